Source: an optimization exercise on an open RTL-to-GDS flow (aim: small area). Production flows keep margins and buffers that such runs may drop. Where RTL was checked, it was by simulation tests only, not by an equivalence proof against the original. The runs stand in the order in which they began. Some may have run side by side, so a run need not build on the results above it, and the first need not be the original design. The series may have gaps, and a smaller design here may also do less where the tests do not look. No functional check of the RTL was part of runs 7 to 9 and 19. Power figures rest on the tool's default switching activity, not on a simulated workload.

[run.sh]
#!/bin/bash
# synth_recipe.tcl (not shown) runs the flow's synth.tcl, then flattens the netlist and writes it again
# the make line also repeats each setting of config.mk as NAME=value (left out here)
make -C /OpenROAD-flow-scripts/flow DESIGN_CONFIG=/design/flow/config.mk WORK_HOME=/design/flow/orfs CLKGATE_MAP_FILE= SYNTH_SCRIPT=/design/flow/synth_recipe.tcl finish
[config.mk]
export PLATFORM = sky130hd
export DESIGN_NAME = MotionDetection
export DESIGN_NICKNAME = MotionDetection
export VERILOG_FILES = /design/flow/design.v
export SDC_FILE = /design/flow/constraint.sdc
export NUM_CORES = 8
export LEC_CHECK = 0
export CAP_MARGIN = 20
export CORE_MARGIN = 2
export CORE_UTILIZATION = 40
export SLEW_MARGIN = 20
[constraint.sdc]
create_clock -name core_clock -period 10.0 [get_ports {clk}]
set_input_delay 2.0000 -clock core_clock [delete_from_list [all_inputs] [get_ports {clk}]]
set_output_delay 2.0000 -clock core_clock [all_outputs]
set_load 0.01 [all_outputs]
[design.v]
module md_sad8(a, b, s, c);
  input [63:0] a;
  input [63:0] b;
  output [10:0] s;
  output [10:0] c;
  wire ns1 = a[0] ^ b[0];
  wire nc2 = a[0] & b[0];
  wire ns3 = a[1] ^ b[1] ^ nc2;
  wire nc4 = (a[1] & b[1]) | (a[1] & nc2) | (b[1] & nc2);
  wire ns5 = a[2] ^ b[2] ^ nc4;
  wire nc6 = (a[2] & b[2]) | (a[2] & nc4) | (b[2] & nc4);
  wire ns7 = a[3] ^ b[3] ^ nc6;
  wire nc8 = (a[3] & b[3]) | (a[3] & nc6) | (b[3] & nc6);
  wire ns9 = a[4] ^ b[4] ^ nc8;
  wire nc10 = (a[4] & b[4]) | (a[4] & nc8) | (b[4] & nc8);
  wire ns11 = a[5] ^ b[5] ^ nc10;
  wire nc12 = (a[5] & b[5]) | (a[5] & nc10) | (b[5] & nc10);
  wire ns13 = a[6] ^ b[6] ^ nc12;
  wire nc14 = (a[6] & b[6]) | (a[6] & nc12) | (b[6] & nc12);
  wire ns15 = a[7] ^ b[7] ^ nc14;
  wire nc16 = (a[7] & b[7]) | (a[7] & nc14) | (b[7] & nc14);
  wire nv17 = ns1 ^ ~nc16;
  wire nv18 = ns3 ^ ~nc16;
  wire nv19 = ns5 ^ ~nc16;
  wire nv20 = ns7 ^ ~nc16;
  wire nv21 = ns9 ^ ~nc16;
  wire nv22 = ns11 ^ ~nc16;
  wire nv23 = ns13 ^ ~nc16;
  wire nv24 = ns15 ^ ~nc16;
  wire ns25 = a[8] ^ b[8];
  wire nc26 = a[8] & b[8];
  wire ns27 = a[9] ^ b[9] ^ nc26;
  wire nc28 = (a[9] & b[9]) | (a[9] & nc26) | (b[9] & nc26);
  wire ns29 = a[10] ^ b[10] ^ nc28;
  wire nc30 = (a[10] & b[10]) | (a[10] & nc28) | (b[10] & nc28);
  wire ns31 = a[11] ^ b[11] ^ nc30;
  wire nc32 = (a[11] & b[11]) | (a[11] & nc30) | (b[11] & nc30);
  wire ns33 = a[12] ^ b[12] ^ nc32;
  wire nc34 = (a[12] & b[12]) | (a[12] & nc32) | (b[12] & nc32);
  wire ns35 = a[13] ^ b[13] ^ nc34;
  wire nc36 = (a[13] & b[13]) | (a[13] & nc34) | (b[13] & nc34);
  wire ns37 = a[14] ^ b[14] ^ nc36;
  wire nc38 = (a[14] & b[14]) | (a[14] & nc36) | (b[14] & nc36);
  wire ns39 = a[15] ^ b[15] ^ nc38;
  wire nc40 = (a[15] & b[15]) | (a[15] & nc38) | (b[15] & nc38);
  wire nv41 = ns25 ^ ~nc40;
  wire nv42 = ns27 ^ ~nc40;
  wire nv43 = ns29 ^ ~nc40;
  wire nv44 = ns31 ^ ~nc40;
  wire nv45 = ns33 ^ ~nc40;
  wire nv46 = ns35 ^ ~nc40;
  wire nv47 = ns37 ^ ~nc40;
  wire nv48 = ns39 ^ ~nc40;
  wire ns49 = a[16] ^ b[16];
  wire nc50 = a[16] & b[16];
  wire ns51 = a[17] ^ b[17] ^ nc50;
  wire nc52 = (a[17] & b[17]) | (a[17] & nc50) | (b[17] & nc50);
  wire ns53 = a[18] ^ b[18] ^ nc52;
  wire nc54 = (a[18] & b[18]) | (a[18] & nc52) | (b[18] & nc52);
  wire ns55 = a[19] ^ b[19] ^ nc54;
  wire nc56 = (a[19] & b[19]) | (a[19] & nc54) | (b[19] & nc54);
  wire ns57 = a[20] ^ b[20] ^ nc56;
  wire nc58 = (a[20] & b[20]) | (a[20] & nc56) | (b[20] & nc56);
  wire ns59 = a[21] ^ b[21] ^ nc58;
  wire nc60 = (a[21] & b[21]) | (a[21] & nc58) | (b[21] & nc58);
  wire ns61 = a[22] ^ b[22] ^ nc60;
  wire nc62 = (a[22] & b[22]) | (a[22] & nc60) | (b[22] & nc60);
  wire ns63 = a[23] ^ b[23] ^ nc62;
  wire nc64 = (a[23] & b[23]) | (a[23] & nc62) | (b[23] & nc62);
  wire nv65 = ns49 ^ ~nc64;
  wire nv66 = ns51 ^ ~nc64;
  wire nv67 = ns53 ^ ~nc64;
  wire nv68 = ns55 ^ ~nc64;
  wire nv69 = ns57 ^ ~nc64;
  wire nv70 = ns59 ^ ~nc64;
  wire nv71 = ns61 ^ ~nc64;
  wire nv72 = ns63 ^ ~nc64;
  wire ns73 = a[24] ^ b[24];
  wire nc74 = a[24] & b[24];
  wire ns75 = a[25] ^ b[25] ^ nc74;
  wire nc76 = (a[25] & b[25]) | (a[25] & nc74) | (b[25] & nc74);
  wire ns77 = a[26] ^ b[26] ^ nc76;
  wire nc78 = (a[26] & b[26]) | (a[26] & nc76) | (b[26] & nc76);
  wire ns79 = a[27] ^ b[27] ^ nc78;
  wire nc80 = (a[27] & b[27]) | (a[27] & nc78) | (b[27] & nc78);
  wire ns81 = a[28] ^ b[28] ^ nc80;
  wire nc82 = (a[28] & b[28]) | (a[28] & nc80) | (b[28] & nc80);
  wire ns83 = a[29] ^ b[29] ^ nc82;
  wire nc84 = (a[29] & b[29]) | (a[29] & nc82) | (b[29] & nc82);
  wire ns85 = a[30] ^ b[30] ^ nc84;
  wire nc86 = (a[30] & b[30]) | (a[30] & nc84) | (b[30] & nc84);
  wire ns87 = a[31] ^ b[31] ^ nc86;
  wire nc88 = (a[31] & b[31]) | (a[31] & nc86) | (b[31] & nc86);
  wire nv89 = ns73 ^ ~nc88;
  wire nv90 = ns75 ^ ~nc88;
  wire nv91 = ns77 ^ ~nc88;
  wire nv92 = ns79 ^ ~nc88;
  wire nv93 = ns81 ^ ~nc88;
  wire nv94 = ns83 ^ ~nc88;
  wire nv95 = ns85 ^ ~nc88;
  wire nv96 = ns87 ^ ~nc88;
  wire ns97 = a[32] ^ b[32];
  wire nc98 = a[32] & b[32];
  wire ns99 = a[33] ^ b[33] ^ nc98;
  wire nc100 = (a[33] & b[33]) | (a[33] & nc98) | (b[33] & nc98);
  wire ns101 = a[34] ^ b[34] ^ nc100;
  wire nc102 = (a[34] & b[34]) | (a[34] & nc100) | (b[34] & nc100);
  wire ns103 = a[35] ^ b[35] ^ nc102;
  wire nc104 = (a[35] & b[35]) | (a[35] & nc102) | (b[35] & nc102);
  wire ns105 = a[36] ^ b[36] ^ nc104;
  wire nc106 = (a[36] & b[36]) | (a[36] & nc104) | (b[36] & nc104);
  wire ns107 = a[37] ^ b[37] ^ nc106;
  wire nc108 = (a[37] & b[37]) | (a[37] & nc106) | (b[37] & nc106);
  wire ns109 = a[38] ^ b[38] ^ nc108;
  wire nc110 = (a[38] & b[38]) | (a[38] & nc108) | (b[38] & nc108);
  wire ns111 = a[39] ^ b[39] ^ nc110;
  wire nc112 = (a[39] & b[39]) | (a[39] & nc110) | (b[39] & nc110);
  wire nv113 = ns97 ^ ~nc112;
  wire nv114 = ns99 ^ ~nc112;
  wire nv115 = ns101 ^ ~nc112;
  wire nv116 = ns103 ^ ~nc112;
  wire nv117 = ns105 ^ ~nc112;
  wire nv118 = ns107 ^ ~nc112;
  wire nv119 = ns109 ^ ~nc112;
  wire nv120 = ns111 ^ ~nc112;
  wire ns121 = a[40] ^ b[40];
  wire nc122 = a[40] & b[40];
  wire ns123 = a[41] ^ b[41] ^ nc122;
  wire nc124 = (a[41] & b[41]) | (a[41] & nc122) | (b[41] & nc122);
  wire ns125 = a[42] ^ b[42] ^ nc124;
  wire nc126 = (a[42] & b[42]) | (a[42] & nc124) | (b[42] & nc124);
  wire ns127 = a[43] ^ b[43] ^ nc126;
  wire nc128 = (a[43] & b[43]) | (a[43] & nc126) | (b[43] & nc126);
  wire ns129 = a[44] ^ b[44] ^ nc128;
  wire nc130 = (a[44] & b[44]) | (a[44] & nc128) | (b[44] & nc128);
  wire ns131 = a[45] ^ b[45] ^ nc130;
  wire nc132 = (a[45] & b[45]) | (a[45] & nc130) | (b[45] & nc130);
  wire ns133 = a[46] ^ b[46] ^ nc132;
  wire nc134 = (a[46] & b[46]) | (a[46] & nc132) | (b[46] & nc132);
  wire ns135 = a[47] ^ b[47] ^ nc134;
  wire nc136 = (a[47] & b[47]) | (a[47] & nc134) | (b[47] & nc134);
  wire nv137 = ns121 ^ ~nc136;
  wire nv138 = ns123 ^ ~nc136;
  wire nv139 = ns125 ^ ~nc136;
  wire nv140 = ns127 ^ ~nc136;
  wire nv141 = ns129 ^ ~nc136;
  wire nv142 = ns131 ^ ~nc136;
  wire nv143 = ns133 ^ ~nc136;
  wire nv144 = ns135 ^ ~nc136;
  wire ns145 = a[48] ^ b[48];
  wire nc146 = a[48] & b[48];
  wire ns147 = a[49] ^ b[49] ^ nc146;
  wire nc148 = (a[49] & b[49]) | (a[49] & nc146) | (b[49] & nc146);
  wire ns149 = a[50] ^ b[50] ^ nc148;
  wire nc150 = (a[50] & b[50]) | (a[50] & nc148) | (b[50] & nc148);
  wire ns151 = a[51] ^ b[51] ^ nc150;
  wire nc152 = (a[51] & b[51]) | (a[51] & nc150) | (b[51] & nc150);
  wire ns153 = a[52] ^ b[52] ^ nc152;
  wire nc154 = (a[52] & b[52]) | (a[52] & nc152) | (b[52] & nc152);
  wire ns155 = a[53] ^ b[53] ^ nc154;
  wire nc156 = (a[53] & b[53]) | (a[53] & nc154) | (b[53] & nc154);
  wire ns157 = a[54] ^ b[54] ^ nc156;
  wire nc158 = (a[54] & b[54]) | (a[54] & nc156) | (b[54] & nc156);
  wire ns159 = a[55] ^ b[55] ^ nc158;
  wire nc160 = (a[55] & b[55]) | (a[55] & nc158) | (b[55] & nc158);
  wire nv161 = ns145 ^ ~nc160;
  wire nv162 = ns147 ^ ~nc160;
  wire nv163 = ns149 ^ ~nc160;
  wire nv164 = ns151 ^ ~nc160;
  wire nv165 = ns153 ^ ~nc160;
  wire nv166 = ns155 ^ ~nc160;
  wire nv167 = ns157 ^ ~nc160;
  wire nv168 = ns159 ^ ~nc160;
  wire ns169 = a[56] ^ b[56];
  wire nc170 = a[56] & b[56];
  wire ns171 = a[57] ^ b[57] ^ nc170;
  wire nc172 = (a[57] & b[57]) | (a[57] & nc170) | (b[57] & nc170);
  wire ns173 = a[58] ^ b[58] ^ nc172;
  wire nc174 = (a[58] & b[58]) | (a[58] & nc172) | (b[58] & nc172);
  wire ns175 = a[59] ^ b[59] ^ nc174;
  wire nc176 = (a[59] & b[59]) | (a[59] & nc174) | (b[59] & nc174);
  wire ns177 = a[60] ^ b[60] ^ nc176;
  wire nc178 = (a[60] & b[60]) | (a[60] & nc176) | (b[60] & nc176);
  wire ns179 = a[61] ^ b[61] ^ nc178;
  wire nc180 = (a[61] & b[61]) | (a[61] & nc178) | (b[61] & nc178);
  wire ns181 = a[62] ^ b[62] ^ nc180;
  wire nc182 = (a[62] & b[62]) | (a[62] & nc180) | (b[62] & nc180);
  wire ns183 = a[63] ^ b[63] ^ nc182;
  wire nc184 = (a[63] & b[63]) | (a[63] & nc182) | (b[63] & nc182);
  wire nv185 = ns169 ^ ~nc184;
  wire nv186 = ns171 ^ ~nc184;
  wire nv187 = ns173 ^ ~nc184;
  wire nv188 = ns175 ^ ~nc184;
  wire nv189 = ns177 ^ ~nc184;
  wire nv190 = ns179 ^ ~nc184;
  wire nv191 = ns181 ^ ~nc184;
  wire nv192 = ns183 ^ ~nc184;
  wire ns193 = nv17 ^ nc16 ^ nv41;
  wire nc194 = (nv17 & nc16) | (nv17 & nv41) | (nc16 & nv41);
  wire ns195 = nc40 ^ nv65 ^ nc64;
  wire nc196 = (nc40 & nv65) | (nc40 & nc64) | (nv65 & nc64);
  wire ns197 = nv89 ^ nc88 ^ nv113;
  wire nc198 = (nv89 & nc88) | (nv89 & nv113) | (nc88 & nv113);
  wire ns199 = nc112 ^ nv137 ^ nc136;
  wire nc200 = (nc112 & nv137) | (nc112 & nc136) | (nv137 & nc136);
  wire ns201 = nv161 ^ nc160 ^ nv185;
  wire nc202 = (nv161 & nc160) | (nv161 & nv185) | (nc160 & nv185);
  wire ns203 = nv18 ^ nv42 ^ nv66;
  wire nc204 = (nv18 & nv42) | (nv18 & nv66) | (nv42 & nv66);
  wire ns205 = nv90 ^ nv114 ^ nv138;
  wire nc206 = (nv90 & nv114) | (nv90 & nv138) | (nv114 & nv138);
  wire ns207 = nv19 ^ nv43 ^ nv67;
  wire nc208 = (nv19 & nv43) | (nv19 & nv67) | (nv43 & nv67);
  wire ns209 = nv91 ^ nv115 ^ nv139;
  wire nc210 = (nv91 & nv115) | (nv91 & nv139) | (nv115 & nv139);
  wire ns211 = nv20 ^ nv44 ^ nv68;
  wire nc212 = (nv20 & nv44) | (nv20 & nv68) | (nv44 & nv68);
  wire ns213 = nv92 ^ nv116 ^ nv140;
  wire nc214 = (nv92 & nv116) | (nv92 & nv140) | (nv116 & nv140);
  wire ns215 = nv21 ^ nv45 ^ nv69;
  wire nc216 = (nv21 & nv45) | (nv21 & nv69) | (nv45 & nv69);
  wire ns217 = nv93 ^ nv117 ^ nv141;
  wire nc218 = (nv93 & nv117) | (nv93 & nv141) | (nv117 & nv141);
  wire ns219 = nv22 ^ nv46 ^ nv70;
  wire nc220 = (nv22 & nv46) | (nv22 & nv70) | (nv46 & nv70);
  wire ns221 = nv94 ^ nv118 ^ nv142;
  wire nc222 = (nv94 & nv118) | (nv94 & nv142) | (nv118 & nv142);
  wire ns223 = nv23 ^ nv47 ^ nv71;
  wire nc224 = (nv23 & nv47) | (nv23 & nv71) | (nv47 & nv71);
  wire ns225 = nv95 ^ nv119 ^ nv143;
  wire nc226 = (nv95 & nv119) | (nv95 & nv143) | (nv119 & nv143);
  wire ns227 = nv24 ^ nv48 ^ nv72;
  wire nc228 = (nv24 & nv48) | (nv24 & nv72) | (nv48 & nv72);
  wire ns229 = nv96 ^ nv120 ^ nv144;
  wire nc230 = (nv96 & nv120) | (nv96 & nv144) | (nv120 & nv144);
  wire ns231 = ns193 ^ ns195 ^ ns197;
  wire nc232 = (ns193 & ns195) | (ns193 & ns197) | (ns195 & ns197);
  wire ns233 = ns199 ^ ns201 ^ nc184;
  wire nc234 = (ns199 & ns201) | (ns199 & nc184) | (ns201 & nc184);
  wire ns235 = nc194 ^ nc196 ^ nc198;
  wire nc236 = (nc194 & nc196) | (nc194 & nc198) | (nc196 & nc198);
  wire ns237 = nc200 ^ nc202 ^ ns203;
  wire nc238 = (nc200 & nc202) | (nc200 & ns203) | (nc202 & ns203);
  wire ns239 = ns205 ^ nv162 ^ nv186;
  wire nc240 = (ns205 & nv162) | (ns205 & nv186) | (nv162 & nv186);
  wire ns241 = nc204 ^ nc206 ^ ns207;
  wire nc242 = (nc204 & nc206) | (nc204 & ns207) | (nc206 & ns207);
  wire ns243 = ns209 ^ nv163 ^ nv187;
  wire nc244 = (ns209 & nv163) | (ns209 & nv187) | (nv163 & nv187);
  wire ns245 = nc208 ^ nc210 ^ ns211;
  wire nc246 = (nc208 & nc210) | (nc208 & ns211) | (nc210 & ns211);
  wire ns247 = ns213 ^ nv164 ^ nv188;
  wire nc248 = (ns213 & nv164) | (ns213 & nv188) | (nv164 & nv188);
  wire ns249 = nc212 ^ nc214 ^ ns215;
  wire nc250 = (nc212 & nc214) | (nc212 & ns215) | (nc214 & ns215);
  wire ns251 = ns217 ^ nv165 ^ nv189;
  wire nc252 = (ns217 & nv165) | (ns217 & nv189) | (nv165 & nv189);
  wire ns253 = nc216 ^ nc218 ^ ns219;
  wire nc254 = (nc216 & nc218) | (nc216 & ns219) | (nc218 & ns219);
  wire ns255 = ns221 ^ nv166 ^ nv190;
  wire nc256 = (ns221 & nv166) | (ns221 & nv190) | (nv166 & nv190);
  wire ns257 = nc220 ^ nc222 ^ ns223;
  wire nc258 = (nc220 & nc222) | (nc220 & ns223) | (nc222 & ns223);
  wire ns259 = ns225 ^ nv167 ^ nv191;
  wire nc260 = (ns225 & nv167) | (ns225 & nv191) | (nv167 & nv191);
  wire ns261 = nc224 ^ nc226 ^ ns227;
  wire nc262 = (nc224 & nc226) | (nc224 & ns227) | (nc226 & ns227);
  wire ns263 = ns229 ^ nv168 ^ nv192;
  wire nc264 = (ns229 & nv168) | (ns229 & nv192) | (nv168 & nv192);
  wire ns265 = nc232 ^ nc234 ^ ns235;
  wire nc266 = (nc232 & nc234) | (nc232 & ns235) | (nc234 & ns235);
  wire ns267 = nc236 ^ nc238 ^ nc240;
  wire nc268 = (nc236 & nc238) | (nc236 & nc240) | (nc238 & nc240);
  wire ns269 = nc242 ^ nc244 ^ ns245;
  wire nc270 = (nc242 & nc244) | (nc242 & ns245) | (nc244 & ns245);
  wire ns271 = nc246 ^ nc248 ^ ns249;
  wire nc272 = (nc246 & nc248) | (nc246 & ns249) | (nc248 & ns249);
  wire ns273 = nc250 ^ nc252 ^ ns253;
  wire nc274 = (nc250 & nc252) | (nc250 & ns253) | (nc252 & ns253);
  wire ns275 = nc254 ^ nc256 ^ ns257;
  wire nc276 = (nc254 & nc256) | (nc254 & ns257) | (nc256 & ns257);
  wire ns277 = nc258 ^ nc260 ^ ns261;
  wire nc278 = (nc258 & nc260) | (nc258 & ns261) | (nc260 & ns261);
  wire ns279 = nc262 ^ nc264 ^ nc228;
  wire nc280 = (nc262 & nc264) | (nc262 & nc228) | (nc264 & nc228);
  wire ns281 = ns265 ^ ns237 ^ ns239;
  wire nc282 = (ns265 & ns237) | (ns265 & ns239) | (ns237 & ns239);
  wire ns283 = nc266 ^ ns267 ^ ns241;
  wire nc284 = (nc266 & ns267) | (nc266 & ns241) | (ns267 & ns241);
  wire ns285 = nc268 ^ ns269 ^ ns247;
  wire nc286 = (nc268 & ns269) | (nc268 & ns247) | (ns269 & ns247);
  wire ns287 = nc270 ^ ns271 ^ ns251;
  wire nc288 = (nc270 & ns271) | (nc270 & ns251) | (ns271 & ns251);
  wire ns289 = nc272 ^ ns273 ^ ns255;
  wire nc290 = (nc272 & ns273) | (nc272 & ns255) | (ns273 & ns255);
  wire ns291 = nc274 ^ ns275 ^ ns259;
  wire nc292 = (nc274 & ns275) | (nc274 & ns259) | (ns275 & ns259);
  wire ns293 = nc276 ^ ns277 ^ ns263;
  wire nc294 = (nc276 & ns277) | (nc276 & ns263) | (ns277 & ns263);
  wire ns295 = nc278 ^ ns279 ^ nc230;
  wire nc296 = (nc278 & ns279) | (nc278 & nc230) | (ns279 & nc230);
  wire ns297 = nc282 ^ ns283 ^ ns243;
  wire nc298 = (nc282 & ns283) | (nc282 & ns243) | (ns283 & ns243);
  wire ns299 = nc298 ^ nc284 ^ ns285;
  wire nc300 = (nc298 & nc284) | (nc298 & ns285) | (nc284 & ns285);
  wire ns301 = nc300 ^ nc286 ^ ns287;
  wire nc302 = (nc300 & nc286) | (nc300 & ns287) | (nc286 & ns287);
  wire ns303 = nc302 ^ nc288 ^ ns289;
  wire nc304 = (nc302 & nc288) | (nc302 & ns289) | (nc288 & ns289);
  wire ns305 = nc304 ^ nc290 ^ ns291;
  wire nc306 = (nc304 & nc290) | (nc304 & ns291) | (nc290 & ns291);
  wire ns307 = nc306 ^ nc292 ^ ns293;
  wire nc308 = (nc306 & nc292) | (nc306 & ns293) | (nc292 & ns293);
  wire ns309 = nc308 ^ nc294 ^ ns295;
  wire nc310 = (nc308 & nc294) | (nc308 & ns295) | (nc294 & ns295);
  wire ns311 = nc310 ^ nc296 ^ nc280;
  wire nc312 = (nc310 & nc296) | (nc310 & nc280) | (nc296 & nc280);
  assign s = {nc312,ns311,ns309,ns307,ns305,ns303,ns301,ns299,ns297,ns281,ns231};
  assign c = {1'b0,1'b0,1'b0,1'b0,1'b0,1'b0,1'b0,1'b0,1'b0,1'b0,ns233};
endmodule
module md_acc(a, x, z, y);
  input [15:0] a;
  input [10:0] x;
  input [10:0] z;
  output [15:0] y;
  wire ms1 = a[0] ^ x[0] ^ z[0];
  wire mc2 = (a[0] & x[0]) | (a[0] & z[0]) | (x[0] & z[0]);
  wire ms3 = a[1] ^ x[1] ^ z[1];
  wire mc4 = (a[1] & x[1]) | (a[1] & z[1]) | (x[1] & z[1]);
  wire ms5 = a[2] ^ x[2] ^ z[2];
  wire mc6 = (a[2] & x[2]) | (a[2] & z[2]) | (x[2] & z[2]);
  wire ms7 = a[3] ^ x[3] ^ z[3];
  wire mc8 = (a[3] & x[3]) | (a[3] & z[3]) | (x[3] & z[3]);
  wire ms9 = a[4] ^ x[4] ^ z[4];
  wire mc10 = (a[4] & x[4]) | (a[4] & z[4]) | (x[4] & z[4]);
  wire ms11 = a[5] ^ x[5] ^ z[5];
  wire mc12 = (a[5] & x[5]) | (a[5] & z[5]) | (x[5] & z[5]);
  wire ms13 = a[6] ^ x[6] ^ z[6];
  wire mc14 = (a[6] & x[6]) | (a[6] & z[6]) | (x[6] & z[6]);
  wire ms15 = a[7] ^ x[7] ^ z[7];
  wire mc16 = (a[7] & x[7]) | (a[7] & z[7]) | (x[7] & z[7]);
  wire ms17 = a[8] ^ x[8] ^ z[8];
  wire mc18 = (a[8] & x[8]) | (a[8] & z[8]) | (x[8] & z[8]);
  wire ms19 = a[9] ^ x[9] ^ z[9];
  wire mc20 = (a[9] & x[9]) | (a[9] & z[9]) | (x[9] & z[9]);
  wire ms21 = a[10] ^ x[10] ^ z[10];
  wire mc22 = (a[10] & x[10]) | (a[10] & z[10]) | (x[10] & z[10]);
  wire ms23 = mc2 ^ ms3;
  wire mc24 = mc2 & ms3;
  wire ms25 = mc4 ^ ms5 ^ mc24;
  wire mc26 = (mc4 & ms5) | (mc4 & mc24) | (ms5 & mc24);
  wire ms27 = mc6 ^ ms7 ^ mc26;
  wire mc28 = (mc6 & ms7) | (mc6 & mc26) | (ms7 & mc26);
  wire ms29 = mc8 ^ ms9 ^ mc28;
  wire mc30 = (mc8 & ms9) | (mc8 & mc28) | (ms9 & mc28);
  wire ms31 = mc10 ^ ms11 ^ mc30;
  wire mc32 = (mc10 & ms11) | (mc10 & mc30) | (ms11 & mc30);
  wire ms33 = mc12 ^ ms13 ^ mc32;
  wire mc34 = (mc12 & ms13) | (mc12 & mc32) | (ms13 & mc32);
  wire ms35 = mc14 ^ ms15 ^ mc34;
  wire mc36 = (mc14 & ms15) | (mc14 & mc34) | (ms15 & mc34);
  wire ms37 = mc16 ^ ms17 ^ mc36;
  wire mc38 = (mc16 & ms17) | (mc16 & mc36) | (ms17 & mc36);
  wire ms39 = mc18 ^ ms19 ^ mc38;
  wire mc40 = (mc18 & ms19) | (mc18 & mc38) | (ms19 & mc38);
  wire ms41 = mc20 ^ ms21 ^ mc40;
  wire mc42 = (mc20 & ms21) | (mc20 & mc40) | (ms21 & mc40);
  wire ms43 = mc22 ^ a[11] ^ mc42;
  wire mc44 = (mc22 & a[11]) | (mc22 & mc42) | (a[11] & mc42);
  wire ms45 = a[12] ^ mc44;
  wire mc46 = a[12] & mc44;
  wire ms47 = a[13] ^ mc46;
  wire mc48 = a[13] & mc46;
  wire ms49 = a[14] ^ mc48;
  wire mc50 = a[14] & mc48;
  wire ms51 = a[15] ^ mc50;
  wire mc52 = a[15] & mc50;
  assign y = {ms51,ms49,ms47,ms45,ms43,ms41,ms39,ms37,ms35,ms33,ms31,ms29,ms27,ms25,ms23,ms1};
endmodule
module MotionDetection(clk, ena, rst, din1, din2, dout, state, count,
                       sr_we, sr_addr, sr_wdata, sr_rdata,
                       cr_we, cr_addr, cr_wdata, cr_rdata);
input [31:0] din1, din2;
input clk, ena, rst;
input [3:0] state;
output [31:0] dout;
input [8:0] count;
output [11:0]  sr_we;
output [83:0]  sr_addr;
output [383:0] sr_wdata;
input  [383:0] sr_rdata;
output [3:0]   cr_we;
output [27:0]  cr_addr;
output [127:0] cr_wdata;
input  [127:0] cr_rdata;
reg        page;           
reg  [5:0] cx, cy;         
reg  [5:0] bestx, besty;
reg [15:0] bestsad;
reg [15:0] acc0, acc1, acc2;
reg [10:0] ps0, pc0, ps1, pc1, ps2, pc2;    
reg  [5:0] mvx, mvy;
assign dout = {10'b0, mvx, 10'b0, mvy};
genvar t;
integer i;
wire ld_c  = (count >= 9'd48)  && (count < 9'd112);
wire ld_01 = (count >= 9'd160) && (count < 9'd224);
wire ld_11 = (count >= 9'd272) && (count < 9'd336);
wire ld_12 = (count >= 9'd384) && (count < 9'd448);
wire ld_21 = (count >= 9'd448);
wire [3:0] lr = count[5:2] + (ld_c ? 4'd4 : ld_01 ? 4'd8 : ld_11 ? 4'd12 : 4'd0);
wire [1:0] lk = count[1:0];
wire tx0 = ld_c  | ld_11 | ld_12;
wire tx1 = ld_01 | ld_11 | ld_21;
wire tx2 = ld_01 | ld_12 | ld_21;
wire [1:0] ty0 = ld_c  ? 2'd0 : ld_11 ? 2'd1 : 2'd2;
wire [1:0] ty1 = ld_01 ? 2'd0 : ld_11 ? 2'd1 : 2'd2;
wire [1:0] ty2 = ld_01 ? 2'd0 : ld_12 ? 2'd1 : 2'd2;
wire [31:0] wd2   = ld_12 ? din1 : din2;        
wire [31:0] bus01 = lk[1] ? din1 : din2;
wire [31:0] bus23 = lk[1] ? din2 : wd2;
wire [31:0] bus45 = lk[1] ? wd2  : din1;
reg  [5:0] lwe;
reg  [6:0] laddr [0:5];
always @* begin
  for (i = 0; i < 6; i = i + 1) begin
    lwe[i] = 1'b0;
    laddr[i] = 7'd0;
  end
  lwe[0] = (tx0 & lk == 2'd0) | (tx1 & lk == 2'd2);
  laddr[0] = lk[1] ? {1'b1, ty1, lr} : {1'b0, ty0, lr};
  lwe[1] = (tx0 & lk == 2'd1) | (tx1 & lk == 2'd3);
  laddr[1] = lk[1] ? {1'b1, ty1, lr} : {1'b0, ty0, lr};
  lwe[2] = (tx0 & lk == 2'd2) | (tx2 & lk == 2'd0);
  laddr[2] = lk[1] ? {1'b0, ty0, lr} : {1'b1, ty2, lr};
  lwe[3] = (tx0 & lk == 2'd3) | (tx2 & lk == 2'd1);
  laddr[3] = lk[1] ? {1'b0, ty0, lr} : {1'b1, ty2, lr};
  lwe[4] = (tx1 & lk == 2'd0) | (tx2 & lk == 2'd2);
  laddr[4] = lk[1] ? {1'b1, ty2, lr} : {1'b0, ty1, lr};
  lwe[5] = (tx1 & lk == 2'd1) | (tx2 & lk == 2'd3);
  laddr[5] = lk[1] ? {1'b1, ty2, lr} : {1'b0, ty1, lr};
end
wire [1:0] step = count[8:7];
wire [6:0] n = count[6:0];
wire st0 = (step == 2'd0), st1 = (step == 2'd1), st2 = (step == 2'd2), st3 = (step == 2'd3);
wire [5:0] s = {2'b0, st0, st1, st2, st3};
wire [5:0] xl = cx - s;
wire [5:0] xr = cx + s;
function [2:0] gsel;    
  input [6:0] v;
  gsel = {(v >= 7'd80) && (v < 7'd112), (v >= 7'd40) && (v < 7'd72), v < 7'd32};
endfunction
wire [2:0] ga = gsel(n);
wire       act = |ga;
wire [4:0] la = ga[2] ? n - 7'd80 : ga[1] ? n - 7'd40 : n;
wire [3:0] rr = la[4:1];
wire       rh = la[0];
wire [5:0] ry = cy + (ga[0] ? -s : ga[1] ? 6'd0 : s) + {2'b0, rr};
wire [5:0] xb = xl + {1'b0, rh, 3'b0};        
wire [3:0] q0 = xb[5:2];
wire       cv = xl[2];
generate
for (t = 0; t < 12; t = t + 1) begin : sr
  localparam M = t % 6;
  wire ldset = (t < 6) ? ~page : page;       
  assign sr_we[t] = ena & ldset & lwe[M];
  assign sr_addr[7*t+6:7*t] = ldset ? laddr[M] : {(q0 > M), ry};
  assign sr_wdata[32*t+31:32*t] = (M < 2) ? bus01 : (M < 4) ? bus23 : bus45;
end
for (t = 0; t < 4; t = t + 1) begin : cr
  localparam E = t % 2;
  wire ldset = (t < 2) ? ~page : page;
  assign cr_we[t] = ena & ldset & ld_c;
  assign cr_addr[7*t+6:7*t] = ldset ? {1'b0, lk[0] ^ E[0], lr, lk[1]} : {1'b0, cv, rr, rh};
  assign cr_wdata[32*t+31:32*t] = ~din1;
end
endgenerate
wire [31:0] wset [0:5];
wire [31:0] cset [0:1];
generate
for (t = 0; t < 6; t = t + 1) begin : ws
  assign wset[t] = page ? sr_rdata[32*t+31:32*t] : sr_rdata[32*(t+6)+31:32*(t+6)];
end
for (t = 0; t < 2; t = t + 1) begin : cs
  assign cset[t] = page ? cr_rdata[32*t+31:32*t] : cr_rdata[32*(t+2)+31:32*(t+2)];
end
endgenerate
function [7:0] wbyte; input [2:0] m; input [1:0] b;
  reg [31:0] w;
  begin w = wset[m]; wbyte = w[31-8*b -: 8]; end
endfunction
wire       h1 = ~count[0];                  
wire [1:0] dd = xl[1:0];
wire [3:0] rl = {st3 & dd[1], st3 & ~dd[1], st2, st0 | st1};          
wire [2:0] rc = {st1 | st2 | (st3 & dd[1]), st3 & ~dd[1], st0};        
wire [3:0] rq = {st3 & dd[1], st3 & ~dd[1], st2, st0 | st1};          
wire [7:0] cl8 [0:7];
generate
for (t = 0; t < 8; t = t + 1) begin : cl
  wire [31:0] cw = cset[t/4];
  assign cl8[t] = cw[31-8*(t%4) -: 8];
end
endgenerate
wire [63:0] wa0, wa1, wa2, cb0, cb1, cb2;
wire [5:0] base0 = xl + {1'b0, h1, 3'b0};
wire [5:0] base1 = cx + {1'b0, h1, 3'b0};
wire [5:0] base2 = xr + {1'b0, h1, 3'b0};
generate
for (t = 0; t < 8; t = t + 1) begin : lane
  wire [2:0] k0 = base0[5:3] + (t < base0[2:0] ? 3'd1 : 3'd0);
  wire [2:0] k1 = base1[5:3] + (t < base1[2:0] ? 3'd1 : 3'd0);
  wire [2:0] k2 = base2[5:3] + (t < base2[2:0] ? 3'd1 : 3'd0);
  wire [2:0] o0 = {k0 == 3'd2 || k0 == 3'd5, k0 == 3'd1 || k0 == 3'd4, k0 == 3'd0 || k0 == 3'd3};
  wire [2:0] o1 = {k1 == 3'd2 || k1 == 3'd5, k1 == 3'd1 || k1 == 3'd4, k1 == 3'd0 || k1 == 3'd3};
  wire [2:0] o2 = {k2 == 3'd2 || k2 == 3'd5, k2 == 3'd1 || k2 == 3'd4, k2 == 3'd0 || k2 == 3'd3};
  localparam G = t / 4, B = t % 4;
  wire [7:0] wb0 = wset[G][31-8*B -: 8];
  wire [7:0] wb1 = wset[G+2][31-8*B -: 8];
  wire [7:0] wb2 = wset[G+4][31-8*B -: 8];
  assign wa0[8*t+7:8*t] = ({8{o0[0]}} & wb0) | ({8{o0[1]}} & wb1) | ({8{o0[2]}} & wb2);
  assign wa1[8*t+7:8*t] = ({8{o1[0]}} & wb0) | ({8{o1[1]}} & wb1) | ({8{o1[2]}} & wb2);
  assign wa2[8*t+7:8*t] = ({8{o2[0]}} & wb0) | ({8{o2[1]}} & wb1) | ({8{o2[2]}} & wb2);
  assign cb0[8*t+7:8*t] = ({8{rl[0]}} & cl8[t]) | ({8{rl[1]}} & cl8[(t+6)%8]) |
                          ({8{rl[2]}} & cl8[(t+7)%8]) | ({8{rl[3]}} & cl8[(t+5)%8]);
  assign cb1[8*t+7:8*t] = ({8{rc[0]}} & cl8[t]) | ({8{rc[1]}} & cl8[(t+6)%8]) |
                          ({8{rc[2]}} & cl8[(t+4)%8]);
  assign cb2[8*t+7:8*t] = ({8{rq[0]}} & cl8[t]) | ({8{rq[1]}} & cl8[(t+2)%8]) |
                          ({8{rq[2]}} & cl8[(t+5)%8]) | ({8{rq[3]}} & cl8[(t+3)%8]);
end
endgenerate
wire [10:0] s0, c0, s1, c1, s2, c2;
md_sad8 u0 (.a(wa0), .b(cb0), .s(s0), .c(c0));
md_sad8 u1 (.a(wa1), .b(cb1), .s(s1), .c(c1));
md_sad8 u2 (.a(wa2), .b(cb2), .s(s2), .c(c2));
always @(posedge clk) begin
  ps0 <= s0; pc0 <= c0;
  ps1 <= s1; pc1 <= c1;
  ps2 <= s2; pc2 <= c2;
end
wire [6:0] n2 = count[6:0] - 7'd2;           
wire [2:0] g2 = gsel(n2);
wire       act2 = |g2;
wire       first2 = (n2 == 7'd0) || (n2 == 7'd40) || (n2 == 7'd80);
wire [15:0] a0, a1, a2;
md_acc v0 (.a(first2 ? 16'd0 : acc0), .x(ps0), .z(pc0), .y(a0));
md_acc v1 (.a(first2 ? 16'd0 : acc1), .x(ps1), .z(pc1), .y(a1));
md_acc v2 (.a(first2 ? 16'd0 : acc2), .x(ps2), .z(pc2), .y(a2));
always @(posedge clk) begin
  if (ena & act2) begin
    acc0 <= a0;
    acc1 <= a1;
    acc2 <= a2;
  end
end
wire [6:0] nc = count[6:0] - 7'd34;
wire [2:0] gc = gsel(nc);
wire [6:0] lc = gc[2] ? nc - 7'd80 : gc[1] ? nc - 7'd40 : nc;
wire       cmp = (|gc) && (lc < 7'd3);
wire [1:0] cu = lc[1:0];
wire [15:0] cand = (cu == 2'd0) ? acc0 : (cu == 2'd1) ? acc1 : acc2;
wire [15:0] bref = (nc == 7'd0) ? 16'hffff : bestsad;
wire        lt = cand < bref;
wire [5:0]  cxu = (cu == 2'd0) ? xl : (cu == 2'd1) ? cx : xr;
wire [5:0]  cyg = cy + (gc[0] ? -s : gc[1] ? 6'd0 : s);
always @(posedge clk) begin
  if (ena) begin
    if (cmp & lt) begin
      bestsad <= cand;
      bestx <= cxu;
      besty <= cyg;
    end
    if (n == 7'd127) begin
      cx <= st3 ? 6'd16 : bestx;
      cy <= st3 ? 6'd16 : besty;
    end
    if (count == 9'd507) begin
      mvx <= bestx;
      mvy <= besty;
    end
  end
end
always @(posedge clk or negedge rst) begin
  if (~rst)
    page <= 1'b0;
  else if (ena && count == 9'd511)
    page <= ~page;
end
endmodule
==> results of run 1 <==
==> cells in the mapped netlist (8+ instances only) <==
library cell,n
mux2_2,353
xnor2_1,72
ha_1,166
o211ai_1,82
nor2_1,409
a221oi_1,29
clkbuf_1,255
a222oi_1,25
and2_1,60
nand3_1,136
mux2i_1,217
a21o_1,11
o32ai_1,8
nor3_1,8
inv_1,355
buf_2,29
o21ai_0,163
o22a_1,8
fa_1,373
edfxtp_1,100
buf_1,46
xnor3_1,9
nor2b_1,25
or2_2,39
a31oi_1,9
dfxtp_1,36
nand2b_1,53
xor2_1,177
a21oi_1,394
a22oi_1,54
o22ai_1,155
nand2_1,418
buf_4,479
a211oi_1,119
==> cells by family after synthesis <==
| family | synth area share (%) |
|---|---|
| buf+inv | 15.5 |
| xor+xnor | 6.31 |
| compound gates | 17.1 |
| other cells | 0.00931 |
| simple gates | 12.8 |
| fa+ha+maj | 23.7 |
| flops | 9.31 |
| mux | 15.3 |
==> results list, run 1 <==
* Status: aborted with a tool error
- Yosys top cell area share: roughly 19%
* Height of the die: around 320 microns
- The stage where the run came to a stop is I/O pin placement.
- Share of synthesized registers carrying an async set or reset: less than 1%
* Effective utilization at floorplan: between 40% and 50%
* Cell taking the most area after synthesis: fa_1
- The floorplan has 116 rows.
- In the synthesized netlist the dominant register cell turns out to be edfxtp_1.
- Averaged over all synthesized cells, the footprint is roughly 8 sq um.
* Number of register bits inferred by synthesis: roughly 140
- Sequential area share after synthesis: 9.31%
- The synthesized netlist occupies a cell area of about 40000 sq um.
- Yosys mapped a number of flops with a built-in enable equal to 100.
* Post-synthesis instance total: 4970
- By area the synthesized netlist is led by fa_1, mux2_2, buf_4.
- The floorplan step set the die width to approximately 320 microns.
* Error that stopped the run: [ERROR PPL-0024] Number of IO pins (1264) exceeds maximum number of available positions (1158). Increase the die perimeter from 1285.02um to 1719.04um.
* Distinct cell type count after synthesis: 75
* Count of yosys warnings during synthesis: 2
==> inputs of run 2 (changes only) <==
--- a/design.v
+++ b/design.v
@@ -1,8 +1,9 @@
-module md_sad8(a, b, s, c);
+module md_sad8(a, b, s, c, p);
   input [63:0] a;
   input [63:0] b;
   output [10:0] s;
   output [10:0] c;
+  output [3:0] p;
   wire ns1 = a[0] ^ b[0];
   wire nc2 = a[0] & b[0];
   wire ns3 = a[1] ^ b[1] ^ nc2;
@@ -195,142 +196,130 @@
   wire nv190 = ns179 ^ ~nc184;
   wire nv191 = ns181 ^ ~nc184;
   wire nv192 = ns183 ^ ~nc184;
-  wire ns193 = nv17 ^ nc16 ^ nv41;
-  wire nc194 = (nv17 & nc16) | (nv17 & nv41) | (nc16 & nv41);
-  wire ns195 = nc40 ^ nv65 ^ nc64;
-  wire nc196 = (nc40 & nv65) | (nc40 & nc64) | (nv65 & nc64);
-  wire ns197 = nv89 ^ nc88 ^ nv113;
-  wire nc198 = (nv89 & nc88) | (nv89 & nv113) | (nc88 & nv113);
-  wire ns199 = nc112 ^ nv137 ^ nc136;
-  wire nc200 = (nc112 & nv137) | (nc112 & nc136) | (nv137 & nc136);
-  wire ns201 = nv161 ^ nc160 ^ nv185;
-  wire nc202 = (nv161 & nc160) | (nv161 & nv185) | (nc160 & nv185);
-  wire ns203 = nv18 ^ nv42 ^ nv66;
-  wire nc204 = (nv18 & nv42) | (nv18 & nv66) | (nv42 & nv66);
-  wire ns205 = nv90 ^ nv114 ^ nv138;
-  wire nc206 = (nv90 & nv114) | (nv90 & nv138) | (nv114 & nv138);
-  wire ns207 = nv19 ^ nv43 ^ nv67;
-  wire nc208 = (nv19 & nv43) | (nv19 & nv67) | (nv43 & nv67);
-  wire ns209 = nv91 ^ nv115 ^ nv139;
-  wire nc210 = (nv91 & nv115) | (nv91 & nv139) | (nv115 & nv139);
-  wire ns211 = nv20 ^ nv44 ^ nv68;
-  wire nc212 = (nv20 & nv44) | (nv20 & nv68) | (nv44 & nv68);
-  wire ns213 = nv92 ^ nv116 ^ nv140;
-  wire nc214 = (nv92 & nv116) | (nv92 & nv140) | (nv116 & nv140);
-  wire ns215 = nv21 ^ nv45 ^ nv69;
-  wire nc216 = (nv21 & nv45) | (nv21 & nv69) | (nv45 & nv69);
-  wire ns217 = nv93 ^ nv117 ^ nv141;
-  wire nc218 = (nv93 & nv117) | (nv93 & nv141) | (nv117 & nv141);
-  wire ns219 = nv22 ^ nv46 ^ nv70;
-  wire nc220 = (nv22 & nv46) | (nv22 & nv70) | (nv46 & nv70);
-  wire ns221 = nv94 ^ nv118 ^ nv142;
-  wire nc222 = (nv94 & nv118) | (nv94 & nv142) | (nv118 & nv142);
-  wire ns223 = nv23 ^ nv47 ^ nv71;
-  wire nc224 = (nv23 & nv47) | (nv23 & nv71) | (nv47 & nv71);
-  wire ns225 = nv95 ^ nv119 ^ nv143;
-  wire nc226 = (nv95 & nv119) | (nv95 & nv143) | (nv119 & nv143);
-  wire ns227 = nv24 ^ nv48 ^ nv72;
-  wire nc228 = (nv24 & nv48) | (nv24 & nv72) | (nv48 & nv72);
-  wire ns229 = nv96 ^ nv120 ^ nv144;
-  wire nc230 = (nv96 & nv120) | (nv96 & nv144) | (nv120 & nv144);
-  wire ns231 = ns193 ^ ns195 ^ ns197;
-  wire nc232 = (ns193 & ns195) | (ns193 & ns197) | (ns195 & ns197);
-  wire ns233 = ns199 ^ ns201 ^ nc184;
-  wire nc234 = (ns199 & ns201) | (ns199 & nc184) | (ns201 & nc184);
-  wire ns235 = nc194 ^ nc196 ^ nc198;
-  wire nc236 = (nc194 & nc196) | (nc194 & nc198) | (nc196 & nc198);
-  wire ns237 = nc200 ^ nc202 ^ ns203;
-  wire nc238 = (nc200 & nc202) | (nc200 & ns203) | (nc202 & ns203);
-  wire ns239 = ns205 ^ nv162 ^ nv186;
-  wire nc240 = (ns205 & nv162) | (ns205 & nv186) | (nv162 & nv186);
-  wire ns241 = nc204 ^ nc206 ^ ns207;
-  wire nc242 = (nc204 & nc206) | (nc204 & ns207) | (nc206 & ns207);
-  wire ns243 = ns209 ^ nv163 ^ nv187;
-  wire nc244 = (ns209 & nv163) | (ns209 & nv187) | (nv163 & nv187);
-  wire ns245 = nc208 ^ nc210 ^ ns211;
-  wire nc246 = (nc208 & nc210) | (nc208 & ns211) | (nc210 & ns211);
-  wire ns247 = ns213 ^ nv164 ^ nv188;
-  wire nc248 = (ns213 & nv164) | (ns213 & nv188) | (nv164 & nv188);
-  wire ns249 = nc212 ^ nc214 ^ ns215;
-  wire nc250 = (nc212 & nc214) | (nc212 & ns215) | (nc214 & ns215);
-  wire ns251 = ns217 ^ nv165 ^ nv189;
-  wire nc252 = (ns217 & nv165) | (ns217 & nv189) | (nv165 & nv189);
-  wire ns253 = nc216 ^ nc218 ^ ns219;
-  wire nc254 = (nc216 & nc218) | (nc216 & ns219) | (nc218 & ns219);
-  wire ns255 = ns221 ^ nv166 ^ nv190;
-  wire nc256 = (ns221 & nv166) | (ns221 & nv190) | (nv166 & nv190);
-  wire ns257 = nc220 ^ nc222 ^ ns223;
-  wire nc258 = (nc220 & nc222) | (nc220 & ns223) | (nc222 & ns223);
-  wire ns259 = ns225 ^ nv167 ^ nv191;
-  wire nc260 = (ns225 & nv167) | (ns225 & nv191) | (nv167 & nv191);
-  wire ns261 = nc224 ^ nc226 ^ ns227;
-  wire nc262 = (nc224 & nc226) | (nc224 & ns227) | (nc226 & ns227);
-  wire ns263 = ns229 ^ nv168 ^ nv192;
-  wire nc264 = (ns229 & nv168) | (ns229 & nv192) | (nv168 & nv192);
-  wire ns265 = nc232 ^ nc234 ^ ns235;
-  wire nc266 = (nc232 & nc234) | (nc232 & ns235) | (nc234 & ns235);
-  wire ns267 = nc236 ^ nc238 ^ nc240;
-  wire nc268 = (nc236 & nc238) | (nc236 & nc240) | (nc238 & nc240);
-  wire ns269 = nc242 ^ nc244 ^ ns245;
-  wire nc270 = (nc242 & nc244) | (nc242 & ns245) | (nc244 & ns245);
-  wire ns271 = nc246 ^ nc248 ^ ns249;
-  wire nc272 = (nc246 & nc248) | (nc246 & ns249) | (nc248 & ns249);
-  wire ns273 = nc250 ^ nc252 ^ ns253;
-  wire nc274 = (nc250 & nc252) | (nc250 & ns253) | (nc252 & ns253);
-  wire ns275 = nc254 ^ nc256 ^ ns257;
-  wire nc276 = (nc254 & nc256) | (nc254 & ns257) | (nc256 & ns257);
-  wire ns277 = nc258 ^ nc260 ^ ns261;
-  wire nc278 = (nc258 & nc260) | (nc258 & ns261) | (nc260 & ns261);
-  wire ns279 = nc262 ^ nc264 ^ nc228;
-  wire nc280 = (nc262 & nc264) | (nc262 & nc228) | (nc264 & nc228);
-  wire ns281 = ns265 ^ ns237 ^ ns239;
-  wire nc282 = (ns265 & ns237) | (ns265 & ns239) | (ns237 & ns239);
-  wire ns283 = nc266 ^ ns267 ^ ns241;
-  wire nc284 = (nc266 & ns267) | (nc266 & ns241) | (ns267 & ns241);
-  wire ns285 = nc268 ^ ns269 ^ ns247;
-  wire nc286 = (nc268 & ns269) | (nc268 & ns247) | (ns269 & ns247);
-  wire ns287 = nc270 ^ ns271 ^ ns251;
-  wire nc288 = (nc270 & ns271) | (nc270 & ns251) | (ns271 & ns251);
-  wire ns289 = nc272 ^ ns273 ^ ns255;
-  wire nc290 = (nc272 & ns273) | (nc272 & ns255) | (ns273 & ns255);
-  wire ns291 = nc274 ^ ns275 ^ ns259;
-  wire nc292 = (nc274 & ns275) | (nc274 & ns259) | (ns275 & ns259);
-  wire ns293 = nc276 ^ ns277 ^ ns263;
-  wire nc294 = (nc276 & ns277) | (nc276 & ns263) | (ns277 & ns263);
-  wire ns295 = nc278 ^ ns279 ^ nc230;
-  wire nc296 = (nc278 & ns279) | (nc278 & nc230) | (ns279 & nc230);
-  wire ns297 = nc282 ^ ns283 ^ ns243;
-  wire nc298 = (nc282 & ns283) | (nc282 & ns243) | (ns283 & ns243);
-  wire ns299 = nc298 ^ nc284 ^ ns285;
-  wire nc300 = (nc298 & nc284) | (nc298 & ns285) | (nc284 & ns285);
-  wire ns301 = nc300 ^ nc286 ^ ns287;
-  wire nc302 = (nc300 & nc286) | (nc300 & ns287) | (nc286 & ns287);
-  wire ns303 = nc302 ^ nc288 ^ ns289;
-  wire nc304 = (nc302 & nc288) | (nc302 & ns289) | (nc288 & ns289);
-  wire ns305 = nc304 ^ nc290 ^ ns291;
-  wire nc306 = (nc304 & nc290) | (nc304 & ns291) | (nc290 & ns291);
-  wire ns307 = nc306 ^ nc292 ^ ns293;
-  wire nc308 = (nc306 & nc292) | (nc306 & ns293) | (nc292 & ns293);
-  wire ns309 = nc308 ^ nc294 ^ ns295;
-  wire nc310 = (nc308 & nc294) | (nc308 & ns295) | (nc294 & ns295);
-  wire ns311 = nc310 ^ nc296 ^ nc280;
-  wire nc312 = (nc310 & nc296) | (nc310 & nc280) | (nc296 & nc280);
-  assign s = {nc312,ns311,ns309,ns307,ns305,ns303,ns301,ns299,ns297,ns281,ns231};
-  assign c = {1'b0,1'b0,1'b0,1'b0,1'b0,1'b0,1'b0,1'b0,1'b0,1'b0,ns233};
+  wire ns193 = nv113 ^ nv137 ^ nv161;
+  wire nc194 = (nv113 & nv137) | (nv113 & nv161) | (nv137 & nv161);
+  wire ns195 = nv17 ^ nv185 ^ nv41;
+  wire nc196 = (nv17 & nv185) | (nv17 & nv41) | (nv185 & nv41);
+  wire ns197 = nv114 ^ nv138 ^ nv162;
+  wire nc198 = (nv114 & nv138) | (nv114 & nv162) | (nv138 & nv162);
+  wire ns199 = nv18 ^ nv186 ^ nv42;
+  wire nc200 = (nv18 & nv186) | (nv18 & nv42) | (nv186 & nv42);
+  wire ns201 = nv115 ^ nv139 ^ nv163;
+  wire nc202 = (nv115 & nv139) | (nv115 & nv163) | (nv139 & nv163);
+  wire ns203 = nv187 ^ nv19 ^ nv43;
+  wire nc204 = (nv187 & nv19) | (nv187 & nv43) | (nv19 & nv43);
+  wire ns205 = nv116 ^ nv140 ^ nv164;
+  wire nc206 = (nv116 & nv140) | (nv116 & nv164) | (nv140 & nv164);
+  wire ns207 = nv188 ^ nv20 ^ nv44;
+  wire nc208 = (nv188 & nv20) | (nv188 & nv44) | (nv20 & nv44);
+  wire ns209 = nv117 ^ nv141 ^ nv165;
+  wire nc210 = (nv117 & nv141) | (nv117 & nv165) | (nv141 & nv165);
+  wire ns211 = nv189 ^ nv21 ^ nv45;
+  wire nc212 = (nv189 & nv21) | (nv189 & nv45) | (nv21 & nv45);
+  wire ns213 = nv118 ^ nv142 ^ nv166;
+  wire nc214 = (nv118 & nv142) | (nv118 & nv166) | (nv142 & nv166);
+  wire ns215 = nv190 ^ nv22 ^ nv46;
+  wire nc216 = (nv190 & nv22) | (nv190 & nv46) | (nv22 & nv46);
+  wire ns217 = nv119 ^ nv143 ^ nv167;
+  wire nc218 = (nv119 & nv143) | (nv119 & nv167) | (nv143 & nv167);
+  wire ns219 = nv191 ^ nv23 ^ nv47;
+  wire nc220 = (nv191 & nv23) | (nv191 & nv47) | (nv23 & nv47);
+  wire ns221 = nv120 ^ nv144 ^ nv168;
+  wire nc222 = (nv120 & nv144) | (nv120 & nv168) | (nv144 & nv168);
+  wire ns223 = nv192 ^ nv24 ^ nv48;
+  wire nc224 = (nv192 & nv24) | (nv192 & nv48) | (nv24 & nv48);
+  wire ns225 = nv65 ^ nv89 ^ ns193;
+  wire nc226 = (nv65 & nv89) | (nv65 & ns193) | (nv89 & ns193);
+  wire ns227 = nv66 ^ nv90 ^ nc194;
+  wire nc228 = (nv66 & nv90) | (nv66 & nc194) | (nv90 & nc194);
+  wire ns229 = nc196 ^ ns197 ^ ns199;
+  wire nc230 = (nc196 & ns197) | (nc196 & ns199) | (ns197 & ns199);
+  wire ns231 = nv67 ^ nv91 ^ nc198;
+  wire nc232 = (nv67 & nv91) | (nv67 & nc198) | (nv91 & nc198);
+  wire ns233 = nc200 ^ ns201 ^ ns203;
+  wire nc234 = (nc200 & ns201) | (nc200 & ns203) | (ns201 & ns203);
+  wire ns235 = nv68 ^ nv92 ^ nc202;
+  wire nc236 = (nv68 & nv92) | (nv68 & nc202) | (nv92 & nc202);
+  wire ns237 = nc204 ^ ns205 ^ ns207;
+  wire nc238 = (nc204 & ns205) | (nc204 & ns207) | (ns205 & ns207);
+  wire ns239 = nv69 ^ nv93 ^ nc206;
+  wire nc240 = (nv69 & nv93) | (nv69 & nc206) | (nv93 & nc206);
+  wire ns241 = nc208 ^ ns209 ^ ns211;
+  wire nc242 = (nc208 & ns209) | (nc208 & ns211) | (ns209 & ns211);
+  wire ns243 = nv70 ^ nv94 ^ nc210;
+  wire nc244 = (nv70 & nv94) | (nv70 & nc210) | (nv94 & nc210);
+  wire ns245 = nc212 ^ ns213 ^ ns215;
+  wire nc246 = (nc212 & ns213) | (nc212 & ns215) | (ns213 & ns215);
+  wire ns247 = nv71 ^ nv95 ^ nc214;
+  wire nc248 = (nv71 & nv95) | (nv71 & nc214) | (nv95 & nc214);
+  wire ns249 = nc216 ^ ns217 ^ ns219;
+  wire nc250 = (nc216 & ns217) | (nc216 & ns219) | (ns217 & ns219);
+  wire ns251 = nv72 ^ nv96 ^ nc218;
+  wire nc252 = (nv72 & nv96) | (nv72 & nc218) | (nv96 & nc218);
+  wire ns253 = nc220 ^ ns221 ^ ns223;
+  wire nc254 = (nc220 & ns221) | (nc220 & ns223) | (ns221 & ns223);
+  wire ns255 = nc226 ^ ns227 ^ ns229;
+  wire nc256 = (nc226 & ns227) | (nc226 & ns229) | (ns227 & ns229);
+  wire ns257 = nc228 ^ nc230 ^ ns231;
+  wire nc258 = (nc228 & nc230) | (nc228 & ns231) | (nc230 & ns231);
+  wire ns259 = nc232 ^ nc234 ^ ns235;
+  wire nc260 = (nc232 & nc234) | (nc232 & ns235) | (nc234 & ns235);
+  wire ns261 = nc236 ^ nc238 ^ ns239;
+  wire nc262 = (nc236 & nc238) | (nc236 & ns239) | (nc238 & ns239);
+  wire ns263 = nc240 ^ nc242 ^ ns243;
+  wire nc264 = (nc240 & nc242) | (nc240 & ns243) | (nc242 & ns243);
+  wire ns265 = nc244 ^ nc246 ^ ns247;
+  wire nc266 = (nc244 & nc246) | (nc244 & ns247) | (nc246 & ns247);
+  wire ns267 = nc248 ^ nc250 ^ ns251;
+  wire nc268 = (nc248 & nc250) | (nc248 & ns251) | (nc250 & ns251);
+  wire ns269 = nc222 ^ nc224 ^ nc252;
+  wire nc270 = (nc222 & nc224) | (nc222 & nc252) | (nc224 & nc252);
+  wire ns271 = ns233 ^ nc256 ^ ns257;
+  wire nc272 = (ns233 & nc256) | (ns233 & ns257) | (nc256 & ns257);
+  wire ns273 = ns237 ^ nc258 ^ ns259;
+  wire nc274 = (ns237 & nc258) | (ns237 & ns259) | (nc258 & ns259);
+  wire ns275 = ns241 ^ nc260 ^ ns261;
+  wire nc276 = (ns241 & nc260) | (ns241 & ns261) | (nc260 & ns261);
+  wire ns277 = ns245 ^ nc262 ^ ns263;
+  wire nc278 = (ns245 & nc262) | (ns245 & ns263) | (nc262 & ns263);
+  wire ns279 = ns249 ^ nc264 ^ ns265;
+  wire nc280 = (ns249 & nc264) | (ns249 & ns265) | (nc264 & ns265);
+  wire ns281 = ns253 ^ nc266 ^ ns267;
+  wire nc282 = (ns253 & nc266) | (ns253 & ns267) | (nc266 & ns267);
+  wire ns283 = nc254 ^ nc268 ^ ns269;
+  wire nc284 = (nc254 & nc268) | (nc254 & ns269) | (nc268 & ns269);
+  wire ns285 = nc112 ^ nc136 ^ nc16;
+  wire nc286 = (nc112 & nc136) | (nc112 & nc16) | (nc136 & nc16);
+  wire ns287 = nc160 ^ nc184 ^ nc40;
+  wire nc288 = (nc160 & nc184) | (nc160 & nc40) | (nc184 & nc40);
+  wire ns289 = nc64 ^ nc88;
+  wire nc290 = nc64 & nc88;
+  wire ns291 = ns289 ^ ns285 ^ ns287;
+  wire nc292 = (ns289 & ns285) | (ns289 & ns287) | (ns285 & ns287);
+  wire ns293 = nc290 ^ nc286 ^ nc288;
+  wire nc294 = (nc290 & nc286) | (nc290 & nc288) | (nc286 & nc288);
+  wire ns295 = nc292 ^ ns293;
+  wire nc296 = nc292 & ns293;
+  wire ns297 = nc294 ^ nc296;
+  wire nc298 = nc294 & nc296;
+  assign p = {nc298,ns297,ns295,ns291};
+  assign s = {1'b0,nc284,nc282,nc280,nc278,nc276,nc274,nc272,ns271,ns255,ns195};
+  assign c = {1'b0,nc270,ns283,ns281,ns279,ns277,ns275,ns273,1'b0,1'b0,ns225};
 endmodule
-module md_acc(a, x, z, y);
+module md_acc(a, x, z, p, y);
   input [15:0] a;
   input [10:0] x;
   input [10:0] z;
+  input [3:0] p;
   output [15:0] y;
-  wire ms1 = a[0] ^ x[0] ^ z[0];
-  wire mc2 = (a[0] & x[0]) | (a[0] & z[0]) | (x[0] & z[0]);
-  wire ms3 = a[1] ^ x[1] ^ z[1];
-  wire mc4 = (a[1] & x[1]) | (a[1] & z[1]) | (x[1] & z[1]);
-  wire ms5 = a[2] ^ x[2] ^ z[2];
-  wire mc6 = (a[2] & x[2]) | (a[2] & z[2]) | (x[2] & z[2]);
-  wire ms7 = a[3] ^ x[3] ^ z[3];
-  wire mc8 = (a[3] & x[3]) | (a[3] & z[3]) | (x[3] & z[3]);
+  wire ms1 = a[0] ^ p[0] ^ x[0];
+  wire mc2 = (a[0] & p[0]) | (a[0] & x[0]) | (p[0] & x[0]);
+  wire ms3 = a[1] ^ p[1] ^ x[1];
+  wire mc4 = (a[1] & p[1]) | (a[1] & x[1]) | (p[1] & x[1]);
+  wire ms5 = a[2] ^ p[2] ^ x[2];
+  wire mc6 = (a[2] & p[2]) | (a[2] & x[2]) | (p[2] & x[2]);
+  wire ms7 = a[3] ^ p[3] ^ x[3];
+  wire mc8 = (a[3] & p[3]) | (a[3] & x[3]) | (p[3] & x[3]);
   wire ms9 = a[4] ^ x[4] ^ z[4];
   wire mc10 = (a[4] & x[4]) | (a[4] & z[4]) | (x[4] & z[4]);
   wire ms11 = a[5] ^ x[5] ^ z[5];
@@ -345,12 +334,12 @@
   wire mc20 = (a[9] & x[9]) | (a[9] & z[9]) | (x[9] & z[9]);
   wire ms21 = a[10] ^ x[10] ^ z[10];
   wire mc22 = (a[10] & x[10]) | (a[10] & z[10]) | (x[10] & z[10]);
-  wire ms23 = mc2 ^ ms3;
-  wire mc24 = mc2 & ms3;
-  wire ms25 = mc4 ^ ms5 ^ mc24;
-  wire mc26 = (mc4 & ms5) | (mc4 & mc24) | (ms5 & mc24);
-  wire ms27 = mc6 ^ ms7 ^ mc26;
-  wire mc28 = (mc6 & ms7) | (mc6 & mc26) | (ms7 & mc26);
+  wire ms23 = z[1] ^ mc2 ^ ms3;
+  wire mc24 = (z[1] & mc2) | (z[1] & ms3) | (mc2 & ms3);
+  wire ms25 = z[2] ^ mc4 ^ ms5;
+  wire mc26 = (z[2] & mc4) | (z[2] & ms5) | (mc4 & ms5);
+  wire ms27 = z[3] ^ mc6 ^ ms7;
+  wire mc28 = (z[3] & mc6) | (z[3] & ms7) | (mc6 & ms7);
   wire ms29 = mc8 ^ ms9 ^ mc28;
   wire mc30 = (mc8 & ms9) | (mc8 & mc28) | (ms9 & mc28);
   wire ms31 = mc10 ^ ms11 ^ mc30;
@@ -365,17 +354,41 @@
   wire mc40 = (mc18 & ms19) | (mc18 & mc38) | (ms19 & mc38);
   wire ms41 = mc20 ^ ms21 ^ mc40;
   wire mc42 = (mc20 & ms21) | (mc20 & mc40) | (ms21 & mc40);
-  wire ms43 = mc22 ^ a[11] ^ mc42;
-  wire mc44 = (mc22 & a[11]) | (mc22 & mc42) | (a[11] & mc42);
-  wire ms45 = a[12] ^ mc44;
-  wire mc46 = a[12] & mc44;
-  wire ms47 = a[13] ^ mc46;
-  wire mc48 = a[13] & mc46;
-  wire ms49 = a[14] ^ mc48;
-  wire mc50 = a[14] & mc48;
-  wire ms51 = a[15] ^ mc50;
-  wire mc52 = a[15] & mc50;
-  assign y = {ms51,ms49,ms47,ms45,ms43,ms41,ms39,ms37,ms35,ms33,ms31,ms29,ms27,ms25,ms23,ms1};
+  wire ms43 = a[11] ^ mc22 ^ mc42;
+  wire mc44 = (a[11] & mc22) | (a[11] & mc42) | (mc22 & mc42);
+  wire ms45 = z[0] ^ ms1;
+  wire mc46 = z[0] & ms1;
+  wire ms47 = ms23 ^ mc46;
+  wire mc48 = ms23 & mc46;
+  wire ms49 = mc24 ^ ms25 ^ mc48;
+  wire mc50 = (mc24 & ms25) | (mc24 & mc48) | (ms25 & mc48);
+  wire ms51 = mc26 ^ ms27 ^ mc50;
+  wire mc52 = (mc26 & ms27) | (mc26 & mc50) | (ms27 & mc50);
+  wire ms53 = ms29 ^ mc52;
+  wire mc54 = ms29 & mc52;
+  wire ms55 = ms31 ^ mc54;
+  wire mc56 = ms31 & mc54;
+  wire ms57 = ms33 ^ mc56;
+  wire mc58 = ms33 & mc56;
+  wire ms59 = ms35 ^ mc58;
+  wire mc60 = ms35 & mc58;
+  wire ms61 = ms37 ^ mc60;
+  wire mc62 = ms37 & mc60;
+  wire ms63 = ms39 ^ mc62;
+  wire mc64 = ms39 & mc62;
+  wire ms65 = ms41 ^ mc64;
+  wire mc66 = ms41 & mc64;
+  wire ms67 = ms43 ^ mc66;
+  wire mc68 = ms43 & mc66;
+  wire ms69 = mc44 ^ a[12] ^ mc68;
+  wire mc70 = (mc44 & a[12]) | (mc44 & mc68) | (a[12] & mc68);
+  wire ms71 = a[13] ^ mc70;
+  wire mc72 = a[13] & mc70;
+  wire ms73 = a[14] ^ mc72;
+  wire mc74 = a[14] & mc72;
+  wire ms75 = a[15] ^ mc74;
+  wire mc76 = a[15] & mc74;
+  assign y = {ms75,ms73,ms71,ms69,ms67,ms65,ms63,ms61,ms59,ms57,ms55,ms53,ms51,ms49,ms47,ms45};
 endmodule
 module MotionDetection(clk, ena, rst, din1, din2, dout, state, count,
                        sr_we, sr_addr, sr_wdata, sr_rdata,
@@ -399,6 +412,7 @@
 reg [15:0] bestsad;
 reg [15:0] acc0, acc1, acc2;
 reg [10:0] ps0, pc0, ps1, pc1, ps2, pc2;    
+reg  [3:0] pp0, pp1, pp2;                   
 reg  [5:0] mvx, mvy;
 assign dout = {10'b0, mvx, 10'b0, mvy};
 genvar t;
@@ -489,11 +503,19 @@
   reg [31:0] w;
   begin w = wset[m]; wbyte = w[31-8*b -: 8]; end
 endfunction
-wire       h1 = ~count[0];                  
-wire [1:0] dd = xl[1:0];
-wire [3:0] rl = {st3 & dd[1], st3 & ~dd[1], st2, st0 | st1};          
-wire [2:0] rc = {st1 | st2 | (st3 & dd[1]), st3 & ~dd[1], st0};        
-wire [3:0] rq = {st3 & dd[1], st3 & ~dd[1], st2, st0 | st1};          
+reg  [5:0] base0, base1, base2;    
+reg  [1:0] st1r, dd;               
+always @(posedge clk) begin
+  base0 <= xl + {1'b0, rh, 3'b0};
+  base1 <= cx + {1'b0, rh, 3'b0};
+  base2 <= xr + {1'b0, rh, 3'b0};
+  st1r <= step;
+  dd <= xl[1:0];
+end
+wire sd0 = (st1r == 2'd0), sd1 = (st1r == 2'd1), sd2 = (st1r == 2'd2), sd3 = (st1r == 2'd3);
+wire [3:0] rl = {sd3 & dd[1], sd3 & ~dd[1], sd2, sd0 | sd1};          
+wire [2:0] rc = {sd1 | sd2 | (sd3 & dd[1]), sd3 & ~dd[1], sd0};        
+wire [3:0] rq = {sd3 & dd[1], sd3 & ~dd[1], sd2, sd0 | sd1};          
 wire [7:0] cl8 [0:7];
 generate
 for (t = 0; t < 8; t = t + 1) begin : cl
@@ -502,9 +524,6 @@
 end
 endgenerate
 wire [63:0] wa0, wa1, wa2, cb0, cb1, cb2;
-wire [5:0] base0 = xl + {1'b0, h1, 3'b0};
-wire [5:0] base1 = cx + {1'b0, h1, 3'b0};
-wire [5:0] base2 = xr + {1'b0, h1, 3'b0};
 generate
 for (t = 0; t < 8; t = t + 1) begin : lane
   wire [2:0] k0 = base0[5:3] + (t < base0[2:0] ? 3'd1 : 3'd0);
@@ -529,22 +548,23 @@
 end
 endgenerate
 wire [10:0] s0, c0, s1, c1, s2, c2;
-md_sad8 u0 (.a(wa0), .b(cb0), .s(s0), .c(c0));
-md_sad8 u1 (.a(wa1), .b(cb1), .s(s1), .c(c1));
-md_sad8 u2 (.a(wa2), .b(cb2), .s(s2), .c(c2));
+wire [3:0]  p0, p1, p2;
+md_sad8 u0 (.a(wa0), .b(cb0), .s(s0), .c(c0), .p(p0));
+md_sad8 u1 (.a(wa1), .b(cb1), .s(s1), .c(c1), .p(p1));
+md_sad8 u2 (.a(wa2), .b(cb2), .s(s2), .c(c2), .p(p2));
 always @(posedge clk) begin
-  ps0 <= s0; pc0 <= c0;
-  ps1 <= s1; pc1 <= c1;
-  ps2 <= s2; pc2 <= c2;
+  ps0 <= s0; pc0 <= c0; pp0 <= p0;
+  ps1 <= s1; pc1 <= c1; pp1 <= p1;
+  ps2 <= s2; pc2 <= c2; pp2 <= p2;
 end
 wire [6:0] n2 = count[6:0] - 7'd2;           
 wire [2:0] g2 = gsel(n2);
 wire       act2 = |g2;
 wire       first2 = (n2 == 7'd0) || (n2 == 7'd40) || (n2 == 7'd80);
 wire [15:0] a0, a1, a2;
-md_acc v0 (.a(first2 ? 16'd0 : acc0), .x(ps0), .z(pc0), .y(a0));
-md_acc v1 (.a(first2 ? 16'd0 : acc1), .x(ps1), .z(pc1), .y(a1));
-md_acc v2 (.a(first2 ? 16'd0 : acc2), .x(ps2), .z(pc2), .y(a2));
+md_acc v0 (.a(first2 ? 16'd0 : acc0), .x(ps0), .z(pc0), .p(pp0), .y(a0));
+md_acc v1 (.a(first2 ? 16'd0 : acc1), .x(ps1), .z(pc1), .p(pp1), .y(a1));
+md_acc v2 (.a(first2 ? 16'd0 : acc2), .x(ps2), .z(pc2), .p(pp2), .y(a2));
 always @(posedge clk) begin
   if (ena & act2) begin
     acc0 <= a0;
--- a/config.mk
+++ b/config.mk
@@ -6,6 +6,6 @@
 export NUM_CORES = 8
 export LEC_CHECK = 0
 export CAP_MARGIN = 20
-export CORE_MARGIN = 2
-export CORE_UTILIZATION = 40
+export CORE_AREA = 10 10 440 440
+export DIE_AREA = 0 0 450 450
 export SLEW_MARGIN = 20
==> run 2 against run 1 <==
  * Now clean on timing, DRC and antenna
  * Synthesized cell count grew 1.4%
  * Synthesized area grew 1.4%
==> results list, run 2 <==
- The run finished with no timing, DRC or antenna violations.
- Insertion delay of the later-clocked pin in the worst-skew pair: 0.46 ns
- The number of enable-type register cells in the synthesized netlist is 100 (unchanged).
- Final global-route overflow total: 0
* Static power due to leakage: 21.0 nW
- In the global route stage, overall resource usage came out at between 20 and 25%.
* Total placed instance area: roughly 52000 sq um
- By area, the combinational part of the netlist is dominated by adder cells.
- Syn_area_per_cell: 8.10 sq um (about the same)
- Sequential area share after synthesis: 11.6% (+2.3 points)
* TritonCTS clock tree: done
- Summing all non-filler instances in the final layout gives an area of ~53000 sq um.
- between 1000 and 1500 I/O pins were placed.
- The count of buffers added on input and output ports is 1235.
- Setup repair after global routing left no endpoint under its margin.
* Type of the most critical hold path: flip-flop to flip-flop
* Slowest-stage cell, CP: fa_1
- The fraction of synthesized cell area in xor and xnor cells was 5.53% (-0.78 points).
- The number of hold buffers added after CTS was 0.
* Total length of routed wires: roughly 240 mm
- Post-synthesis instance total: 5042 (+1.4%)
- The number of warnings printed during yosys synthesis came to 2 (unchanged).
- Count of antenna-violating nets left after detailed routing: 0
- Counting the buffers created by CTS gives 17.
* Total setup violations reported at the end of the flow: 0
- DR WL met3: about 15 mm
- The distinct cell type count after synthesis was 68 (-9.3%).
- Root Driver: clkbuf_16
- For the final database, setup skew stands at about 0.017 ns.
- Traced cell by cell, the critical path runs through clkdlybuf4s50_1, mux2_2, mux2_2, nand2_1, nand3_1, ha_1, fa_1, fa_1, fa_1, fa_1, fa_1, fa_1, fa_1, buf_4, xor2_1, fa_1, fa_1, fa_1, inv_1, fa_1.
* Via/cell ratio: roughly 4.9
- After synthesis, the cell types taking the most area are fa_1, mux2_2, buf_4.
- Highest net fanout along the worst path: 8
* Post-cts repair resize count: 0
- The async set-reset flop share out of synthesis was 0.538% (-0.19 points).
- The startpoint identified for the worst register-to-register timing path is base1[1]$_DFF_P_.
- After layout, the minimum clock period comes to roughly 9.2 ns.
* Hold Path Origin: besty[0]$_DFFE_PP_
- After detailed routing, the average wire length per cell comes to ~30 microns.
* Synthesized-area fraction occupied by adder cells: 24.6% (+0.92 points)
- The most used flip-flop cell after synthesis is edfxtp_1.
- Crit path largest cell delay: between 0.5 and 0.6 ns
* Die Footprint: around 200000 sq um
- The number of antenna violations at the first check in global routing was 22.
* Total Neg Setup Slack: 0 ns
- The chip width came to 450 microns (+40%).
- Data on the critical path is required at its endpoint by 10.41 ns.
- Data on the critical path arrives at its endpoint at a little under 10 ns.
- Post-Synthesis Cell Area: 40800 sq um (+1.4%)
- The number of max-slew violations in the final report is 0.
- H-Tree Depth: 4
* Launching instance or port of the critical path: cr_rdata[48]
- The mux cell area share after synthesis was 13.6% (-1.7 points).
- Post-CTS repair timing setup buffer count: 0
- First-pass GRT wire length: 318 mm
- STA classifies the critical path startpoint as an input port.
- The detailed router put a total of approximately 86 mm of wire on met1.
- After the last flow step, the layout net total stands at 6778.
- Worst vdd ir: 0.374 mV
- At the pin with the least slew margin, the transition time is roughly 1.2 ns.
* Final hold violations: 0
- Placement row count: 157 (+35%)
- The tool flagged a number of max-cap violations equal to 0.
- The worst pin sits at a relative slew slack of a little under 20%.
* Top Layer Used: met5
- Vias: 39500
- Clock Sink Count: 186
* Height of the die: 450 microns (+40%)
- The post-synthesis register bit count is 186 (+36%).
* Share of the synthesized area in compound gates (AO/OA/AOI/OAI): 16.7% (-0.38 points)
- The fraction of the mapped netlist area in simple logic gates was 12.6% (-0.23 points).
- Cell taking the most area after synthesis: fa_1
- Share of post-route cells with drive strength above 1: under 10%
- STA classifies the critical path endpoint as a flip-flop.
- On the critical path the largest part of the delay comes from adder cells.
- Critical path buffer and inverter count: 3
* Most common cell after layout, fill and taps aside: clkdlybuf4s50_1
- Max Fclk: about 0.11 GHz
- CTS clk-pin slew, worst paths: about 0.08 ns
- In the post-synthesis netlist, the cell with the most instances is nand2_1.
- Effective utilization at floorplan: 22.2% (-18 points)
* Area inside the core boundary: between 150000 and 200000 sq um
* Largest net degree at the start of global routing: 66
- Sorting the synthesized cells by how often they occur yields nand2_1, buf_4, nor2_1.
* Yosys top cell area share: 19.1% (+0.53 points)
* Area growth syn-to-layout: 29.9%
- Top library cells by usage in the layout, fill and taps aside: clkdlybuf4s50_1, nand2_1, nor2_1, fa_1, a21oi_1
- Drt pass-1 iters: 8
* Most frequent cell on the critical path: fa_1
* HPWL after detailed placement: ~210 mm
- Maximum root-to-sink buffer count: 2
- Routability congestion estimate: roughly 1.0
- Power density normalized to cell area: 301 nW/um^2
- Final cycle utilization of the critical path: just over 90%
* DRC violation count after routing: 0
* DRC marker count from the first detailed-route iteration: around 3800
* Setup Crit Path Kind: input port to flip-flop
- Sum of met2 wire segment lengths after detailed routing: 122 mm
- Number of global-route vias before repair: around 39000
==> run 2: changes by cell type after synthesis, moves of 32 or more <==
| cell | before | now |
|---|---|---|
| a211oi_1 | 119 | 180 |
| mux2i_1 | 217 | 159 |
| or2_2 | 39 | 7 |
| xor2_1 | 177 | 123 |
| o21ai_0 | 163 | 244 |
| o211ai_1 | 82 | 3 |
| nand2_1 | 418 | 559 |
| xnor2_1 | 72 | 129 |
| dfxtp_1 | 36 | 85 |
==> run 2: cell type report <==
type	instances	area, sq um
Antenna cell	5	12.5
Clock buffer	18	450
Clock inverter	14	168
Fill cell	19700	130000
Inverter	353	1330
Multi-Input combinational cell	3710	30000
Sequential cell	186	4740
Tap cell	2464	3080
Timing Repair Buffer	1348	13200
==> run 2: power by group <==
part           switching (W)  internal [W]  total (W)
registers           0.000196       0.00157    0.00177
clock network       0.000352      0.000354   0.000706
logic                0.00799       0.00548     0.0135
==> run 2: cell families (layout without fill, tap and decap cells) <==
| group | count (synthesis) | after routing |
|---|---|---|
| AOI/OAI and AO/OA | 1127 | 1127 |
| adders and majority gates | 570 | 570 |
| buffers and inverters | 1169 | 1733 |
| and+or+nand+nor | 1222 | 1222 |
| muxes | 512 | 512 |
| DFF | 186 | 186 |
| xor gates and xnor gates | 255 | 255 |
| other | 1 | 29 |
==> run 2: final timing paths <==
check,endpoint,cells past startpoint,slack (ns)
min in group asynchronous,page$_DFFE_PN0P_,1,1.68
worst min register to register,mvy[0]$_DFFE_PP_,0,0.45
worst min-delay path,mvy[0]$_DFFE_PP_,0,0.45
max in group asynchronous,page$_DFFE_PN0P_,1,8.21
worst max-delay path,ps0[2]$_DFF_P_,20,0.79
worst max register to register,pc1[4]$_DFF_P_,19,0.82
==> run 2: per-layer routing <==
metal / vias up / GRT usage (%)
li1: 17900 / -
met1: 19200 / 24.1
met2: 2043 / 40.4
met3: 350 / 3.42
met4: 12 / 12.6
met5: - / 0
==> run 2: through the flow <==
| step | utilization, % | worst slack (ns) | hold WS [ns] | std cells | total power, W |
|---|---|---|---|---|---|
| after detailed placement | 28.5 | 0.320 | 0.437 | 8061 | 0.0152 |
| final | 28.9 | 0.788 | 0.452 | 8098 | 0.0159 |
| after CTS | 28.9 | 0.807 | 0.452 | 8093 | 0.0160 |
| after floorplan | - | 1.19 | 0.399 | 5065 | 0.00999 |
| after global placement | 28.5 | 0.356 | 0.428 | 8061 | 0.0149 |
| after global routing | 28.9 | 0.504 | 0.465 | 8095 | 0.0176 |
==> inputs of run 3 (changes only) <==
==> flow/run.sh (new file) <==
#!/bin/bash
# Standard layout (standard.sh), with the port buffers that ORFS's
# buffer_ports inserts on every input and output made sky130_fd_sc_hd__buf_1.
set -euo pipefail
bash standard.sh BUFFER_PORTS_ARGS="-buffer_cell sky130_fd_sc_hd__buf_1" finish > orfs_make.log 2>&1
==> standard.sh (new file) <==
#!/bin/bash
# synth_recipe.tcl (not shown) runs the flow's synth.tcl, then flattens the netlist and writes it again
# the make line also repeats each setting of config.mk as NAME=value (left out here)
make -C /OpenROAD-flow-scripts/flow DESIGN_CONFIG=/design/flow/config.mk WORK_HOME=/design/flow/orfs CLKGATE_MAP_FILE= SYNTH_SCRIPT=/design/flow/synth_recipe.tcl "${@:-finish}"
removed: run.sh
==> run 3 against run 2 <==
  * Still clean
  * Design area fell by 15%
  * Sequential share of layout area rose by 1.5 points
  * Flip-flop and latch count did not move
  * Synthesized area did not move
  * Sequential power barely moved
  * Critical path type unchanged
  * Critical endpoint is now acc1[15]$_DFFE_PP_
  * Largest cell class unchanged
==> results list, run 3 <==
- The synthesized instance count is 5042 (unchanged).
- Setup Crit Path Kind: input port to flip-flop
- Count of antenna-violating nets left after detailed routing: 0 (unchanged)
- The count of buffers from port buffering came to 1235 (unchanged).
- Final hold violations: 0 (unchanged)
- Total setup violations reported at the end of the flow: 0 (unchanged)
- The fill cell total of the finished layout is 20100 (+1.7%).
- Share of post-route cells with drive strength above 1: 9.46% (-0.077 points)
* Signal arrival time at the worst endpoint: 9.30 ns (-0.32 ns)
- The detailed router used layers up to and including met5.
- The number of hold buffers added after CTS came to 0 (unchanged).
* Die Footprint: 203000 sq um (unchanged)
* Sum of met2 wire segment lengths after detailed routing: 122 mm (about the same)
- The CTS buffer count is 17 (unchanged).
- The power spent charging and discharging nets came to 0.00861 W (+0.81%).
* Root Driver: clkbuf_16
- Most common cell in the netlist: nand2_1
* H-Tree Depth: 4 (unchanged)
- Post-place setup slack: 0.445 ns (+0.125 ns)
- Among cell families on the critical path, the largest total delay comes from adder cells.
- The final critical-path required period is 9.12 ns (-0.0974 ns).
* Area growth syn-to-layout: 10.7%
- Worst rel slew slack: 24.1% (+4.4 points)
- The power per cell area is 345 nW/um^2 (+15%).
- Share of synthesized registers carrying an async set or reset: 0.538% (unchanged)
* Number of global-route vias before repair: 39000 (+1.3%)
- The library cell used most frequently in the layout, excluding fill and tap cells, is buf_1.
- The detailed-placement wirelength estimate was 207 mm (-0.13%).
- Via/cell ratio: 4.88 (about the same)
* Count of yosys warnings during synthesis: 2 (unchanged)
* Top library cells by usage in the layout, fill and taps aside: buf_1, nand2_1, nor2_1, fa_1, a21oi_1
- Met1 Wirelength: 86.2 mm (about the same)
- The depth of the worst register-to-register path is 19 (unchanged).
- Yosys top cell area share: 19.1% (unchanged)
- The largest stage delay on the critical path is 0.53 ns (about the same).
- DRC violation count after routing: 0 (unchanged)
- The final setup skew came to 0.0188 ns (+0.00183 ns).
* Launching element type of the critical path: input port
- Vias: 39500 (-0.038%)
* Max Fclk: 0.110 GHz (+1.1%)
- The first-pass iteration count of the detailed router came to 8 (unchanged).
* Top area cells in the synthesized netlist: fa_1, mux2_2, buf_4
- Clock Sink Count: 186 (unchanged)
- The commonest cells after synthesis are nand2_1, buf_4, nor2_1.
* Die Span X: 450 microns (unchanged)
- The data required time of the worst path is 10.19 ns (-0.22 ns).
- Area inside the core boundary: 183000 sq um (unchanged)
- The total of max-cap violations came to 0 (unchanged).
* Switching Share: 55.1% (+1.6 points)
- Distinct cell type count after synthesis: 68 (unchanged)
- Setup repair after global routing left no endpoint under its margin.
* Most frequent cell on the critical path: fa_1
- DR WL/cell: 29.4 microns (-0.20%)
- The sum of negative setup slack is 0 ns (unchanged).
- The height of the chip was 450 microns (unchanged).
- The number of max-slew violations in the final report is 0 (unchanged).
* Setup WS post-layout: 0.885 ns (+0.0974 ns)
- The worst-case clock buffer depth came to 2 (unchanged).
- The internal power was 0.00701 W (-5.3%).
- The worst ir drop on vdd came to 0.408 mV (+8.9%).
- The register-to-register setup slack is 0.98 ns (+0.16 ns).
- The post-route worst hold slack was 0.446 ns (-0.00576 ns).
* Static power due to leakage: 17.6 nW (-16%)
- The post-layout net count was 6771 (-0.10%).
- Sequential area share after synthesis: 11.6% (unchanged)
* Post-cts repair resize count: 0 (unchanged)
- The final core utilization came to 24.6% (-4.3 points).
- Crit. path cell count: 29 (+45%)
- Antenna violations before repair: 25 (+14%)
* Highest net fanout along the worst path: 21 (+13)
* Post-Synthesis Cell Area: 40800 sq um (unchanged)
* Type of the most critical hold path: flip-flop to flip-flop
* Total length of routed wires: 238 mm (-0.25%)
- Effective utilization at floorplan: 22.2% (unchanged)
- Final global-route overflow total: 0 (unchanged)
- The first-iteration detailed-routing DRC count was 3811 (-0.96%).
* Final cycle utilization of the critical path: 91.2% (-0.97 points)
* Post-CTS repair timing setup buffer count: 0 (unchanged)
- DR WL met3: 15.4 mm (+5.9%)
- Number of register bits inferred by synthesis: 186 (unchanged)
* Total GRT Usage: 22.1% (about the same)
- The first-pass GRT wire length was 319 mm (about the same).
- Number of enable-type register cells in the synthesized netlist: 100 (unchanged)
- Largest net degree at the start of global routing: 63 (-4.5%)
- The clock slew seen by the registers of the worst setup and hold paths is 0.07 ns (about the same).
- The count of buffering cells on the critical path with inverters included came to 8 (+5).
- Slowest-stage cell, CP: a21oi_4
- The global placer's final weighted congestion is 1.06 (+1.4%).
- Syn_area_per_cell: 8.10 sq um (unchanged)
* Number of stages on the worst hold path: 0 (unchanged)
- The measured slew at the worst slew-check pin is 1.14 ns (-0.0657 ns).
- The worst setup path is captured at a flip-flop.
- The largest total area in the synthesized netlist belongs to fa_1.
- Status: no timing/DRC/antenna violations
- Register share of total power: 11.2% (about the same)
- The power share of the clock group is 4.2% (-0.2 points).
- Insertion delay of the later-clocked pin in the worst-skew pair: 0.46 ns (about the same)
- TritonCTS built the clock tree.
- Main flop type after synthesis: edfxtp_1
- The count of boundary I/O pins was 1264 (unchanged).
* Placement row count: 157 (unchanged)
- Part of the power in combinational logic: 84.5% (about the same)
run 3: routing by layer:
| layer | up-vias | track usage, % |
|---|---|---|
| met1 | 19300 | 24.2 |
| li1 | 17900 | - |
| met5 | - | 0 |
| met4 | 16 | 11.6 |
| met3 | 308 | 3.74 |
| met2 | 2022 | 40.4 |
run 3: area by class of cell:
cell class                 instances  area [sq um]  share of cell area (%)
inverter                         353          1330                    2.93
clock inverter                    14           129                   0.285
sequential                       186          4740                    10.5
tap                             2464          3080                    6.82
timing repair buffer            1341          5490                    12.1
antenna                            8          20.0                  0.0443
multi-input combinational       3710         30000                    66.3
clock buffer                      18           430                   0.952
run 3: logic make-up after synthesis:
group	after synthesis	share of synthesized area [%]
AOI/OAI and AO/OA	1127	16.7
adders and majority gates	570	24.6
xor gates and xnor gates	255	5.53
other	1	0.00919
muxes	512	13.6
and+or+nand+nor	1222	12.6
DFF	186	11.6
buffers and inverters	1169	15.3
run 3: worst register-to-register path, delay by kind of cell (launching register included):
family | cells | cell delay, ns
AO/OA/AOI/OAI | 1 | 0.28
adder cells (fa/ha/maj) | 14 | 6.40
flip-flops | 1 | 1.07
XOR/XNOR | 1 | 0.30
buffers and inverters | 1 | 0.06
AND/OR/NAND/NOR | 2 | 0.79
run 3: worst paths after layout:
kind                               startpoint                 end
max                                  count[2]  acc1[15]$_DFFE_PP_
min                        bestx[4]$_DFFE_PP_    mvx[4]$_DFFE_PP_
max reg2reg                  base2[1]$_DFF_P_      pc2[5]$_DFF_P_
min reg2reg                bestx[4]$_DFFE_PP_    mvx[4]$_DFFE_PP_
max in group asynchronous                 rst    page$_DFFE_PN0P_
min in group asynchronous                 rst    page$_DFFE_PN0P_
run 3: power by group through the flow:
stage	clock network, W	logic (W)	registers [W]
after floorplan	0	0.00830	0.00168
after global placement	0	0.0130	0.00177
after detailed placement	0	0.0131	0.00177
after CTS	0.000674	0.0131	0.00176
after global routing	0.000705	0.0148	0.00178
final	0.000661	0.0132	0.00175
run 3: metrics by stage:
| stage | cells | area [sq um] | total power [W] |
|---|---|---|---|
| 3_5_place_dp | 8054 | 44600 | 0.0149 |
| 6_report | 8094 | 45200 | 0.0156 |
| 3_3_place_gp | 8054 | 44600 | 0.0147 |
| 2_1_floorplan | 5065 | 40900 | 0.00999 |
| 5_1_grt | 8087 | 45200 | 0.0172 |
| 4_1_cts | 8086 | 45200 | 0.0156 |
==> inputs of run 4 (changes only) <==
--- a/design.v
+++ b/design.v
@@ -524,14 +524,19 @@
 end
 endgenerate
 wire [63:0] wa0, wa1, wa2, cb0, cb1, cb2;
+function [2:0] mod3oh; input [2:0] v;
+  mod3oh = {v == 3'd2 || v == 3'd5, v == 3'd1 || v == 3'd4, v == 3'd0 || v == 3'd3};
+endfunction
+function [7:0] therm; input [2:0] v;    
+  therm = ~(8'hff << v);
+endfunction
+wire [2:0] bk0 = mod3oh(base0[5:3]), bk1 = mod3oh(base1[5:3]), bk2 = mod3oh(base2[5:3]);
+wire [7:0] th0 = therm(base0[2:0]), th1 = therm(base1[2:0]), th2 = therm(base2[2:0]);
 generate
 for (t = 0; t < 8; t = t + 1) begin : lane
-  wire [2:0] k0 = base0[5:3] + (t < base0[2:0] ? 3'd1 : 3'd0);
-  wire [2:0] k1 = base1[5:3] + (t < base1[2:0] ? 3'd1 : 3'd0);
-  wire [2:0] k2 = base2[5:3] + (t < base2[2:0] ? 3'd1 : 3'd0);
-  wire [2:0] o0 = {k0 == 3'd2 || k0 == 3'd5, k0 == 3'd1 || k0 == 3'd4, k0 == 3'd0 || k0 == 3'd3};
-  wire [2:0] o1 = {k1 == 3'd2 || k1 == 3'd5, k1 == 3'd1 || k1 == 3'd4, k1 == 3'd0 || k1 == 3'd3};
-  wire [2:0] o2 = {k2 == 3'd2 || k2 == 3'd5, k2 == 3'd1 || k2 == 3'd4, k2 == 3'd0 || k2 == 3'd3};
+  wire [2:0] o0 = th0[t] ? {bk0[1:0], bk0[2]} : bk0;
+  wire [2:0] o1 = th1[t] ? {bk1[1:0], bk1[2]} : bk1;
+  wire [2:0] o2 = th2[t] ? {bk2[1:0], bk2[2]} : bk2;
   localparam G = t / 4, B = t % 4;
   wire [7:0] wb0 = wset[G][31-8*B -: 8];
   wire [7:0] wb1 = wset[G+2][31-8*B -: 8];
--- a/config.mk
+++ b/config.mk
@@ -5,7 +5,9 @@
 export SDC_FILE = /design/flow/constraint.sdc
 export NUM_CORES = 8
 export LEC_CHECK = 0
+export ABC_AREA = 1
 export CAP_MARGIN = 20
 export CORE_AREA = 10 10 440 440
 export DIE_AREA = 0 0 450 450
+export GPL_TIMING_DRIVEN = 0
 export SLEW_MARGIN = 20
==> run 4 against run 3 <==
  * Clock skew down 0.0053 ns
  * Utilization shrank 0.31 points
  * Sequential power down 5%
==> results list, run 4 <==
* Status: no timing/DRC/antenna violations
* Count of antenna-violating nets left after detailed routing: 0 (unchanged)
- The number of max-slew violations in the final report was 0 (unchanged).
- Via/cell ratio: 4.48 (-8.1%)
- The sum of negative setup slack is 0 ns (unchanged).
- The number of warnings printed during yosys synthesis was 2 (unchanged).
* Sequential area share after synthesis: 13.5% (+1.9 points)
* Power density normalized to cell area: 322 nW/um^2 (-6.7%)
* Yosys top cell area share: 22.2% (+3.1 points)
- The netlist area before placement was 35100 sq um (-14%).
* Final global-route overflow total: 0 (unchanged)
* Number of register bits inferred by synthesis: 186 (unchanged)
- Clock skew after layout: 0.0135 ns (-0.00533 ns)
* Height of the die: 450 microns (unchanged)
* Share of synthesized registers carrying an async set or reset: 0.538% (unchanged)
* Final net count: 7575 (+12%)
- The ratio of cells with drive above 1 in the final layout was 11.2% (+1.8 points).
* Post-synthesis instance total: 5114 (+1.4%)
* Main flop type after synthesis: edfxtp_1
- The final core utilization was 24.3% (-0.31 points).
- The relative slew slack came to 15.7% (-8.4 points).
* Post-place setup slack: -0.823 ns (-1.27 ns)
- Synth cell count leaders: nand2_1, inv_1, buf_4
* Routability congestion estimate: 1.03 (-2.8%)
- The register-to-register setup slack was 0.21 ns (-0.77 ns).
* Static power due to leakage: 21.1 nW (+20%)
* Final hold violations: 0 (unchanged)
- The measured slew at the worst slew-check pin came to 1.25 ns (+0.115 ns).
- DRC marker count from the first detailed-route iteration: 3780 (-0.81%)
- DRC violation count after routing: 0 (unchanged)
- Top area cells in the synthesized netlist: fa_1, nand2_1, buf_4
- The CTS buffer count is 17 (unchanged).
- The insertion delay of the later-clocked pin in the worst-skew pair came to 0.46 ns (about the same).
* RSZ-0062 raised after global routing: yes
* Setup WS post-layout: 0.132 ns (-0.753 ns)
* CP endpoint kind: flip-flop
- The average cell area after synthesis came to 6.86 sq um (-15%).
* Final Critical Period: 9.87 ns (+0.753 ns)
- Vias: 40100 (+1.5%)
* Area inside the core boundary: 183000 sq um (unchanged)
- The count of standard-cell rows is 157 (unchanged).
- Die Span X: 450 microns (unchanged)
* Distinct cell type count after synthesis: 49 (-28%)
* Total setup violations reported at the end of the flow: 0 (unchanged)
* CTS Hold Bufs: 0 (unchanged)
- Maximum root-to-sink buffer count: 2 (unchanged)
- The floorplan die area was 203000 sq um (unchanged).
- The global router's overall resource usage is 25.8% (+3.7 points).
- The number of global-route vias before repair is 39800 (+1.9%).
- The H-tree level count is 4 (unchanged).
- Leaving out fill and tap cells, the most frequent cell in the layout is nand2_1.
- The number of enable-type register cells in the synthesized netlist is 100 (unchanged).
- Cell taking the most area after synthesis: fa_1
- Type of the most critical hold path: flip-flop to flip-flop
- Tightest hold margin: 0.449 ns (+0.00313 ns)
* Most common cell in the netlist: nand2_1
- The area growth from synthesis to layout is 27.2%.
* DR WL/cell: 30.8 microns (+4.7%)
- Signal arrival time at the worst endpoint: 10.27 ns (+0.97 ns)
- Largest net degree at the start of global routing: 23 (-63%)
- Number of fillers in the final layout: 20800 (+3.7%)
- Max Fclk: 0.101 GHz (-7.6%)
* Top library cells by usage in the layout, fill and taps aside: nand2_1, buf_1, inv_1, buf_4, fa_1
- First-pass GRT wire length: 358 mm (+12%)
- By startpoint and endpoint, the worst setup path is classified as input port to flip-flop.
- TritonCTS clock tree: done
* Final cycle utilization of the critical path: 98.7% (+7.5 points)
* Total length of routed wires: 275 mm (+16%)
- Count of buffers inserted at the top-level ports: 1234 (-0.081%)
- Number of placed I/O pins: 1264 (unchanged)
- The peak fanout along the critical path was 8 (-62%).
* CTS clk-pin slew, worst paths: 0.08 ns (about the same)
* Launching element type of the critical path: input port
* Effective utilization at floorplan: 19.1% (-3.1 points)
- The detailed-placement wirelength estimate is 248 mm (+20%).
* Drt pass-1 iters: 8 (unchanged)
- Clock Sink Count: 186 (unchanged)
* Root Driver: clkbuf_16
- The number of antenna violations at the first check in global routing came to 16 (-36%).
- CP required: 10.40 ns (+0.21 ns)
* Max Cap Viol: 0 (unchanged)
- The worst ir drop on vdd was 0.525 mV (+29%).
==> run 4: cell count changes after synthesis, moves of 46 or more <==
cell      change
nand2_1    +1450
mux2_2      -352
a21oi_1     -326
nand3_1     +242
nor2_1      -241
inv_1       +212
a211oi_1    -177
mux2i_1     -146
o22ai_1     -143
clkbuf_1     -89
and2_1       -53
buf_1        -46
==> run 4: per-layer routing <==
| metal | wire length (microns) | vias up | track usage, % |
|---|---|---|---|
| met5 | 56 | - | 0 |
| met4 | 20700 | 8 | 15.7 |
| met3 | 14200 | 401 | 3.18 |
| met2 | 141000 | 2042 | 47.5 |
| met1 | 98800 | 19600 | 27.9 |
| li1 | - | 18000 | - |
==> run 4: timing repair <==
| item | in CTS | in global routing |
|---|---|---|
| buffers inserted | 0 | 0 |
| gates resized for setup | 2 | 3 |
| endpoints found under the setup margin | 8 | 24 |
==> run 4: cell families (layout without fill, tap and decap cells) <==
logic type,Yosys count,count (layout),synth area share [%]
multiplexers,13,13,0.371
adder cells (fa/ha/maj),526,526,27.1
AND/OR/NAND/NOR,2576,2576,29.4
flip-flops,186,186,13.5
XOR/XNOR,215,215,5.42
other,1,30,0.0107
AO/OA/AOI/OAI,368,368,5.85
buffers and inverters,1229,2562,18.4
==> run 4: worst max-delay path, cell delays in order <==
cell,delay [ns]
buf_1,0.07
or2_2,0.28
o21ai_1,0.53
inv_1,0.35
nand2_1,0.17
nand4_1,0.30
fa_1,0.54
fa_1,0.46
fa_1,0.46
fa_1,0.57
fa_1,0.56
fa_1,0.49
fa_1,0.51
clkbuf_1,0.34
xnor2_1,0.26
fa_1,0.68
inv_1,0.12
fa_1,0.44
fa_1,0.54
inv_1,0.06
fa_1,0.52
==> run 4: report_power, final <==
group	leakage, nW	internal [W]	switching, W	total, W
Clock	0.286	0.000334	0.000334	0.000668
Combinational	19.2	0.00456	0.00749	0.0121
Sequential	1.66	0.00152	0.000144	0.00167
==> run 4: layout make-up <==
cell class | count | area (sq um) | share of cell area (%)
Multi-Input combinational cell | 3722 | 24300 | 54.4
Timing Repair Buffer | 1302 | 5490 | 12.3
Sequential cell | 186 | 4730 | 10.6
Buffer | 653 | 4320 | 9.67
Tap cell | 2464 | 3080 | 6.91
Inverter | 575 | 2160 | 4.84
Clock buffer | 18 | 429 | 0.961
Clock inverter | 14 | 149 | 0.334
Antenna cell | 6 | 15.0 | 0.0336
==> run 4: path summary, 6_finish.rpt <==
kind / startpoint / endpoint / cells past startpoint
max: cr_rdata[1] / pc0[5]$_DFF_P_ / 21
min: bestx[4]$_DFFE_PP_ / mvx[4]$_DFFE_PP_ / 0
max reg2reg: st1r[0]$_DFF_P_ / pc0[5]$_DFF_P_ / 23
min reg2reg: bestx[4]$_DFFE_PP_ / mvx[4]$_DFFE_PP_ / 0
max in group asynchronous: rst / page$_DFFE_PN0P_ / 1
min in group asynchronous: rst / page$_DFFE_PN0P_ / 1
==> run 4: metrics by stage <==
stage | cells | cell area, sq um | power (W)
6_report | 8940 | 44600 | 0.0144
5_1_grt | 8936 | 44600 | 0.0159
4_1_cts | 8935 | 44600 | 0.0143
3_5_place_dp | 8903 | 44000 | 0.0136
3_3_place_gp | 8835 | 42900 | 0.0133
2_1_floorplan | 5137 | 35200 | 0.00850
==> inputs of run 5 (changes only) <==
--- a/config.mk
+++ b/config.mk
@@ -9,5 +9,4 @@
 export CAP_MARGIN = 20
 export CORE_AREA = 10 10 440 440
 export DIE_AREA = 0 0 450 450
-export GPL_TIMING_DRIVEN = 0
 export SLEW_MARGIN = 20
==> run 5 against run 4 <==
  * Highest routed layer unchanged
  * Clock skew decreased by 0.00063 ns
  * Global-route usage decreased by 4.0 points
  * Critical path type unchanged
  * Largest power group unchanged
  * Power decreased by 8.1%
  * Largest cell class unchanged
  * Clock power increased by 7.3%
  * Flip-flop and latch count unchanged
  * Sequential power about the same
  * Design area decreased by 9.1%
  * First-iteration DRC count decreased by 3.1%
  * Critical endpoint is now pc2[4]$_DFF_P_
  * Still clean
  * Final cell count decreased by 6.4%
==> results list, run 5 <==
* Total length of routed wires: 233 mm (-15%)
* Die Footprint: 203000 sq um (unchanged)
* Post-CTS repair timing setup buffer count: 0 (unchanged)
- The post-layout net count is 7005 (-7.5%).
- Overall power: 0.0132 W (-8.1%)
- Final Max Slew Viols: 0 (unchanged)
- Insertion delay of the later-clocked pin in the worst-skew pair: 0.46 ns (about the same)
- Final hold violations: 0 (unchanged)
- The synthesized design spends more area on one cell type than any other, namely fa_1.
- H-Tree Depth: 4 (unchanged)
- The clock slew seen by the registers of the worst setup and hold paths is 0.08 ns (about the same).
* Xor/xnor share of the synthesized area: 5.42% (unchanged)
- The mean number of vias per cell is 4.40 (-1.8%).
- Share of synthesized registers carrying an async set or reset: 0.538% (unchanged)
* Syn_area_per_cell: 6.86 sq um (unchanged)
* DR WL/cell: 27.9 microns (-9.4%)
* Antenna violations before repair: 16 (unchanged)
* Number of enable-type register cells in the synthesized netlist: 100 (unchanged)
- Share of the synthesized area in compound gates (AO/OA/AOI/OAI): 5.85% (unchanged)
* Top area cells in the synthesized netlist: fa_1, nand2_1, buf_4
- Crit path largest cell delay: 0.69 ns (about the same)
* Launching instance or port of the critical path: cr_rdata[25]
* Status: no timing/DRC/antenna violations
- The total congestion overflow after global routing is 0 (unchanged).
- The peak fanout along the critical path is 9 (+1).
- Main flop type after synthesis: edfxtp_1
- Launching point of the worst reg2reg path: page$_DFFE_PN0P_
- The critical path goes through buf_1, or2_2, o21ai_1, buf_4, inv_1, buf_4, nand2_1, nand3_1, fa_1, fa_1, fa_1, fa_1, fa_1, fa_1, fa_1, xnor2_1, fa_1, inv_1, fa_1, fa_1, inv_1, fa_1.
- Top library cells by usage in the layout, fill and taps aside: nand2_1, buf_1, inv_1, fa_1, nand3_1
* Worst reg2reg path depth: 22 (-4.3%)
- The effective utilization at floorplan came to 19.1% (unchanged).
- Share of post-route cells with drive strength above 1: 4.49% (-6.7 points)
* Placement row count: 157 (unchanged)
- The number of routed nets with antenna violations came to 0 (unchanged).
* Type of the most critical hold path: flip-flop to flip-flop
- Yosys top cell area share: 22.2% (unchanged)
- The first-pass GRT wire length came to 308 mm (-14%).
- The sum of negative setup slack is 0 ns (unchanged).
- Post-cts repair resize count: 0 (-2)
- The fraction of the mapped netlist area in simple logic gates was 29.4% (unchanged).
- By instance count, the cell type seen most on the critical path is fa_1.
- Vias: 36800 (-8.1%)
* Most common cell after layout, fill and taps aside: nand2_1
- The global router's overall resource usage was 21.7% (-4.0 points).
* Clock Sink Count: 186 (unchanged)
* Number of fillers in the final layout: 20700 (-0.48%)
* Synthesized-area fraction occupied by adder cells: 27.1% (unchanged)
* Height of the die: 450 microns (unchanged)
- Post-Synthesis Cell Area: 35100 sq um (unchanged)
- Setup repair after global routing left no endpoint under its margin.
- Die Span X: 450 microns (unchanged)
- Slowest-stage cell, CP: fa_1
- Most common cell in the netlist: nand2_1
- Tightest hold margin: 0.446 ns (-0.00352 ns)
- Launching element type of the critical path: input port
- On the critical path the largest part of the delay comes from adder cells.
* Number of register bits inferred by synthesis: 186 (unchanged)
* Final cycle utilization of the critical path: 90.2% (-8.5 points)
- The final setup skew is 0.0129 ns (-0.000633 ns).
- The final worst slack came to 0.980 ns (+0.849 ns).
- Final Critical Period: 9.02 ns (-0.849 ns)
- The number of cells on the critical path was 22 (+4.8%).
- Number of placed I/O pins: 1264 (unchanged)
- Number of global-route vias before repair: 36200 (-8.9%)
- The pin count of the biggest net entering global routing came to 125 (+440%).
* Count of yosys warnings during synthesis: 2 (unchanged)
* Sequential area share after synthesis: 13.5% (unchanged)
- Number of stages on the worst hold path: 0 (unchanged)
- The relative slew slack is 21.0% (+5.3 points).
- CP endpoint kind: flip-flop
- The first-pass iteration count of the detailed router came to 6 (-2).
* Fraction of synthesized area in multiplexers: 0.371% (unchanged)
- The worst hold path begins at cx[0]$_SDFFCE_PP0P_.
* Static power due to leakage: 18.7 nW (-11%)
* Post-synthesis instance total: 5114 (unchanged)
- Compared with the post-synthesis result, the final layout area differs by 15.7%.
* Max Cap Viol: 0 (unchanged)
* Synth cell count leaders: nand2_1, inv_1, buf_4
- The global placer's final weighted congestion is 1.08 (+4.9%).
- TritonCTS built the clock tree.
- Signal arrival time at the worst endpoint: 9.43 ns (-0.84 ns)
* Worst vdd ir: 0.308 mV (-41%)
- Distinct cell type count after synthesis: 49 (unchanged)
- Critical path buffer and inverter count: 6 (+1)
* Area inside the core boundary: 183000 sq um (unchanged)
- Post-place setup slack: 0.511 ns (+1.33 ns)
- CP required: 10.41 ns (about the same)
- The critical path in this run is classified as input port to flip-flop.
* Power density normalized to cell area: 326 nW/um^2 (+1.0%)
* Count of buffers inserted at the top-level ports: 1235 (+0.081%)
- CTS Buf Count: 17 (unchanged)
- Root Driver: clkbuf_16
- HPWL after detailed placement: 210 mm (-15%)
* Maximum root-to-sink buffer count: 2 (unchanged)
- CTS Hold Bufs: 0 (unchanged)
* Total setup violations reported at the end of the flow: 0 (unchanged)
- Dominant combinational cell family by area after synthesis: simple AND/OR/NAND/NOR gates
- Max Fclk: 0.111 GHz (+9.4%)
- The remaining routing DRC violations is 0 (unchanged).
* DRC marker count from the first detailed-route iteration: 3664 (-3.1%)
- The measured slew at the worst slew-check pin came to 1.17 ns (-0.0793 ns).
## run 5: cell count changes in the layout (fill, tap and decap cells not counted), sizes merged
cell	change
clkbuf	-136
clkinv	-1
bufinv	+1
buf	-434
diode	-1
## run 5: worst reg2reg max path, stage by stage (launching register included)
cell and delay, ns:
dfrtp_4 0.66, inv_8 0.20, or2_2 0.65, o21ai_1 0.18, buf_4 0.24, inv_1 0.11, buf_4 0.14, nand2_1 0.09
nand3_1 0.14, fa_1 0.48, fa_1 0.48, fa_1 0.47, fa_1 0.48, fa_1 0.49, fa_1 0.48, fa_1 0.68
xnor2_1 0.26, fa_1 0.69, inv_1 0.10, fa_1 0.46, fa_1 0.52, inv_1 0.05, fa_1 0.52
## run 5: area by class of cell
class                           instances  area, sq um  share of cell area, %
Multi-Input combinational cell       3722        24100                   59.5
Timing Repair Buffer                 1385         5840                   14.4
Sequential cell                       186         4730                   11.7
Tap cell                             2464         3080                   7.59
Inverter                              575         2170                   5.35
Clock buffer                           18          439                   1.08
Clock inverter                         14          176                  0.435
Antenna cell                            5         12.5                 0.0308
## run 5: final timing paths
path / slack [ns] / endpoint
min in group asynchronous: 1.30 / page$_DFFE_PN0P_
setup / recovery: 0.98 / pc2[4]$_DFF_P_
setup reg to reg: 1.36 / pc2[4]$_DFF_P_
hold / removal: 0.45 / base1[0]$_DFF_P_
hold reg to reg: 0.45 / base1[0]$_DFF_P_
max in group asynchronous: 8.59 / page$_DFFE_PN0P_
## run 5: per-stage QoR
| step | area [sq um] | cells | utilization, % |
|---|---|---|---|
| 4_1_cts | 40600 | 8364 | 22.1 |
| 2_1_floorplan | 35200 | 5137 | - |
| 3_5_place_dp | 40000 | 8332 | 21.8 |
| 3_3_place_gp | 39900 | 8330 | 21.8 |
| 5_1_grt | 40600 | 8365 | 22.1 |
| 6_report | 40600 | 8369 | 22.1 |
## run 5: metal layers
metal | GRT usage, % | vias up | wire [microns]
li1 | - | 16800 | -
met2 | 41.1 | 1802 | 122000
met1 | 23.6 | 17900 | 84400
met5 | 0 | - | 45
met4 | 10.9 | 8 | 14300
met3 | 2.78 | 290 | 12100
## run 5: power by group
part	switching, W	internal, W	total, W	leakage [nW]
registers	0.000155	0.00152	0.00168	1.65
logic	0.00673	0.00409	0.0108	16.7
clock network	0.000348	0.000368	0.000717	0.304
total	0.00724	0.00598	0.0132	18.7
## run 5: logic make-up after synthesis
kind of cell | count (synthesis)
and+or+nand+nor | 2576
buffers and inverters | 1229
adders and majority gates | 526
AOI/OAI and AO/OA | 368
xor gates and xnor gates | 215
DFF | 186
muxes | 13
other | 1
==> inputs of run 6 (changes only) <==
--- a/config.mk
+++ b/config.mk
@@ -9,4 +9,5 @@
 export CAP_MARGIN = 20
 export CORE_AREA = 10 10 440 440
 export DIE_AREA = 0 0 450 450
+export PLACE_DENSITY = 0.85
 export SLEW_MARGIN = 20
==> run 6 against run 5 <==
  * Still clean on timing, DRC and antenna
  * Sequential share of layout area is 0.13 points higher
  * Combinational power hardly changed
  * Synthesized area stayed put
  * Die area stayed put
  * Utilization is 0.25 points lower
  * Register-to-register slack worse by 0.07 ns
  * Count of clock-buffer cells in the layout is 1 higher
  * Clock skew is 0.00055 ns higher
  * Non-clock buffer count is 43 lower
  * Via count is 1.5% higher
  * First-iteration DRC count is 28% higher
  * Critical endpoint is now pc0[7]$_DFF_P_
  * Largest power group unchanged
  * Highest routed layer unchanged
==> results list, run 6 <==
- The ratio of cells with drive above 1 in the final layout is 3.70% (-0.79 points).
- Insertion delay of the later-clocked pin in the worst-skew pair: 0.45 ns (about the same)
* DR WL/cell: 27.5 microns (-1.3%)
* Final Max Slew Viols: 0 (unchanged)
- The height of the chip came to 450 microns (unchanged).
* TritonCTS clock tree: done
* Endpoint of the lowest-slack register-to-register path: pc0[7]$_DFF_P_
* Count of antenna-violating nets left after detailed routing: 0 (unchanged)
- Die Footprint: 203000 sq um (unchanged)
* Number of placed I/O pins: 1264 (unchanged)
* Signal arrival time at the worst endpoint: 9.52 ns (+0.09 ns)
* Number of global-route vias before repair: 36000 (-0.64%)
- Most frequent cell on the critical path: fa_1
- Crit path largest cell delay: 0.73 ns (+0.04 ns)
- The clock slew seen by the registers of the worst setup and hold paths was 0.07 ns (about the same).
- Type of the most critical hold path: flip-flop to flip-flop
- Slew at the pin with the worst max-slew slack: 1.28 ns (+0.112 ns)
- The number of cells on the critical path is 19 (-14%).
- Sequential area share after synthesis: 13.5% (unchanged)
- The register-to-register setup slack came to 1.29 ns (-0.07 ns).
- Worst rel slew slack: 13.4% (-7.6 points)
- Yosys top cell area share: 22.2% (unchanged)
- The CTS buffer count is 17 (unchanged).
* Main flop type after synthesis: edfxtp_1
* H-Tree Depth: 4 (unchanged)
- Total GRT Usage: 21.3% (-0.46 points)
- The first-iteration detailed-routing DRC count is 4689 (+28%).
- The worst-case clock buffer depth came to 2 (unchanged).
- The data required time of the worst path was 10.31 ns (-0.10 ns).
* Most common cell after layout, fill and taps aside: nand2_1
* Xor/xnor share of the synthesized area: 5.42% (unchanged)
* Worst reg2reg path depth: 19 (-14%)
* Number of enable-type register cells in the synthesized netlist: 100 (unchanged)
- The global placer's final weighted congestion is 1.08 (-0.90%).
- Highest net fanout along the worst path: 9 (unchanged)
- The final critical-path required period was 9.21 ns (+0.188 ns).
* CTS Hold Bufs: 0 (unchanged)
- Setup WS post-layout: 0.792 ns (-0.188 ns)
- Area growth syn-to-layout: 14.4%
* CP endpoint kind: flip-flop
- In this run the critical register-to-register path is launched from page$_DFFE_PN0P_.
- The final total power is 0.0130 W (-1.4%).
* Total length of routed wires: 229 mm (-1.7%)
- The post-synthesis register bit count is 186 (unchanged).
- Antenna violations before repair: 28 (+12)
- Slowest-stage cell, CP: fa_1
- RSZ-0062 raised after global routing: no
* HPWL after detailed placement: 203 mm (-3.3%)
* Number of fillers in the final layout: 20600 (-0.32%)
- The run finished with no timing, DRC or antenna violations.
- The remaining routing DRC violations was 0 (unchanged).
- The leakage power figure came to 18.4 nW (-1.4%).
* First-pass GRT wire length: 301 mm (-2.1%)
- Clock skew after layout: 0.0134 ns (+0.000549 ns)
* Family of cells with the greatest summed delay on the critical path: adder cells
- The pre-CTS worst setup slack was 0.328 ns (-0.183 ns).
* Placement row count: 157 (unchanged)
- Vias: 37400 (+1.5%)
- Yosys attributes the largest share of cell area to fa_1, nand2_1, buf_4.
- Post-Synthesis Cell Area: 35100 sq um (unchanged)
- The distinct cell type count after synthesis was 49 (unchanged).
- Synthesized-area fraction occupied by adder cells: 27.1% (unchanged)
- Following the worst setup path forward leads to its endpoint at pc0[7]$_DFF_P_.
- Worst vdd ir: 0.358 mV (+16%)
* Max Fclk: 0.109 GHz (-2.0%)
- The count of buffering cells on the critical path with inverters included was 3 (-3).
- After synthesis, the largest family of logic cells by area is simple AND/OR/NAND/NOR gates.
- Fraction of synthesized area in multiplexers: 0.371% (unchanged)
* Post-cts repair resize count: 0 (unchanged)
- Post-synthesis instance total: 5114 (unchanged)
- Critical-path cell list: buf_1, or2_2, o21ai_1, inv_1, nand2_1, nand4_1, fa_1, fa_1, fa_1, fa_1, fa_1, fa_1, fa_1, xor2_1, fa_1, fa_1, fa_1, inv_1, fa_1
- Top library cells by usage in the layout, fill and taps aside: nand2_1, buf_1, inv_1, fa_1, nand3_1
- Total setup violations reported at the end of the flow: 0 (unchanged)
- The total congestion overflow after global routing was 0 (unchanged).
* Number of stages on the worst hold path: 0 (unchanged)
- Clock Sink Count: 186 (unchanged)
- Basic-gate share of the synthesized area counting and, or, nand and nor cells: 29.4% (unchanged)
* Post-CTS repair timing setup buffer count: 0 (unchanged)
- The power per cell area came to 325 nW/um^2 (-0.31%).
* Syn_area_per_cell: 6.86 sq um (unchanged)
- The first-pass iteration count of the detailed router was 7 (+1).
- The hold violation total from the final report is 0 (unchanged).
- Most common cell in the netlist: nand2_1
- The mean number of vias per cell was 4.48 (+1.9%).
- Count of buffers inserted at the top-level ports: 1235 (unchanged)
* Final Util: 21.9% (-0.25 points)
- The ratio of final minimum period to clock period was 92.1% (+1.9 points).
- Share of synthesized registers carrying an async set or reset: 0.538% (unchanged)
- The effective utilization at floorplan came to 19.1% (unchanged).
- The post-layout net count came to 6962 (-0.61%).
- The sum of negative setup slack is 0 ns (unchanged).
- Area inside the core boundary: 183000 sq um (unchanged)
* Largest net degree at the start of global routing: 102 (-18%)
- The biggest area contributor in the post-synthesis netlist is fa_1.
- Launching instance or port of the critical path: cr_rdata[49]
- By startpoint and endpoint, the worst setup path is classified as input port to flip-flop.
- The compound-cell area share of the yosys netlist was 5.85% (unchanged).
- Tightest hold margin: 0.444 ns (-0.00164 ns)
* Launching element type of the critical path: input port
- Hold Path Origin: cx[0]$_SDFFCE_PP0P_
- Root Driver: clkbuf_16
* Synth cell count leaders: nand2_1, inv_1, buf_4
* Max Cap Viol: 0 (unchanged)
- The chip width was 450 microns (unchanged).
* Count of yosys warnings during synthesis: 2 (unchanged)
==> run 6: changes by cell type in the layout (fill, tap and decap cells not counted), moves of 3 or more <==
cell / before / now
clkinv_2: 0 / 5
buf_12: 6 / 1
mux2i_1: 13 / 10
o21ai_1: 67 / 74
diode_2: 5 / 13
o21ai_2: 31 / 25
mux2i_2: 0 / 3
inv_8: 6 / 1
buf_4: 144 / 106
==> run 6: how the worst min path moves through the flow <==
stage                             to  slack [ns]
finish              base1[0]$_DFF_P_        0.44
global route        mvx[3]$_DFFE_PP_        0.46
CTS                 base1[0]$_DFF_P_        0.44
detailed placement  base1[0]$_DFF_P_        0.41
global placement    base1[0]$_DFF_P_        0.42
floorplan           base1[0]$_DFF_P_        0.38
==> run 6: metal layers <==
layer	part of all wire (%)	track usage, %
met1	32	21.7
met2	52	39.5
met3	6.9	3.03
met4	8.7	15.5
met5	0.019	0
==> run 6: where the power goes <==
group / switching (W) / total, W / internal (W)
Sequential: 0.000154 / 0.00168 / 0.00152
Combinational: 0.00666 / 0.0107 / 0.00405
Clock: 0.000314 / 0.000640 / 0.000327
Total: 0.00713 / 0.0130 / 0.00590
==> run 6: through the flow <==
stage,area (sq um),std cells
2_1_floorplan,35200,5137
3_5_place_dp,39600,8289
4_1_cts,40100,8321
5_1_grt,40100,8330
6_report,40100,8334
3_3_place_gp,39500,8287
==> run 6: final cells by class <==
class | instances | area, sq um | share of cell area (%)
multi-input combinational | 3722 | 24100 | 60.1
sequential | 186 | 4730 | 11.8
timing repair buffer | 1342 | 5460 | 13.6
clock buffer | 19 | 443 | 1.10
inverter | 575 | 2170 | 5.41
clock inverter | 13 | 92.6 | 0.231
tap | 2464 | 3080 | 7.68
antenna | 13 | 32.5 | 0.0811
==> run 6: logic make-up (layout without fill, tap and decap cells) <==
| group | after synthesis | in the layout |
|---|---|---|
| other cells | 1 | 37 |
| mux | 13 | 13 |
| xor+xnor | 215 | 215 |
| buf+inv | 1229 | 1949 |
| simple gates | 2576 | 2576 |
| fa+ha+maj | 526 | 526 |
| compound gates | 368 | 368 |
| flops | 186 | 186 |
==> inputs of run 7 (changes only) <==
--- a/design.v
+++ b/design.v
@@ -4,22 +4,22 @@
   output [10:0] s;
   output [10:0] c;
   output [3:0] p;
-  wire ns1 = a[0] ^ b[0];
-  wire nc2 = a[0] & b[0];
-  wire ns3 = a[1] ^ b[1] ^ nc2;
-  wire nc4 = (a[1] & b[1]) | (a[1] & nc2) | (b[1] & nc2);
-  wire ns5 = a[2] ^ b[2] ^ nc4;
-  wire nc6 = (a[2] & b[2]) | (a[2] & nc4) | (b[2] & nc4);
-  wire ns7 = a[3] ^ b[3] ^ nc6;
-  wire nc8 = (a[3] & b[3]) | (a[3] & nc6) | (b[3] & nc6);
-  wire ns9 = a[4] ^ b[4] ^ nc8;
-  wire nc10 = (a[4] & b[4]) | (a[4] & nc8) | (b[4] & nc8);
-  wire ns11 = a[5] ^ b[5] ^ nc10;
-  wire nc12 = (a[5] & b[5]) | (a[5] & nc10) | (b[5] & nc10);
-  wire ns13 = a[6] ^ b[6] ^ nc12;
-  wire nc14 = (a[6] & b[6]) | (a[6] & nc12) | (b[6] & nc12);
-  wire ns15 = a[7] ^ b[7] ^ nc14;
-  wire nc16 = (a[7] & b[7]) | (a[7] & nc14) | (b[7] & nc14);
+  wire ns1 = a[0] ^ ~b[0];
+  wire nc2 = a[0] & ~b[0];
+  wire ns3 = a[1] ^ ~b[1] ^ nc2;
+  wire nc4 = (a[1] & ~b[1]) | (a[1] & nc2) | (~b[1] & nc2);
+  wire ns5 = a[2] ^ ~b[2] ^ nc4;
+  wire nc6 = (a[2] & ~b[2]) | (a[2] & nc4) | (~b[2] & nc4);
+  wire ns7 = a[3] ^ ~b[3] ^ nc6;
+  wire nc8 = (a[3] & ~b[3]) | (a[3] & nc6) | (~b[3] & nc6);
+  wire ns9 = a[4] ^ ~b[4] ^ nc8;
+  wire nc10 = (a[4] & ~b[4]) | (a[4] & nc8) | (~b[4] & nc8);
+  wire ns11 = a[5] ^ ~b[5] ^ nc10;
+  wire nc12 = (a[5] & ~b[5]) | (a[5] & nc10) | (~b[5] & nc10);
+  wire ns13 = a[6] ^ ~b[6] ^ nc12;
+  wire nc14 = (a[6] & ~b[6]) | (a[6] & nc12) | (~b[6] & nc12);
+  wire ns15 = a[7] ^ ~b[7] ^ nc14;
+  wire nc16 = (a[7] & ~b[7]) | (a[7] & nc14) | (~b[7] & nc14);
   wire nv17 = ns1 ^ ~nc16;
   wire nv18 = ns3 ^ ~nc16;
   wire nv19 = ns5 ^ ~nc16;
@@ -28,22 +28,22 @@
   wire nv22 = ns11 ^ ~nc16;
   wire nv23 = ns13 ^ ~nc16;
   wire nv24 = ns15 ^ ~nc16;
-  wire ns25 = a[8] ^ b[8];
-  wire nc26 = a[8] & b[8];
-  wire ns27 = a[9] ^ b[9] ^ nc26;
-  wire nc28 = (a[9] & b[9]) | (a[9] & nc26) | (b[9] & nc26);
-  wire ns29 = a[10] ^ b[10] ^ nc28;
-  wire nc30 = (a[10] & b[10]) | (a[10] & nc28) | (b[10] & nc28);
-  wire ns31 = a[11] ^ b[11] ^ nc30;
-  wire nc32 = (a[11] & b[11]) | (a[11] & nc30) | (b[11] & nc30);
-  wire ns33 = a[12] ^ b[12] ^ nc32;
-  wire nc34 = (a[12] & b[12]) | (a[12] & nc32) | (b[12] & nc32);
-  wire ns35 = a[13] ^ b[13] ^ nc34;
-  wire nc36 = (a[13] & b[13]) | (a[13] & nc34) | (b[13] & nc34);
-  wire ns37 = a[14] ^ b[14] ^ nc36;
-  wire nc38 = (a[14] & b[14]) | (a[14] & nc36) | (b[14] & nc36);
-  wire ns39 = a[15] ^ b[15] ^ nc38;
-  wire nc40 = (a[15] & b[15]) | (a[15] & nc38) | (b[15] & nc38);
+  wire ns25 = a[8] ^ ~b[8];
+  wire nc26 = a[8] & ~b[8];
+  wire ns27 = a[9] ^ ~b[9] ^ nc26;
+  wire nc28 = (a[9] & ~b[9]) | (a[9] & nc26) | (~b[9] & nc26);
+  wire ns29 = a[10] ^ ~b[10] ^ nc28;
+  wire nc30 = (a[10] & ~b[10]) | (a[10] & nc28) | (~b[10] & nc28);
+  wire ns31 = a[11] ^ ~b[11] ^ nc30;
+  wire nc32 = (a[11] & ~b[11]) | (a[11] & nc30) | (~b[11] & nc30);
+  wire ns33 = a[12] ^ ~b[12] ^ nc32;
+  wire nc34 = (a[12] & ~b[12]) | (a[12] & nc32) | (~b[12] & nc32);
+  wire ns35 = a[13] ^ ~b[13] ^ nc34;
+  wire nc36 = (a[13] & ~b[13]) | (a[13] & nc34) | (~b[13] & nc34);
+  wire ns37 = a[14] ^ ~b[14] ^ nc36;
+  wire nc38 = (a[14] & ~b[14]) | (a[14] & nc36) | (~b[14] & nc36);
+  wire ns39 = a[15] ^ ~b[15] ^ nc38;
+  wire nc40 = (a[15] & ~b[15]) | (a[15] & nc38) | (~b[15] & nc38);
   wire nv41 = ns25 ^ ~nc40;
   wire nv42 = ns27 ^ ~nc40;
   wire nv43 = ns29 ^ ~nc40;
@@ -52,22 +52,22 @@
   wire nv46 = ns35 ^ ~nc40;
   wire nv47 = ns37 ^ ~nc40;
   wire nv48 = ns39 ^ ~nc40;
-  wire ns49 = a[16] ^ b[16];
-  wire nc50 = a[16] & b[16];
-  wire ns51 = a[17] ^ b[17] ^ nc50;
-  wire nc52 = (a[17] & b[17]) | (a[17] & nc50) | (b[17] & nc50);
-  wire ns53 = a[18] ^ b[18] ^ nc52;
-  wire nc54 = (a[18] & b[18]) | (a[18] & nc52) | (b[18] & nc52);
-  wire ns55 = a[19] ^ b[19] ^ nc54;
-  wire nc56 = (a[19] & b[19]) | (a[19] & nc54) | (b[19] & nc54);
-  wire ns57 = a[20] ^ b[20] ^ nc56;
-  wire nc58 = (a[20] & b[20]) | (a[20] & nc56) | (b[20] & nc56);
-  wire ns59 = a[21] ^ b[21] ^ nc58;
-  wire nc60 = (a[21] & b[21]) | (a[21] & nc58) | (b[21] & nc58);
-  wire ns61 = a[22] ^ b[22] ^ nc60;
-  wire nc62 = (a[22] & b[22]) | (a[22] & nc60) | (b[22] & nc60);
-  wire ns63 = a[23] ^ b[23] ^ nc62;
-  wire nc64 = (a[23] & b[23]) | (a[23] & nc62) | (b[23] & nc62);
+  wire ns49 = a[16] ^ ~b[16];
+  wire nc50 = a[16] & ~b[16];
+  wire ns51 = a[17] ^ ~b[17] ^ nc50;
+  wire nc52 = (a[17] & ~b[17]) | (a[17] & nc50) | (~b[17] & nc50);
+  wire ns53 = a[18] ^ ~b[18] ^ nc52;
+  wire nc54 = (a[18] & ~b[18]) | (a[18] & nc52) | (~b[18] & nc52);
+  wire ns55 = a[19] ^ ~b[19] ^ nc54;
+  wire nc56 = (a[19] & ~b[19]) | (a[19] & nc54) | (~b[19] & nc54);
+  wire ns57 = a[20] ^ ~b[20] ^ nc56;
+  wire nc58 = (a[20] & ~b[20]) | (a[20] & nc56) | (~b[20] & nc56);
+  wire ns59 = a[21] ^ ~b[21] ^ nc58;
+  wire nc60 = (a[21] & ~b[21]) | (a[21] & nc58) | (~b[21] & nc58);
+  wire ns61 = a[22] ^ ~b[22] ^ nc60;
+  wire nc62 = (a[22] & ~b[22]) | (a[22] & nc60) | (~b[22] & nc60);
+  wire ns63 = a[23] ^ ~b[23] ^ nc62;
+  wire nc64 = (a[23] & ~b[23]) | (a[23] & nc62) | (~b[23] & nc62);
   wire nv65 = ns49 ^ ~nc64;
   wire nv66 = ns51 ^ ~nc64;
   wire nv67 = ns53 ^ ~nc64;
@@ -76,22 +76,22 @@
   wire nv70 = ns59 ^ ~nc64;
   wire nv71 = ns61 ^ ~nc64;
   wire nv72 = ns63 ^ ~nc64;
-  wire ns73 = a[24] ^ b[24];
-  wire nc74 = a[24] & b[24];
-  wire ns75 = a[25] ^ b[25] ^ nc74;
-  wire nc76 = (a[25] & b[25]) | (a[25] & nc74) | (b[25] & nc74);
-  wire ns77 = a[26] ^ b[26] ^ nc76;
-  wire nc78 = (a[26] & b[26]) | (a[26] & nc76) | (b[26] & nc76);
-  wire ns79 = a[27] ^ b[27] ^ nc78;
-  wire nc80 = (a[27] & b[27]) | (a[27] & nc78) | (b[27] & nc78);
-  wire ns81 = a[28] ^ b[28] ^ nc80;
-  wire nc82 = (a[28] & b[28]) | (a[28] & nc80) | (b[28] & nc80);
-  wire ns83 = a[29] ^ b[29] ^ nc82;
-  wire nc84 = (a[29] & b[29]) | (a[29] & nc82) | (b[29] & nc82);
-  wire ns85 = a[30] ^ b[30] ^ nc84;
-  wire nc86 = (a[30] & b[30]) | (a[30] & nc84) | (b[30] & nc84);
-  wire ns87 = a[31] ^ b[31] ^ nc86;
-  wire nc88 = (a[31] & b[31]) | (a[31] & nc86) | (b[31] & nc86);
+  wire ns73 = a[24] ^ ~b[24];
+  wire nc74 = a[24] & ~b[24];
+  wire ns75 = a[25] ^ ~b[25] ^ nc74;
+  wire nc76 = (a[25] & ~b[25]) | (a[25] & nc74) | (~b[25] & nc74);
+  wire ns77 = a[26] ^ ~b[26] ^ nc76;
+  wire nc78 = (a[26] & ~b[26]) | (a[26] & nc76) | (~b[26] & nc76);
+  wire ns79 = a[27] ^ ~b[27] ^ nc78;
+  wire nc80 = (a[27] & ~b[27]) | (a[27] & nc78) | (~b[27] & nc78);
+  wire ns81 = a[28] ^ ~b[28] ^ nc80;
+  wire nc82 = (a[28] & ~b[28]) | (a[28] & nc80) | (~b[28] & nc80);
+  wire ns83 = a[29] ^ ~b[29] ^ nc82;
+  wire nc84 = (a[29] & ~b[29]) | (a[29] & nc82) | (~b[29] & nc82);
+  wire ns85 = a[30] ^ ~b[30] ^ nc84;
+  wire nc86 = (a[30] & ~b[30]) | (a[30] & nc84) | (~b[30] & nc84);
+  wire ns87 = a[31] ^ ~b[31] ^ nc86;
+  wire nc88 = (a[31] & ~b[31]) | (a[31] & nc86) | (~b[31] & nc86);
   wire nv89 = ns73 ^ ~nc88;
   wire nv90 = ns75 ^ ~nc88;
   wire nv91 = ns77 ^ ~nc88;
@@ -100,22 +100,22 @@
   wire nv94 = ns83 ^ ~nc88;
   wire nv95 = ns85 ^ ~nc88;
   wire nv96 = ns87 ^ ~nc88;
-  wire ns97 = a[32] ^ b[32];
-  wire nc98 = a[32] & b[32];
-  wire ns99 = a[33] ^ b[33] ^ nc98;
-  wire nc100 = (a[33] & b[33]) | (a[33] & nc98) | (b[33] & nc98);
-  wire ns101 = a[34] ^ b[34] ^ nc100;
-  wire nc102 = (a[34] & b[34]) | (a[34] & nc100) | (b[34] & nc100);
-  wire ns103 = a[35] ^ b[35] ^ nc102;
-  wire nc104 = (a[35] & b[35]) | (a[35] & nc102) | (b[35] & nc102);
-  wire ns105 = a[36] ^ b[36] ^ nc104;
-  wire nc106 = (a[36] & b[36]) | (a[36] & nc104) | (b[36] & nc104);
-  wire ns107 = a[37] ^ b[37] ^ nc106;
-  wire nc108 = (a[37] & b[37]) | (a[37] & nc106) | (b[37] & nc106);
-  wire ns109 = a[38] ^ b[38] ^ nc108;
-  wire nc110 = (a[38] & b[38]) | (a[38] & nc108) | (b[38] & nc108);
-  wire ns111 = a[39] ^ b[39] ^ nc110;
-  wire nc112 = (a[39] & b[39]) | (a[39] & nc110) | (b[39] & nc110);
+  wire ns97 = a[32] ^ ~b[32];
+  wire nc98 = a[32] & ~b[32];
+  wire ns99 = a[33] ^ ~b[33] ^ nc98;
+  wire nc100 = (a[33] & ~b[33]) | (a[33] & nc98) | (~b[33] & nc98);
+  wire ns101 = a[34] ^ ~b[34] ^ nc100;
+  wire nc102 = (a[34] & ~b[34]) | (a[34] & nc100) | (~b[34] & nc100);
+  wire ns103 = a[35] ^ ~b[35] ^ nc102;
+  wire nc104 = (a[35] & ~b[35]) | (a[35] & nc102) | (~b[35] & nc102);
+  wire ns105 = a[36] ^ ~b[36] ^ nc104;
+  wire nc106 = (a[36] & ~b[36]) | (a[36] & nc104) | (~b[36] & nc104);
+  wire ns107 = a[37] ^ ~b[37] ^ nc106;
+  wire nc108 = (a[37] & ~b[37]) | (a[37] & nc106) | (~b[37] & nc106);
+  wire ns109 = a[38] ^ ~b[38] ^ nc108;
+  wire nc110 = (a[38] & ~b[38]) | (a[38] & nc108) | (~b[38] & nc108);
+  wire ns111 = a[39] ^ ~b[39] ^ nc110;
+  wire nc112 = (a[39] & ~b[39]) | (a[39] & nc110) | (~b[39] & nc110);
   wire nv113 = ns97 ^ ~nc112;
   wire nv114 = ns99 ^ ~nc112;
   wire nv115 = ns101 ^ ~nc112;
@@ -124,22 +124,22 @@
   wire nv118 = ns107 ^ ~nc112;
   wire nv119 = ns109 ^ ~nc112;
   wire nv120 = ns111 ^ ~nc112;
-  wire ns121 = a[40] ^ b[40];
-  wire nc122 = a[40] & b[40];
-  wire ns123 = a[41] ^ b[41] ^ nc122;
-  wire nc124 = (a[41] & b[41]) | (a[41] & nc122) | (b[41] & nc122);
-  wire ns125 = a[42] ^ b[42] ^ nc124;
-  wire nc126 = (a[42] & b[42]) | (a[42] & nc124) | (b[42] & nc124);
-  wire ns127 = a[43] ^ b[43] ^ nc126;
-  wire nc128 = (a[43] & b[43]) | (a[43] & nc126) | (b[43] & nc126);
-  wire ns129 = a[44] ^ b[44] ^ nc128;
-  wire nc130 = (a[44] & b[44]) | (a[44] & nc128) | (b[44] & nc128);
-  wire ns131 = a[45] ^ b[45] ^ nc130;
-  wire nc132 = (a[45] & b[45]) | (a[45] & nc130) | (b[45] & nc130);
-  wire ns133 = a[46] ^ b[46] ^ nc132;
-  wire nc134 = (a[46] & b[46]) | (a[46] & nc132) | (b[46] & nc132);
-  wire ns135 = a[47] ^ b[47] ^ nc134;
-  wire nc136 = (a[47] & b[47]) | (a[47] & nc134) | (b[47] & nc134);
+  wire ns121 = a[40] ^ ~b[40];
+  wire nc122 = a[40] & ~b[40];
+  wire ns123 = a[41] ^ ~b[41] ^ nc122;
+  wire nc124 = (a[41] & ~b[41]) | (a[41] & nc122) | (~b[41] & nc122);
+  wire ns125 = a[42] ^ ~b[42] ^ nc124;
+  wire nc126 = (a[42] & ~b[42]) | (a[42] & nc124) | (~b[42] & nc124);
+  wire ns127 = a[43] ^ ~b[43] ^ nc126;
+  wire nc128 = (a[43] & ~b[43]) | (a[43] & nc126) | (~b[43] & nc126);
+  wire ns129 = a[44] ^ ~b[44] ^ nc128;
+  wire nc130 = (a[44] & ~b[44]) | (a[44] & nc128) | (~b[44] & nc128);
+  wire ns131 = a[45] ^ ~b[45] ^ nc130;
+  wire nc132 = (a[45] & ~b[45]) | (a[45] & nc130) | (~b[45] & nc130);
+  wire ns133 = a[46] ^ ~b[46] ^ nc132;
+  wire nc134 = (a[46] & ~b[46]) | (a[46] & nc132) | (~b[46] & nc132);
+  wire ns135 = a[47] ^ ~b[47] ^ nc134;
+  wire nc136 = (a[47] & ~b[47]) | (a[47] & nc134) | (~b[47] & nc134);
   wire nv137 = ns121 ^ ~nc136;
   wire nv138 = ns123 ^ ~nc136;
   wire nv139 = ns125 ^ ~nc136;
@@ -148,22 +148,22 @@
   wire nv142 = ns131 ^ ~nc136;
   wire nv143 = ns133 ^ ~nc136;
   wire nv144 = ns135 ^ ~nc136;
-  wire ns145 = a[48] ^ b[48];
-  wire nc146 = a[48] & b[48];
-  wire ns147 = a[49] ^ b[49] ^ nc146;
-  wire nc148 = (a[49] & b[49]) | (a[49] & nc146) | (b[49] & nc146);
-  wire ns149 = a[50] ^ b[50] ^ nc148;
-  wire nc150 = (a[50] & b[50]) | (a[50] & nc148) | (b[50] & nc148);
-  wire ns151 = a[51] ^ b[51] ^ nc150;
-  wire nc152 = (a[51] & b[51]) | (a[51] & nc150) | (b[51] & nc150);
-  wire ns153 = a[52] ^ b[52] ^ nc152;
-  wire nc154 = (a[52] & b[52]) | (a[52] & nc152) | (b[52] & nc152);
-  wire ns155 = a[53] ^ b[53] ^ nc154;
-  wire nc156 = (a[53] & b[53]) | (a[53] & nc154) | (b[53] & nc154);
-  wire ns157 = a[54] ^ b[54] ^ nc156;
-  wire nc158 = (a[54] & b[54]) | (a[54] & nc156) | (b[54] & nc156);
-  wire ns159 = a[55] ^ b[55] ^ nc158;
-  wire nc160 = (a[55] & b[55]) | (a[55] & nc158) | (b[55] & nc158);
+  wire ns145 = a[48] ^ ~b[48];
+  wire nc146 = a[48] & ~b[48];
+  wire ns147 = a[49] ^ ~b[49] ^ nc146;
+  wire nc148 = (a[49] & ~b[49]) | (a[49] & nc146) | (~b[49] & nc146);
+  wire ns149 = a[50] ^ ~b[50] ^ nc148;
+  wire nc150 = (a[50] & ~b[50]) | (a[50] & nc148) | (~b[50] & nc148);
+  wire ns151 = a[51] ^ ~b[51] ^ nc150;
+  wire nc152 = (a[51] & ~b[51]) | (a[51] & nc150) | (~b[51] & nc150);
+  wire ns153 = a[52] ^ ~b[52] ^ nc152;
+  wire nc154 = (a[52] & ~b[52]) | (a[52] & nc152) | (~b[52] & nc152);
+  wire ns155 = a[53] ^ ~b[53] ^ nc154;
+  wire nc156 = (a[53] & ~b[53]) | (a[53] & nc154) | (~b[53] & nc154);
+  wire ns157 = a[54] ^ ~b[54] ^ nc156;
+  wire nc158 = (a[54] & ~b[54]) | (a[54] & nc156) | (~b[54] & nc156);
+  wire ns159 = a[55] ^ ~b[55] ^ nc158;
+  wire nc160 = (a[55] & ~b[55]) | (a[55] & nc158) | (~b[55] & nc158);
   wire nv161 = ns145 ^ ~nc160;
   wire nv162 = ns147 ^ ~nc160;
   wire nv163 = ns149 ^ ~nc160;
@@ -172,22 +172,22 @@
   wire nv166 = ns155 ^ ~nc160;
   wire nv167 = ns157 ^ ~nc160;
   wire nv168 = ns159 ^ ~nc160;
-  wire ns169 = a[56] ^ b[56];
-  wire nc170 = a[56] & b[56];
-  wire ns171 = a[57] ^ b[57] ^ nc170;
-  wire nc172 = (a[57] & b[57]) | (a[57] & nc170) | (b[57] & nc170);
-  wire ns173 = a[58] ^ b[58] ^ nc172;
-  wire nc174 = (a[58] & b[58]) | (a[58] & nc172) | (b[58] & nc172);
-  wire ns175 = a[59] ^ b[59] ^ nc174;
-  wire nc176 = (a[59] & b[59]) | (a[59] & nc174) | (b[59] & nc174);
-  wire ns177 = a[60] ^ b[60] ^ nc176;
-  wire nc178 = (a[60] & b[60]) | (a[60] & nc176) | (b[60] & nc176);
-  wire ns179 = a[61] ^ b[61] ^ nc178;
-  wire nc180 = (a[61] & b[61]) | (a[61] & nc178) | (b[61] & nc178);
-  wire ns181 = a[62] ^ b[62] ^ nc180;
-  wire nc182 = (a[62] & b[62]) | (a[62] & nc180) | (b[62] & nc180);
-  wire ns183 = a[63] ^ b[63] ^ nc182;
-  wire nc184 = (a[63] & b[63]) | (a[63] & nc182) | (b[63] & nc182);
+  wire ns169 = a[56] ^ ~b[56];
+  wire nc170 = a[56] & ~b[56];
+  wire ns171 = a[57] ^ ~b[57] ^ nc170;
+  wire nc172 = (a[57] & ~b[57]) | (a[57] & nc170) | (~b[57] & nc170);
+  wire ns173 = a[58] ^ ~b[58] ^ nc172;
+  wire nc174 = (a[58] & ~b[58]) | (a[58] & nc172) | (~b[58] & nc172);
+  wire ns175 = a[59] ^ ~b[59] ^ nc174;
+  wire nc176 = (a[59] & ~b[59]) | (a[59] & nc174) | (~b[59] & nc174);
+  wire ns177 = a[60] ^ ~b[60] ^ nc176;
+  wire nc178 = (a[60] & ~b[60]) | (a[60] & nc176) | (~b[60] & nc176);
+  wire ns179 = a[61] ^ ~b[61] ^ nc178;
+  wire nc180 = (a[61] & ~b[61]) | (a[61] & nc178) | (~b[61] & nc178);
+  wire ns181 = a[62] ^ ~b[62] ^ nc180;
+  wire nc182 = (a[62] & ~b[62]) | (a[62] & nc180) | (~b[62] & nc180);
+  wire ns183 = a[63] ^ ~b[63] ^ nc182;
+  wire nc184 = (a[63] & ~b[63]) | (a[63] & nc182) | (~b[63] & nc182);
   wire nv185 = ns169 ^ ~nc184;
   wire nv186 = ns171 ^ ~nc184;
   wire nv187 = ns173 ^ ~nc184;
@@ -486,7 +486,7 @@
   wire ldset = (t < 2) ? ~page : page;
   assign cr_we[t] = ena & ldset & ld_c;
   assign cr_addr[7*t+6:7*t] = ldset ? {1'b0, lk[0] ^ E[0], lr, lk[1]} : {1'b0, cv, rr, rh};
-  assign cr_wdata[32*t+31:32*t] = ~din1;
+  assign cr_wdata[32*t+31:32*t] = din1;
 end
 endgenerate
 wire [31:0] wset [0:5];
@@ -503,15 +503,19 @@
   reg [31:0] w;
   begin w = wset[m]; wbyte = w[31-8*b -: 8]; end
 endfunction
-reg  [5:0] base0, base1, base2;    
-reg  [1:0] st1r, dd;               
+reg  [1:0] st1r;
+reg        h1;
 always @(posedge clk) begin
-  base0 <= xl + {1'b0, rh, 3'b0};
-  base1 <= cx + {1'b0, rh, 3'b0};
-  base2 <= xr + {1'b0, rh, 3'b0};
   st1r <= step;
-  dd <= xl[1:0];
+  h1 <= rh;
 end
+wire [5:0] sstep1 = {2'b0, st1r == 2'd0, st1r == 2'd1, st1r == 2'd2, st1r == 2'd3};
+wire [5:0] x1l = cx - sstep1;
+wire [5:0] x1r = cx + sstep1;
+wire [1:0] dd = x1l[1:0];
+wire [5:0] base0 = x1l + {1'b0, h1, 3'b0};    
+wire [5:0] base1 = cx  + {1'b0, h1, 3'b0};
+wire [5:0] base2 = x1r + {1'b0, h1, 3'b0};
 wire sd0 = (st1r == 2'd0), sd1 = (st1r == 2'd1), sd2 = (st1r == 2'd2), sd3 = (st1r == 2'd3);
 wire [3:0] rl = {sd3 & dd[1], sd3 & ~dd[1], sd2, sd0 | sd1};          
 wire [2:0] rc = {sd1 | sd2 | (sd3 & dd[1]), sd3 & ~dd[1], sd0};        
==> flow/run.sh (replaced) <==
#!/bin/bash
# Standard layout (standard.sh) with two changes:
#  - the port buffers that ORFS's buffer_ports inserts on every input and output
#    are sky130_fd_sc_hd__buf_1;
#  - synthesis maps the logic with flow/abc_area.script (an area-oriented ABC
#    script) instead of ORFS's abc_area.script. Everything else, registers
#    included, is the standard synthesis.
set -euo pipefail
here=$(pwd)
mkdir -p scripts
for f in "$FLOW_HOME"/scripts/*; do ln -sf "$f" scripts/; done
rm -f scripts/abc_area.script
cp flow/abc_area.script scripts/abc_area.script
bash standard.sh SCRIPTS_DIR="$here/scripts" \
  BUFFER_PORTS_ARGS="-buffer_cell sky130_fd_sc_hd__buf_1" finish > orfs_make.log 2>&1
==> flow/abc_area.script (new file) <==
strash
dch -f
map -a
mfs2
strash
dch -f
map -a
topo
stime -c
--- a/config.mk
+++ b/config.mk
@@ -9,5 +9,4 @@
 export CAP_MARGIN = 20
 export CORE_AREA = 10 10 440 440
 export DIE_AREA = 0 0 450 450
-export PLACE_DENSITY = 0.85
 export SLEW_MARGIN = 20
==> run 7 against run 6 <==
  * Still clean
  * Count of clock-buffer cells in the layout shrank 2
  * Critical path depth rose by 14
  * Via count is 5.6% lower
  * Global-route usage fell by 0.37 points
  * Utilization rose by 0.51 points
  * Die area stayed put
  * Clock skew rose by 0.0078 ns
  * Register-to-register slack worse by 0.84 ns
  * Sequential power down 3%
==> results list, run 7 <==
- The run finished with no timing, DRC or antenna violations.
- The number of global-route vias before repair came to 34800 (-3.3%).
- Yosys top cell area share: 23.6% (+1.4 points)
- Via/cell ratio: 4.51 (+0.46%)
- Setup WS post-layout: 0.452 ns (-0.340 ns)
- Setup repair after global routing left no endpoint under its margin.
- The relative slew slack was 17.7% (+4.3 points).
- Synth cell count leaders: nand2_1, clkinv_1, buf_4
* Sequential area share after synthesis: 13.3% (-0.21 points)
- CTS Buf Count: 17 (unchanged)
* Most common cell after layout, fill and taps aside: buf_1
- The sequential group share of total power came to 9.9% (-3.0 points).
- Syn_area_per_cell: 7.54 sq um (+9.9%)
- The height of the chip came to 450 microns (unchanged).
* Final hold violations: 0 (unchanged)
* Number of register bits inferred by synthesis: 170 (-8.6%)
- Count of antenna-violating nets left after detailed routing: 0 (unchanged)
- Final Critical Period: 9.55 ns (+0.340 ns)
- The number of max-slew violations in the final report was 0 (unchanged).
* Area growth syn-to-layout: 23.6%
- The post-route worst hold slack came to 0.467 ns (+0.0226 ns).
* Power density normalized to cell area: 401 nW/um^2 (+23%)
* Routability congestion estimate: 1.06 (-1.2%)
* Effective utilization at floorplan: 18.1% (-1.0 points)
* CP endpoint kind: flip-flop
- CP required: 10.40 ns (+0.09 ns)
* Final cycle utilization of the critical path: 95.5% (+3.4 points)
- The post-route standard cell area excluding fillers is 41100 sq um (+2.3%).
- The final count of negative-setup-slack endpoints is 0 (unchanged).
* Clock Sink Count: 170 (-8.6%)
- HPWL after detailed placement: 201 mm (-0.99%)
- Vias: 35300 (-5.6%)
* Part of the power in combinational logic: 85.6% (+3.4 points)
- Root Driver: clkbuf_16
- The area of placed instances was 40400 sq um (+2.1%).
* Top library cells by usage in the layout, fill and taps aside: buf_1, nand2_1, clkinv_1, nor2_1, fa_2
- Final net count: 6486 (-6.8%)
- The number of antenna violations at the first check in global routing was 7 (-75%).
- Switching Share: 53.4% (-1.4 points)
- The power share of the clock group is 4.5% (-0.4 points).
- Max Fclk: 0.105 GHz (-3.6%)
- The count of boundary I/O pins is 1264 (unchanged).
* Maximum root-to-sink buffer count: 2 (unchanged)
- The clock slew seen by the registers of the worst setup and hold paths came to 0.09 ns (+0.02 ns).
* Final Util: 22.4% (+0.51 points)
- The remaining routing DRC violations came to 0 (unchanged).
* DRC marker count from the first detailed-route iteration: 3960 (-16%)
* Crit path largest cell delay: 0.56 ns (-0.17 ns)
- Launching element type of the critical path: flip-flop
- TritonCTS clock tree: done
- The total of max-cap violations came to 0 (unchanged).
- The per-cell routed wire length came to 28.7 microns (+4.4%).
* Highest net fanout along the worst path: 9 (unchanged)
- The H-tree level count came to 4 (unchanged).
* Worst vdd ir: 0.624 mV (+74%)
* Main flop type after synthesis: edfxtp_1
- Share of synthesized registers carrying an async set or reset: 0.588% (+0.051 points)
- Signal arrival time at the worst endpoint: 9.95 ns (+0.43 ns)
- Slowest-stage cell, CP: fa_1
* Count of buffers inserted at the top-level ports: 1235 (unchanged)
* Clock skew after layout: 0.0212 ns (+0.00780 ns)
* Setup Crit Path Kind: flip-flop to flip-flop
- Total length of routed wires: 225 mm (-1.9%)
* Top area cells in the synthesized netlist: fa_1, nand2_1, buf_4
- Drt pass-1 iters: 9 (+2)
* Die Footprint: 203000 sq um (unchanged)
- Post-place setup slack: 0.260 ns (-0.0678 ns)
- The synthesized instance count came to 4404 (-14%).
* Cell Int Power: 0.00767 W (+30%)
- Share of post-route cells with drive strength above 1: 12.7% (+9.0 points)
- The core box area came to 183000 sq um (unchanged).
- The leakage power figure came to 15.9 nW (-14%).
- The total congestion overflow after global routing is 0 (unchanged).
* Type of the most critical hold path: flip-flop to flip-flop
* Cell taking the most area after synthesis: fa_1
* Die Span X: 450 microns (unchanged)
- Number of enable-type register cells in the synthesized netlist: 100 (unchanged)
* First-pass GRT wire length: 296 mm (-1.8%)
* Net switching power: 0.00878 W (+23%)
* Placement row count: 157 (unchanged)
* Post-Synthesis Cell Area: 33200 sq um (-5.3%)
- The number of hold buffers added after CTS came to 0 (unchanged).
- The insertion delay of the later-clocked pin in the worst-skew pair was 0.47 ns (+0.02 ns).
- Post-CTS repair timing setup buffer count: 0 (unchanged)
- Most common cell in the netlist: nand2_1
- Counting stages on the worst path, the most repeated cell is fa_2.
* Slew at the pin with the worst max-slew slack: 1.22 ns (-0.0638 ns)
- Overall power: 0.0165 W (+26%)
- The number of warnings printed during yosys synthesis came to 2 (unchanged).
- The global router's overall resource usage was 20.9% (-0.37 points).
- The distinct cell type count after synthesis was 39 (-20%).
- The post-cts sizing count was 0 (unchanged).
- The pin count of the biggest net entering global routing is 110 (+7.8%).
-- run 7: cell count changes after synthesis, moves of 175 or more --
cell      previous run  this run
a22oi_1              5       180
clkinv_1             3       510
inv_1              564         0
nand2_1           2009      1164
nand3_1            367        24
nor2_1             149       387
-- run 7: path summary, 6_finish.rpt --
check / cells past startpoint / start / to / slack [ns]
worst min-delay path: 0 / bestx[4]$_DFFE_PP_ / mvx[4]$_DFFE_PP_ / 0.47
worst max register to register: 33 / st1r[1]$_DFF_P_ / pc2[7]$_DFF_P_ / 0.45
worst max-delay path: 33 / st1r[1]$_DFF_P_ / pc2[7]$_DFF_P_ / 0.45
min in group asynchronous: 1 / rst / page$_DFFE_PN0P_ / 1.28
worst min register to register: 0 / bestx[4]$_DFFE_PP_ / mvx[4]$_DFFE_PP_ / 0.47
max in group asynchronous: 1 / rst / page$_DFFE_PN0P_ / 8.61
-- run 7: power groups by stage --
stage | Clock [W] | Combinational, W | Sequential (W)
after floorplan | 0 | 0.00869 | 0.00162
after CTS | 0.000751 | 0.0138 | 0.00164
final | 0.000736 | 0.0141 | 0.00163
after detailed placement | 0 | 0.0138 | 0.00166
after global routing | 0.000776 | 0.0154 | 0.00166
after global placement | 0 | 0.0135 | 0.00165
-- run 7: cell type report --
class / instances / area [sq um]
Antenna cell: 5 / 12.5
Clock buffer: 17 / 425
Clock inverter: 15 / 213
Fill cell: 20500 / 142000
Inverter: 510 / 1990
Multi-Input combinational cell: 3243 / 24900
Sequential cell: 170 / 4410
Tap cell: 2464 / 3080
Timing Repair Buffer: 1411 / 6070
-- run 7: logic make-up (layout without fill, tap and decap cells) --
logic type               Yosys count  in the layout  share of synthesized area (%)
AO/OA/AOI/OAI                    669            669                           12.4
XOR/XNOR                         222            222                           5.85
adder cells (fa/ha/maj)          541            541                           29.2
buffers and inverters           1014           1953                           17.2
flip-flops                       170            170                           13.3
multiplexers                      56             56                           1.69
other                              1             29                         0.0113
AND/OR/NAND/NOR                 1731           1731                           20.3
-- run 7: metrics by stage --
stage,setup TNS (ns),instances
floorplan,-93.69,4427
global placement,0,7796
detailed placement,0,7797
CTS,0,7829
global route,0,7831
finish,0,7835
-- run 7: metal layers --
layer	global-route usage (%)	up-vias	wire (microns)
met1	23.2	17300	80200
met3	3.14	256	15400
li1	-	15700	-
met5	0	-	18
met2	39.0	2005	117000
met4	9.53	2	12000
-- run 7: critical path: cells and delay by family (launching register included) --
family | cells | cell delay, ns
compound gates | 4 | 1.08
xor+xnor | 1 | 0.22
fa+ha+maj | 15 | 5.85
buf+inv | 7 | 0.92
flops | 1 | 0.36
simple gates | 6 | 1.03
==> inputs of run 8 (changes only) <==
==> flow/run.sh (replaced) <==
#!/bin/bash
# Standard layout (standard.sh), with the port buffers that ORFS's
# buffer_ports inserts on every input and output made sky130_fd_sc_hd__buf_1.
set -euo pipefail
bash standard.sh BUFFER_PORTS_ARGS="-buffer_cell sky130_fd_sc_hd__buf_1" finish > orfs_make.log 2>&1
--- a/config.mk
+++ b/config.mk
@@ -9,4 +9,5 @@
 export CAP_MARGIN = 20
 export CORE_AREA = 10 10 440 440
 export DIE_AREA = 0 0 450 450
+export PLACE_DENSITY = 0.85
 export SLEW_MARGIN = 20
removed: flow/abc_area.script
==> run 8 against run 7 <==
  * First-iteration DRC count increased by 26%
  * Sequential power about the same
  * Wire length increased by 5.3%
  * Final cell count increased by 6.2%
  * Count of clock-buffer cells in the layout unchanged
==> results list, run 8 <==
- Number of global-route vias before repair: 36500 (+4.9%)
- The clock net sink count is 170 (unchanged).
- Final hold violations: 0 (unchanged)
- The run finished with no timing, DRC or antenna violations.
* Family of cells with the greatest summed delay on the critical path: adder cells
- The ratio of final minimum period to clock period was 96.0% (+0.57 points).
* Yosys top cell area share: 22.0% (-1.6 points)
- Dominant combinational cell family by area after synthesis: simple AND/OR/NAND/NOR gates
* Syn_area_per_cell: 7.00 sq um (-7.2%)
- The height of the chip is 450 microns (unchanged).
- The fraction of synthesized cell area in xor and xnor cells is 5.49% (-0.36 points).
- The depth of the worst register-to-register path came to 26 (-21%).
* H-Tree Depth: 4 (unchanged)
- Post-cts repair resize count: 0 (unchanged)
- Setup Crit Path Kind: flip-flop to flip-flop
- Worst rel slew slack: 10.5% (-7.3 points)
* Worst vdd ir: 0.485 mV (-22%)
- Proportion of power drawn by the clock network: 5.0% (+0.5 points)
- The async set-reset flop share out of synthesis was 0.588% (unchanged).
- Routability congestion estimate: 1.12 (+5.0%)
* Signal arrival time at the worst endpoint: 9.93 ns (-0.02 ns)
- FF-to-FF setup slack: 0.40 ns (-0.06 ns)
- Top area cells in the synthesized netlist: fa_1, nand2_1, buf_4
- The mean number of vias per cell was 4.61 (+2.2%).
- Antenna violations before repair: 36 (+29)
- The power spent charging and discharging nets is 0.00766 W (-13%).
* Synth cell count leaders: nand2_1, inv_1, buf_4
- Area growth syn-to-layout: 14.2%
* DRC marker count from the first detailed-route iteration: 4999 (+26%)
- Sequential area share after synthesis: 12.3% (-0.92 points)
- Total length of routed wires: 237 mm (+5.3%)
- Number of stages on the worst hold path: 0 (unchanged)
- The net switching share of the total power is 55.1% (+1.8 points).
* Distinct cell type count after synthesis: 58 (+49%)
- Cell taking the most area after synthesis: fa_1
* Crit path largest cell delay: 0.80 ns (+0.24 ns)
- Share of the synthesized area in compound gates (AO/OA/AOI/OAI): 8.50% (-3.9 points)
- For this design, the slowest cell found on the critical path is fa_1.
* Final global-route overflow total: 0 (unchanged)
- The pin count of the biggest net entering global routing is 123 (+12%).
* Final Critical Period: 9.60 ns (+0.0567 ns)
- Slew at the pin with the worst max-slew slack: 1.33 ns (+0.108 ns)
- TritonCTS clock tree: done
- The clock slew seen by the registers of the worst setup and hold paths was 0.08 ns (about the same).
- The number of hold buffers added after CTS came to 0 (unchanged).
- Tightest hold margin: 0.453 ns (-0.0138 ns)
- DRC violation count after routing: 0 (unchanged)
* Most frequent cell on the critical path: fa_1
* Final Max Slew Viols: 0 (unchanged)
* Most common cell after layout, fill and taps aside: nand2_1
* Area inside the core boundary: 183000 sq um (unchanged)
- The CTS buffer count is 17 (unchanged).
- The detailed-routing wirelength on met1 is 73.1 mm (-8.8%).
* Insertion delay of the later-clocked pin in the worst-skew pair: 0.46 ns (about the same)
* Number of fillers in the final layout: 20700 (+0.78%)
- Max Fclk: 0.104 GHz (-0.59%)
- Register share of total power: 11.9% (+2.0 points)
- Share of post-route cells with drive strength above 1: 6.04% (-6.6 points)
- The worst setup path is captured at a flip-flop.
- Count of yosys warnings during synthesis: 2 (unchanged)
- Number of enable-type register cells in the synthesized netlist: 100 (unchanged)
- The worst setup path is launched from a flip-flop.
- First-pass GRT wire length: 310 mm (+4.9%)
* Clock skew after layout: 0.0123 ns (-0.00889 ns)
- Main flop type after synthesis: edfxtp_1
* Most common cell in the netlist: nand2_1
* Highest net fanout along the worst path: 9 (unchanged)
- The data required time of the worst path was 10.33 ns (-0.07 ns).
* Total Neg Setup Slack: 0 ns (unchanged)
* Die Footprint: 203000 sq um (unchanged)
* DR WL/cell: 28.5 microns (-0.81%)
- The number of vias after detailed routing came to 38300 (+8.6%).
* HPWL after detailed placement: 210 mm (+4.5%)
- Total GRT Usage: 22.0% (+1.1 points)
- Placement row count: 157 (unchanged)
- Total setup violations reported at the end of the flow: 0 (unchanged)
- Number of register bits inferred by synthesis: 170 (unchanged)
- Type of the most critical hold path: flip-flop to flip-flop
- The count of buffers from port buffering is 1235 (unchanged).
* Effective utilization at floorplan: 19.5% (+1.4 points)
- Sum of met2 wire segment lengths after detailed routing: 123 mm (+4.5%)
- The worst register-to-register path begins at st1r[0]$_DFF_P_.
- Post-Synthesis Cell Area: 35700 sq um (+7.5%)
- Hold Path Origin: besty[1]$_DFFE_PP_
- Synthesized-area fraction occupied by adder cells: 27.2% (-2.0 points)
* RSZ-0062 raised after global routing: no
- The worst-case clock buffer depth came to 2 (unchanged).
- The post-layout net count came to 6961 (+7.3%).
- The mux cell area share after synthesis came to 0.0841% (-1.6 points).
* Critical path buffer and inverter count: 4 (-3)
* Number of placed I/O pins: 1264 (unchanged)
- The total of max-cap violations was 0 (unchanged).
- Post-synthesis instance total: 5102 (+16%)
- The worst hold path terminates at mvy[1]$_DFFE_PP_.
- The chip width came to 450 microns (unchanged).
* Top library cells by usage in the layout, fill and taps aside: nand2_1, buf_1, inv_1, nand3_1, fa_1
- Top Layer Used: met5
- The leakage power figure came to 18.2 nW (+15%).
* Power density normalized to cell area: 341 nW/um^2 (-15%)
* DR WL met3: 19.8 mm (+29%)
- Cell Int Power: 0.00623 W (-19%)
- Basic-gate share of the synthesized area counting and, or, nand and nor cells: 27.6% (+7.3 points)
- Post-CTS repair timing setup buffer count: 0 (unchanged)
* Endpoint of the lowest-slack register-to-register path: pc2[8]$_DFF_P_
- In this run the clock root is driven by a clkbuf_16.
- Count of antenna-violating nets left after detailed routing: 0 (unchanged)
- The proportion of power drawn by combinational gates came to 83.1% (-2.5 points).
- The first-pass iteration count of the detailed router is 8 (-1).
-- run 8: kinds of logic (layout without fill, tap and decap cells) --
kind of cell	Yosys count	after routing
and+or+nand+nor	2369	2369
buffers and inverters	1252	1968
AOI/OAI and AO/OA	545	545
adders and majority gates	541	541
xor gates and xnor gates	221	221
DFF	170	170
muxes	3	3
other	1	38
-- run 8: layout make-up --
cell class              count  area, sq um  area share [%]
well taps                2464         3080            7.56
clock inverters            15          170           0.417
flip-flops and latches    170         4410            10.8
multi-input cells        3703        24800            60.8
diodes                     14         35.0          0.0859
inverters                 560         2120            5.21
clock buffers              17          425            1.04
repair buffers           1376         5740            14.1
-- run 8: routing by layer --
layer  GRT usage, %  up-vias
li1               -    17000
met1           21.6    18100
met2           41.1     2685
met3           4.26      557
met4           15.6       12
met5              0        -
-- run 8: per-stage QoR --
stage	area [sq um]	std cells	utilization (%)	total power, W	worst slack (ns)
floorplan	35800	5125	-	0.00873	0.841
global placement	40100	8270	21.9	0.0121	0.412
detailed placement	40100	8272	21.9	0.0127	0.429
CTS	40700	8304	22.2	0.0135	0.360
global route	40800	8312	22.2	0.0152	0.0439
finish	40800	8319	22.2	0.0139	0.395
-- run 8: worst max-delay path by stage --
| stage | cells past startpoint | start | endpoint |
|---|---|---|---|
| 2_1_floorplan | 35 | st1r[0]$_DFF_P_ | pc0[7]$_DFF_P_ |
| 3_3_place_gp | 35 | st1r[1]$_DFF_P_ | pc0[5]$_DFF_P_ |
| 3_5_place_dp | 35 | st1r[1]$_DFF_P_ | pc0[5]$_DFF_P_ |
| 4_1_cts | 35 | st1r[1]$_DFF_P_ | pc0[5]$_DFF_P_ |
| 5_1_grt | 35 | st1r[1]$_DFF_P_ | pc0[5]$_DFF_P_ |
| 6_report | 26 | st1r[0]$_DFF_P_ | pc2[8]$_DFF_P_ |
-- run 8: power by group through the flow --
stage | clock network [W] | logic (W) | registers [W]
after detailed placement | 0 | 0.0110 | 0.00166
after global placement | 0 | 0.0105 | 0.00165
after global routing | 0.000717 | 0.0128 | 0.00167
final | 0.000692 | 0.0116 | 0.00166
after CTS | 0.000689 | 0.0112 | 0.00165
after floorplan | 0 | 0.00714 | 0.00159
==> inputs of run 9 (changes only) <==
==> flow/run.sh (replaced) <==
#!/bin/bash
# Standard layout (standard.sh) with two changes:
#  - the port buffers that ORFS's buffer_ports inserts on every input and output
#    are sky130_fd_sc_hd__buf_1;
#  - synthesis maps the logic with flow/abc_area.script (an area-oriented ABC
#    script) instead of ORFS's abc_area.script. Everything else, registers
#    included, is the standard synthesis.
set -euo pipefail
here=$(pwd)
mkdir -p scripts
for f in "$FLOW_HOME"/scripts/*; do ln -sf "$f" scripts/; done
rm -f scripts/abc_area.script
cp flow/abc_area.script scripts/abc_area.script
bash standard.sh SCRIPTS_DIR="$here/scripts" \
  BUFFER_PORTS_ARGS="-buffer_cell sky130_fd_sc_hd__buf_1" finish > orfs_make.log 2>&1
==> flow/abc_area.script (new file) <==
strash
&get -n
&st
&dch
&nf
&put
topo
stime -c
upsize -c
dnsize -c
==> run 9 against run 8 <==
  * Worst hold slack about the same
  * Highest routed layer unchanged
  * Via count down 14%
  * Sequential share of layout area up 0.19 points
  * Design area down 1.7%
  * Still clean
  * Synthesized area down 6.4%
  * Non-clock buffer count up 83
  * Die area unchanged
  * Critical endpoint is now pc2[6]$_DFF_P_
  * Clock skew up 0.0053 ns
==> results list, run 9 <==
- Crit. path cell count: 30 (+15%)
- Critical path buffer and inverter count: 6 (+2)
- Number of global-route vias before repair: 33300 (-8.8%)
- Post-synthesis instance total: 3629 (-29%)
- Endpoint of the lowest-slack register-to-register path: pc2[6]$_DFF_P_
- The global placer's final weighted congestion came to 1.08 (-2.8%).
- Final hold violations: 0 (unchanged)
* Cell Int Power: 0.00686 W (+10%)
- The netlist area before placement came to 33400 sq um (-6.4%).
- Slowest-stage cell, CP: fa_1
- Most common cell in the netlist: buf_4
* Maximum root-to-sink buffer count: 2 (unchanged)
- The sequential group share of total power was 11.2% (-0.7 points).
- The distinct cell type count after synthesis is 54 (-6.9%).
- The post-layout net count is 5759 (-17%).
* Switching Share: 54.0% (-1.1 points)
- Clock Sink Count: 170 (unchanged)
- The number of warnings printed during yosys synthesis is 2 (unchanged).
* Worst Setup EP: pc2[6]$_DFF_P_
- The first-pass GRT wire length is 269 mm (-13%).
- CP endpoint kind: flip-flop
- Post-place setup slack: -0.0308 ns (-0.459 ns)
- The floorplan die area came to 203000 sq um (unchanged).
* HPWL after detailed placement: 180 mm (-14%)
- Worst vdd ir: 0.454 mV (-6.4%)
* Antenna violations before repair: 59 (+64%)
- Effective utilization at floorplan: 18.2% (-1.2 points)
- Among cell families on the critical path, the largest total delay comes from adder cells.
* Yosys top cell area share: 23.5% (+1.5 points)
- Placement row count: 157 (unchanged)
* Total length of routed wires: 204 mm (-14%)
* Final Critical Period: 9.79 ns (+0.187 ns)
- CP required: 10.34 ns (about the same)
- The sum of negative setup slack came to 0 ns (unchanged).
* Share of synthesized registers carrying an async set or reset: 0.588% (unchanged)
- Largest net degree at the start of global routing: 95 (-23%)
* Insertion delay of the later-clocked pin in the worst-skew pair: 0.46 ns (about the same)
- Syn_area_per_cell: 9.21 sq um (+32%)
- The first-pass iteration count of the detailed router came to 7 (-1).
* Type of the most critical hold path: flip-flop to flip-flop
- The data arrival time of the critical path is 10.13 ns (+0.20 ns).
- The number of hold buffers added after CTS is 0 (unchanged).
- The power per cell area was 372 nW/um^2 (+9.2%).
* DRC violation count after routing: 0 (unchanged)
- Final cycle utilization of the critical path: 97.9% (+1.9 points)
* Top library cells by usage in the layout, fill and taps aside: buf_1, fa_1, nand2_1, clkinv_1, nor2_1
- CTS clk-pin slew, worst paths: 0.07 ns (about the same)
* Final Max Slew Viols: 0 (unchanged)
- Overall power: 0.0149 W (+7.4%)
- Part of the power in combinational logic: 84.4% (+1.3 points)
* Total placed instance area: 39300 sq um (-2.2%)
- The number of enable-type register cells in the synthesized netlist was 100 (unchanged).
* Max Cap Viol: 0 (unchanged)
- Total setup violations reported at the end of the flow: 0 (unchanged)
* Hold Path Origin: besty[5]$_DFFE_PP_
- In this run the clock root is driven by a clkbuf_16.
* DRC marker count from the first detailed-route iteration: 4043 (-19%)
- The most critical setup path has its startpoint at st1r[0]$_DFF_P_.
- The count of buffers from port buffering is 1235 (unchanged).
* TritonCTS clock tree: done
* Status: no timing/DRC/antenna violations
- Proportion of power drawn by the clock network: 4.4% (-0.6 points)
* DR WL/cell: 28.7 microns (+0.71%)
- Slew at the pin with the worst max-slew slack: 1.20 ns (-0.134 ns)
- The non-filler instance count after layout came to 7110 (-15%).
- The global router's overall resource usage is 18.8% (-3.2 points).
- The startpoint identified for the worst register-to-register timing path is st1r[0]$_DFF_P_.
* Via/cell ratio: 4.63 (+0.41%)
- CTS Buf Count: 17 (unchanged)
- Crit path largest cell delay: 0.61 ns (-0.19 ns)
- The chip width came to 450 microns (unchanged).
- Clock skew after layout: 0.0176 ns (+0.00528 ns)
- The number of vias after detailed routing came to 32900 (-14%).
- The number of routed nets with antenna violations was 0 (unchanged).
- Worst rel slew slack: 20.0% (+9.5 points)
- Compared with the post-synthesis result, the final layout area differs by 19.9%.
* Main flop type after synthesis: edfxtp_1
- Most frequent cell on the critical path: fa_1
- The ratio of cells with drive above 1 in the final layout was 7.82% (+1.8 points).
- The height of the chip was 450 microns (unchanged).
- Top area cells in the synthesized netlist: fa_1, buf_4, edfxtp_1
* Number of placed I/O pins: 1264 (unchanged)
* Most common cell after layout, fill and taps aside: buf_1
* H-Tree Depth: 4 (unchanged)
- STA classifies the critical path startpoint as a flip-flop.
* Setup Crit Path Kind: flip-flop to flip-flop
* Setup WS post-layout: 0.208 ns (-0.187 ns)
* Number of stages on the worst hold path: 0 (unchanged)
* Synth cell count leaders: buf_4, fa_1, nand2_1
- Static power due to leakage: 14.1 nW (-23%)
* Max Fclk: 0.102 GHz (-1.9%)
- The power spent charging and discharging nets came to 0.00806 W (+5.2%).
* Final global-route overflow total: 0 (unchanged)
* FF-to-FF setup slack: 0.21 ns (-0.19 ns)
- Post-placement cell count: 7061 (-15%)
- The peak fanout along the critical path came to 9 (unchanged).
- The core box area came to 183000 sq um (unchanged).
- Number of register bits inferred by synthesis: 170 (unchanged)
* Cell taking the most area after synthesis: fa_1
- The post-route standard cell area excluding fillers was 40100 sq um (-1.7%).
- Sequential area share after synthesis: 13.2% (+0.84 points)
- Worst reg2reg path depth: 30 (+15%)
==> run 9: cell types whose count changed in the layout (fill, tap and decap cells not counted), sizes merged, moves of 108 or more <==
cell | before | now
inv | 566 | 10
nand2 | 1615 | 365
clkinv | 6 | 319
nand3 | 403 | 15
mux2i | 3 | 163
mux2 | 0 | 205
o21ai | 295 | 187
==> run 9: power groups by stage <==
stage | registers (W) | logic, W | clock network (W)
3_5_place_dp | 0.00168 | 0.0121 | 0
4_1_cts | 0.00167 | 0.0122 | 0.000654
5_1_grt | 0.00170 | 0.0138 | 0.000685
6_report | 0.00167 | 0.0126 | 0.000654
3_3_place_gp | 0.00167 | 0.0116 | 0
2_1_floorplan | 0.00162 | 0.00772 | 0
==> run 9: worst min path at each step <==
stage                            end  slack (ns)
floorplan           mvx[4]$_DFFE_PP_        0.42
global placement    mvy[4]$_DFFE_PP_        0.43
detailed placement  mvx[3]$_DFFE_PP_        0.43
CTS                 mvy[5]$_DFFE_PP_        0.45
global route        mvy[5]$_DFFE_PP_        0.46
finish              mvy[5]$_DFFE_PP_        0.45
==> run 9: metrics by stage <==
step	utilization, %	hold WS [ns]
floorplan	-	0.417
global placement	21.4	0.430
detailed placement	21.4	0.430
CTS	21.7	0.454
global route	21.8	0.457
finish	21.8	0.453
==> run 9: layer usage <==
| layer | vias up | track usage (%) | part of all wire, % |
|---|---|---|---|
| li1 | 14200 | - | - |
| met5 | - | 0 | 0.063 |
| met3 | 602 | 4.38 | 8.5 |
| met1 | 15800 | 18.2 | 31 |
| met2 | 2290 | 34.8 | 51 |
| met4 | 20 | 13.8 | 9.2 |
==> run 9: cell type report <==
type                            count  area (sq um)
Antenna cell                        7          17.5
Sequential cell                   170          4410
Inverter                          320          1200
Timing Repair Buffer             1459          6420
Fill cell                       20100        143000
Multi-Input combinational cell   2658         24400
Clock buffer                       19           433
Tap cell                         2464          3080
Clock inverter                     13           130
==> run 9: cells by family (layout without fill, tap and decap cells) <==
kind of cell / after synthesis / in the layout / share of synthesized area, %
flip-flops: 170 / 170 / 13.2
buffers and inverters: 824 / 1811 / 14.9
adder cells (fa/ha/maj): 541 / 541 / 29.1
AO/OA/AOI/OAI: 690 / 690 / 14.4
multiplexers: 368 / 368 / 11.9
XOR/XNOR: 234 / 234 / 6.13
AND/OR/NAND/NOR: 801 / 801 / 10.4
other: 1 / 31 / 0.0112
==> run 9: what timing repair did <==
item	in CTS	in global routing
gates resized for setup	1	37
setup endpoints to repair	9	28
buffers inserted	0	2
pin swaps	0	2
cloned	0	1
==> run 9: worst register-to-register path: cells and delay by family, from the launching register on <==
| family | cells | cell delay [ns] |
|---|---|---|
| adder cells (fa/ha/maj) | 15 | 6.69 |
| buffers and inverters | 6 | 0.83 |
| AO/OA/AOI/OAI | 3 | 0.72 |
| multiplexers | 1 | 0.43 |
| XOR/XNOR | 2 | 0.40 |
| flip-flops | 1 | 0.34 |
| AND/OR/NAND/NOR | 3 | 0.28 |
==> inputs of run 10 (changes only) <==
==> design.v: back to that of run 4 <==
==> run 10 against run 9 <==
  * Still clean on timing, DRC and antenna
  * Critical path type is now input port to flip-flop
  * Largest cell class unchanged
  * Highest routed layer unchanged
  * Wire length increased by 11%
  * Non-clock buffer count decreased by 69
  * First-iteration DRC count increased by 29%
  * Count of clock-buffer cells in the layout increased by 8
  * Critical path depth increased by 2
==> results list, run 10 <==
- Cell Int Power: 0.00626 W (-8.6%)
* Highest net fanout along the worst path: 36 (+27)
* Share of synthesized registers carrying an async set or reset: 0.538% (-0.051 points)
* Final Max Slew Viols: 0 (unchanged)
- Clock skew after layout: 0.0315 ns (+0.0138 ns)
- The first-pass iteration count of the detailed router came to 11 (+4).
- CTS clk-pin slew, worst paths: 0.06 ns (about the same)
- Hold Path Origin: besty[5]$_DFFE_PP_
* Static power due to leakage: 13.9 nW (-1.5%)
- STA classifies the critical path startpoint as an input port.
- Signal arrival time at the worst endpoint: 9.68 ns (-0.45 ns)
- Setup repair after global routing left no endpoint under its margin.
- Crit path largest cell delay: 0.42 ns (-0.19 ns)
- DR WL/cell: 31.5 microns (+9.9%)
- Final cycle utilization of the critical path: 94.3% (-3.6 points)
* Via/cell ratio: 4.78 (+3.4%)
- Area inside the core boundary: 183000 sq um (unchanged)
- The depth of the worst register-to-register path is 19 (-37%).
* Total Neg Setup Slack: 0 ns (unchanged)
* Share of post-route cells with drive strength above 1: 6.88% (-0.94 points)
* Die Span X: 450 microns (unchanged)
* Max Fclk: 0.106 GHz (+3.9%)
- The average cell area after synthesis was 8.88 sq um (-3.6%).
- Net switching power: 0.00717 W (-11%)
- In this run the worst hold path is classified as flip-flop to flip-flop.
- Most frequent cell on the critical path: fa_1
- Final Critical Period: 9.43 ns (-0.364 ns)
* Root Driver: clkbuf_16
- CTS Buf Count: 25 (+8)
- Clock Sink Count: 186 (+9.4%)
- Worst vdd ir: 0.335 mV (-26%)
- The number of hold buffers added after CTS was 0 (unchanged).
- Height of the die: 450 microns (unchanged)
- Total GRT Usage: 20.9% (+2.1 points)
- The worst setup path is of the input port to flip-flop kind.
* Top library cells by usage in the layout, fill and taps aside: buf_1, nand2_1, fa_1, clkinv_1, nor2_1
- The largest individual stage delay along the critical path comes from the cell clkinv_1.
* Endpoint of the lowest-slack register-to-register path: ps1[2]$_DFF_P_
- The power share of the clock group came to 6.1% (+1.7 points).
- Status: no timing/DRC/antenna violations
- The number of routed nets with antenna violations is 0 (unchanged).
- The floorplan die area is 203000 sq um (unchanged).
* Post-Synthesis Cell Area: 32900 sq um (-1.7%)
- The relative slew slack was 12.8% (-7.2 points).
- Sequential area share after synthesis: 14.4% (+1.2 points)
- The net switching share of the total power was 53.4% (-0.68 points).
- The count of buffers from port buffering came to 1235 (unchanged).
- Part of the power in combinational logic: 81.2% (-3.2 points)
- The post-cts sizing count was 0 (-1).
* Post-CTS repair timing setup buffer count: 0 (unchanged)
- Final net count: 5789 (+0.52%)
* Antenna violations before repair: 64 (+8.5%)
- The H-tree level count is 4 (unchanged).
- The count of boundary I/O pins came to 1264 (unchanged).
* Maximum root-to-sink buffer count: 3 (+1)
* Final global-route overflow total: 0 (unchanged)
- The pin count of the biggest net entering global routing was 79 (-17%).
* Synth cell count leaders: nand2_1, buf_4, fa_1
- Launching point of the worst reg2reg path: base0[1]$_DFF_P_
- DRC marker count from the first detailed-route iteration: 5200 (+29%)
* Number of stages on the worst hold path: 0 (unchanged)
- Most common cell in the netlist: nand2_1
- The synthesized instance count is 3703 (+2.0%).
- Final Util: 21.5% (-0.39 points)
- Number of global-route vias before repair: 33500 (+0.63%)
* Placement row count: 157 (unchanged)
- Yosys top cell area share: 23.7% (+0.21 points)
- Distinct cell type count after synthesis: 49 (-9.3%)
- HPWL after detailed placement: 197 mm (+9.3%)
- The number of vias after detailed routing came to 34300 (+4.3%).
- The post-synthesis register bit count was 186 (+9.4%).
- The data required time of the worst path came to 10.25 ns (-0.09 ns).
- The number of enable-type register cells in the synthesized netlist came to 100 (unchanged).
- The synthesized design spends more area on one cell type than any other, namely fa_1.
- Top area cells in the synthesized netlist: fa_1, buf_4, edfxtp_1
- The final count of negative-setup-slack endpoints came to 0 (unchanged).
- The total detailed-routing wirelength came to 226 mm (+11%).
- The library cell used most frequently in the layout, excluding fill and tap cells, is buf_1.
- Slew at the pin with the worst max-slew slack: 1.31 ns (+0.112 ns)
- The effective utilization at floorplan is 17.9% (-0.30 points).
- Endpoint of the worst hold path: mvy[5]$_DFFE_PP_
- DRC violation count after routing: 0 (unchanged)
- The most used flip-flop cell after synthesis is edfxtp_1.
- The insertion delay of the later-clocked pin in the worst-skew pair is 0.52 ns (+0.06 ns).
- Register share of total power: 12.7% (+1.5 points)
- CP endpoint kind: flip-flop
- The power per cell area was 341 nW/um^2 (-8.3%).
* Final hold violations: 0 (unchanged)
- The first-pass GRT wire length was 292 mm (+8.5%).
* Count of yosys warnings during synthesis: 2 (unchanged)
* TritonCTS clock tree: done
- The register-to-register setup slack was 0.84 ns (+0.63 ns).
- The total of max-cap violations came to 0 (unchanged).
* Area growth syn-to-layout: 19.8%
* Routability congestion estimate: 1.18 (+8.5%)
-- run 10: changes by cell type in the layout (fill, tap and decap cells not counted), moves of 50 or more --
cell	previous run	this run
mux2_1	146	74
nand2_1	364	520
nand4_1	1	51
clkinv_1	317	370
buf_4	209	152
o221ai_1	63	164
a221oi_1	78	3
nand3_1	15	94
o21ai_0	175	99
-- run 10: cells by family (layout without fill, tap and decap cells) --
logic type                 count (synthesis)  in the layout  synth area share (%)
AOI/OAI and AO/OA                        619            619                  12.9
xor gates and xnor gates                 225            225                  5.99
adders and majority gates                526            526                  28.9
buffers and inverters                    858           1809                  15.2
DFF                                      186            186                  14.4
muxes                                    293            293                  9.45
other                                      1             52                0.0114
and+or+nand+nor                          995            995                  13.2
-- run 10: power by group through the flow --
stage	sequential, W	clock (W)	combinational [W]
after floorplan	0.00167	0	0.00732
final	0.00171	0.000819	0.0109
after global routing	0.00173	0.000854	0.0123
after detailed placement	0.00172	0	0.0106
after global placement	0.00171	0	0.0102
after CTS	0.00171	0.000832	0.0107
-- run 10: routing by layer --
layer,wire [microns],global-route usage (%),vias up
met5,208,0,-
met4,16800,12.4,30
met3,28500,8.06,654
met2,98800,32.6,2868
met1,81500,24.3,16500
li1,-,-,14300
-- run 10: critical path: cells and delay by family --
family	cells	cell delay, ns
adder cells (fa/ha/maj)	16	4.75
AND/OR/NAND/NOR	4	0.43
XOR/XNOR	2	0.39
AO/OA/AOI/OAI	1	0.14
buffers and inverters	9	1.92
-- run 10: area by class of cell --
| type | instances | area, sq um |
|---|---|---|
| Multi-Input combinational cell | 2682 | 23500 |
| Timing Repair Buffer | 1390 | 5830 |
| Sequential cell | 186 | 4730 |
| Clock buffer | 27 | 643 |
| Fill cell | 20100 | 144000 |
| Antenna cell | 28 | 70.1 |
| Tap cell | 2464 | 3080 |
| Clock inverter | 6 | 65.1 |
| Inverter | 386 | 1450 |
-- run 10: worst max-delay path by stage --
stage                    endpoint        startpoint
2_1_floorplan      pc1[7]$_DFF_P_  page$_DFFE_PN0P_
3_3_place_gp   acc2[15]$_DFFE_PP_          count[2]
3_5_place_dp   acc0[15]$_DFFE_PP_          count[2]
4_1_cts        acc0[15]$_DFFE_PP_          count[2]
5_1_grt        acc2[15]$_DFFE_PP_          count[2]
6_report       acc2[15]$_DFFE_PP_          count[2]
-- run 10: metrics by stage --
step / total power [W] / instances / setup slack [ns] / area (sq um) / hold WS (ns)
6_report: 0.0134 / 7169 / 0.572 / 39400 / 0.446
5_1_grt: 0.0149 / 7151 / 0.161 / 39300 / 0.454
4_1_cts: 0.0132 / 7137 / 0.669 / 39200 / 0.441
3_5_place_dp: 0.0124 / 7104 / 0.153 / 38500 / 0.430
3_3_place_gp: 0.0119 / 7104 / 0.219 / 38500 / 0.432
2_1_floorplan: 0.00899 / 3726 / 0.449 / 33000 / 0.404
==> inputs of run 11 (changes only) <==
--- a/design.v
+++ b/design.v
@@ -407,12 +407,15 @@
 output [127:0] cr_wdata;
 input  [127:0] cr_rdata;
 reg        page;           
+reg  [3:0] slot;           
+reg  [5:0] loc;            
 reg  [5:0] cx, cy;         
 reg  [5:0] bestx, besty;
 reg [15:0] bestsad;
 reg [15:0] acc0, acc1, acc2;
 reg [10:0] ps0, pc0, ps1, pc1, ps2, pc2;    
 reg  [3:0] pp0, pp1, pp2;                   
+reg        act1, first1, act2, first2;      
 reg  [5:0] mvx, mvy;
 assign dout = {10'b0, mvx, 10'b0, mvy};
 genvar t;
@@ -437,10 +440,6 @@
 reg  [5:0] lwe;
 reg  [6:0] laddr [0:5];
 always @* begin
-  for (i = 0; i < 6; i = i + 1) begin
-    lwe[i] = 1'b0;
-    laddr[i] = 7'd0;
-  end
   lwe[0] = (tx0 & lk == 2'd0) | (tx1 & lk == 2'd2);
   laddr[0] = lk[1] ? {1'b1, ty1, lr} : {1'b0, ty0, lr};
   lwe[1] = (tx0 & lk == 2'd1) | (tx1 & lk == 2'd3);
@@ -454,22 +453,34 @@
   lwe[5] = (tx1 & lk == 2'd1) | (tx2 & lk == 2'd3);
   laddr[5] = lk[1] ? {1'b1, ty2, lr} : {1'b0, ty1, lr};
 end
-wire [1:0] step = count[8:7];
-wire [6:0] n = count[6:0];
+wire [1:0] step = (slot >= 4'd9) ? 2'd3 : (slot >= 4'd6) ? 2'd2 : (slot >= 4'd3) ? 2'd1 : 2'd0;
+wire [1:0] grow = slot - {step, 1'b0} - {2'b0, step};    
+wire       run  = (slot < 4'd12);
+wire       last = (loc == ((grow == 2'd2 || slot == 4'd0) ? 6'd36 : 6'd34));
+always @(posedge clk) begin
+  if (ena) begin
+    if (count == 9'd511) begin
+      slot <= 4'd0;
+      loc <= 6'd0;
+    end else if (run & last) begin
+      if (slot != 4'd0 || count == 9'd111) begin
+        slot <= slot + 4'd1;
+        loc <= 6'd0;
+      end
+    end else if (run) begin
+      loc <= loc + 6'd1;
+    end
+  end
+end
 wire st0 = (step == 2'd0), st1 = (step == 2'd1), st2 = (step == 2'd2), st3 = (step == 2'd3);
 wire [5:0] s = {2'b0, st0, st1, st2, st3};
 wire [5:0] xl = cx - s;
 wire [5:0] xr = cx + s;
-function [2:0] gsel;    
-  input [6:0] v;
-  gsel = {(v >= 7'd80) && (v < 7'd112), (v >= 7'd40) && (v < 7'd72), v < 7'd32};
-endfunction
-wire [2:0] ga = gsel(n);
-wire       act = |ga;
-wire [4:0] la = ga[2] ? n - 7'd80 : ga[1] ? n - 7'd40 : n;
-wire [3:0] rr = la[4:1];
-wire       rh = la[0];
-wire [5:0] ry = cy + (ga[0] ? -s : ga[1] ? 6'd0 : s) + {2'b0, rr};
+wire       act = run & (loc < 6'd32);
+wire [3:0] rr = loc[4:1];
+wire       rh = loc[0];
+wire [5:0] gy = cy + (grow == 2'd0 ? -s : grow == 2'd1 ? 6'd0 : s);    
+wire [5:0] ry = gy + {2'b0, rr};
 wire [5:0] xb = xl + {1'b0, rh, 3'b0};        
 wire [3:0] q0 = xb[5:2];
 wire       cv = xl[2];
@@ -481,28 +492,15 @@
   assign sr_addr[7*t+6:7*t] = ldset ? laddr[M] : {(q0 > M), ry};
   assign sr_wdata[32*t+31:32*t] = (M < 2) ? bus01 : (M < 4) ? bus23 : bus45;
 end
-for (t = 0; t < 4; t = t + 1) begin : cr
-  localparam E = t % 2;
-  wire ldset = (t < 2) ? ~page : page;
-  assign cr_we[t] = ena & ldset & ld_c;
-  assign cr_addr[7*t+6:7*t] = ldset ? {1'b0, lk[0] ^ E[0], lr, lk[1]} : {1'b0, cv, rr, rh};
+for (t = 0; t < 2; t = t + 1) begin : cr
+  assign cr_we[t] = ena & ld_c;
+  assign cr_addr[7*t+6:7*t] = ld_c ? {page, lk[0] ^ t[0], lr, lk[1]} : {~page, cv, rr, rh};
   assign cr_wdata[32*t+31:32*t] = ~din1;
 end
 endgenerate
-wire [31:0] wset [0:5];
-wire [31:0] cset [0:1];
-generate
-for (t = 0; t < 6; t = t + 1) begin : ws
-  assign wset[t] = page ? sr_rdata[32*t+31:32*t] : sr_rdata[32*(t+6)+31:32*(t+6)];
-end
-for (t = 0; t < 2; t = t + 1) begin : cs
-  assign cset[t] = page ? cr_rdata[32*t+31:32*t] : cr_rdata[32*(t+2)+31:32*(t+2)];
-end
-endgenerate
-function [7:0] wbyte; input [2:0] m; input [1:0] b;
-  reg [31:0] w;
-  begin w = wset[m]; wbyte = w[31-8*b -: 8]; end
-endfunction
+assign cr_we[3:2] = 2'b00;
+assign cr_addr[27:14] = 14'd0;
+assign cr_wdata[127:64] = 128'd0;
 reg  [5:0] base0, base1, base2;    
 reg  [1:0] st1r, dd;               
 always @(posedge clk) begin
@@ -511,15 +509,25 @@
   base2 <= xr + {1'b0, rh, 3'b0};
   st1r <= step;
   dd <= xl[1:0];
+  act1 <= act;
+  first1 <= act & (loc == 6'd0);
+  act2 <= act1;
+  first2 <= first1;
 end
 wire sd0 = (st1r == 2'd0), sd1 = (st1r == 2'd1), sd2 = (st1r == 2'd2), sd3 = (st1r == 2'd3);
+wire [31:0] wset [0:5];
+generate
+for (t = 0; t < 6; t = t + 1) begin : ws
+  assign wset[t] = page ? sr_rdata[32*t+31:32*t] : sr_rdata[32*(t+6)+31:32*(t+6)];
+end
+endgenerate
 wire [3:0] rl = {sd3 & dd[1], sd3 & ~dd[1], sd2, sd0 | sd1};          
 wire [2:0] rc = {sd1 | sd2 | (sd3 & dd[1]), sd3 & ~dd[1], sd0};        
 wire [3:0] rq = {sd3 & dd[1], sd3 & ~dd[1], sd2, sd0 | sd1};          
 wire [7:0] cl8 [0:7];
 generate
 for (t = 0; t < 8; t = t + 1) begin : cl
-  wire [31:0] cw = cset[t/4];
+  wire [31:0] cw = cr_rdata[32*(t/4)+31:32*(t/4)];
   assign cl8[t] = cw[31-8*(t%4) -: 8];
 end
 endgenerate
@@ -562,10 +570,6 @@
   ps1 <= s1; pc1 <= c1; pp1 <= p1;
   ps2 <= s2; pc2 <= c2; pp2 <= p2;
 end
-wire [6:0] n2 = count[6:0] - 7'd2;           
-wire [2:0] g2 = gsel(n2);
-wire       act2 = |g2;
-wire       first2 = (n2 == 7'd0) || (n2 == 7'd40) || (n2 == 7'd80);
 wire [15:0] a0, a1, a2;
 md_acc v0 (.a(first2 ? 16'd0 : acc0), .x(ps0), .z(pc0), .p(pp0), .y(a0));
 md_acc v1 (.a(first2 ? 16'd0 : acc1), .x(ps1), .z(pc1), .p(pp1), .y(a1));
@@ -577,26 +581,37 @@
     acc2 <= a2;
   end
 end
-wire [6:0] nc = count[6:0] - 7'd34;
-wire [2:0] gc = gsel(nc);
-wire [6:0] lc = gc[2] ? nc - 7'd80 : gc[1] ? nc - 7'd40 : nc;
-wire       cmp = (|gc) && (lc < 7'd3);
-wire [1:0] cu = lc[1:0];
-wire [15:0] cand = (cu == 2'd0) ? acc0 : (cu == 2'd1) ? acc1 : acc2;
-wire [15:0] bref = (nc == 7'd0) ? 16'hffff : bestsad;
-wire        lt = cand < bref;
-wire [5:0]  cxu = (cu == 2'd0) ? xl : (cu == 2'd1) ? cx : xr;
-wire [5:0]  cyg = cy + (gc[0] ? -s : gc[1] ? 6'd0 : s);
+reg  [4:0]  cpipe;                 
+reg  [5:0]  cgy;                   
+reg         cg0, cg2;              
+always @(posedge clk) begin
+  cpipe <= {cpipe[3:0], act & (loc == 6'd31)};
+  if (act & (loc == 6'd31)) begin
+    cgy <= gy;
+    cg0 <= (grow == 2'd0);
+    cg2 <= (grow == 2'd2);
+  end
+end
+wire        cmp0 = cpipe[2], cmp1 = cpipe[3], cmp2 = cpipe[4];
+wire [15:0] cand = cmp0 ? acc0 : cmp1 ? acc1 : acc2;
+wire [15:0] bref = (cmp0 & cg0) ? 16'hffff : bestsad;
+wire        lt = (cmp0 | cmp1 | cmp2) & (cand < bref);
+wire [5:0]  cxu = cmp0 ? xl : cmp1 ? cx : xr;
+wire [5:0]  nbx = lt ? cxu : bestx;
+wire [5:0]  nby = lt ? cgy : besty;
 always @(posedge clk) begin
   if (ena) begin
-    if (cmp & lt) begin
+    if (lt) begin
       bestsad <= cand;
       bestx <= cxu;
-      besty <= cyg;
+      besty <= cgy;
     end
-    if (n == 7'd127) begin
-      cx <= st3 ? 6'd16 : bestx;
-      cy <= st3 ? 6'd16 : besty;
+    if (count == 9'd511) begin
+      cx <= 6'd16;
+      cy <= 6'd16;
+    end else if (cmp2 & cg2) begin
+      cx <= nbx;
+      cy <= nby;
     end
     if (count == 9'd507) begin
       mvx <= bestx;
--- a/config.mk
+++ b/config.mk
@@ -8,6 +8,7 @@
 export ABC_AREA = 1
 export CAP_MARGIN = 20
 export CORE_AREA = 10 10 440 440
+export CTS_BUF_LIST = sky130_fd_sc_hd__clkbuf_4 sky130_fd_sc_hd__clkbuf_8
 export DIE_AREA = 0 0 450 450
 export PLACE_DENSITY = 0.85
 export SLEW_MARGIN = 20
==> run 11 against run 10 <==
  * Synthesized cell count is 5.9% lower
  * Count of clock-buffer cells in the layout increased by 22
  * Design area shrank 2.4%
  * Maximum frequency up 3.5%
  * Synthesized area fell by 0.84%
  * Flip-flop and latch count rose by 27
  * Clock power fell by 5.3%
  * Clock skew rose by 0.031 ns
  * Sequential power is 4% lower
  * Wire length fell by 0.93%
  * Critical endpoint is now ps1[8]$_DFF_P_
  * Utilization decreased by 0.52 points
==> results list, run 11 <==
- The pre-CTS worst setup slack was 0.613 ns (+0.460 ns).
* Number of register bits inferred by synthesis: 213 (+15%)
* Area inside the core boundary: 183000 sq um (unchanged)
- Number of placed I/O pins: 1264 (unchanged)
- The total of max-cap violations is 0 (unchanged).
- DR WL/cell: 32.6 microns (+3.4%)
* Maximum root-to-sink buffer count: 3 (unchanged)
- Power density normalized to cell area: 218 nW/um^2 (-36%)
- The fill cell total of the finished layout came to 20300 (+0.85%).
- Crit path largest cell delay: 1.02 ns (+0.60 ns)
- The count of buffers from port buffering was 1095 (-11%).
- Total placed instance area: 37700 sq um (-2.1%)
* Worst vdd ir: 0.202 mV (-40%)
- The sequential share of the synthesized area is 16.7% (+2.3 points).
- Area growth syn-to-layout: 17.9%
- The post-route standard cell area excluding fillers was 38400 sq um (-2.4%).
- DR WL met3: 24.0 mm (-16%)
* Synth cell count leaders: buf_4, nand2_1, fa_1
* RSZ-0062 raised after global routing: no
* CTS Hold Bufs: 0 (unchanged)
- Yosys top cell area share: 23.6% (-0.046 points)
- The remaining routing DRC violations is 0 (unchanged).
* DRC marker count from the first detailed-route iteration: 4786 (-8.0%)
- The floorplan die area came to 203000 sq um (unchanged).
- Share of post-route cells with drive strength above 1: 5.11% (-1.8 points)
- The post-route worst hold slack is 0.336 ns (-0.109 ns).
- The post-layout net count is 5470 (-5.5%).
* CTS Buf Count: 34 (+36%)
* Count of yosys warnings during synthesis: 2 (unchanged)
- The leakage power figure is 13.7 nW (-1.4%).
- Setup Crit Path Kind: flip-flop to flip-flop
- The global placer's final weighted congestion is 1.13 (-3.6%).
- Status: no timing/DRC/antenna violations
* Total setup violations reported at the end of the flow: 0 (unchanged)
* Final cycle utilization of the critical path: 91.1% (-3.2 points)
* Vias: 32100 (-6.4%)
- The final critical-path required period came to 9.11 ns (-0.317 ns).
- The number of enable-type register cells in the synthesized netlist came to 118 (+18%).
- Slew at the pin with the worst max-slew slack: 1.38 ns (+0.0751 ns)
* Post-CTS repair timing setup buffer count: 0 (unchanged)
- Largest net degree at the start of global routing: 78 (-1.3%)
- The number of antenna violations at the first check in global routing came to 56 (-13%).
- Post-synthesis instance total: 3485 (-5.9%)
* Root Driver: clkbuf_8
- Main flop type after synthesis: edfxtp_1
- Syn_area_per_cell: 9.36 sq um (+5.4%)
- The detailed-placement wirelength estimate was 195 mm (-0.81%).
- The multi-input logic area was 22700 sq um (-3.4%).
- Critical-path cell list: nor2_1, o21ai_0, o221ai_1, ha_1, fa_1, fa_1, fa_1, fa_1, fa_1, fa_1, fa_1, xnor2_1, fa_1, clkinv_1, fa_1, fa_1, clkinv_1, fa_1
- Final Util: 20.9% (-0.52 points)
- The insertion delay of the later-clocked pin in the worst-skew pair was 0.58 ns (+0.06 ns).
- Clock Sink Count: 213 (+15%)
- The H-tree level count is 2 (-2).
- CP endpoint kind: flip-flop
- Met1 Wirelength: 94.6 mm (+16%)
- The slowest stage of the critical path is the dfxtp_1 cell.
* Number of global-route vias before repair: 32500 (-2.9%)
- The global router's overall resource usage is 20.9% (-0.085 points).
- The worst setup path is launched from a flip-flop.
- CTS clk-pin slew, worst paths: 0.07 ns (about the same)
- Final global-route overflow total: 0 (unchanged)
- Die Span X: 450 microns (unchanged)
* Clock skew after layout: 0.0621 ns (+0.0306 ns)
* Distinct cell type count after synthesis: 55 (+12%)
* Highest net fanout along the worst path: 12 (-67%)
* Total Neg Setup Slack: 0 ns (unchanged)
- Worst rel slew slack: 7.80% (-5.0 points)
- Share of synthesized registers carrying an async set or reset: 0.469% (-0.068 points)
* CP required: 10.45 ns (+0.20 ns)
* Most common cell in the netlist: buf_4
- The data arrival time of the critical path came to 9.56 ns (-0.12 ns).
- The first-pass iteration count of the detailed router was 13 (+2).
* Final hold violations: 0 (unchanged)
* Type of the most critical hold path: flip-flop to flip-flop
* Final Max Slew Viols: 0 (unchanged)
- The combined flip-flop and latch cell area was 5450 sq um (+15%).
- Height of the die: 450 microns (unchanged)
* Sum of met2 wire segment lengths after detailed routing: 94.1 mm (-4.8%)
* Post-Synthesis Cell Area: 32600 sq um (-0.84%)
- Top area cells in the synthesized netlist: fa_1, buf_4, edfxtp_1
* Post-cts repair resize count: 0 (unchanged)
* Cell taking the most area after synthesis: fa_1
- The total detailed-routing wirelength is 224 mm (-0.93%).
- First-pass GRT wire length: 291 mm (-0.57%)
* Via/cell ratio: 4.68 (-2.3%)
* Most common cell after layout, fill and taps aside: buf_1
- The count of standard-cell rows came to 157 (unchanged).
* Top library cells by usage in the layout, fill and taps aside: buf_1, nand2_1, fa_1, clkinv_1, o221ai_1
- Max Fclk: 0.110 GHz (+3.5%)
- By instance count, the cell type seen most on the critical path is fa_1.
- Top Layer Used: met5
* Count of antenna-violating nets left after detailed routing: 0 (unchanged)
- Effective utilization at floorplan: 17.8% (-0.15 points)
- The final worst slack is 0.889 ns (+0.317 ns).
* TritonCTS clock tree: done
run 11: changes by cell type after synthesis, sizes merged, moves of 18 or more:
| cell | delta |
|---|---|
| nand4 | -39 |
| nand2 | -93 |
| a22oi | +49 |
| nor2b | +43 |
| nor2 | -45 |
| nand3 | +21 |
| and2 | -50 |
| a21oi | -29 |
| o21ai | -85 |
| edfxtp | +18 |
| nand2b | -20 |
| a222oi | +19 |
| o221ai | +21 |
run 11: report_power, final:
group / internal, W / switching, W
Combinational: 0.00233 / 0.00364
Sequential: 0.00148 / 0.000167
Clock: 0.000396 / 0.000380
Total: 0.00421 / 0.00419
run 11: critical path: cells and delay by family (launching register included):
family          cells  cell delay, ns
fa+ha+maj          12            6.14
compound gates      2            1.05
flops               1            1.02
simple gates        1            0.27
xor+xnor            1            0.26
buf+inv             2            0.26
run 11: area by class of cell:
type | instances | area share [%]
timing repair buffer | 1217 | 13.2
sequential | 213 | 14.2
inverter | 374 | 3.65
antenna | 19 | 0.124
tap | 2464 | 8.02
clock inverter | 13 | 0.212
multi-input combinational | 2518 | 59.1
clock buffer | 49 | 1.58
run 11: path summary, 6_finish.rpt:
kind	start	to	slack, ns	cells after the start
worst min-delay path	cpipe[1]$_DFF_P_	cpipe[2]$_DFF_P_	0.34	0
max in group asynchronous	rst	page$_DFFE_PN0P_	8.57	1
worst max register to register	base1[2]$_DFF_P_	ps1[8]$_DFF_P_	0.89	18
min in group asynchronous	rst	page$_DFFE_PN0P_	1.26	1
worst min register to register	cpipe[1]$_DFF_P_	cpipe[2]$_DFF_P_	0.34	0
worst max-delay path	base1[2]$_DFF_P_	ps1[8]$_DFF_P_	0.89	18
run 11: metal layers:
layer	vias to the layer above	global-route usage [%]
li1	13400	-
met1	15900	27.4
met4	20	7.97
met3	509	7.51
met5	-	0
met2	2335	31.1
run 11: metrics by stage:
| stage | std cells | power (W) |
|---|---|---|
| after detailed placement | 6786 | 0.00756 |
| after global routing | 6852 | 0.00922 |
| after global placement | 6786 | 0.00728 |
| after CTS | 6848 | 0.00835 |
| final | 6867 | 0.00840 |
| after floorplan | 3584 | 0.00560 |
run 11: logic make-up (layout without fill, tap and decap cells):
logic type,Yosys count,after routing,synth area share (%)
AND/OR/NAND/NOR,829,829,11.1
multiplexers,277,277,9.03
XOR/XNOR,225,225,6.09
AO/OA/AOI/OAI,567,567,12.9
buffers and inverters,853,1653,15.3
adder cells (fa/ha/maj),520,520,28.8
flip-flops,213,213,16.7
other,1,119,0.0115
==> inputs of run 12 (changes only) <==
--- a/config.mk
+++ b/config.mk
@@ -8,7 +8,6 @@
 export ABC_AREA = 1
 export CAP_MARGIN = 20
 export CORE_AREA = 10 10 440 440
-export CTS_BUF_LIST = sky130_fd_sc_hd__clkbuf_4 sky130_fd_sc_hd__clkbuf_8
 export DIE_AREA = 0 0 450 450
 export PLACE_DENSITY = 0.85
 export SLEW_MARGIN = 20
==> run 12 against run 11 <==
  * Still clean
  * Critical path depth unchanged
  * Maximum frequency down 0.16%
  * Power up 1.6%
  * Design area up 0.15%
  * Utilization about the same
  * Sequential power about the same
  * Critical endpoint is now pc1[7]$_DFF_P_
  * Largest cell class unchanged
==> results list, run 12 <==
- Largest net degree at the start of global routing: 78 (unchanged)
- The total detailed-routing wirelength came to 224 mm (about the same).
* Final cycle utilization of the critical path: 91.3% (+0.15 points)
- Count of antenna-violating nets left after detailed routing: 0 (unchanged)
* Synth cell count leaders: buf_4, nand2_1, fa_1
* Part of the power in combinational logic: 70.4% (-0.8 points)
- Top Layer Used: met5
- Syn_area_per_cell: 9.36 sq um (unchanged)
- The floorplan die area is 203000 sq um (unchanged).
* Slew at the pin with the worst max-slew slack: 1.40 ns (+0.0162 ns)
* Status: no timing/DRC/antenna violations
* Most common cell after layout, fill and taps aside: buf_1
* CTS Buf Count: 21 (-38%)
* Root Driver: clkbuf_16
* Count of buffers inserted at the top-level ports: 1095 (unchanged)
- The mean number of vias per cell is 4.66 (-0.32%).
- Clock skew after layout: 0.0320 ns (-0.0301 ns)
* CP endpoint kind: flip-flop
- Top library cells by usage in the layout, fill and taps aside: buf_1, nand2_1, fa_1, clkinv_1, o221ai_1
- The hold violation total from the final report came to 0 (unchanged).
- The multi-input logic area is 22700 sq um (unchanged).
* Register share of total power: 19.3% (-0.3 points)
- Area inside the core boundary: 183000 sq um (unchanged)
- Xor/xnor share of the synthesized area: 6.09% (unchanged)
- The netlist area before placement was 32600 sq um (unchanged).
- The compound-cell area share of the yosys netlist is 12.9% (unchanged).
* Synthesized-area fraction occupied by adder cells: 28.8% (unchanged)
- The leakage power figure is 13.7 nW (about the same).
- The number of antenna violations at the first check in global routing came to 53 (-5.4%).
- The final total power was 0.00854 W (+1.6%).
- Final net count: 5457 (-0.24%)
- The data arrival time of the critical path is 9.54 ns (-0.02 ns).
- The synthesized instance count is 3485 (unchanged).
* Final Max Slew Viols: 0 (unchanged)
- Vias: 31900 (-0.69%)
- DR WL/cell: 32.7 microns (+0.45%)
- Yosys top cell area share: 23.6% (unchanged)
- DR WL met3: 24.4 mm (+1.5%)
- The internal power was 0.00434 W (+3.3%).
- Effective utilization at floorplan: 17.8% (unchanged)
- The power per cell area is 222 nW/um^2 (+1.5%).
* Height of the die: 450 microns (unchanged)
- Compared with the post-synthesis result, the final layout area differs by 18.1%.
* Share of synthesized registers carrying an async set or reset: 0.469% (unchanged)
- Routability congestion estimate: 1.13 (unchanged)
* Switching Share: 49.1% (-0.83 points)
* Number of register bits inferred by synthesis: 213 (unchanged)
- In the synthesized netlist the dominant register cell turns out to be edfxtp_1.
- The sum of negative setup slack came to 0 ns (unchanged).
- Launching element type of the critical path: flip-flop
- CTS clk-pin slew, worst paths: 0.07 ns (about the same)
- Final Critical Period: 9.13 ns (+0.0146 ns)
- Total setup violations reported at the end of the flow: 0 (unchanged)
- The distinct cell type count after synthesis is 55 (unchanged).
* Count of yosys warnings during synthesis: 2 (unchanged)
- The combined flip-flop and latch cell area came to 5450 sq um (unchanged).
- Top area cells in the synthesized netlist: fa_1, buf_4, edfxtp_1
* CTS Hold Bufs: 0 (unchanged)
- By area, the combinational part of the netlist is dominated by adder cells.
* Launching point of the worst reg2reg path: base1[2]$_DFF_P_
- TritonCTS built the clock tree.
- The maximum operating frequency is 0.110 GHz (-0.16%).
* Sequential area share after synthesis: 16.7% (unchanged)
- DRC violation count after routing: 0 (unchanged)
- The number of global-route vias before repair is 32400 (-0.26%).
* H-Tree Depth: 1 (-1)
- Hold Path Origin: act1$_DFF_P_
* Worst rel slew slack: 6.72% (-1.1 points)
- Placement row count: 157 (unchanged)
- CP required: 10.41 ns (-0.04 ns)
- The post-CTS repair timing setup buffer count was 0 (unchanged).
- The post-cts sizing count came to 0 (unchanged).
- Number of placed I/O pins: 1264 (unchanged)
- Tracing the worst setup path back leads to its startpoint at base1[2]$_DFF_P_.
- The worst-case clock buffer depth is 3 (unchanged).
- Insertion delay of the later-clocked pin in the worst-skew pair: 0.53 ns (-0.05 ns)
- The detailed-placement wirelength estimate is 195 mm (unchanged).
* Share of post-route cells with drive strength above 1: 4.59% (-0.52 points)
* Proportion of power drawn by the clock network: 10.4% (+1.2 points)
- The first-pass GRT wire length came to 291 mm (about the same).
- The critical path is of the flip-flop to flip-flop type.
- The mux cell area share after synthesis came to 9.03% (unchanged).
* Cell taking the most area after synthesis: fa_1
* Sum of met2 wire segment lengths after detailed routing: 93.9 mm (-0.22%)
- Basic-gate share of the synthesized area counting and, or, nand and nor cells: 11.1% (unchanged)
* Number of fillers in the final layout: 20200 (-0.23%)
* Most common cell in the netlist: buf_4
- The total congestion overflow after global routing was 0 (unchanged).
- The global router's overall resource usage is 20.9% (about the same).
- The chip width is 450 microns (unchanged).
- DRC marker count from the first detailed-route iteration: 4352 (-9.1%)
* Clock Sink Count: 213 (unchanged)
* Type of the most critical hold path: flip-flop to flip-flop
- Drt pass-1 iters: 13 (unchanged)
- Tightest hold margin: 0.337 ns (+0.000514 ns)
- The peak fanout along the critical path is 12 (unchanged).
* Number of enable-type register cells in the synthesized netlist: 118 (unchanged)
- The total of max-cap violations is 0 (unchanged).
- The detailed-routing wirelength on met1 was 94.3 mm (-0.31%).
- RSZ-0062 raised after global routing: no
- Worst vdd ir: 0.204 mV (+0.71%)
* Net switching power: 0.00419 W (about the same)
* Final Util: 21.0% (+0.031 points)
-- run 12: cells by family after synthesis --
kind of cell / after synthesis
adder cells (fa/ha/maj): 520
AND/OR/NAND/NOR: 829
XOR/XNOR: 225
flip-flops: 213
buffers and inverters: 853
AO/OA/AOI/OAI: 567
multiplexers: 277
other: 1
-- run 12: metal layers --
layer	GRT usage, %	vias to the layer above
li1	-	13400
met3	7.36	517
met2	31.0	2372
met5	0.142	-
met1	27.5	15600
met4	7.93	18
-- run 12: worst max-delay path, cell delays in order, from the launching register on --
cell,delay (ns)
dfxtp_1,1.02
nor2_1,0.27
o21ai_0,0.75
o221ai_1,0.31
ha_1,0.28
fa_1,0.45
fa_1,0.52
fa_1,0.51
fa_1,0.47
fa_1,0.46
fa_1,0.46
fa_1,0.69
xnor2_1,0.26
fa_1,0.82
clkinv_1,0.17
fa_1,0.47
fa_1,0.53
clkinv_1,0.09
fa_1,0.47
-- run 12: power by group through the flow --
stage,logic (W),registers [W],clock network (W)
after global routing,0.00676,0.00166,0.000920
after global placement,0.00563,0.00166,0
final,0.00601,0.00164,0.000885
after detailed placement,0.00590,0.00166,0
after CTS,0.00597,0.00165,0.000891
after floorplan,0.00400,0.00160,0
-- run 12: final timing paths --
| check | to | slack (ns) | cells past startpoint |
|---|---|---|---|
| worst min-delay path | act2$_DFF_P_ | 0.34 | 0 |
| worst min register to register | act2$_DFF_P_ | 0.34 | 0 |
| max in group asynchronous | page$_DFFE_PN0P_ | 8.55 | 1 |
| worst max-delay path | pc1[7]$_DFF_P_ | 0.87 | 18 |
| min in group asynchronous | page$_DFFE_PN0P_ | 1.28 | 1 |
| worst max register to register | pc1[7]$_DFF_P_ | 0.87 | 18 |
-- run 12: cell type report --
| cell class | count | area share [%] |
|---|---|---|
| diodes | 18 | 0.117 |
| clock buffers | 25 | 1.43 |
| clock inverters | 13 | 0.507 |
| inverters | 374 | 3.65 |
| multi-input cells | 2518 | 59.0 |
| flip-flops and latches | 213 | 14.2 |
| well taps | 2464 | 8.01 |
| repair buffers | 1217 | 13.1 |
-- run 12: metrics by stage --
stage          setup slack, ns  instances  area [sq um]
2_1_floorplan            0.572       3584         33000
3_5_place_dp             0.613       6786         37700
5_1_grt                  0.712       6827         38500
4_1_cts                   1.15       6824         38400
6_report                 0.875       6842         38500
3_3_place_gp             0.656       6786         37700
==> inputs of run 13 (changes only) <==
--- a/config.mk
+++ b/config.mk
@@ -7,7 +7,7 @@
 export LEC_CHECK = 0
 export ABC_AREA = 1
 export CAP_MARGIN = 20
-export CORE_AREA = 10 10 440 440
-export DIE_AREA = 0 0 450 450
-export PLACE_DENSITY = 0.85
+export CORE_AREA = 5 5 435 435
+export DIE_AREA = 0 0 440 440
+export PLACE_DENSITY = 0.92
 export SLEW_MARGIN = 20
==> run 13 against run 12 <==
  * Worst hold slack lost 0.0047 ns
  * Power shrank 0.92%
  * Via count is essentially flat
  * Critical endpoint is now pc0[4]$_DFF_P_
  * Highest routed layer unchanged
==> results list, run 13 <==
- The run finished with no timing, DRC or antenna violations.
* Top area cells in the synthesized netlist: fa_1, buf_4, edfxtp_1
- The average cell area after synthesis is 9.36 sq um (unchanged).
- The endpoint identified for the worst register-to-register timing path is pc0[4]$_DFF_P_.
* Main flop type after synthesis: edfxtp_1
- Share of post-route cells with drive strength above 1: 4.21% (-0.38 points)
- The number of enable-type register cells in the synthesized netlist was 118 (unchanged).
- Static power due to leakage: 13.6 nW (-0.68%)
- TritonCTS clock tree: done
- The worst ir drop on vdd came to 0.168 mV (-18%).
- Number of global-route vias before repair: 30900 (-4.7%)
* CP endpoint kind: flip-flop
* Slew at the pin with the worst max-slew slack: 1.31 ns (-0.0910 ns)
* Met2 Resource Use GR: 30.6% (-0.48 points)
- The total detailed-routing wirelength is 224 mm (about the same).
- The number of hold buffers added after CTS is 0 (unchanged).
* Cell taking the most area after synthesis: fa_1
* Net switching power: 0.00423 W (+0.99%)
- The insertion delay of the later-clocked pin in the worst-skew pair came to 0.54 ns (about the same).
* Post-synthesis instance total: 3485 (unchanged)
- The total of max-cap violations was 0 (unchanged).
- Drt pass-1 iters: 14 (+1)
- The library cell used most frequently in the layout, excluding fill and tap cells, is buf_1.
- The number of routed nets with antenna violations was 0 (unchanged).
- Post-CTS repair timing setup buffer count: 0 (unchanged)
* Largest net degree at the start of global routing: 83 (+6.4%)
* Final Max Slew Viols: 0 (unchanged)
* Share of synthesized registers carrying an async set or reset: 0.469% (unchanged)
* Worst rel slew slack: 12.8% (+6.1 points)
* DR WL/cell: 32.7 microns (about the same)
* Clock Sink Count: 213 (unchanged)
- The post-layout net count came to 5443 (-0.26%).
* Antenna violations before repair: 75 (+42%)
* FF-to-FF setup slack: 0.98 ns (+0.11 ns)
* Synth cell count leaders: buf_4, nand2_1, fa_1
- Switching Share: 50.0% (+0.95 points)
* Vias: 31900 (+0.082%)
- Number of placed I/O pins: 1264 (unchanged)
* Most common cell in the netlist: buf_4
* Setup Crit Path Kind: flip-flop to flip-flop
* Effective utilization at floorplan: 17.8% (unchanged)
* Root Driver: clkbuf_16
- Final Critical Period: 9.02 ns (-0.110 ns)
- DRC marker count from the first detailed-route iteration: 4481 (+3.0%)
- The core box area came to 183000 sq um (unchanged).
- Hold Path Origin: first1$_DFF_P_
- The detailed-placement wirelength estimate was 195 mm (about the same).
- Count of yosys warnings during synthesis: 2 (unchanged)
* Overall power: 0.00846 W (-0.92%)
- The instance count along the most critical hold path was 0 (unchanged).
- Global-route layer with the greatest usage: met2
- Type of the most critical hold path: flip-flop to flip-flop
- The data arrival time of the critical path was 9.43 ns (-0.11 ns).
- The fill cell total of the finished layout came to 20300 (+0.25%).
- The path with the worst hold slack has its endpoint at first2$_DFF_P_.
- Final global-route overflow total: 0 (unchanged)
- The distinct cell type count after synthesis came to 55 (unchanged).
- CP required: 10.42 ns (about the same)
* Routability congestion estimate: 1.05 (-7.3%)
- CTS clk-pin slew, worst paths: 0.07 ns (about the same)
* Fraction of met3 tracks used by global routing: 8.89% (+1.5 points)
- The hold violation total from the final report was 0 (unchanged).
- Fraction of met1 tracks used by global routing: 28.3% (+0.80 points)
- H-Tree Depth: 1 (unchanged)
* Total placed instance area: 37600 sq um (-0.30%)
- RSZ-0062 raised after global routing: no
- DRC violation count after routing: 0 (unchanged)
- Proportion of power drawn by the clock network: 9.7% (-0.7 points)
- The mean number of vias per cell was 4.66 (about the same).
- Launching point of the worst reg2reg path: base0[4]$_DFF_P_
- Area growth syn-to-layout: 17.7%
- Final cycle utilization of the critical path: 90.2% (-1.1 points)
- Maximum root-to-sink buffer count: 3 (unchanged)
* Die Span X: 440 microns (-2.2%)
* Die Footprint: 194000 sq um (-4.4%)
* Final Util: 20.9% (-0.063 points)
- The count of buffers from port buffering came to 1095 (unchanged).
- The sequential group share of total power came to 19.3% (about the same).
- The post-cts sizing count was 0 (unchanged).
* Max Fclk: 0.111 GHz (+1.2%)
- The count of standard-cell rows is 157 (unchanged).
* Sequential area share after synthesis: 16.7% (unchanged)
* Clock skew after layout: 0.0241 ns (-0.00785 ns)
- The proportion of power drawn by combinational gates is 71.0% (+0.6 points).
- Yosys top cell area share: 23.6% (unchanged)
- The sum of negative setup slack came to 0 ns (unchanged).
- The power per cell area came to 220 nW/um^2 (-0.62%).
- Top library cells by usage in the layout, fill and taps aside: buf_1, nand2_1, fa_1, clkinv_1, o221ai_1
* Worst reg2reg path depth: 21 (+3)
- The post-synthesis register bit count was 213 (unchanged).
* First-pass GRT wire length: 284 mm (-2.4%)
- The worst setup path is launched from a flip-flop.
- The global router's overall resource usage was 21.9% (+1.1 points).
- Height of the die: 440 microns (-2.2%)
* Total setup violations reported at the end of the flow: 0 (unchanged)
- The internal power came to 0.00423 W (-2.8%).
- The peak fanout along the critical path is 9 (-3).
- The netlist area before placement came to 32600 sq um (unchanged).
- The CTS buffer count was 21 (unchanged).
* Post-route design area: 38400 sq um (-0.30%)
==> run 13: worst max path at each step <==
stage                           startpoint              to  slack (ns)  cells after the start
after floorplan            st1r[0]$_DFF_P_  pc1[3]$_DFF_P_        0.57                     19
after global placement        cr_rdata[16]  pc1[5]$_DFF_P_        0.66                     18
after detailed placement      cr_rdata[16]  pc1[3]$_DFF_P_        0.60                     18
after CTS                 base0[4]$_DFF_P_  pc0[4]$_DFF_P_        1.07                     21
after global routing      base0[1]$_DFF_P_  pc0[4]$_DFF_P_        0.80                     18
final                     base0[4]$_DFF_P_  pc0[4]$_DFF_P_        0.98                     21
==> run 13: power groups by stage <==
stage | clock, W | sequential (W) | combinational [W]
after global placement | 0 | 0.00164 | 0.00563
after global routing | 0.000859 | 0.00166 | 0.00678
final | 0.000819 | 0.00164 | 0.00600
after floorplan | 0 | 0.00160 | 0.00400
after CTS | 0.000823 | 0.00164 | 0.00593
after detailed placement | 0 | 0.00165 | 0.00590
==> run 13: cell families (layout without fill, tap and decap cells) <==
family	after synthesis	in the layout	synth area share, %
buf+inv	853	1615	15.3
simple gates	829	829	11.1
compound gates	567	567	12.9
fa+ha+maj	520	520	28.8
mux	277	277	9.03
xor+xnor	225	225	6.09
flops	213	213	16.7
other cells	1	134	0.0115
==> run 13: layout make-up <==
type                            count  area [sq um]  share of cell area [%]
Antenna cell                       34          85.1                   0.222
Timing Repair Buffer             1203          4950                    12.9
Tap cell                         2464          3080                    8.03
Clock inverter                     12           128                   0.333
Multi-Input combinational cell   2518         22700                    59.2
Sequential cell                   213          5450                    14.2
Clock buffer                       26           564                    1.47
Inverter                          374          1400                    3.66
==> run 13: worst max-delay path: stages, from the launching register on <==
cell and delay (ns):
dfxtp_1 0.39, nand2b_1 0.25, nor2_1 0.10, a21oi_2 0.76, nor2_1 0.11, a21oi_1 0.56
o221ai_1 0.29, ha_1 0.29, fa_1 0.45, fa_1 0.47, fa_1 0.47, fa_1 0.49
fa_1 0.49, fa_1 0.47, fa_1 0.68, xnor2_1 0.26, fa_1 0.66, clkinv_1 0.12
fa_1 0.47, fa_1 0.53, clkinv_1 0.10, fa_1 0.48
==> run 13: per-layer routing <==
layer  wire length (microns)  vias up  share of wire, %
met5                     745        -              0.33
met4                   14000       28               6.2
met3                   28100      475                13
met2                   90400     2416                40
met1                   90800    15700                41
li1                        -    13300                 -
==> run 13: per-stage QoR <==
stage | hold WS (ns) | setup slack, ns | instances
finish | 0.332 | 0.985 | 6844
global route | 0.344 | 0.802 | 6831
CTS | 0.335 | 1.07 | 6809
detailed placement | 0.314 | 0.605 | 6771
global placement | 0.310 | 0.664 | 6771
floorplan | 0.310 | 0.572 | 3584
==> inputs of run 14 (changes only) <==
--- a/config.mk
+++ b/config.mk
@@ -7,7 +7,9 @@
 export LEC_CHECK = 0
 export ABC_AREA = 1
 export CAP_MARGIN = 20
-export CORE_AREA = 5 5 435 435
-export DIE_AREA = 0 0 440 440
-export PLACE_DENSITY = 0.92
+export CORE_AREA = 10 10 440 440
+export CTS_BUF_LIST = sky130_fd_sc_hd__clkbuf_8 sky130_fd_sc_hd__clkbuf_16
+export CTS_CLUSTER_SIZE = 40
+export DIE_AREA = 0 0 450 450
+export PLACE_DENSITY = 0.85
 export SLEW_MARGIN = 20
==> run 14 against run 13 <==
  * Utilization increased by 0.063 points
  * Power grew 0.91%
  * Global-route usage down 1.1 points
  * Largest cell class unchanged
  * Highest routed layer unchanged
==> results list, run 14 <==
- Status: no timing/DRC/antenna violations
* Count of yosys warnings during synthesis: 2 (unchanged)
- DRC violation count after routing: 0 (unchanged)
* TritonCTS clock tree: done
* Area inside the core boundary: 183000 sq um (unchanged)
- The worst-case clock buffer depth is 3 (unchanged).
- DR WL/cell: 32.7 microns (about the same)
- Insertion delay of the later-clocked pin in the worst-skew pair: 0.53 ns (about the same)
- The maximum operating frequency came to 0.110 GHz (-1.2%).
- Die Span X: 450 microns (+2.3%)
- The pre-CTS worst setup slack came to 0.613 ns (+0.00814 ns).
* Root Driver: clkbuf_16
- The post-layout net count is 5457 (+0.26%).
- Sequential area share after synthesis: 16.7% (unchanged)
- The final setup skew is 0.0323 ns (+0.00825 ns).
- Final global-route overflow total: 0 (unchanged)
* Area taken by flip-flops and latches: 5450 sq um (unchanged)
* Effective utilization at floorplan: 17.8% (unchanged)
- Total length of routed wires: 224 mm (about the same)
- The number of global-route vias before repair came to 32400 (+5.0%).
* CP required: 10.41 ns (about the same)
- Height of the die: 450 microns (+2.3%)
- The register-to-register setup slack is 0.87 ns (-0.11 ns).
- The count of buffers from port buffering was 1095 (unchanged).
- Placement row count: 157 (unchanged)
* Synth cell count leaders: buf_4, nand2_1, fa_1
- Antenna violations before repair: 53 (-29%)
- The mean number of vias per cell was 4.66 (-0.13%).
- Highest net fanout along the worst path: 12 (+3)
- The largest stage delay on the critical path is 1.03 ns (+0.27 ns).
- Distinct cell type count after synthesis: 55 (unchanged)
- The sum of negative setup slack was 0 ns (unchanged).
- The async set-reset flop share out of synthesis was 0.469% (unchanged).
* Setup Crit Path Kind: flip-flop to flip-flop
* Main flop type after synthesis: edfxtp_1
- First-pass GRT wire length: 291 mm (+2.4%)
* Launching element type of the critical path: flip-flop
- CP endpoint kind: flip-flop
- Area of the multi-input gates: 22700 sq um (about the same)
- Yosys top cell area share: 23.6% (unchanged)
- The data arrival time of the critical path is 9.54 ns (+0.11 ns).
* Most common cell in the netlist: buf_4
* Post-CTS repair timing setup buffer count: 0 (unchanged)
- The power per cell area is 222 nW/um^2 (+0.61%).
- Count of antenna-violating nets left after detailed routing: 0 (unchanged)
* Max Cap Viol: 0 (unchanged)
- The ratio of final minimum period to clock period came to 91.3% (+1.1 points).
* CTS Hold Bufs: 0 (unchanged)
- Final Max Slew Viols: 0 (unchanged)
* Static power due to leakage: 13.7 nW (+0.78%)
- The measured slew at the worst slew-check pin is 1.40 ns (+0.0910 ns).
* Setup WS post-layout: 0.872 ns (-0.113 ns)
- The average cell area after synthesis is 9.36 sq um (unchanged).
- Total GRT Usage: 20.9% (-1.1 points)
* Top library cells by usage in the layout, fill and taps aside: buf_1, nand2_1, fa_1, clkinv_1, o221ai_1
* Most frequent cell on the critical path: fa_1
- Ranked by total cell area, the synthesized netlist is headed by fa_1, buf_4, edfxtp_1.
* Post-Synthesis Cell Area: 32600 sq um (unchanged)
- Number of placed I/O pins: 1264 (unchanged)
- Setup repair after global routing left no endpoint under its margin.
* Drt pass-1 iters: 15 (+1)
- Post-cts repair resize count: 0 (unchanged)
- H-Tree Depth: 1 (unchanged)
* Worst rel slew slack: 6.72% (-6.1 points)
* Final Critical Period: 9.13 ns (+0.113 ns)
- Cell taking the most area after synthesis: fa_1
- Routability congestion estimate: 1.13 (+7.9%)
- The library cell used most frequently in the layout, excluding fill and tap cells, is buf_1.
- Number of enable-type register cells in the synthesized netlist: 118 (unchanged)
* Largest net degree at the start of global routing: 78 (-6.0%)
- DRC marker count from the first detailed-route iteration: 4348 (-3.0%)
- Number of fillers in the final layout: 20200 (-0.25%)
- Post-synthesis instance total: 3485 (unchanged)
* Die Footprint: 203000 sq um (+4.6%)
- CTS clk-pin slew, worst paths: 0.07 ns (about the same)
* Clock Sink Count: 213 (unchanged)
- Worst vdd ir: 0.204 mV (+21%)
* Total setup violations reported at the end of the flow: 0 (unchanged)
- Final hold violations: 0 (unchanged)
- The detailed-placement wirelength estimate came to 195 mm (about the same).
- Traced cell by cell, the critical path runs through nor2_1, o21ai_0, o221ai_1, ha_1, fa_1, fa_1, fa_1, fa_1, fa_1, fa_1, fa_1, xnor2_1, fa_1, clkinv_1, fa_1, fa_1, clkinv_1, fa_1.
* Type of the most critical hold path: flip-flop to flip-flop
- CTS Buf Count: 21 (unchanged)
* Share of post-route cells with drive strength above 1: 4.59% (+0.38 points)
* Final Util: 21.0% (+0.063 points)
- Area growth syn-to-layout: 18.1%
* Vias: 31900 (-0.16%)
* Slowest-stage cell, CP: dfxtp_1
- The post-synthesis register bit count came to 213 (unchanged).
## run 14: cell counts after synthesis
Identical to the previous run, type by type.
## run 14: logic make-up (layout without fill, tap and decap cells)
family | count (synthesis) | count (layout) | synth area share, %
buf+inv | 853 | 1629 | 15.3
other cells | 1 | 118 | 0.0115
fa+ha+maj | 520 | 520 | 28.8
xor+xnor | 225 | 225 | 6.09
mux | 277 | 277 | 9.03
simple gates | 829 | 829 | 11.1
compound gates | 567 | 567 | 12.9
flops | 213 | 213 | 16.7
## run 14: stage by stage
| stage | hold slack [ns] | std cells | total power, W | area [sq um] |
|---|---|---|---|---|
| after floorplan | 0.310 | 3584 | 0.00560 | 33000 |
| after global placement | 0.312 | 6786 | 0.00728 | 37700 |
| after detailed placement | 0.315 | 6786 | 0.00756 | 37700 |
| after CTS | 0.335 | 6824 | 0.00850 | 38400 |
| after global routing | 0.346 | 6827 | 0.00935 | 38500 |
| final | 0.337 | 6842 | 0.00853 | 38500 |
## run 14: final timing paths
| kind | endpoint | cells past startpoint | start |
|---|---|---|---|
| max reg2reg | pc1[7]$_DFF_P_ | 18 | base1[2]$_DFF_P_ |
| min reg2reg | act2$_DFF_P_ | 0 | act1$_DFF_P_ |
| max | pc1[7]$_DFF_P_ | 18 | base1[2]$_DFF_P_ |
| min | act2$_DFF_P_ | 0 | act1$_DFF_P_ |
| max in group asynchronous | page$_DFFE_PN0P_ | 1 | rst |
| min in group asynchronous | page$_DFFE_PN0P_ | 1 | rst |
## run 14: final cells by class
class,count,share of cell area (%)
multi-input combinational,2518,59.0
sequential,213,14.2
timing repair buffer,1217,13.1
tap,2464,8.01
inverter,374,3.65
clock buffer,22,1.40
clock inverter,16,0.536
antenna,18,0.117
## run 14: routing by layer
layer	up-vias	global-route usage [%]	part of all wire, %
met2	2383	31.0	42
met4	18	7.93	5.0
li1	13400	-	-
met5	-	0.142	0.071
met1	15600	27.5	42
met3	518	7.36	11
## run 14: power by group
part	internal [W]	total [W]	leakage (nW)	switching (W)
Sequential	0.00148	0.00164	1.89	0.000167
Clock	0.000521	0.000882	0.370	0.000361
Combinational	0.00235	0.00601	11.4	0.00366
## run 14: worst max-delay path, delay by kind of cell (launching register included)
family	cells	cell delay [ns]
XOR/XNOR	1	0.26
adder cells (fa/ha/maj)	12	6.12
flip-flops	1	1.03
buffers and inverters	2	0.26
AO/OA/AOI/OAI	2	1.07
AND/OR/NAND/NOR	1	0.27
==> inputs of run 15 (changes only) <==
==> flow/abc_area.script (replaced) <==
strash
&get -n
&st
&syn2
&dch
&nf
&put
topo
stime -c
upsize -c
dnsize -c
==> config.mk (replaced) <==
export PLATFORM = sky130hd
export DESIGN_NAME = MotionDetection
export DESIGN_NICKNAME = MotionDetection
export VERILOG_FILES = /design/flow/design.v
export SDC_FILE = /design/flow/constraint.sdc
export NUM_CORES = 8
export LEC_CHECK = 0
export ABC_AREA = 1
export CAP_MARGIN = 20
export CORE_AREA = 5 5 435 435
export CTS_CLUSTER_DIAMETER = 150
export CTS_CLUSTER_SIZE = 22
export DIE_AREA = 0 0 440 440
export PLACE_DENSITY = 0.92
export SLEW_MARGIN = 20
==> run 15 against run 14 <==
  * Combinational power decreased by 1%
  * Largest cell class unchanged
  * Via count increased by 1.5%
  * Synthesized area decreased by 0.59%
  * Flip-flop and latch count unchanged
  * Register-to-register slack got worse by 0.19 ns
  * Still clean on timing, DRC and antenna
  * Clock skew decreased by 0.0040 ns
  * Count of clock-buffer cells in the layout decreased by 2
==> results list, run 15 <==
- Via/cell ratio: 4.69 (+0.68%)
- Routability congestion estimate: 1.08 (-4.4%)
* Setup Crit Path Kind: flip-flop to flip-flop
- First-pass GRT wire length: 274 mm (-5.8%)
- Antenna violations before repair: 46 (-13%)
- The run finished with no timing, DRC or antenna violations.
* Sequential area share after synthesis: 16.8% (+0.099 points)
- CP required: 10.43 ns (+0.02 ns)
- Yosys top cell area share: 23.8% (+0.14 points)
- The final setup skew came to 0.0283 ns (-0.00400 ns).
- The worst-case clock buffer depth came to 3 (unchanged).
* Highest net fanout along the worst path: 9 (-3)
- Total GRT Usage: 21.0% (+0.13 points)
- The total of max-cap violations came to 0 (unchanged).
- The CTS buffer count came to 13 (-38%).
- buf_4 is the most common cell in the netlist.
- Main flop type after synthesis: edfxtp_1
- The number of global-route vias before repair is 30400 (-6.2%).
* Post-synthesis instance total: 3519 (+0.98%)
- Post-CTS repair timing setup buffer count: 0 (unchanged)
- Launching point of the worst reg2reg path: base0[1]$_DFF_P_
- The measured slew at the worst slew-check pin was 1.25 ns (-0.153 ns).
* Total Neg Setup Slack: 0 ns (unchanged)
- Insertion delay of the later-clocked pin in the worst-skew pair: 0.50 ns (-0.03 ns)
- In this run the critical register-to-register path is captured at pc0[5]$_DFF_P_.
* Number of stages on the worst hold path: 0 (unchanged)
- HPWL after detailed placement: 188 mm (-4.1%)
* Count of yosys warnings during synthesis: 2 (unchanged)
- Share of synthesized registers carrying an async set or reset: 0.469% (unchanged)
- Worst rel slew slack: 16.9% (+10 points)
- The first-iteration detailed-routing DRC count came to 4740 (+9.0%).
- The H-tree level count is 1 (unchanged).
- The average cell area after synthesis was 9.21 sq um (-1.5%).
- The chip width is 440 microns (-2.2%).
- Height of the die: 440 microns (-2.2%)
* Final Critical Period: 9.32 ns (+0.193 ns)
* Effective utilization at floorplan: 17.7% (-0.10 points)
- CTS Hold Bufs: 0 (unchanged)
- Clock Sink Count: 213 (unchanged)
* Endpoint of the worst hold path: act2$_DFF_P_
- In the layout the commonest cells are buf_1, clkinv_1, fa_1, nand2_1, nor2_1.
* Final Max Slew Viols: 0 (unchanged)
* Cell taking the most area after synthesis: fa_1
- Number of placed I/O pins: 1264 (unchanged)
* Root Driver: clkbuf_16
- The clock slew seen by the registers of the worst setup and hold paths is 0.10 ns (+0.03 ns).
- Tightest hold margin: 0.335 ns (-0.00183 ns)
* Die Footprint: 194000 sq um (-4.4%)
- The per-cell routed wire length came to 31.2 microns (-4.8%).
* Most common cell after layout, fill and taps aside: buf_1
- The leakage power figure was 13.5 nW (-1.5%).
- Launching element type of the critical path: flip-flop
- Synth cell count leaders: buf_4, clkinv_1, fa_1
- The worst ir drop on vdd is 0.192 mV (-5.7%).
- Count of buffers inserted at the top-level ports: 1095 (unchanged)
* Drt pass-1 iters: 16 (+1)
- The hold violation total from the final report came to 0 (unchanged).
- Signal arrival time at the worst endpoint: 9.75 ns (+0.21 ns)
- From synthesis to final layout, the design area changed by 17.7%.
- The total congestion overflow after global routing came to 0 (unchanged).
* Type of the most critical hold path: flip-flop to flip-flop
* FF-to-FF setup slack: 0.68 ns (-0.19 ns)
* Placement row count: 157 (unchanged)
* Count of antenna-violating nets left after detailed routing: 0 (unchanged)
- The number of enable-type register cells in the synthesized netlist was 118 (unchanged).
- The number of vias after detailed routing is 32300 (+1.5%).
* Total length of routed wires: 215 mm (-4.1%)
- STA classifies the critical path endpoint as a flip-flop.
- In this run the most critical hold path is launched from act1$_DFF_P_.
- The distinct cell type count after synthesis is 56 (+1.8%).
- Final cycle utilization of the critical path: 93.2% (+1.9 points)
- The post-layout net count was 5508 (+0.93%).
- The pin count of the biggest net entering global routing is 65 (-17%).
- The power per cell area was 213 nW/um^2 (-3.9%).
* DRC violation count after routing: 0 (unchanged)
- The maximum operating frequency is 0.107 GHz (-2.1%).
- Sorting the synthesized cells by area gives the leading types as fa_1, buf_4, edfxtp_1.
- TritonCTS built the clock tree.
- Post-cts repair resize count: 0 (unchanged)
- The final count of negative-setup-slack endpoints came to 0 (unchanged).
* Post-Synthesis Cell Area: 32400 sq um (-0.59%)
- Worst reg2reg path depth: 17 (-1)
- Setup repair after global routing left no endpoint under its margin.
* Share of post-route cells with drive strength above 1: 4.79% (+0.21 points)
* Area inside the core boundary: 183000 sq um (unchanged)
- The post-synthesis register bit count came to 213 (unchanged).
## run 15: changes by cell type after synthesis, moves of 19 or more
cell and change:
nor2_1 +65, nand2_1 -62, mux2_1 -61, a21oi_1 +42
a22oi_1 -37, clkinv_1 +24, nand3_1 +20, a211oi_1 +19
o22ai_1 +19
## run 15: logic make-up after synthesis
family	Yosys count	share of synthesized area, %
fa+ha+maj	520	29.0
mux	219	7.05
simple gates	833	11.2
compound gates	632	14.2
flops	213	16.8
other cells	1	0.0116
buf+inv	877	15.7
xor+xnor	224	6.10
## run 15: per-layer routing
metal	vias up	share of wire, %	track usage (%)	wire (microns)
li1	13500	-	-	-
met1	15800	33	22.4	70700
met2	2548	50	37.4	107000
met3	488	10	5.78	22300
met4	12	6.9	11.6	14900
met5	-	0.078	0.378	167
## run 15: critical path, stage by stage (launching register included)
cell and delay, ns:
dfxtp_1 1.14, nand3_1 0.58, a21oi_1 0.71, o221ai_1 0.29, ha_1 0.28, fa_1 0.46, fa_1 0.47, fa_1 0.47
fa_1 0.52, fa_1 0.54, fa_1 0.50, fa_1 0.72, xor2_1 0.28, fa_1 0.57, fa_1 0.55, fa_1 0.55
clkinv_1 0.08, fa_1 0.53
## run 15: worst max-delay path by stage
stage / depth (start not counted) / slack, ns / startpoint / to
after detailed placement: 18 / 0.61 / sr_rdata[112] / pc2[5]$_DFF_P_
after global placement: 18 / 0.64 / sr_rdata[112] / pc2[5]$_DFF_P_
after floorplan: 19 / 0.25 / st1r[0]$_DFF_P_ / pc2[3]$_DFF_P_
after CTS: 17 / 0.92 / base0[1]$_DFF_P_ / pc0[5]$_DFF_P_
after global routing: 17 / 0.52 / base0[1]$_DFF_P_ / pc0[5]$_DFF_P_
final: 17 / 0.68 / base0[1]$_DFF_P_ / pc0[5]$_DFF_P_
## run 15: area by class of cell
class / count / area [sq um]
Timing Repair Buffer: 1242 / 5240
Fill cell: 20000 / 145000
Clock buffer: 20 / 352
Antenna cell: 29 / 72.6
Inverter: 398 / 1490
Sequential cell: 213 / 5450
Tap cell: 2464 / 3080
Multi-Input combinational cell: 2528 / 22400
Clock inverter: 2 / 17.5
## run 15: metrics by stage
| stage | total power [W] | worst slack (ns) | utilization (%) | cells | area (sq um) |
|---|---|---|---|---|---|
| CTS | 0.00809 | 0.919 | 20.8 | 6867 | 38100 |
| finish | 0.00813 | 0.679 | 20.8 | 6896 | 38100 |
| detailed placement | 0.00748 | 0.610 | 20.6 | 6845 | 37700 |
| floorplan | 0.00545 | 0.255 | - | 3618 | 32800 |
| global placement | 0.00708 | 0.645 | 20.5 | 6843 | 37700 |
| global route | 0.00890 | 0.523 | 20.8 | 6869 | 38100 |
## run 15: where the power goes
group | internal [W] | total, W | switching, W
combinational | 0.00229 | 0.00594 | 0.00365
sequential | 0.00147 | 0.00163 | 0.000164
clock | 0.000250 | 0.000558 | 0.000309
total | 0.00400 | 0.00813 | 0.00412
==> inputs of run 16 (changes only) <==
==> flow/run.sh (replaced) <==
#!/bin/bash
# Standard layout (standard.sh) with three changes:
#  - the port buffers that ORFS's buffer_ports inserts on every input and output
#    are sky130_fd_sc_hd__buf_1;
#  - yosys synth runs with -noabc (SYNTH_ARGS), so the explicit full-adder
#    structure of the RTL reaches extract_fa as written;
#  - the final ABC mapping uses flow/abc_area.script (an area-oriented script)
#    instead of ORFS's abc_area.script.
# Everything else, registers included, is the standard synthesis and layout.
set -euo pipefail
here=$(pwd)
mkdir -p scripts
for f in "$FLOW_HOME"/scripts/*; do ln -sf "$f" scripts/; done
rm -f scripts/abc_area.script
cp flow/abc_area.script scripts/abc_area.script
bash standard.sh SCRIPTS_DIR="$here/scripts" SYNTH_ARGS=-noabc \
  BUFFER_PORTS_ARGS="-buffer_cell sky130_fd_sc_hd__buf_1" finish > orfs_make.log 2>&1
==> run 16 against run 15 <==
  * Wire length fell by 6.7%
  * Global-route usage fell by 1.6 points
  * Flip-flop and latch count did not move
  * First-iteration DRC count fell by 24%
  * Final cell count fell by 3.6%
  * Maximum frequency rose by 1.4%
  * Worst hold slack improved by 0.0015 ns
  * Register-to-register slack improved by 0.32 ns
==> results list, run 16 <==
* Largest net degree at the start of global routing: 93 (+43%)
- Area inside the core boundary: 183000 sq um (unchanged)
- Routability congestion estimate: 1.06 (-1.9%)
- The startpoint identified for the worst register-to-register timing path is base0[1]$_DFF_P_.
- The count of boundary I/O pins came to 1264 (unchanged).
- Total Neg Setup Slack: 0 ns (unchanged)
- CTS Buf Count: 13 (unchanged)
- The pre-CTS worst setup slack is 0.723 ns (+0.113 ns).
- Post-placement cell count: 6604 (-3.5%)
* Root Driver: clkbuf_16
* Insertion delay of the later-clocked pin in the worst-skew pair: 0.51 ns (about the same)
- Number of stages on the worst hold path: 0 (unchanged)
* Filler-free cell count of the finished design: 6650 (-3.6%)
- The floorplan die area is 194000 sq um (unchanged).
* First-pass GRT wire length: 254 mm (-7.2%)
- Post-synthesis instance total: 3308 (-6.0%)
- For this run, the leading register cell type out of synthesis is edfxtp_1.
* Share of synthesized registers carrying an async set or reset: 0.469% (unchanged)
- Number of global-route vias before repair: 28500 (-6.3%)
* Signal arrival time at the worst endpoint: 7.19 ns (-2.56 ns)
- Cell taking the most area after synthesis: fa_1
- The final count of negative-setup-slack endpoints is 0 (unchanged).
- The height of the chip came to 440 microns (unchanged).
- The data required time of the worst path was 8.00 ns (-2.43 ns).
- Share of post-route cells with drive strength above 1: 4.40% (-0.40 points)
- Power density normalized to cell area: 204 nW/um^2 (-4.4%)
* CP endpoint kind: output pin
- The post-layout net count is 5275 (-4.2%).
* Count of antenna-violating nets left after detailed routing: 0 (unchanged)
- Endpoint of the lowest-slack register-to-register path: pc1[3]$_DFF_P_
- Number of register bits inferred by synthesis: 213 (unchanged)
* Antenna violations before repair: 47 (+2.2%)
* CTS Hold Bufs: 0 (unchanged)
* Placement row count: 157 (unchanged)
- Final Util: 20.2% (-0.55 points)
* Area taken by flip-flops and latches: 5450 sq um (unchanged)
- Static power due to leakage: 12.9 nW (-4.4%)
* Most common cell in the netlist: buf_4
- Final cycle utilization of the critical path: 91.9% (-1.3 points)
- Endpoint of the worst hold path: cpipe[1]$_DFF_P_
* Hold Path Origin: cpipe[0]$_DFF_P_
* Die Span X: 440 microns (unchanged)
* Top area cells in the synthesized netlist: fa_1, buf_4, edfxtp_1
* FF-to-FF setup slack: 1.00 ns (+0.32 ns)
* Number of fillers in the final layout: 20100 (+0.42%)
- Vias: 30900 (-4.6%)
- The share of the synthesized area in the top cell type was 24.4% (+0.60 points).
- Max Fclk: 0.109 GHz (+1.4%)
* Crit path largest cell delay: 0.91 ns (-0.23 ns)
- Max Cap Viol: 0 (unchanged)
- Via/cell ratio: 4.64 (-1.0%)
- Post-Synthesis Cell Area: 31600 sq um (-2.5%)
* Clock skew after layout: 0.0335 ns (+0.00514 ns)
* Post-cts repair resize count: 0 (unchanged)
* TritonCTS clock tree: done
- Family of cells with the greatest summed delay on the critical path: adder cells
- Count of yosys warnings during synthesis: 2 (unchanged)
- Synth cell count leaders: buf_4, fa_1, nand2_1
- The first-iteration detailed-routing DRC count was 3614 (-24%).
- Distinct cell type count after synthesis: 51 (-8.9%)
* CTS clk-pin slew, worst paths: 0.09 ns (about the same)
- Final global-route overflow total: 0 (unchanged)
* Most common cell after layout, fill and taps aside: buf_1
- Post-route design area: 37100 sq um (-2.6%)
- Drt pass-1 iters: 14 (-2)
* RSZ-0062 raised after global routing: no
- Final Critical Period: 9.19 ns (-0.132 ns)
* Number of enable-type register cells in the synthesized netlist: 118 (unchanged)
- Setup WS post-layout: 0.811 ns (+0.132 ns)
* Type of the most critical hold path: flip-flop to flip-flop
- The area of placed instances came to 36700 sq um (-2.6%).
- The worst ir drop on vdd came to 0.173 mV (-9.9%).
- Top library cells by usage in the layout, fill and taps aside: buf_1, fa_1, nand2_1, nor2_1, xnor2_1
- Critical path buffer and inverter count: 5 (+4)
- Highest net fanout along the worst path: 7 (-2)
- Among all stages on the critical path, the largest delay is contributed by xor2_1.
* Area growth syn-to-layout: 17.5%
- The multi-input logic area was 22600 sq um (+0.60%).
- The remaining routing DRC violations was 0 (unchanged).
* Syn_area_per_cell: 9.56 sq um (+3.8%)
- The number of max-slew violations in the final report came to 0 (unchanged).
- The worst-case clock buffer depth is 3 (unchanged).
- Clock Sink Count: 213 (unchanged)
- The run finished with no timing, DRC or antenna violations.
- The per-cell routed wire length came to 30.1 microns (-3.3%).
- The depth of the worst register-to-register path came to 16 (-1).
* HPWL after detailed placement: 175 mm (-6.8%)
- Post-CTS repair timing setup buffer count: 0 (unchanged)
- H-Tree Depth: 1 (unchanged)
* Worst rel slew slack: 20.4% (+3.4 points)
- The total detailed-routing wirelength is 200 mm (-6.7%).
- Sequential area share after synthesis: 17.2% (+0.43 points)
- Effective utilization at floorplan: 17.2% (-0.44 points)
- The hold violation total from the final report was 0 (unchanged).
- Total GRT Usage: 19.4% (-1.6 points)
- By instance count, the cell type seen most on the critical path is ha_1.
- The measured slew at the worst slew-check pin is 1.19 ns (-0.0528 ns).
- The critical path in this run is classified as flip-flop to output pin.
- The count of buffers from port buffering is 1095 (unchanged).
- STA classifies the critical path startpoint as a flip-flop.
## run 16: changes by cell type after synthesis, sizes merged, moves of 13 or more
cell    before  now
mux2i      144  123
clkinv     397  148
o21ai       51   65
nor3        12   27
xnor2      132  210
xor2        91   14
o221ai     186  171
nand2      365  380
nand3      135  148
a211oi      22    5
## run 16: worst max-delay path by stage
stage,endpoint,depth (start not counted),startpoint,slack (ns)
after global routing,sr_addr[61],25,slot[0]$_SDFFCE_PN0P_,0.53
after detailed placement,ps0[2]$_DFF_P_,16,sr_rdata[152],0.72
final,sr_addr[68],25,slot[0]$_SDFFCE_PN0P_,0.81
after CTS,sr_addr[68],25,slot[0]$_SDFFCE_PN0P_,0.98
after floorplan,ps2[2]$_DFF_P_,16,page$_DFFE_PN0P_,0.22
after global placement,ps2[2]$_DFF_P_,16,sr_rdata[152],0.78
## run 16: routing by layer
| layer | GRT usage (%) | part of all wire, % | up-vias |
|---|---|---|---|
| met2 | 36.7 | 53 | 2331 |
| met1 | 19.0 | 30 | 15000 |
| li1 | - | - | 13000 |
| met3 | 3.08 | 7.9 | 516 |
| met5 | 0 | 0.041 | - |
| met4 | 13.9 | 8.3 | 12 |
## run 16: per-stage QoR
step | hold WS [ns] | total power, W
6_report | 0.336 | 0.00756
5_1_grt | 0.344 | 0.00820
4_1_cts | 0.340 | 0.00752
3_5_place_dp | 0.316 | 0.00694
3_3_place_gp | 0.313 | 0.00652
2_1_floorplan | 0.310 | 0.00503
## run 16: cell families (layout without fill, tap and decap cells)
| group | Yosys count | after routing | share of synthesized area [%] |
|---|---|---|---|
| xor+xnor | 226 | 226 | 6.35 |
| simple gates | 877 | 877 | 12.0 |
| buf+inv | 628 | 1383 | 13.1 |
| flops | 213 | 213 | 17.2 |
| mux | 209 | 209 | 6.96 |
| fa+ha+maj | 528 | 528 | 30.0 |
| other cells | 1 | 124 | 0.0119 |
| compound gates | 626 | 626 | 14.3 |
## run 16: power by group
part / switching (W) / leakage [nW] / total [W] / internal, W
registers: 0.000170 / 1.89 / 0.00163 / 0.00146
clock network: 0.000309 / 0.178 / 0.000558 / 0.000250
logic: 0.00312 / 10.8 / 0.00537 / 0.00225
total: 0.00360 / 12.9 / 0.00756 / 0.00397
## run 16: final cells by class
| type | instances | area share (%) |
|---|---|---|
| multi-input combinational | 2566 | 60.8 |
| sequential | 213 | 14.7 |
| timing repair buffer | 1212 | 13.6 |
| tap | 2464 | 8.30 |
| inverter | 149 | 1.51 |
| clock buffer | 20 | 0.947 |
| antenna | 24 | 0.162 |
| clock inverter | 2 | 0.0472 |
==> inputs of run 17 (changes only) <==
--- a/config.mk
+++ b/config.mk
@@ -7,9 +7,9 @@
 export LEC_CHECK = 0
 export ABC_AREA = 1
 export CAP_MARGIN = 20
-export CORE_AREA = 5 5 435 435
+export CORE_AREA = 4 4 428 428
 export CTS_CLUSTER_DIAMETER = 150
 export CTS_CLUSTER_SIZE = 22
-export DIE_AREA = 0 0 440 440
-export PLACE_DENSITY = 0.92
+export DIE_AREA = 0 0 432 432
+export PLACE_DENSITY = 0.95
 export SLEW_MARGIN = 20
==> run 17 against run 16 <==
  * Flip-flop and latch count unchanged
  * Non-clock buffer count down 5
  * Synthesized area unchanged
  * Count of clock-buffer cells in the layout is the same
  * Final cell count is 1.8% lower
  * Global-route usage grew 0.12 points
  * Largest power group unchanged
==> results list, run 17 <==
- Static power due to leakage: 12.8 nW (-0.41%)
* Count of buffers inserted at the top-level ports: 1095 (unchanged)
* Synthesized-area fraction occupied by adder cells: 30.0% (unchanged)
- Number of global-route vias before repair: 28400 (-0.48%)
- The final worst slack is 0.785 ns (-0.0255 ns).
- Highest net fanout along the worst path: 7 (unchanged)
- Launching point of the worst reg2reg path: base1[2]$_DFF_P_
* Top library cells by usage in the layout, fill and taps aside: buf_1, fa_1, nand2_1, nor2_1, xnor2_1
- Vias: 30800 (-0.14%)
* Xor/xnor share of the synthesized area: 6.35% (unchanged)
- The ratio of final minimum period to clock period came to 92.1% (+0.26 points).
- Endpoint of the lowest-slack register-to-register path: pc1[3]$_DFF_P_
* Die Span X: 432 microns (-1.8%)
- Root Driver: clkbuf_16
- TritonCTS built the clock tree.
- Setup Crit Path Kind: flip-flop to output pin
- The share of the synthesized area in the top cell type is 24.4% (unchanged).
- After synthesis, the largest family of logic cells by area is adder cells.
* Share of post-route cells with drive strength above 1: 3.73% (-0.67 points)
- The total detailed-routing wirelength came to 194 mm (-3.3%).
- The CTS buffer count is 13 (unchanged).
* Area inside the core boundary: 179000 sq um (-2.6%)
* Tightest hold margin: 0.337 ns (+0.000800 ns)
* Signal arrival time at the worst endpoint: 7.21 ns (+0.02 ns)
- Final hold violations: 0 (unchanged)
- Of all cell types, the one taking the most synthesized area is fa_1.
* Post-place setup slack: 0.807 ns (+0.0841 ns)
- The first-pass GRT wire length is 247 mm (-2.9%).
- Most common cell after layout, fill and taps aside: buf_1
- Drt pass-1 iters: 17 (+3)
* Die Footprint: 187000 sq um (-3.6%)
- Status: no timing/DRC/antenna violations
- The mean number of vias per cell is 4.72 (+1.7%).
- Height of the die: 432 microns (-1.8%)
- FF-to-FF setup slack: 1.19 ns (+0.19 ns)
* Top area cells in the synthesized netlist: fa_1, buf_4, edfxtp_1
- The maximum operating frequency came to 0.109 GHz (-0.28%).
* Largest net degree at the start of global routing: 65 (-30%)
- The fill cell total of the finished layout is 19600 (-2.7%).
- Final Max Slew Viols: 0 (unchanged)
- Count of antenna-violating nets left after detailed routing: 0 (unchanged)
- DRC marker count from the first detailed-route iteration: 4527 (+25%)
* Effective utilization at floorplan: 17.7% (+0.47 points)
- The number of enable-type register cells in the synthesized netlist is 118 (unchanged).
- Placement row count: 155 (-1.3%)
* Post-CTS repair timing setup buffer count: 0 (unchanged)
* Worst rel slew slack: 20.0% (-0.37 points)
* Area growth syn-to-layout: 16.5%
* Distinct cell type count after synthesis: 51 (unchanged)
- The detailed-placement wirelength estimate was 169 mm (-3.3%).
- The H-tree level count came to 1 (unchanged).
* Share of synthesized registers carrying an async set or reset: 0.469% (unchanged)
- Overall power: 0.00754 W (-0.34%)
- The average cell area after synthesis came to 9.56 sq um (unchanged).
- The fraction of the mapped netlist area in simple logic gates is 12.0% (unchanged).
- Total setup violations reported at the end of the flow: 0 (unchanged)
- The worst-case clock buffer depth came to 3 (unchanged).
- In this run the worst hold path is classified as flip-flop to flip-flop.
- Number of stages on the worst hold path: 0 (unchanged)
- RSZ-0062 raised after global routing: no
- Main flop type after synthesis: edfxtp_1
- Fraction of synthesized area in multiplexers: 6.96% (unchanged)
* Most common cell in the netlist: buf_4
* Sequential area share after synthesis: 17.2% (unchanged)
- The synthesized instance count was 3308 (unchanged).
- CP endpoint kind: output pin
- The number of antenna violations at the first check in global routing is 47 (unchanged).
- The number of hold buffers added after CTS was 0 (unchanged).
* Clock Sink Count: 213 (unchanged)
* Hold Path Origin: first1$_DFF_P_
- The netlist area before placement came to 31600 sq um (unchanged).
- The remaining routing DRC violations was 0 (unchanged).
* Worst reg2reg path depth: 16 (unchanged)
- The count of boundary I/O pins came to 1264 (unchanged).
* Synth cell count leaders: buf_4, fa_1, nand2_1
- Total Neg Setup Slack: 0 ns (unchanged)
* CTS clk-pin slew, worst paths: 0.10 ns (about the same)
* Final global-route overflow total: 0 (unchanged)
- Endpoint of the worst hold path: first2$_DFF_P_
- The final setup skew came to 0.0167 ns (-0.0168 ns).
- The insertion delay of the later-clocked pin in the worst-skew pair came to 0.48 ns (-0.03 ns).
- The measured slew at the worst slew-check pin is 1.20 ns (+0.00709 ns).
* Number of register bits inferred by synthesis: 213 (unchanged)
- CP required: 8.00 ns (about the same)
- Routability congestion estimate: 1.08 (+1.6%)
* Post-cts repair resize count: 0 (unchanged)
* Launching element type of the critical path: flip-flop
* Count of yosys warnings during synthesis: 2 (unchanged)
- Share of the synthesized area in compound gates (AO/OA/AOI/OAI): 14.3% (unchanged)
* DR WL/cell: 29.7 microns (-1.5%)
- Final Critical Period: 9.21 ns (+0.0255 ns)
- The worst ir drop on vdd was 0.184 mV (+6.6%).
* Max Cap Viol: 0 (unchanged)
- The power per cell area was 205 nW/um^2 (+0.55%).
* Total GRT Usage: 19.5% (+0.12 points)
- Final net count: 5270 (-0.095%)
==> run 17: metrics by stage <==
| step | cell area [sq um] | cells | utilization [%] |
|---|---|---|---|
| 2_1_floorplan | 32000 | 3407 | - |
| 3_3_place_gp | 36400 | 6490 | 20.4 |
| 4_1_cts | 36800 | 6511 | 20.6 |
| 6_report | 36800 | 6530 | 20.6 |
| 5_1_grt | 36800 | 6519 | 20.6 |
| 3_5_place_dp | 36400 | 6490 | 20.4 |
==> run 17: area by class of cell <==
class | count | area, sq um | area share, %
multi-input combinational | 2566 | 22500 | 61.1
tap | 2355 | 2950 | 8.00
sequential | 213 | 5450 | 14.8
clock inverter | 1 | 8.76 | 0.0238
timing repair buffer | 1207 | 4970 | 13.5
clock buffer | 20 | 352 | 0.955
inverter | 149 | 559 | 1.52
antenna | 19 | 47.5 | 0.129
==> run 17: worst max-delay path: stages, from the launching register on <==
cell	delay (ns)
edfxtp_1	0.48
clkinv_1	0.13
ha_1	0.15
o21ai_0	0.08
nand2b_1	0.32
o21a_1	0.26
clkinv_1	0.28
ha_1	0.39
ha_1	0.28
clkinv_1	0.06
ha_1	0.18
nor2_1	0.18
xnor2_1	0.31
nand2_1	0.20
clkinv_1	0.09
nand2_1	0.05
o21ai_0	0.19
ha_1	0.32
nand3_1	0.10
nor2_1	0.06
a2111oi_0	0.71
xnor3_1	0.54
xor2_1	0.65
mux2i_1	0.48
buf_1	0.24
==> run 17: power breakdown <==
| part | switching (W) | internal [W] |
|---|---|---|
| clock | 0.000292 | 0.000247 |
| sequential | 0.000153 | 0.00146 |
| combinational | 0.00311 | 0.00227 |
==> run 17: worst max path at each step <==
| stage | end | start | slack (ns) |
|---|---|---|---|
| final | sr_addr[19] | slot[0]$_SDFFCE_PN0P_ | 0.79 |
| after global routing | sr_addr[19] | slot[0]$_SDFFCE_PN0P_ | 0.52 |
| after CTS | sr_addr[19] | slot[0]$_SDFFCE_PN0P_ | 0.97 |
| after detailed placement | pc1[6]$_DFF_P_ | sr_rdata[80] | 0.81 |
| after global placement | pc1[6]$_DFF_P_ | sr_rdata[80] | 0.85 |
| after floorplan | ps2[2]$_DFF_P_ | page$_DFFE_PN0P_ | 0.22 |
==> run 17: cell families (layout without fill, tap and decap cells) <==
logic type / after synthesis / count (layout)
DFF: 213 / 213
buffers and inverters: 628 / 1377
muxes: 209 / 209
other: 1 / 119
and+or+nand+nor: 877 / 877
xor gates and xnor gates: 226 / 226
adders and majority gates: 528 / 528
AOI/OAI and AO/OA: 626 / 626
==> run 17: routing by layer <==
metal / share of wire, % / routed length (microns) / vias to the layer above / global-route usage, %
li1: - / - / 13000 / -
met1: 31 / 59400 / 14800 / 19.2
met2: 53 / 103000 / 2413 / 37.4
met3: 7.7 / 15000 / 542 / 3.10
met4: 8.5 / 16500 / 22 / 12.7
met5: 0.088 / 171 / - / 0
==> inputs of run 18 (changes only) <==
==> config.mk (replaced) <==
export PLATFORM = sky130hd
export DESIGN_NAME = MotionDetection
export DESIGN_NICKNAME = MotionDetection
export VERILOG_FILES = /design/flow/design.v
export SDC_FILE = /design/flow/constraint.sdc
export NUM_CORES = 8
export LEC_CHECK = 0
export ABC_AREA = 1
export CAP_MARGIN = 5
export CORE_AREA = 5 5 435 435
export CTS_CLUSTER_DIAMETER = 150
export CTS_CLUSTER_SIZE = 22
export DIE_AREA = 0 0 440 440
export PLACE_DENSITY = 0.92
export SLEW_MARGIN = 5
==> run 18 against run 17 <==
  * Synthesized area is the same
  * Clock power is 4.5% higher
  * Via count shrank 0.42%
  * Die area grew 3.7%
  * Maximum frequency is 0.32% higher
  * Design area grew 0.87%
  * Count of clock-buffer cells in the layout unchanged
  * Synthesized cell count is the same
  * Final cell count is 1.9% higher
  * First-iteration DRC count shrank 16%
  * Sequential share of layout area is 0.13 points lower
==> results list, run 18 <==
- Cell Int Power: 0.00396 W (-0.68%)
- CTS Hold Bufs: 0 (unchanged)
* CTS clk-pin slew, worst paths: 0.09 ns (about the same)
* Most frequent cell on the critical path: ha_1
* Sequential area share after synthesis: 17.2% (unchanged)
- Crit path largest cell delay: 0.84 ns (+0.13 ns)
* Met1 Wirelength: 61.0 mm (+2.8%)
* DR WL met3: 15.8 mm (+4.9%)
* Distinct cell type count after synthesis: 51 (unchanged)
- Count of yosys warnings during synthesis: 2 (unchanged)
* Final hold violations: 0 (unchanged)
* Share of synthesized registers carrying an async set or reset: 0.469% (unchanged)
- Max Cap Viol: 0 (unchanged)
- In the layout the commonest cells are buf_1, fa_1, nand2_1, nor2_1, xnor2_1.
- The insertion delay of the later-clocked pin in the worst-skew pair came to 0.51 ns (+0.03 ns).
* Routability congestion estimate: 1.06 (-1.6%)
- The most common cell in the synthesized netlist is buf_4.
- The worst setup path is captured at an output pin.
- The clock net sink count came to 213 (unchanged).
* CP required: 8.00 ns (about the same)
- Slew at the pin with the worst max-slew slack: 1.23 ns (+0.0310 ns)
* Highest net fanout along the worst path: 7 (unchanged)
- The pre-CTS worst setup slack is 0.717 ns (-0.0905 ns).
- Post-Synthesis Cell Area: 31600 sq um (unchanged)
- The synthesized instance count is 3308 (unchanged).
* DR WL/cell: 30.1 microns (+1.3%)
* Final net count: 5273 (+0.057%)
- The count of standard-cell rows came to 157 (+1.3%).
- The core box area is 183000 sq um (+2.7%).
- Root Driver: clkbuf_16
* Synth cell count leaders: buf_4, fa_1, nand2_1
- Cell taking the most area after synthesis: fa_1
* Share of post-route cells with drive strength above 1: 4.35% (+0.62 points)
- The final setup skew came to 0.0372 ns (+0.0205 ns).
* Setup WS post-layout: 0.815 ns (+0.0296 ns)
- Final Critical Period: 9.19 ns (-0.0296 ns)
- The flow ran to the end and the layout has no timing, DRC or antenna violations.
* Effective utilization at floorplan: 17.2% (-0.47 points)
- The sequential group share of total power came to 21.7% (+0.2 points).
* Static power due to leakage: 12.9 nW (+0.32%)
- CTS Buf Count: 13 (unchanged)
- Max Fclk: 0.109 GHz (+0.32%)
* Number of register bits inferred by synthesis: 213 (unchanged)
- The global router's overall resource usage was 19.4% (-0.077 points).
- For this design, the slowest cell found on the critical path is xor2_1.
- Type of the most critical hold path: flip-flop to flip-flop
- Number of fillers in the final layout: 20100 (+2.8%)
- Compared with the post-synthesis result, the final layout area differs by 17.5%.
- Total Neg Setup Slack: 0 ns (unchanged)
- Vias: 30700 (-0.42%)
- The height of the chip came to 440 microns (+1.9%).
- The power spent charging and discharging nets came to 0.00359 W (+0.98%).
- Antenna violations before repair: 49 (+4.3%)
- Setup Crit Path Kind: flip-flop to output pin
* Yosys top cell area share: 24.4% (unchanged)
* Post-placement cell count: 6602 (+1.7%)
- The count of buffering cells on the critical path with inverters included was 5 (unchanged).
- For this run, the leading register cell type out of synthesis is edfxtp_1.
* Die Footprint: 194000 sq um (+3.7%)
* Drt pass-1 iters: 12 (-5)
- The total congestion overflow after global routing came to 0 (unchanged).
- The pin count of the biggest net entering global routing came to 93 (+43%).
- The total detailed-routing wirelength is 200 mm (+3.2%).
- Final Max Slew Viols: 0 (unchanged)
- The power share of the clock group came to 7.5% (+0.4 points).
- The remaining routing DRC violations came to 0 (unchanged).
- Total setup violations reported at the end of the flow: 0 (unchanged)
* Final cycle utilization of the critical path: 91.9% (-0.30 points)
- Worst rel slew slack: 15.6% (-4.4 points)
- Top area cells in the synthesized netlist: fa_1, buf_4, edfxtp_1
* HPWL after detailed placement: 175 mm (+3.5%)
* Sum of met2 wire segment lengths after detailed routing: 105 mm (+1.9%)
- First-pass GRT wire length: 255 mm (+3.2%)
* Post-CTS repair timing setup buffer count: 0 (unchanged)
- Part of the power in combinational logic: 70.9% (-0.5 points)
* Count of buffers inserted at the top-level ports: 1095 (unchanged)
- The data arrival time of the critical path is 7.19 ns (-0.02 ns).
- The post-cts sizing count was 0 (unchanged).
- Power density normalized to cell area: 203 nW/um^2 (-0.77%)
- The average cell area after synthesis was 9.56 sq um (unchanged).
- Switching Share: 47.6% (+0.41 points)
- DRC marker count from the first detailed-route iteration: 3815 (-16%)
- The chip width is 440 microns (+1.9%).
- Family of cells with the greatest summed delay on the critical path: adder cells
- Launching element type of the critical path: flip-flop
- The number of global-route vias before repair was 28600 (+0.92%).
* H-Tree Depth: 1 (unchanged)
- TritonCTS clock tree: done
- Setup repair after global routing left no endpoint under its margin.
* Via/cell ratio: 4.61 (-2.2%)
* Filler-free cell count of the finished design: 6652 (+1.9%)
- Count of antenna-violating nets left after detailed routing: 0 (unchanged)
- In this run the top signal layer used is met5.
* Worst vdd ir: 0.176 mV (-4.3%)
* Number of placed I/O pins: 1264 (unchanged)
* Most common cell after layout, fill and taps aside: buf_1
* Maximum root-to-sink buffer count: 3 (unchanged)
- Number of enable-type register cells in the synthesized netlist: 118 (unchanged)
-- run 18: kinds of logic after synthesis --
group	count (synthesis)	share of synthesized area, %
flops	213	17.2
other cells	1	0.0119
compound gates	626	14.3
mux	209	6.96
simple gates	877	12.0
buf+inv	628	13.1
fa+ha+maj	528	30.0
xor+xnor	226	6.35
-- run 18: metrics by stage --
stage	area (sq um)	util, %	total power, W	hold slack [ns]
floorplan	32000	-	0.00503	0.310
global placement	36700	20.0	0.00652	0.313
detailed placement	36700	20.0	0.00692	0.316
CTS	37100	20.2	0.00750	0.334
global route	37100	20.2	0.00818	0.354
finish	37100	20.2	0.00755	0.332
-- run 18: final cells by class --
class	count	area, sq um	area share [%]
inverter	149	559	1.51
tap	2464	3080	8.30
timing repair buffer	1210	5030	13.5
clock buffer	20	352	0.947
multi-input combinational	2566	22600	60.8
clock inverter	2	17.5	0.0472
antenna	28	70.1	0.189
sequential	213	5450	14.7
-- run 18: routing by layer --
metal  GRT usage, %  up-vias
li1               -    13000
met3           3.07      511
met4           14.6       14
met5              0        -
met2           36.3     2334
met1           19.1    14800
-- run 18: final timing paths --
path / start / to / slack [ns] / cells after the start
min: cpipe[0]$_DFF_P_ / cpipe[1]$_DFF_P_ / 0.33 / 0
max in group asynchronous: rst / page$_DFFE_PN0P_ / 8.62 / 1
max: slot[0]$_SDFFCE_PN0P_ / sr_addr[61] / 0.81 / 25
min in group asynchronous: rst / page$_DFFE_PN0P_ / 1.26 / 1
min reg2reg: cpipe[0]$_DFF_P_ / cpipe[1]$_DFF_P_ / 0.33 / 0
max reg2reg: base0[1]$_DFF_P_ / ps1[2]$_DFF_P_ / 1.09 / 16
-- run 18: power by group through the flow --
stage               Combinational (W)  Clock [W]  Sequential [W]
finish                        0.00535   0.000563         0.00163
global route                  0.00593   0.000597         0.00166
CTS                           0.00530   0.000567         0.00163
detailed placement            0.00527          0         0.00165
global placement              0.00488          0         0.00164
floorplan                     0.00344          0         0.00159
==> inputs of run 19 (changes only) <==
--- a/design.v
+++ b/design.v
@@ -430,29 +430,19 @@
 wire tx0 = ld_c  | ld_11 | ld_12;
 wire tx1 = ld_01 | ld_11 | ld_21;
 wire tx2 = ld_01 | ld_12 | ld_21;
-wire [1:0] ty0 = ld_c  ? 2'd0 : ld_11 ? 2'd1 : 2'd2;
-wire [1:0] ty1 = ld_01 ? 2'd0 : ld_11 ? 2'd1 : 2'd2;
-wire [1:0] ty2 = ld_01 ? 2'd0 : ld_12 ? 2'd1 : 2'd2;
 wire [31:0] wd2   = ld_12 ? din1 : din2;        
 wire [31:0] bus01 = lk[1] ? din1 : din2;
 wire [31:0] bus23 = lk[1] ? din2 : wd2;
 wire [31:0] bus45 = lk[1] ? wd2  : din1;
-reg  [5:0] lwe;
-reg  [6:0] laddr [0:5];
-always @* begin
-  lwe[0] = (tx0 & lk == 2'd0) | (tx1 & lk == 2'd2);
-  laddr[0] = lk[1] ? {1'b1, ty1, lr} : {1'b0, ty0, lr};
-  lwe[1] = (tx0 & lk == 2'd1) | (tx1 & lk == 2'd3);
-  laddr[1] = lk[1] ? {1'b1, ty1, lr} : {1'b0, ty0, lr};
-  lwe[2] = (tx0 & lk == 2'd2) | (tx2 & lk == 2'd0);
-  laddr[2] = lk[1] ? {1'b0, ty0, lr} : {1'b1, ty2, lr};
-  lwe[3] = (tx0 & lk == 2'd3) | (tx2 & lk == 2'd1);
-  laddr[3] = lk[1] ? {1'b0, ty0, lr} : {1'b1, ty2, lr};
-  lwe[4] = (tx1 & lk == 2'd0) | (tx2 & lk == 2'd2);
-  laddr[4] = lk[1] ? {1'b1, ty2, lr} : {1'b0, ty1, lr};
-  lwe[5] = (tx1 & lk == 2'd1) | (tx2 & lk == 2'd3);
-  laddr[5] = lk[1] ? {1'b1, ty2, lr} : {1'b0, ty1, lr};
-end
+wire [5:0] lwe;
+wire [5:0] lhi = {lk[1], lk[1], ~lk[1], ~lk[1], lk[1], lk[1]};
+assign lwe[0] = (tx0 & lk == 2'd0) | (tx1 & lk == 2'd2);
+assign lwe[1] = (tx0 & lk == 2'd1) | (tx1 & lk == 2'd3);
+assign lwe[2] = (tx0 & lk == 2'd2) | (tx2 & lk == 2'd0);
+assign lwe[3] = (tx0 & lk == 2'd3) | (tx2 & lk == 2'd1);
+assign lwe[4] = (tx1 & lk == 2'd0) | (tx2 & lk == 2'd2);
+assign lwe[5] = (tx1 & lk == 2'd1) | (tx2 & lk == 2'd3);
+wire [5:0] lrow = {ld_c | ld_01 ? 2'd0 : ld_11 ? 2'd1 : ld_12 ? 2'd3 : 2'd2, lr};
 wire [1:0] step = (slot >= 4'd9) ? 2'd3 : (slot >= 4'd6) ? 2'd2 : (slot >= 4'd3) ? 2'd1 : 2'd0;
 wire [1:0] grow = slot - {step, 1'b0} - {2'b0, step};    
 wire       run  = (slot < 4'd12);
@@ -484,12 +474,18 @@
 wire [5:0] xb = xl + {1'b0, rh, 3'b0};        
 wire [3:0] q0 = xb[5:2];
 wire       cv = xl[2];
+wire [5:0] rowa = page ? ry : lrow;
+wire [5:0] rowb = page ? lrow : ry;
+wire       ry1 = (ry[5:4] == 2'd1), ry2 = (ry[5:4] == 2'd2);
 generate
 for (t = 0; t < 12; t = t + 1) begin : sr
   localparam M = t % 6;
   wire ldset = (t < 6) ? ~page : page;       
+  wire sel = (q0 > M);                       
+  wire mv4 = ~ldset & ((M >= 2 && sel && ry1) || (M <= 3 && !sel && ry2));
+  wire [5:0] row = (t < 6) ? rowa : rowb;
   assign sr_we[t] = ena & ldset & lwe[M];
-  assign sr_addr[7*t+6:7*t] = ldset ? laddr[M] : {(q0 > M), ry};
+  assign sr_addr[7*t+6:7*t] = {ldset ? lhi[M] : sel, row[5:4] | {mv4, mv4}, row[3:0]};
   assign sr_wdata[32*t+31:32*t] = (M < 2) ? bus01 : (M < 4) ? bus23 : bus45;
 end
 for (t = 0; t < 2; t = t + 1) begin : cr
==> config.mk (replaced) <==
export PLATFORM = sky130hd
export DESIGN_NAME = MotionDetection
export DESIGN_NICKNAME = MotionDetection
export VERILOG_FILES = /design/flow/design.v
export SDC_FILE = /design/flow/constraint.sdc
export NUM_CORES = 8
export LEC_CHECK = 0
export ABC_AREA = 1
export CAP_MARGIN = 20
export CORE_AREA = 4 4 428 428
export CTS_CLUSTER_DIAMETER = 150
export CTS_CLUSTER_SIZE = 22
export DIE_AREA = 0 0 432 432
export PLACE_DENSITY = 0.95
export SLEW_MARGIN = 20
==> run 19 against run 18 <==
  * Still clean
  * Critical endpoint is now sr_addr[75]
  * Sequential power about the same
  * Sequential share of layout area grew 0.14 points
  * Non-clock buffer count decreased by 20
  * Clock skew down 0.017 ns
  * Register-to-register slack gained 0.22 ns
  * Highest routed layer unchanged
==> results list, run 19 <==
* Syn_area_per_cell: 9.60 sq um (+0.45%)
- The remaining routing DRC violations is 0 (unchanged).
- In this run the most critical hold path is launched from cpipe[0]$_DFF_P_.
- Fraction of synthesized area in multiplexers: 7.49% (+0.54 points)
- Count of antenna-violating nets left after detailed routing: 0 (unchanged)
* Die Footprint: 187000 sq um (-3.6%)
- By area, the combinational part of the netlist is dominated by adder cells.
* Top area cells in the synthesized netlist: fa_1, buf_4, edfxtp_1
* Die Span X: 432 microns (-1.8%)
- CTS clk-pin slew, worst paths: 0.10 ns (about the same)
- Worst rel slew slack: 17.0% (+1.4 points)
* Drt pass-1 iters: 14 (+2)
- The adder-cell share of the synthesized area came to 30.0% (-0.090 points).
- Area growth syn-to-layout: 16.5%
- Setup repair after global routing left no endpoint under its margin.
- The H-tree level count is 1 (unchanged).
- Worst vdd ir: 0.155 mV (-12%)
- The final critical-path required period was 9.39 ns (+0.201 ns).
* Xor/xnor share of the synthesized area: 6.40% (+0.048 points)
- The post-route standard cell area excluding fillers was 36900 sq um (-0.56%).
- The count of standard-cell rows is 155 (-1.3%).
- Post-Synthesis Cell Area: 31700 sq um (+0.30%)
- Insertion delay of the later-clocked pin in the worst-skew pair: 0.49 ns (-0.02 ns)
- In the layout the commonest cells are buf_1, fa_1, nand2_1, nor2_1, xnor2_1.
* Count of buffers inserted at the top-level ports: 1095 (unchanged)
- Number of global-route vias before repair: 29300 (+2.3%)
- The post-cts sizing count is 0 (unchanged).
- The worst setup path is captured at an output pin.
- Signal arrival time at the worst endpoint: 7.39 ns (+0.20 ns)
* DR WL/cell: 32.4 microns (+7.8%)
- The pin count of the biggest net entering global routing came to 90 (-3.2%).
* Final net count: 5252 (-0.40%)
* Setup Crit Path Kind: flip-flop to output pin
* Type of the most critical hold path: flip-flop to flip-flop
- Height of the die: 432 microns (-1.8%)
- The path with the worst hold slack has its endpoint at cpipe[1]$_DFF_P_.
- Number of register bits inferred by synthesis: 214 (+0.47%)
- Sequential area share after synthesis: 17.3% (about the same)
* Clock skew after layout: 0.0197 ns (-0.0175 ns)
* Power density normalized to cell area: 212 nW/um^2 (+4.1%)
* Share of synthesized registers carrying an async set or reset: 0.467% (-0.0022 points)
* Final cycle utilization of the critical path: 93.9% (+2.0 points)
- Cell taking the most area after synthesis: fa_1
- The global placer's final weighted congestion is 1.09 (+2.5%).
- The worst register-to-register path ends at pc0[5]$_DFF_P_.
* Share of post-route cells with drive strength above 1: 3.50% (-0.85 points)
- The share of the synthesized area in the top cell type came to 24.3% (-0.073 points).
- CTS Buf Count: 13 (unchanged)
- The leakage power figure is 12.8 nW (-0.26%).
- FF-to-FF setup slack: 1.31 ns (+0.22 ns)
* HPWL after detailed placement: 185 mm (+5.8%)
- By count the netlist is led by buf_4, fa_1, nand2_1.
- The post-CTS repair timing setup buffer count is 0 (unchanged).
- The most used flip-flop cell after synthesis is edfxtp_1.
- Area inside the core boundary: 179000 sq um (-2.6%)
- The peak fanout along the critical path was 8 (+1).
* Launching point of the worst reg2reg path: base0[5]$_DFF_P_
* Launching element type of the critical path: flip-flop
- The total congestion overflow after global routing is 0 (unchanged).
- Basic-gate share of the synthesized area counting and, or, nand and nor cells: 11.9% (-0.024 points)
- TritonCTS built the clock tree.
* Final Max Slew Viols: 0 (unchanged)
* First-pass GRT wire length: 268 mm (+5.0%)
- Slew at the pin with the worst max-slew slack: 1.25 ns (+0.0144 ns)
- The most common cell in the synthesized netlist is buf_4.
- Maximum root-to-sink buffer count: 3 (unchanged)
- The number of hold buffers added after CTS is 0 (unchanged).
* DRC marker count from the first detailed-route iteration: 4343 (+14%)
* Most common cell after layout, fill and taps aside: buf_1
- The number of antenna violations at the first check in global routing is 85 (+73%).
- Worst reg2reg path depth: 17 (+1)
- The final core utilization is 20.7% (+0.43 points).
- The instance count along the most critical hold path was 0 (unchanged).
* Max Fclk: 0.107 GHz (-2.1%)
* Root Driver: clkbuf_16
- Final hold violations: 0 (unchanged)
- The effective utilization at floorplan is 17.8% (+0.52 points).
- The global router's overall resource usage is 21.4% (+2.0 points).
- Count of yosys warnings during synthesis: 1 (-1)
- The synthesized instance count was 3303 (-0.15%).
* Vias: 31600 (+2.8%)
- Via/cell ratio: 4.83 (+4.7%)
* Clock Sink Count: 214 (+0.47%)
* Filler-free cell count of the finished design: 6533 (-1.8%)
* Number of placed I/O pins: 1264 (unchanged)
- The final count of negative-setup-slack endpoints is 0 (unchanged).
* Share of the synthesized area in compound gates (AO/OA/AOI/OAI): 14.0% (-0.27 points)
* Max Cap Viol: 0 (unchanged)
- Post-place setup slack: 0.848 ns (+0.132 ns)
- The flow ran to the end and the layout has no timing, DRC or antenna violations.
- The distinct cell type count after synthesis came to 51 (unchanged).
- The number of enable-type register cells in the synthesized netlist was 118 (unchanged).
- Total length of routed wires: 212 mm (+5.9%)
- Total Neg Setup Slack: 0 ns (unchanged)
* CP required: 8.00 ns (about the same)
* Total placed instance area: 36400 sq um (-0.72%)
- Post-placement cell count: 6472 (-2.0%)
- Setup WS post-layout: 0.613 ns (-0.201 ns)
run 19: final cells by class:
| cell class | instances | area [sq um] |
|---|---|---|
| clock buffers | 20 | 352 |
| repair buffers | 1190 | 4860 |
| fillers | 19500 | 142000 |
| clock inverters | 1 | 8.76 |
| well taps | 2355 | 2950 |
| inverters | 139 | 536 |
| diodes | 40 | 100 |
| flip-flops and latches | 214 | 5470 |
| multi-input cells | 2574 | 22600 |
run 19: cell families (layout without fill, tap and decap cells):
group           count (synthesis)  in the layout
other cells                     1            140
compound gates                609            609
buf+inv                       614           1350
flops                         214            214
fa+ha+maj                     528            528
simple gates                  881            881
mux                           226            226
xor+xnor                      230            230
run 19: worst max-delay path: stages (launching register included):
cell      delay [ns]
edfxtp_1        0.45
clkinv_1        0.16
ha_1            0.21
o21ai_0         0.14
nand2b_1        0.20
o21a_1          0.28
clkinv_1        0.13
ha_1            0.26
ha_1            0.28
clkinv_1        0.05
ha_1            0.12
nor2_1          0.05
xnor2_1         0.49
or2_0           0.27
clkinv_1        0.10
a22o_1          0.25
fa_1            0.46
xor2_1          0.27
ha_1            0.32
a21oi_1         0.22
nor2b_1         0.08
o21a_1          0.20
xor2_1          0.21
o21ai_0         0.80
clkinv_1        0.43
a31o_1          0.31
buf_1           0.15
run 19: metrics by stage:
step           hold slack (ns)  total power (W)
2_1_floorplan            0.310          0.00504
4_1_cts                  0.341          0.00768
3_5_place_dp             0.312          0.00707
5_1_grt                  0.350          0.00836
3_3_place_gp             0.313          0.00668
6_report                 0.341          0.00781
run 19: worst max-delay path by stage:
stage                          startpoint             end  depth (start not counted)
finish              slot[0]$_SDFFCE_PN0P_     sr_addr[75]                         26
global route        slot[0]$_SDFFCE_PN0P_     sr_addr[75]                         26
CTS                 slot[0]$_SDFFCE_PN0P_     sr_addr[75]                         26
detailed placement           cr_rdata[32]  pc1[4]$_DFF_P_                         16
global placement             cr_rdata[32]  pc1[3]$_DFF_P_                         16
floorplan                page$_DFFE_PN0P_  ps2[2]$_DFF_P_                         16
run 19: per-layer routing:
metal | share of wire (%) | GRT usage [%] | vias up
met1 | 36 | 25.0 | 15300
met2 | 44 | 33.3 | 2699
li1 | - | - | 12900
met4 | 7.8 | 13.4 | 10
met5 | 0.079 | 1.01 | -
met3 | 11 | 7.45 | 583
run 19: power breakdown:
group	switching, W	internal [W]
Sequential	0.000151	0.00147
Clock	0.000301	0.000247
Combinational	0.00333	0.00232
Total	0.00378	0.00403

==> separate check: timing with driven ports <==
In the flow no input, the clock included, has a driving cell. The finished layouts below were timed again as built, in two steps.
Step 1 assumes that a clkbuf_16 drives the clock port and a buf_2 every other input.
Step 2 moves the port delays by t, midway between the first and last clock arrival at a register: inputs arrive t later, outputs are due t later. That takes back most of the time a late clock gives input paths.
Slacks: ideal / step 1 / step 2; pairs: ideal / step 1.
run	t, ns	setup slack, ns	pins driven straight from the clock port
run 2	0.518	0.788 / 0.815 / 0.306	1
run 3	0.520	0.885 / 0.921 / 0.401	1
run 4	0.516	0.132 / 0.161 / -0.355	1
run 5	0.528	0.980 / 1.018 / 0.490	1
run 6	0.506	0.792 / 0.829 / 0.323	1
run 7	0.526	0.452 / 0.452 / 0.233	1
run 8	0.505	0.395 / 0.395 / 0.218	1
run 9	0.495	0.208 / 0.208 / 0.021	1
run 10	0.576	0.572 / 0.583 / 0.007	1
run 11	0.619	0.889 / 0.889 / 0.334	1
run 12	0.589	0.875 / 0.875 / 0.378	1
run 13	0.597	0.985 / 0.985 / 0.512	1
run 14	0.589	0.872 / 0.872 / 0.370	1
run 15	0.573	0.679 / 0.679 / 0.483	1
run 16	0.542	0.811 / 0.757 / 0.656	1
run 17	0.544	0.785 / 0.717 / 0.745	1
run 18	0.551	0.815 / 0.758 / 0.687	1
run 19	0.536	0.613 / 0.556 / 0.663	1
With both steps, setup timing fails in run 4, where it was met with ideal ports. The setup slack of run 10, which loses most, moves by +0.011 ns with the drivers and by -0.565 ns with both steps.
